What follows belongs to an exercise in optimizing a design on an open flow for small area and a short achievable clock period; a production flow would make more cautious choices. The RTL was checked by simulation tests, not by an equivalence proof against the original design. Runs are listed by start time; runs that overlapped did not see each other's results, and the first one shown may already differ from the original design. Some runs may be left out. An edit can pass the tests and still lose a function that they never use.

`flow/run.sh`:
```
#!/bin/bash
# synth_recipe.tcl (not shown) runs the flow's synth.tcl, then flattens the netlist and writes it again
# the make line also repeats each setting of config.mk as NAME=value (left out here)
make -C /OpenROAD-flow-scripts/flow DESIGN_CONFIG=/design/flow/config.mk WORK_HOME=/design/flow/orfs CLKGATE_MAP_FILE= SYNTH_SCRIPT=/design/flow/synth_recipe.tcl finish
```
`flow/config.mk`:
```
export PLATFORM = sky130hd
export DESIGN_NAME = KEYBOARD_CONTROLLER
export DESIGN_NICKNAME = KEYBOARD_CONTROLLER
export VERILOG_FILES = /design/flow/design.v
export SDC_FILE = /design/flow/constraint.sdc
export NUM_CORES = 4
export LEC_CHECK = 0
export CAP_MARGIN = 20
export CORE_MARGIN = 2
export CORE_UTILIZATION = 40
export SLEW_MARGIN = 20
```
`flow/constraint.sdc`:
```
create_clock -name core_clock -period 160.0 [get_ports {CLK_50MHZ}]
set_input_delay 32.0000 -clock core_clock [delete_from_list [all_inputs] [get_ports {CLK_50MHZ}]]
set_output_delay 32.0000 -clock core_clock [all_outputs]
set_load 0.01 [all_outputs]
```
`flow/design.v`:
```
`timescale 1ns/1ps
module KEYBOARD_CONTROLLER (
	RST_N     ,
	DATA      ,
	CLK_50MHZ ,
	PS2CLK    ,
	ASCII_OUT ,
	COLOR     ,
	COMMAND
	);
	input        RST_N;
	input        DATA;
	input        CLK_50MHZ;
	input        PS2CLK;
	output [7:0] ASCII_OUT;
	output [7:0] COLOR;
	output [1:0] COMMAND;
	wire clk = CLK_50MHZ;
	localparam [5:0] Y_PT = 6'b010000, Y_LP = 6'b010010, Y_RP = 6'b010011,
		Y_SP = 6'b010100, Y_EQ = 6'b010101, Y_QU = 6'b010110, Y_MI = 6'b011001,
		Y_SL = 6'b011011;
	function [5:0] L;    
		input [4:0] n;
		L = {1'b1, n};
	endfunction
	function [5:0] scan2sym;
		input [7:0] s;
		case (s)
			8'h45, 8'h70: scan2sym = 6'd0;
			8'h16, 8'h69: scan2sym = 6'd1;
			8'h1E, 8'h72: scan2sym = 6'd2;
			8'h26, 8'h7A: scan2sym = 6'd3;
			8'h25, 8'h6B: scan2sym = 6'd4;
			8'h2E, 8'h73: scan2sym = 6'd5;
			8'h36, 8'h74: scan2sym = 6'd6;
			8'h3D, 8'h6C: scan2sym = 6'd7;
			8'h3E, 8'h75: scan2sym = 6'd8;
			8'h46, 8'h7D: scan2sym = 6'd9;
			8'h1C: scan2sym = L(1);   8'h32: scan2sym = L(2);   8'h21: scan2sym = L(3);
			8'h23: scan2sym = L(4);   8'h24: scan2sym = L(5);   8'h2B: scan2sym = L(6);
			8'h34: scan2sym = L(7);   8'h33: scan2sym = L(8);   8'h43: scan2sym = L(9);
			8'h3B: scan2sym = L(10);  8'h42: scan2sym = L(11);  8'h4B: scan2sym = L(12);
			8'h3A: scan2sym = L(13);  8'h31: scan2sym = L(14);  8'h44: scan2sym = L(15);
			8'h4D: scan2sym = L(16);  8'h15: scan2sym = L(17);  8'h2D: scan2sym = L(18);
			8'h1B: scan2sym = L(19);  8'h2C: scan2sym = L(20);  8'h3C: scan2sym = L(21);
			8'h2A: scan2sym = L(22);  8'h1D: scan2sym = L(23);  8'h22: scan2sym = L(24);
			8'h35: scan2sym = L(25);  8'h1A: scan2sym = L(26);
			8'h4E, 8'h7B: scan2sym = Y_MI;
			8'h55:        scan2sym = Y_EQ;
			8'h41:        scan2sym = 6'b010001;
			8'h49, 8'h71: scan2sym = Y_PT;
			8'h4A:        scan2sym = Y_SL;
			8'h7C:        scan2sym = 6'b011010;
			8'h79:        scan2sym = 6'b011000;
			8'h54:        scan2sym = Y_LP;
			8'h5B:        scan2sym = Y_RP;
			8'h52:        scan2sym = Y_QU;
			default:      scan2sym = Y_SP;
		endcase
	endfunction
	function [6:0] sym2asc;
		input [5:0] y;
		if (y[5])
			sym2asc = {2'b11, y[4:0]};
		else if (!y[4])
			sym2asc = {3'b011, y[3:0]};
		else
			case (y[3:0])
				4'b0000: sym2asc = 7'h2E;
				4'b0001: sym2asc = 7'h2C;
				4'b0010: sym2asc = 7'h28;
				4'b0011: sym2asc = 7'h29;
				4'b0100: sym2asc = 7'h20;
				4'b0101: sym2asc = 7'h3D;
				4'b0110: sym2asc = 7'h22;
				4'b1000: sym2asc = 7'h2B;
				4'b1001: sym2asc = 7'h2D;
				4'b1010: sym2asc = 7'h2A;
				default: sym2asc = 7'h2F;
			endcase
	endfunction
	function [2:0] sym2col;
		input [5:0] y;
		if (y[5] || y == Y_QU)
			sym2col = 3'b100;
		else if (!y[4] || y[3:1] == 3'b000)
			sym2col = 3'b010;
		else if (y == Y_SP)
			sym2col = 3'b111;
		else
			sym2col = 3'b001;
	endfunction
	function [31:0] atan32;
		input [4:0] i;
		case (i)
			5'd0  : atan32 = 32'b11001001000011111101101010100010;
			5'd1  : atan32 = 32'b01110110101100011001110000010110;
			5'd2  : atan32 = 32'b00111110101101101110101111110010;
			5'd3  : atan32 = 32'b00011111110101011011101010011011;
			5'd4  : atan32 = 32'b00001111111110101010110111011100;
			5'd5  : atan32 = 32'b00000111111111110101010101101111;
			5'd6  : atan32 = 32'b00000011111111111110101010101011;
			5'd7  : atan32 = 32'b00000001111111111111110101010101;
			5'd8  : atan32 = 32'b00000000111111111111111110101011;
			5'd9  : atan32 = 32'b00000000011111111111111111110101;
			5'd10 : atan32 = 32'b00000000001111111111111111111111;
			default: atan32 = 32'd1 << (6'd32 - {1'b0, i});
		endcase
	endfunction
	reg       c1, c2, d1;
	reg [3:0] bc;
	reg [7:0] sr;
	reg       bdone;
	reg       rel;
	wire      fall = c2 & ~c1;
	always @(posedge clk or negedge RST_N) begin
		if (!RST_N) begin
			c1    <= 1'b1;
			c2    <= 1'b1;
			bc    <= 4'd0;
			bdone <= 1'b0;
			rel   <= 1'b0;
		end
		else begin
			c1    <= PS2CLK;
			c2    <= c1;
			bdone <= fall & (bc == 4'd8);
			if (fall)
				bc <= (bc == 4'd10) ? 4'd0 : bc + 4'd1;
			if (bdone) begin
				if (sr == 8'hF0)
					rel <= 1'b1;
				else if (sr != 8'hE0)
					rel <= 1'b0;
			end
		end
	end
	always @(posedge clk) begin
		d1 <= DATA;
		if (fall && bc != 4'd0 && bc <= 4'd8)
			sr <= {d1, sr[7:1]};
	end
	wire kev   = bdone & ~rel & (sr != 8'hF0) & (sr != 8'hE0);
	wire k_ent = (sr == 8'h5A);
	wire k_bs  = (sr == 8'h66);
	wire [5:0] ksym = scan2sym(sr);
	reg [5:0] ring [0:79];
	reg [6:0] ph;
	reg [6:0] count;
	reg [6:0] r;
	reg       pend;
	reg       lock;
	reg       wen;
	reg [5:0] wdat;
	wire [5:0] rout = ring[79];
	integer gi;
	always @(posedge clk) begin
		for (gi = 79; gi > 0; gi = gi - 1)
			ring[gi] <= ring[gi-1];
		ring[0] <= wen ? wdat : ring[79];
	end
	reg [34:0] A, X, Y, T;
	reg [1:0]  psel;
	reg [2:0]  qsel;
	reg [2:0]  kidx;
	reg        sub, cinx, mask;
	reg [1:0]  aop;
	reg        abin;
	reg [2:0]  xop;
	reg        xbin;
	reg [1:0]  yop;
	reg [1:0]  top;
	reg [5:0] st;
	reg [5:0] cnt;
	reg [4:0] it;
	reg [1:0] dret;
	reg       fr, mulf, fb, qs, negr;
	reg [5:0] sym;
	reg       sym_ent;
	reg       x_int, x_fract, y_int, y_fract, letter, neg_oper, err;
	reg [2:0] oper;
	reg [2:0] cd;
	reg [1:0] cc;
	reg [5:0] mat;      
	reg [3:0] dlast;
	reg [1:0] conv;
	reg [34:0] P, Q, K;
	always @(*) begin
		case (kidx)
			3'd0:    K = {31'd0, sym[3:0]};
			3'd1:    K = {31'd0, dlast};
			3'd2:    K = 35'd100000;
			3'd3:    K = 35'd10;
			3'd4:    K = {3'b000, atan32(it)};
			3'd5:    K = {32'b001_10010010000111111011010101000, 3'b000};
			default: K = {32'b000_10011011011100111111011111001, 3'b000};
		endcase
		case (psel)
			2'd0:    P = A;
			2'd1:    P = X;
			2'd2:    P = Y;
			default: P = 35'd0;
		endcase
		case (qsel)
			3'd1:    Q = X;
			3'd2:    Q = Y;
			3'd3:    Q = T;
			3'd4:    Q = K;
			default: Q = 35'd0;
		endcase
	end
	wire [35:0] S    = {1'b0, P} + {1'b0, Q ^ {35{sub}}} + {35'd0, sub | cinx};
	wire        cout = S[35];
	wire [34:0] Sm   = mask ? {3'b000, S[31:0]} : S[34:0];
	always @(posedge clk) begin
		case (aop)
			2'd1: A <= Sm;
			2'd2: A <= {1'b0, S[34:1]};
			2'd3: A <= {A[33:0], abin};
			default: ;
		endcase
		case (xop)
			3'd1: X <= Sm;
			3'd2: X <= {X[33:0], xbin};
			3'd3: X[15:0] <= {X[14:0], xbin};
			3'd4: X[31:16] <= A[15:0];
			default: ;
		endcase
		case (yop)
			2'd1: Y <= Sm;
			2'd2: Y <= {3'b000, S[0], Y[31:1]};
			default: ;
		endcase
		case (top)
			2'd1: T <= Sm;
			2'd2: T <= {T[34], T[34:1]};
			default: ;
		endcase
	end
	localparam [5:0]
		S_IDLE = 6'd0,  S_FETCH = 6'd1, S_DISP = 6'd2,  S_M1 = 6'd3,   S_M2 = 6'd4,
		S_M3   = 6'd5,  S_M4 = 6'd6,    S_M5 = 6'd7,    S_DG6 = 6'd8,  S_DG7 = 6'd9,
		S_CLRA = 6'd10, S_FR0 = 6'd11,  S_FRA = 6'd12,  S_FRB = 6'd13, S_FRC = 6'd14,
		S_FRE  = 6'd15, S_YI = 6'd16,   S_YS = 6'd17,   S_EV = 6'd18,  S_CLRY = 6'd19,
		S_MST  = 6'd20, S_EVT = 6'd21,  S_QZ1 = 6'd22,  S_QZ2 = 6'd23, S_DV0 = 6'd24,
		S_DV2  = 6'd25, S_DV3 = 6'd26,  S_DS1 = 6'd27,  S_DS2 = 6'd28, S_DV4 = 6'd29,
		S_C1   = 6'd30, S_C2 = 6'd31,   S_C3 = 6'd32,   S_C4 = 6'd33,  S_C5 = 6'd34,
		S_I1   = 6'd35, S_I2 = 6'd36,   S_I3 = 6'd37,   S_I4 = 6'd38,  S_I5 = 6'd39,
		S_I6   = 6'd40, S_I7 = 6'd41,   S_R1 = 6'd42,   S_R2 = 6'd43,  S_R3 = 6'd44,
		S_R4   = 6'd45, S_R5 = 6'd46,   S_P0 = 6'd47,   S_P1 = 6'd48,  S_P2 = 6'd49,
		S_P3   = 6'd50, S_P4 = 6'd51,   S_PF1 = 6'd52,  S_PF2 = 6'd53, S_PF3 = 6'd54,
		S_PF4  = 6'd55, S_PF5 = 6'd56,  S_PF6 = 6'd57,  S_PF7 = 6'd58, S_PF8 = 6'd59,
		S_PSH  = 6'd60, S_PF9 = 6'd61,  S_OUT = 6'd62,  S_ERR = 6'd63;
	wire any_n  = x_int | x_fract | y_int | y_fract;
	wire none   = ~any_n & ~letter;
	wire is_dig = (sym[5:4] == 2'b00);
	wire is_pt  = (sym[5:1] == 5'b01000);
	wire is_op  = (sym[5:2] == 4'b0110);
	wire is_let = sym[5];
	wire cd_nz  = (cd != 3'd0);
	wire sgn_z  = A[34];                  
	wire cp     = ~A[34] & (A[33:3] > 31'b01_10111101011100001010001111011);
	wire cn     =  A[34] & (A[33:3] < 31'b10_01001100100011110101110000101);
	wire fnz    = |Y[31:0];
	wire is_sin = mat[1] & mat[3] & mat[5];
	wire is_cos = mat[0] & mat[2] & mat[4];
	wire c_swap = conv[1];
	wire srcY   = (oper[0] == c_swap);
	wire negv   = c_swap & (oper[0] ^ conv[0]);
	reg [5:0] msym;
	reg       mend;
	always @(*) begin
		mend = 1'b0;
		msym = Y_SP;
		case (cnt[4:0])
			5'd0: msym = Y_SP;   5'd1: msym = L(5);   5'd2: msym = L(18);  5'd3: msym = L(18);
			5'd4: msym = L(15);  5'd5: msym = L(18);  5'd6: msym = Y_SL;   5'd7: msym = Y_SP;
			default:
				if (err)
					case (cnt[4:0])
						5'd8:  msym = L(21); 5'd9:  msym = L(14); 5'd10: msym = L(11); 5'd11: msym = L(14);
						5'd12: msym = L(15); 5'd13: msym = L(23); 5'd14: msym = L(14); 5'd15: msym = Y_SP;
						5'd16: msym = L(3);  5'd17: msym = L(15); 5'd18: msym = L(13); 5'd19: msym = L(13);
						5'd20: msym = L(1);  5'd21: msym = L(14); 5'd22: msym = L(4);
						default: mend = 1'b1;
					endcase
				else if (sym_ent)
					case (cnt[4:0])
						5'd8:  msym = L(5);  5'd9:  msym = L(24); 5'd10: msym = L(16); 5'd11: msym = L(18);
						5'd12: msym = L(5);  5'd13: msym = L(19); 5'd14: msym = L(19); 5'd15: msym = L(9);
						5'd16: msym = L(15); 5'd17: msym = L(14); 5'd18: msym = Y_SP;  5'd19: msym = L(14);
						5'd20: msym = L(15); 5'd21: msym = L(20); 5'd22: msym = Y_SP;  5'd23: msym = L(6);
						5'd24: msym = L(21); 5'd25: msym = L(12); 5'd26: msym = L(12);
						default: mend = 1'b1;
					endcase
				else
					case (cnt[4:0])
						5'd8:  msym = L(21); 5'd9:  msym = L(14); 5'd10: msym = L(5);  5'd11: msym = L(24);
						5'd12: msym = L(16); 5'd13: msym = L(5);  5'd14: msym = L(3);  5'd15: msym = L(20);
						5'd16: msym = L(5);  5'd17: msym = L(4);  5'd18: msym = Y_SP;  5'd19: msym = L(20);
						5'd20: msym = L(15); 5'd21: msym = L(11); 5'd22: msym = L(5);  5'd23: msym = L(14);
						5'd24: msym = Y_SP;  5'd25: msym = Y_QU;  5'd27: msym = Y_QU;
						5'd26: if (sym[5:1] == 5'b01001) mend = 1'b1; else msym = sym;
						default: mend = 1'b1;
					endcase
		endcase
	end
	always @(*) begin
		psel = 2'd3; qsel = 3'd0; kidx = 3'd0; sub = 1'b0; cinx = 1'b0; mask = 1'b0;
		aop = 2'd0; abin = 1'b0; xop = 3'd0; xbin = 1'b0; yop = 2'd0; top = 2'd0;
		case (st)
			S_IDLE: begin aop = 2'd1; xop = 3'd1; yop = 2'd1; end
			S_DISP: begin
				if (!sym_ent && is_pt && cd_nz && x_int) begin
					xop = 3'd4; aop = 2'd1;
				end
				else if (!sym_ent && is_pt && cd_nz && y_int && !letter) begin
					psel = 2'd0; yop = 2'd1;
				end
				else if (!sym_ent && is_op && !letter && x_int) begin
					xop = 3'd4; aop = 2'd1;
				end
				else if (!sym_ent && sym == Y_RP && letter && x_int && cd_nz) begin
					xop = 3'd4; aop = 2'd1;
				end
			end
			S_CLRA: aop = 2'd1;
			S_M1:  begin psel = 2'd0; top = 2'd1; end
			S_M2, S_M3, S_M5, S_FRA: aop = 2'd3;
			S_M4:  begin psel = 2'd0; qsel = 3'd3; aop = 2'd1; end
			S_DG6: begin psel = 2'd0; mask = 1'b1; if (letter) yop = 2'd1; end
			S_DG7: begin psel = 2'd0; qsel = 3'd4; kidx = 3'd0; aop = 2'd1; end
			S_FRB: begin
				psel = 2'd0; qsel = 3'd4; kidx = 3'd2; sub = 1'b1;
				if (cout) aop = 2'd1;
				if (x_fract) begin xop = 3'd3; xbin = cout; end
			end
			S_FRC: begin psel = 2'd2; qsel = 3'd2; cinx = fb; mask = 1'b1; yop = 2'd1; end
			S_FRE: if (x_fract) aop = 2'd1;
			S_YI:  begin psel = 2'd0; mask = 1'b1; yop = 2'd1; end
			S_YS:  begin psel = 2'd2; qsel = 3'd2; mask = 1'b1; yop = 2'd1; end
			S_EV: begin
				case (oper[1:0])
					2'b00: begin psel = 2'd1; qsel = 3'd2; aop = 2'd1; end
					2'b01: begin psel = 2'd1; qsel = 3'd2; sub = 1'b1; mask = 1'b1; aop = 2'd1; end
					2'b10: aop = 2'd1;
					default: ;
				endcase
			end
			S_CLRY: yop = 2'd1;
			S_MST: begin psel = 2'd0; qsel = (mulf & Y[0]) ? 3'd1 : 3'd0; aop = 2'd2; yop = 2'd2; end
			S_EVT: if (oper != 3'b011 && !oper[2]) aop = 2'd1;
			S_QZ1: begin psel = 2'd2; mask = 1'b1; xop = 3'd1; end
			S_QZ2: begin qsel = 3'd4; kidx = 3'd1; yop = 2'd1; end
			S_DV0: begin
				if (Y[31:0] == 32'd0) aop = 2'd1;
				else if (X[31]) begin qsel = 3'd1; sub = 1'b1; mask = 1'b1; xop = 3'd1; end
			end
			S_DV2: if (Y[31]) begin qsel = 3'd2; sub = 1'b1; mask = 1'b1; yop = 2'd1; end
			S_DV3: aop = 2'd1;
			S_DS1: begin aop = 2'd3; abin = X[31]; end
			S_DS2: begin
				psel = 2'd0; qsel = 3'd2; sub = 1'b1;
				if (cout) aop = 2'd1;
				xop = 3'd2; xbin = cout;
			end
			S_DV4: begin qsel = 3'd1; sub = qs; mask = 1'b1; aop = 2'd1; end
			S_C1:  xop = 3'd2;
			S_C2:  begin qsel = 3'd1; sub = neg_oper; aop = 2'd1; end
			S_C3:  if (cp | cn) begin psel = 2'd0; qsel = 3'd4; kidx = 3'd5; sub = cp; aop = 2'd1; end
			S_C4:  begin qsel = 3'd4; kidx = 3'd6; xop = 3'd1; end
			S_C5:  yop = 2'd1;
			S_I1:  begin qsel = 3'd2; top = 2'd1; end
			S_I2, S_I5, S_R2, S_PF3: top = (st == S_PF3 || cnt != 6'd0) ? 2'd2 : 2'd0;
			S_I3:  begin psel = 2'd1; qsel = 3'd3; sub = ~sgn_z; xop = 3'd1; end
			S_I4:  begin psel = 2'd1; qsel = 3'd3; sub = sgn_z; top = 2'd1; end
			S_I6:  begin psel = 2'd2; qsel = 3'd3; sub = sgn_z; yop = 2'd1; end
			S_I7:  begin psel = 2'd0; qsel = 3'd4; kidx = 3'd4; sub = ~sgn_z; aop = 2'd1; end
			S_R1:  begin qsel = srcY ? 3'd2 : 3'd1; top = 2'd1; end
			S_R3:  begin qsel = 3'd3; sub = negv; mask = 1'b1; top = 2'd1; end
			S_R4:  if (T[31]) begin qsel = 3'd3; sub = 1'b1; mask = 1'b1; top = 2'd1; end
			S_R5:  begin qsel = 3'd3; aop = 2'd1; end
			S_P4:  if (!A[31]) begin psel = 2'd0; xop = 3'd1; end
			S_PF1: begin qsel = 3'd4; kidx = 3'd2; top = 2'd1; end
			S_PF2: aop = 2'd1;
			S_PF4: if (Y[31]) begin psel = 2'd0; qsel = 3'd3; aop = 2'd1; end
			S_PF5: begin psel = 2'd2; qsel = 3'd2; yop = 2'd1; end
			S_PF6: begin psel = 2'd1; top = 2'd1; end
			S_PF7: begin psel = 2'd0; xop = 3'd1; end
			S_PF8: begin qsel = 3'd4; kidx = 3'd3; yop = 2'd1; end
			S_PF9: begin qsel = 3'd3; xop = 3'd1; end
			default: ;
		endcase
	end
	reg [1:0] ocmd;
	reg [6:0] oasc;
	reg [2:0] ocol;
	reg       e_sym, e_nl, e_del;
	reg [5:0] esym;
	assign COMMAND   = ocmd;
	assign ASCII_OUT = {1'b0, oasc};
	assign COLOR     = {{3{ocol[2]}}, {3{ocol[1]}}, {2{ocol[0]}}};
	always @(posedge clk or negedge RST_N) begin
		if (!RST_N) begin
			ocmd <= 2'b11;
			oasc <= 7'd0;
			ocol <= 3'b111;
		end
		else if (e_sym) begin
			ocmd <= 2'b00;
			oasc <= sym2asc(esym);
			ocol <= sym2col(esym);
		end
		else begin
			ocmd <= e_nl ? 2'b10 : e_del ? 2'b01 : 2'b11;
			oasc <= 7'd0;
			ocol <= 3'b111;
		end
	end
	wire ph_r  = (ph == r);
	wire ph_c  = (ph == count);
	always @(*) begin
		e_sym = 1'b0; e_nl = 1'b0; e_del = 1'b0; esym = ksym;
		wen = 1'b0; wdat = ksym;
		if (pend && ph_c)
			wen = 1'b1;
		if (kev && !lock) begin
			if (k_bs) begin
				if (count != 7'd0) e_del = 1'b1;
			end
			else if (!k_ent && count != 7'd80)
				e_sym = 1'b1;
		end
		case (st)
			S_PSH: begin
				wdat = (dret == 2'd3) ? Y_PT : {2'b00, A[3:0]};
				wen  = ph_c;
			end
			S_P0, S_P2: begin e_sym = 1'b1; esym = Y_SP; end
			S_P1:       begin e_sym = 1'b1; esym = Y_EQ; end
			S_P3:       begin e_sym = negr; esym = Y_MI; end
			S_P4:       e_nl = A[31];
			S_OUT:      if (cnt[0] && ph_r) begin e_sym = 1'b1; esym = rout; end
			S_ERR:      if (cnt[5]) ; else if (mend) e_nl = 1'b1; else begin e_sym = 1'b1; esym = msym; end
			default: ;
		endcase
		if (st == S_OUT && cnt == 6'd2) begin e_nl = 1'b1; e_sym = 1'b0; end
	end
	always @(posedge clk or negedge RST_N) begin
		if (!RST_N) begin
			st    <= S_IDLE;
			ph    <= 7'd0;
			count <= 7'd0;
			r     <= 7'd0;
			pend  <= 1'b0;
			lock  <= 1'b0;
			cnt <= 6'd0; it <= 5'd0; dret <= 2'd0; fr <= 1'b0; mulf <= 1'b0; fb <= 1'b0;
			qs <= 1'b0; negr <= 1'b0; sym <= 6'd0; sym_ent <= 1'b0;
			x_int <= 1'b0; x_fract <= 1'b0; y_int <= 1'b0; y_fract <= 1'b0;
			letter <= 1'b0; neg_oper <= 1'b0; err <= 1'b0; oper <= 3'd0; cd <= 3'd0;
			cc <= 2'd0; mat <= 6'd0; dlast <= 4'd0; conv <= 2'd0;
		end
		else begin
			ph <= (ph == 7'd79) ? 7'd0 : ph + 7'd1;
			if (pend && ph_c) begin
				pend  <= 1'b0;
				count <= count + 7'd1;
			end
			if (kev && !lock) begin
				if (k_bs) begin
					if (count != 7'd0) count <= count - 7'd1;
				end
				else if (k_ent)
					lock <= 1'b1;
				else if (count != 7'd80)
					pend <= 1'b1;
			end
			case (st)
				S_FETCH: begin
					if (r == count) begin
						sym_ent <= 1'b1;
						st <= S_DISP;
					end
					else if (ph_r) begin
						sym     <= rout;
						sym_ent <= 1'b0;
						r       <= r + 7'd1;
						st      <= S_DISP;
					end
				end
				S_PSH: if (ph_c) begin
					count <= count - 7'd1;
					if (dret == 2'd3) begin
						dret <= 2'd2;
						st <= S_PF9;
					end
					else if (dret == 2'd1) begin
						it <= it - 5'd1;
						if (it == 5'd1) dret <= 2'd3;
						else st <= S_DV3;
					end
					else if (X[31:0] == 32'd0) begin
						r   <= count - 7'd1;
						cnt <= 6'd0;
						st  <= S_OUT;
					end
					else
						st <= S_DV3;
				end
				S_OUT: begin
					if (cnt == 6'd2) begin
						lock  <= 1'b0;
						count <= 7'd0;
						st    <= S_IDLE;
					end
					else if (!cnt[0]) begin
						r   <= r + 7'd1;
						cnt <= 6'd1;
					end
					else if (ph_r) begin
						if (r == 7'd79) cnt <= 6'd2;
						else cnt <= 6'd0;
					end
				end
				S_ERR: begin
					if (cnt[5] || mend) begin
						lock  <= 1'b0;
						count <= 7'd0;
						st    <= S_IDLE;
					end
					else
						cnt <= cnt + 6'd1;
				end
				S_P4: begin
					if (A[31]) begin
						cnt <= 6'd32;
						st  <= S_ERR;
					end
					else begin
						count <= 7'd79;
						dret  <= fnz ? 2'd1 : 2'd2;
						it    <= 5'd5;
						st    <= fnz ? S_PF1 : S_PF8;
					end
				end
				S_IDLE: begin
					if (lock && !pend) begin
						r <= 7'd0;
						st <= S_FETCH;
					end
					x_int <= 1'b0; x_fract <= 1'b0; y_int <= 1'b0; y_fract <= 1'b0;
					letter <= 1'b0; neg_oper <= 1'b0; err <= 1'b0; negr <= 1'b0;
					oper <= 3'b000; cd <= 3'd0; cc <= 2'd0; mat <= 6'd0;
				end
				S_DISP: begin
					if (sym_ent) begin
						if (letter)                 st <= S_EVT;
						else if (y_int && cd_nz)    st <= S_YI;
						else if (y_fract)           st <= S_FR0;
						else                        begin cnt <= 6'd0; st <= S_ERR; end
					end
					else if (is_dig) begin
						if (none) begin x_int <= 1'b1; fr <= 1'b0; st <= S_M1; end
						else if (any_n) begin fr <= 1'b0; st <= S_M1; end
						else begin cnt <= 6'd0; st <= S_ERR; end
					end
					else if (is_pt) begin
						if (cd_nz && x_int) begin
							x_int <= 1'b0; x_fract <= 1'b1; cd <= 3'd0; st <= S_FETCH;
						end
						else if (cd_nz && y_int) begin
							y_int <= 1'b0; y_fract <= 1'b1; cd <= 3'd0; st <= S_CLRA;
						end
						else begin cnt <= 6'd0; st <= S_ERR; end
					end
					else if (is_op) begin
						if (!letter) begin
							if (x_int) begin
								x_int <= 1'b0; y_int <= 1'b1; oper <= {1'b0, sym[1:0]}; cd <= 3'd0;
								st <= S_FETCH;
							end
							else if (x_fract) begin
								oper <= {1'b0, sym[1:0]};
								st <= S_FR0;
							end
							else begin cnt <= 6'd0; st <= S_ERR; end
						end
						else if (x_int && !cd_nz && sym[1:0] == 2'b01 && !neg_oper) begin
							neg_oper <= 1'b1; st <= S_FETCH;
						end
						else begin cnt <= 6'd0; st <= S_ERR; end
					end
					else if (is_let) begin
						if (none || (letter && !any_n)) begin
							letter <= 1'b1;
							cc <= cc + 2'd1;
							case (cc)
								2'd0: mat[1:0] <= {sym == L(19), sym == L(3)};
								2'd1: mat[3:2] <= {sym == L(9),  sym == L(15)};
								2'd2: mat[5:4] <= {sym == L(14), sym == L(19)};
								default: ;
							endcase
							st <= S_FETCH;
						end
						else begin cnt <= 6'd0; st <= S_ERR; end
					end
					else if (sym == Y_LP) begin
						if (letter) begin
							x_int <= 1'b1;
							if (is_sin)      begin oper <= 3'b100; st <= S_FETCH; end
							else if (is_cos) begin oper <= 3'b101; st <= S_FETCH; end
							else begin err <= 1'b1; cnt <= 6'd0; st <= S_ERR; end
						end
						else begin cnt <= 6'd0; st <= S_ERR; end
					end
					else if (sym == Y_RP) begin
						if (letter && x_int && cd_nz) begin
							x_int <= 1'b0; y_int <= 1'b1; oper <= 3'b011; cd <= 3'd0;
							st <= S_FETCH;
						end
						else if (letter && x_fract) st <= S_FR0;
						else begin cnt <= 6'd0; st <= S_ERR; end
					end
					else if (sym == Y_SP) st <= S_FETCH;
					else begin cnt <= 6'd0; st <= S_ERR; end
				end
				S_CLRA: st <= S_FETCH;
				S_M1: st <= S_M2;
				S_M2: st <= S_M3;
				S_M3: st <= S_M4;
				S_M4: st <= S_M5;
				S_M5: begin
					if (cd != 3'd7) cd <= cd + 3'd1;
					st <= fr ? S_FR0 : S_DG6;
				end
				S_DG6: begin
					if (letter) dlast <= sym[3:0];
					st <= S_DG7;
				end
				S_DG7: st <= S_FETCH;
				S_FR0: begin
					if (cd == 3'd0 || cd > 3'd5) begin cnt <= 6'd0; st <= S_ERR; end
					else if (cd != 3'd5) begin fr <= 1'b1; st <= S_M1; end
					else begin cd <= 3'd0; cnt <= 6'd16; st <= S_FRA; end
				end
				S_FRA: st <= S_FRB;
				S_FRB: begin
					fb <= cout;
					if (x_fract) begin
						cnt <= cnt - 6'd1;
						st <= cnt == 6'd1 ? S_FRE : S_FRA;
					end
					else st <= S_FRC;
				end
				S_FRC: begin
					cnt <= cnt - 6'd1;
					st <= cnt == 6'd1 ? S_FRE : S_FRA;
				end
				S_FRE: begin
					if (x_fract) begin
						x_fract <= 1'b0; y_int <= 1'b1; st <= S_FETCH;
					end
					else begin
						y_fract <= 1'b0; st <= S_EV;
					end
				end
				S_YI: begin y_int <= 1'b0; cnt <= 6'd16; st <= S_YS; end
				S_YS: begin
					cnt <= cnt - 6'd1;
					if (cnt == 6'd1) st <= S_EV;
				end
				S_EV: begin
					mulf <= (oper[1:0] == 2'b10);
					case (oper[1:0])
						2'b00, 2'b01: begin cnt <= 6'd16; st <= S_CLRY; end
						2'b10: begin cnt <= 6'd32; st <= S_MST; end
						default: st <= S_DV0;
					endcase
				end
				S_CLRY: begin
					mulf <= 1'b0;
					st <= cnt == 6'd0 ? S_P0 : S_MST;
				end
				S_MST: begin
					cnt <= cnt - 6'd1;
					if (cnt == 6'd1) st <= S_P0;
				end
				S_EVT: begin
					if (oper == 3'b011) st <= S_QZ1;
					else if (oper[2]) begin cnt <= 6'd16; st <= S_C1; end
					else begin cnt <= 6'd0; st <= S_CLRY; end
				end
				S_QZ1: st <= S_QZ2;
				S_QZ2: st <= S_DV0;
				S_DV0: begin
					qs <= X[31] ^ Y[31];
					dret <= 2'd0;
					if (Y[31:0] == 32'd0) begin cnt <= 6'd0; st <= S_CLRY; end
					else st <= S_DV2;
				end
				S_DV2: st <= S_DV3;
				S_DV3: begin cnt <= 6'd32; st <= S_DS1; end
				S_DS1: st <= S_DS2;
				S_DS2: begin
					cnt <= cnt - 6'd1;
					if (cnt != 6'd1) st <= S_DS1;
					else if (dret == 2'd0) st <= S_DV4;
					else st <= S_PSH;
				end
				S_DV4: begin cnt <= 6'd0; st <= S_CLRY; end
				S_C1: begin
					cnt <= cnt - 6'd1;
					if (cnt == 6'd1) st <= S_C2;
				end
				S_C2: st <= S_C3;
				S_C3: begin
					conv <= cp ? 2'b10 : cn ? 2'b11 : 2'b00;
					st <= S_C4;
				end
				S_C4: st <= S_C5;
				S_C5: begin it <= 5'd0; st <= S_I1; end
				S_I1: begin cnt <= {1'b0, it}; st <= S_I2; end
				S_I2: begin
					if (cnt == 6'd0) st <= S_I3;
					else cnt <= cnt - 6'd1;
				end
				S_I3: st <= S_I4;
				S_I4: begin cnt <= {1'b0, it}; st <= S_I5; end
				S_I5: begin
					if (cnt == 6'd0) st <= S_I6;
					else cnt <= cnt - 6'd1;
				end
				S_I6: st <= S_I7;
				S_I7: begin
					it <= it + 5'd1;
					st <= it == 5'd31 ? S_R1 : S_I1;
				end
				S_R1: begin cnt <= 6'd3; st <= S_R2; end
				S_R2: begin
					cnt <= cnt - 6'd1;
					if (cnt == 6'd1) st <= S_R3;
				end
				S_R3: st <= S_R4;
				S_R4: begin
					if (T[31]) negr <= 1'b1;
					st <= S_R5;
				end
				S_R5: begin cnt <= 6'd29; st <= S_CLRY; end
				S_P0: st <= S_P1;
				S_P1: st <= S_P2;
				S_P2: st <= S_P3;
				S_P3: st <= S_P4;
				S_PF1: st <= S_PF2;
				S_PF2: begin cnt <= 6'd16; st <= S_PF3; end
				S_PF3: st <= S_PF4;
				S_PF4: st <= S_PF5;
				S_PF5: begin
					cnt <= cnt - 6'd1;
					st <= cnt == 6'd1 ? S_PF6 : S_PF3;
				end
				S_PF6: st <= S_PF7;
				S_PF7: st <= S_PF8;
				S_PF8: st <= S_DV3;
				S_PF9: st <= S_DV3;
				default: ;
			endcase
		end
	end
endmodule  
```
==> results of run 1 <==
## cell families after synthesis
group | count (synthesis)
adder cells (fa/ha/maj) | 79
other | 1
AND/OR/NAND/NOR | 1032
multiplexers | 111
buffers and inverters | 295
XOR/XNOR | 115
flip-flops | 736
AO/OA/AOI/OAI | 990
## worst reg2reg max path: stages, from the launching register on
cell and delay (ps):
dfrtp_1 750, buf_4 550, nor2b_1 210, a22o_1 230
nand2_1 80, a21o_1 120, nand2_1 50, buf_4 260
a2111oi_0 780, nand3_1 860, buf_4 500, o21ai_0 220
ha_1 280, nand4_1 170, or2_2 360, a211oi_1 450
nor4_1 210, a211oi_1 600, a2111oi_0 230, nor2_1 140
nor2_1 140, o21ai_4 570, buf_4 500
## layout make-up
class / instances / area [µm²] / share of cell area
tap: 1060 / 1330 / 0.0366
timing repair buffer: 83 / 674 / 0.0186
clock buffer: 104 / 2240 / 0.0618
inverter: 61 / 229 / 0.00632
clock inverter: 42 / 460 / 0.0127
sequential: 736 / 16700 / 0.462
multi-input combinational: 2328 / 14500 / 0.402
## worst max path at each step
stage                to  slack, ps
3_3_place_gp      st[3]     126580
6_report       COLOR[2]     126280
3_5_place_dp      st[3]     126560
2_1_floorplan  COLOR[3]     127340
5_1_grt        COLOR[2]     126240
4_1_cts        COLOR[2]     126240
## layer usage
metal  wire length, µm  part of all wire  vias to the layer above  global-route usage
met2             45200              0.43                     1265               0.376
li1                  -                 -                    12100                   -
met4              4240             0.041                        2               0.101
met5                 9          0.000087                        -                   0
met3              8700             0.084                      234              0.0461
met1             45700              0.44                    12700               0.345
## state kept, by name (all words and copies together), names as in the netlist, 3 cells and up, named ones only
name and count:
A 35, it 5, ocol 3, cnt 6
sym 6, X 35, r 7, Y 35
st 6, oper 3, dlast 4, T 35
cd 3, oasc 7, mat 6, sr 8
ph 7, bc 4, ring 480, count 7
## per-stage QoR
stage	setup slack [ps]	utilization	area (µm²)
6_report	126280	0.450	36200
5_1_grt	126240	0.450	36200
4_1_cts	126240	0.450	36200
3_5_place_dp	126560	0.417	33500
3_3_place_gp	126580	0.416	33500
2_1_floorplan	127340	-	32400
## layout by cell type (no fill, tap or decap), drive strengths merged, types with 77 or more instances in the layout
cell / Yosys / final
dfxtp: 487 / 487
nand2: 375 / 375
o21ai: 343 / 343
nor2: 223 / 223
a21oi: 193 / 193
edfxtp: 148 / 148
clkbuf: 156 / 104
nand3: 95 / 95
dfrtp: 94 / 94
mux2i: 87 / 87
ha: 77 / 77
==> flow_summary.toml, run 1 <==
[worst_setup_path]
crit_arrival_ps = 1720
cp-start-kind = "flip-flop"
cp_slowest_stage_delay_ps = 530
startpoint = "ocol[1]"
reg2reg_to = "A[22]"
crit_chain = "clkdlybuf4s50_1"
cp.required_ps = 128000
crit_slowest_cell = "dfstp_2"
cp.depth = 1
cp_max_fo = 3
r2r-start = "st[4]"
endpoint_kind = "output pin"
rrSetupSlack_ps = 151300
reg2regPathDepth = 22
critical_path_class = "flip-flop to output pin"
crit_buf_inv = 1
critPathTopFamily = "flip-flops"

[logic_synthesis]
synthMuxAreaShare = 0.0357
seq_area_frac_synth = 0.516
yosysTopAreaCellShare = 0.301
synthFlopType = "dfxtp_1"
async_reset_ff_frac = 0.137
synth_cell_type_count = 101
synthXorXnorAreaFrac = 0.0311
synth_top_family_by_area = "compound AO/OA/AOI/OAI gates"
yosys.area_share.simple = 0.151
synth.avg_cell_area_um2 = 9.65
syn_inst = 3359
ys_top_cells_by_count = "487 x dfxtp_1, 375 x nand2_1, 336 x o21ai_0"
yosys_warnings = 2
synth_top_area_cell = "dfxtp_1"
synth_seq_cells = 736
synth_compound_area_frac = 0.197
post-synth-top-count-cell = "dfxtp_1"
synth_nets = 3442
synth_area_um2 = 32400
synth_edf_count = 148
yosys-top-cells-area = "dfxtp_1 30%, edfxtp_1 14%, dfrtp_1 7.3%"
synth_fa_ha_area_frac = 0.0310

[min_path]
worst_hold_path.endpoint = "ring[77][3]"
whs_path_depth = 0
hold_path_class = "flip-flop to flip-flop"
hold_start = "ring[76][3]"

[detailed_routing]
viasPerCell = 5.97
drt-total-wl_mm = 104
vias = 26300
drc = 0
avgRoutedWirePerCell_um = 23.5
ant_nets = 0
drt_pass1_iterations = 6
drt_iter0_drc = 2806

[layout]
diodes = 0
fin_cells = 4414
drive_gt1_frac = 0.0868
areaGrowthSynthToFinish_pct = 11.7
fillers = 7713
layout.nets = 3371

[placed_design]
portBuffers = 20
gp_congestion = 1.01
place.detailed.hpwl_mm = 72.0
placed_cells = 4268

[clock_tree]
cts_resized = 0
post_cts_buffers = 0
worstSkewPairLatency_ps = 660
path_clk_slew_ps = 60
clkSinkCount = 736
cts_tree = "built"
clk_root_buffer_cell = "clkbuf_16"
cts_buffers = 78
h-tree-depth = 3
cts_buffer_depth = 3
cts_hold_buf = 0

[global_route]
grt_max_degree = 73
track_usage = 0.247
grt_pass1_wl_mm = 159
gr-total-overflow = 0
antenna_found_initial = 5
grt_pass1_vias = 24900

[sta]
finalCriticalPeriod_ps = 33720
max-slew-margin-rel = 0.291
tightest_slew_ps = 1030
fin_hold_ws_ps = 299
finalHoldViolCount = 0
rsz0062_at_grt = "no"
skew_ps = 40.3
setup_viol = 0
clock.fmax_mhz = 29.7
final_max_slew_viol_count = 0
tns_ps = 0
min_period_over_period = 0.211

[floorplanning]
initial_core_util = 0.403
die_w_um = 289
die_y_um = 289
io_pins = 22
fp.dieArea_um2 = 83300
core.rowCount = 104
coreArea_um2 = 80400

[run]
drv_cap = 0

[outcome]
status = "finished clean"
Power of run 1 is not shown: the default activity estimate is doubtful for this run.
==> run 2: changes to the inputs <==
==> flow/design.v (replaced) <==
`timescale 1ns/1ps
module KEYBOARD_CONTROLLER (
	RST_N     ,
	DATA      ,
	CLK_50MHZ ,
	PS2CLK    ,
	ASCII_OUT ,
	COLOR     ,
	COMMAND
	);
	input        RST_N;
	input        DATA;
	input        CLK_50MHZ;
	input        PS2CLK;
	output [7:0] ASCII_OUT;
	output [7:0] COLOR;
	output [1:0] COMMAND;
	wire clk = CLK_50MHZ;
	localparam [5:0] Y_PT = 6'b010000, Y_LP = 6'b010010, Y_RP = 6'b010011,
		Y_SP = 6'b010100, Y_EQ = 6'b010101, Y_QU = 6'b010110, Y_MI = 6'b011001,
		Y_SL = 6'b011011;
	function [5:0] L;    
		input [4:0] n;
		L = {1'b1, n};
	endfunction
	function [5:0] scan2sym;
		input [7:0] s;
		case (s)
			8'h45, 8'h70: scan2sym = 6'd0;
			8'h16, 8'h69: scan2sym = 6'd1;
			8'h1E, 8'h72: scan2sym = 6'd2;
			8'h26, 8'h7A: scan2sym = 6'd3;
			8'h25, 8'h6B: scan2sym = 6'd4;
			8'h2E, 8'h73: scan2sym = 6'd5;
			8'h36, 8'h74: scan2sym = 6'd6;
			8'h3D, 8'h6C: scan2sym = 6'd7;
			8'h3E, 8'h75: scan2sym = 6'd8;
			8'h46, 8'h7D: scan2sym = 6'd9;
			8'h1C: scan2sym = L(1);   8'h32: scan2sym = L(2);   8'h21: scan2sym = L(3);
			8'h23: scan2sym = L(4);   8'h24: scan2sym = L(5);   8'h2B: scan2sym = L(6);
			8'h34: scan2sym = L(7);   8'h33: scan2sym = L(8);   8'h43: scan2sym = L(9);
			8'h3B: scan2sym = L(10);  8'h42: scan2sym = L(11);  8'h4B: scan2sym = L(12);
			8'h3A: scan2sym = L(13);  8'h31: scan2sym = L(14);  8'h44: scan2sym = L(15);
			8'h4D: scan2sym = L(16);  8'h15: scan2sym = L(17);  8'h2D: scan2sym = L(18);
			8'h1B: scan2sym = L(19);  8'h2C: scan2sym = L(20);  8'h3C: scan2sym = L(21);
			8'h2A: scan2sym = L(22);  8'h1D: scan2sym = L(23);  8'h22: scan2sym = L(24);
			8'h35: scan2sym = L(25);  8'h1A: scan2sym = L(26);
			8'h4E, 8'h7B: scan2sym = Y_MI;
			8'h55:        scan2sym = Y_EQ;
			8'h41:        scan2sym = 6'b010001;
			8'h49, 8'h71: scan2sym = Y_PT;
			8'h4A:        scan2sym = Y_SL;
			8'h7C:        scan2sym = 6'b011010;
			8'h79:        scan2sym = 6'b011000;
			8'h54:        scan2sym = Y_LP;
			8'h5B:        scan2sym = Y_RP;
			8'h52:        scan2sym = Y_QU;
			default:      scan2sym = Y_SP;
		endcase
	endfunction
	function [6:0] sym2asc;
		input [5:0] y;
		if (y[5])
			sym2asc = {2'b11, y[4:0]};
		else if (!y[4])
			sym2asc = {3'b011, y[3:0]};
		else
			case (y[3:0])
				4'b0000: sym2asc = 7'h2E;
				4'b0001: sym2asc = 7'h2C;
				4'b0010: sym2asc = 7'h28;
				4'b0011: sym2asc = 7'h29;
				4'b0100: sym2asc = 7'h20;
				4'b0101: sym2asc = 7'h3D;
				4'b0110: sym2asc = 7'h22;
				4'b1000: sym2asc = 7'h2B;
				4'b1001: sym2asc = 7'h2D;
				4'b1010: sym2asc = 7'h2A;
				default: sym2asc = 7'h2F;
			endcase
	endfunction
	function [2:0] sym2col;
		input [5:0] y;
		if (y[5] || y == Y_QU)
			sym2col = 3'b100;
		else if (!y[4] || y[3:1] == 3'b000)
			sym2col = 3'b010;
		else if (y == Y_SP)
			sym2col = 3'b111;
		else
			sym2col = 3'b001;
	endfunction
	function [31:0] atan32;
		input [4:0] i;
		case (i)
			5'd0  : atan32 = 32'b11001001000011111101101010100010;
			5'd1  : atan32 = 32'b01110110101100011001110000010110;
			5'd2  : atan32 = 32'b00111110101101101110101111110010;
			5'd3  : atan32 = 32'b00011111110101011011101010011011;
			5'd4  : atan32 = 32'b00001111111110101010110111011100;
			5'd5  : atan32 = 32'b00000111111111110101010101101111;
			5'd6  : atan32 = 32'b00000011111111111110101010101011;
			5'd7  : atan32 = 32'b00000001111111111111110101010101;
			5'd8  : atan32 = 32'b00000000111111111111111110101011;
			5'd9  : atan32 = 32'b00000000011111111111111111110101;
			5'd10 : atan32 = 32'b00000000001111111111111111111111;
			default: atan32 = 32'd1 << (6'd32 - {1'b0, i});
		endcase
	endfunction
	reg       c1, c2, d1;
	reg [3:0] bc;
	reg [7:0] sr;
	reg       bdone;
	reg       rel;
	wire      fall = c2 & ~c1;
	always @(posedge clk or negedge RST_N) begin
		if (!RST_N) begin
			c1    <= 1'b1;
			c2    <= 1'b1;
			bc    <= 4'd0;
			bdone <= 1'b0;
			rel   <= 1'b0;
		end
		else begin
			c1    <= PS2CLK;
			c2    <= c1;
			bdone <= fall & (bc == 4'd8);
			if (fall)
				bc <= (bc == 4'd10) ? 4'd0 : bc + 4'd1;
			if (bdone) begin
				if (sr == 8'hF0)
					rel <= 1'b1;
				else if (sr != 8'hE0)
					rel <= 1'b0;
			end
		end
	end
	always @(posedge clk) begin
		d1 <= DATA;
		if (fall && bc != 4'd0 && bc <= 4'd8)
			sr <= {d1, sr[7:1]};
	end
	wire kev   = bdone & ~rel & (sr != 8'hF0) & (sr != 8'hE0);
	wire k_ent = (sr == 8'h5A);
	wire k_bs  = (sr == 8'h66);
	wire [5:0] ksym = scan2sym(sr);
	reg [5:0] ring [0:79];
	reg [6:0] ph;
	reg [6:0] count;
	reg [6:0] r;
	reg       pend;
	reg       lock;
	reg       wen;
	reg [5:0] wdat;
	wire [5:0] rout = ring[79];
	integer gi;
	always @(posedge clk) begin
		for (gi = 79; gi > 0; gi = gi - 1)
			ring[gi] <= ring[gi-1];
		ring[0] <= wen ? wdat : ring[79];
	end
	reg [34:0] A, X, Y, T;
	reg [5:0]  b;                  
	wire       pe = (b == 6'd34);  
	wire       b0 = (b == 6'd0);
	reg [6:0] st;
	reg [5:0] cnt;
	reg [4:0] it;
	reg [1:0] dret;
	reg       fr, mulf, qs, negr, got;
	reg [5:0] sym;
	reg       sym_ent;
	reg       x_int, x_fract, y_int, y_fract, letter, neg_oper, err;
	reg [2:0] oper;
	reg [2:0] cd;
	reg [1:0] cc;
	reg [5:0] mat;
	reg [3:0] dlast;
	reg [1:0] conv;
	reg       cpf, cnf;
	reg       xs, ys, yz, tsg, aneg, fz, ybit, xz;
	reg        c;         
	reg        ad;        
	reg        ex, ey;    
	reg        y0f, s0f, tsf;
	reg        asg;       
	reg [2:0]  psel;      
	reg [2:0]  qsel;      
	reg [3:0]  kidx;
	reg        sub, cinx, mask, abin;
	reg [1:0]  amode;     
	reg [2:0]  xmode;     
	reg        xbin;
	reg [1:0]  ymode;     
	reg        ybin;
	reg [1:0]  tmode;     
	function kbit;
		input [3:0] k;
		input [5:0] bb;
		input [4:0] ii;
		input [5:0] sy;
		input [3:0] dl;
		reg [34:0] v;
		reg [31:0] at;
		begin
			at = atan32(ii);
			case (k)
				4'd0:    v = {31'd0, sy[3:0]};
				4'd1:    v = {31'd0, dl};
				4'd2:    v = 35'd100000;
				4'd3:    v = 35'd10;
				4'd4:    v = {3'b000, at};
				4'd5:    v = {32'b001_10010010000111111011010101000, 3'b000};
				4'd6:    v = {32'b000_10011011011100111111011111001, 3'b000};
				4'd7:    v = {1'b0, 31'b01_10111101011100001010001111011 + 31'd1, 3'b000};
				default: v = {1'b1, 31'b10_01001100100011110101110000101, 3'b000};
			endcase
			kbit = v[bb];
		end
	endfunction
	reg pb, qb;
	always @(*) begin
		case (psel)
			3'd0:    pb = A[0];
			3'd1:    pb = X[0];
			3'd2:    pb = Y[0];
			3'd4:    pb = b0 ? abin : ad;
			default: pb = 1'b0;
		endcase
		case (qsel)
			3'd1:    qb = X[0];
			3'd2:    qb = Y[0];
			3'd3:    qb = T[0];
			3'd4:    qb = kbit(kidx, b, it, sym, dlast);
			default: qb = 1'b0;
		endcase
	end
	wire qx   = qb ^ sub;
	wire ci   = b0 ? (sub | cinx) : c;
	wire sb   = pb ^ qx ^ ci;
	wire co   = (pb & qx) | (pb & ci) | (qx & ci);
	wire sbm  = sb & ~(mask & b[5]);      
	wire y0   = b0 ? Y[0] : y0f;
	reg a34;    
	always @(*) begin
		case (amode)
			2'd1:    a34 = sbm;
			2'd2:    a34 = 1'b0;
			default: a34 = A[0];
		endcase
	end
	always @(posedge clk) begin
		b  <= pe ? 6'd0 : b + 6'd1;
		c  <= co;
		ad <= A[0];
		ex <= X[0];
		ey <= Y[0];
		if (b0) begin
			y0f <= Y[0];
			s0f <= sb;
			tsf <= T[34];
		end
		if (pe) asg <= a34;
		if (amode == 2'd2)
			A <= {1'b0, pe ? 1'b0 : sb, A[33:1]};
		else
			A <= {a34, A[34:1]};
		case (xmode)
			3'd1:    X <= {sbm, X[34:1]};
			3'd2:    X <= {(b >= 6'd16 && b < 6'd32) ? A[19] : X[0], X[34:1]};
			3'd3:    X <= {b0 ? xbin : ex, X[34:1]};
			3'd4:    X <= {b0 ? xbin : (b < 6'd16) ? ex : X[0], X[34:1]};
			default: X <= {X[0], X[34:1]};
		endcase
		case (ymode)
			2'd1:    Y <= {sbm, Y[34:1]};
			2'd2:    Y <= {1'b0, (b < 6'd32) ? Y[0] : (b == 6'd32) ? s0f : 1'b0, Y[33:1]};
			2'd3:    Y <= {b0 ? ybin : ey, Y[34:1]};
			default: Y <= {Y[0], Y[34:1]};
		endcase
		case (tmode)
			2'd1:    T <= {sbm, T[34:1]};
			2'd2:    T <= {tsf, pe ? tsf : T[0], T[33:1]};
			default: T <= {T[0], T[34:1]};
		endcase
	end
	localparam [6:0]
		S_IDLE = 7'd0,  S_FETCH = 7'd1, S_DISP = 7'd2,  S_M1 = 7'd3,   S_M2 = 7'd4,
		S_M3   = 7'd5,  S_M4 = 7'd6,    S_DG6 = 7'd8,  S_DG7 = 7'd9,
		S_CLRA = 7'd10, S_FR0 = 7'd11,  S_FRA = 7'd12,  S_FRF = 7'd13, S_YM = 7'd14,
		S_YI   = 7'd16, S_YS = 7'd17,   S_EV = 7'd18,  S_CLRY = 7'd19,
		S_MST  = 7'd20, S_EVT = 7'd21,  S_QZ1 = 7'd22,  S_QZ2 = 7'd23, S_DV0 = 7'd24,
		S_DV1  = 7'd7,  S_DV2 = 7'd25,  S_DV3 = 7'd26,  S_DS = 7'd27,  S_DSF = 7'd28, S_DV4 = 7'd29,
		S_C1   = 7'd30, S_C2 = 7'd31,   S_C3A = 7'd32,  S_C3B = 7'd15, S_C3C = 7'd64, S_C4 = 7'd33,
		S_C5   = 7'd34,
		S_I1   = 7'd35, S_I2 = 7'd36,   S_I3 = 7'd37,   S_I4 = 7'd38,  S_I5 = 7'd39,
		S_I6   = 7'd40, S_I7 = 7'd41,   S_R1 = 7'd42,   S_R2 = 7'd43,  S_R3 = 7'd44,
		S_R4   = 7'd45, S_R5 = 7'd46,   S_P0 = 7'd47,   S_P1 = 7'd48,  S_P2 = 7'd49,
		S_P3   = 7'd50, S_P4 = 7'd51,   S_PF1 = 7'd52,  S_PF2 = 7'd53, S_PF3 = 7'd54,
		S_PF4  = 7'd55, S_ZR = 7'd56,   S_PF6 = 7'd57,  S_PF7 = 7'd58, S_PF8 = 7'd59,
		S_PSH  = 7'd60, S_PF9 = 7'd61,  S_OUT = 7'd62,  S_ERR = 7'd63, S_PPT = 7'd65;
	wire any_n  = x_int | x_fract | y_int | y_fract;
	wire none   = ~any_n & ~letter;
	wire is_dig = (sym[5:4] == 2'b00);
	wire is_pt  = (sym[5:1] == 5'b01000);
	wire is_op  = (sym[5:2] == 4'b0110);
	wire is_let = sym[5];
	wire cd_nz  = (cd != 3'd0);
	wire is_sin = mat[1] & mat[3] & mat[5];
	wire is_cos = mat[0] & mat[2] & mat[4];
	wire c_swap = conv[1];
	wire srcY   = (oper[0] == c_swap);
	wire negv   = c_swap & (oper[0] ^ conv[0]);
	wire d_pt_x = !sym_ent && is_pt && cd_nz && x_int;
	wire d_pt_y = !sym_ent && is_pt && cd_nz && !x_int && y_int;
	wire d_op_x = !sym_ent && is_op && !letter && x_int;
	wire d_rp_x = !sym_ent && !is_pt && !is_op && sym == Y_RP && letter && x_int && cd_nz;
	reg [5:0] msym;
	reg       mend;
	always @(*) begin
		mend = 1'b0;
		msym = Y_SP;
		case (cnt[4:0])
			5'd0: msym = Y_SP;   5'd1: msym = L(5);   5'd2: msym = L(18);  5'd3: msym = L(18);
			5'd4: msym = L(15);  5'd5: msym = L(18);  5'd6: msym = Y_SL;   5'd7: msym = Y_SP;
			default:
				if (err)
					case (cnt[4:0])
						5'd8:  msym = L(21); 5'd9:  msym = L(14); 5'd10: msym = L(11); 5'd11: msym = L(14);
						5'd12: msym = L(15); 5'd13: msym = L(23); 5'd14: msym = L(14); 5'd15: msym = Y_SP;
						5'd16: msym = L(3);  5'd17: msym = L(15); 5'd18: msym = L(13); 5'd19: msym = L(13);
						5'd20: msym = L(1);  5'd21: msym = L(14); 5'd22: msym = L(4);
						default: mend = 1'b1;
					endcase
				else if (sym_ent)
					case (cnt[4:0])
						5'd8:  msym = L(5);  5'd9:  msym = L(24); 5'd10: msym = L(16); 5'd11: msym = L(18);
						5'd12: msym = L(5);  5'd13: msym = L(19); 5'd14: msym = L(19); 5'd15: msym = L(9);
						5'd16: msym = L(15); 5'd17: msym = L(14); 5'd18: msym = Y_SP;  5'd19: msym = L(14);
						5'd20: msym = L(15); 5'd21: msym = L(20); 5'd22: msym = Y_SP;  5'd23: msym = L(6);
						5'd24: msym = L(21); 5'd25: msym = L(12); 5'd26: msym = L(12);
						default: mend = 1'b1;
					endcase
				else
					case (cnt[4:0])
						5'd8:  msym = L(21); 5'd9:  msym = L(14); 5'd10: msym = L(5);  5'd11: msym = L(24);
						5'd12: msym = L(16); 5'd13: msym = L(5);  5'd14: msym = L(3);  5'd15: msym = L(20);
						5'd16: msym = L(5);  5'd17: msym = L(4);  5'd18: msym = Y_SP;  5'd19: msym = L(20);
						5'd20: msym = L(15); 5'd21: msym = L(11); 5'd22: msym = L(5);  5'd23: msym = L(14);
						5'd24: msym = Y_SP;  5'd25: msym = Y_QU;  5'd27: msym = Y_QU;
						5'd26: if (sym[5:1] == 5'b01001) mend = 1'b1; else msym = sym;
						default: mend = 1'b1;
					endcase
		endcase
	end
	always @(*) begin
		psel = 3'd3; qsel = 3'd0; kidx = 4'd0; sub = 1'b0; cinx = 1'b0; mask = 1'b0; abin = 1'b0;
		amode = 2'd0; xmode = 3'd0; xbin = 1'b0; ymode = 2'd0; ybin = 1'b0; tmode = 2'd0;
		case (st)
			S_IDLE: begin amode = 2'd1; xmode = 3'd1; ymode = 2'd1; end
			S_DISP: begin
				if (d_pt_x || d_op_x || d_rp_x) xmode = 3'd2;
				else if (d_pt_y && !letter) begin psel = 3'd0; ymode = 2'd1; end
			end
			S_CLRA, S_DV3, S_PF2, S_ZR: amode = 2'd1;
			S_M1:  begin psel = 3'd4; tmode = 2'd1; end
			S_M2, S_M3: begin psel = 3'd4; amode = 2'd1; end
			S_M4:  begin psel = 3'd4; qsel = 3'd3; amode = 2'd1; end
			S_DG6: if (letter) begin psel = 3'd0; mask = 1'b1; ymode = 2'd1; end
			S_DG7: begin psel = 3'd0; qsel = 3'd4; kidx = 4'd0; amode = 2'd1; end
			S_FRA: begin
				psel = 3'd4; qsel = 3'd4; kidx = 4'd2; sub = ~asg; amode = 2'd1;
				if (cnt != 6'd16) begin
					if (x_fract) begin xmode = 3'd4; xbin = ~asg; end
					else begin ymode = 2'd3; ybin = ~asg; end
				end
			end
			S_FRF: begin
				if (x_fract) begin xmode = 3'd4; xbin = ~asg; end
				else begin ymode = 2'd3; ybin = ~asg; end
			end
			S_YM:  begin psel = 3'd2; mask = 1'b1; ymode = 2'd1; end
			S_YI:  begin psel = 3'd0; ymode = 2'd1; end
			S_YS:  begin psel = 3'd2; qsel = 3'd2; mask = 1'b1; ymode = 2'd1; end
			S_EV: begin
				case (oper[1:0])
					2'b00: begin psel = 3'd1; qsel = 3'd2; amode = 2'd1; end
					2'b01: begin psel = 3'd1; qsel = 3'd2; sub = 1'b1; mask = 1'b1; amode = 2'd1; end
					2'b10: amode = 2'd1;
					default: ;
				endcase
			end
			S_CLRY, S_C5: ymode = 2'd1;
			S_MST: begin psel = 3'd0; qsel = (mulf & y0) ? 3'd1 : 3'd0; amode = 2'd2; ymode = 2'd2; end
			S_EVT: if (oper != 3'b011 && !oper[2]) amode = 2'd1;
			S_QZ1: begin psel = 3'd2; mask = 1'b1; xmode = 3'd1; end
			S_QZ2: begin qsel = 3'd4; kidx = 4'd1; ymode = 2'd1; end
			S_DV1: if (xs) begin qsel = 3'd1; sub = 1'b1; mask = 1'b1; xmode = 3'd1; end
			S_DV2: if (ys) begin qsel = 3'd2; sub = 1'b1; mask = 1'b1; ymode = 2'd1; end
			S_DS:  begin psel = 3'd4; abin = X[31]; qsel = 3'd2; sub = ~asg; amode = 2'd1; xmode = 3'd3; xbin = ~asg; end
			S_DSF: begin
				xmode = 3'd3; xbin = ~asg;
				if (asg) begin psel = 3'd0; qsel = 3'd2; amode = 2'd1; end
			end
			S_DV4: begin qsel = 3'd1; sub = qs; mask = 1'b1; amode = 2'd1; end
			S_C1:  xmode = 3'd3;
			S_C2:  begin qsel = 3'd1; sub = neg_oper; amode = 2'd1; end
			S_C3A: begin psel = 3'd0; qsel = 3'd4; kidx = 4'd7; sub = 1'b1; end
			S_C3B: begin psel = 3'd0; qsel = 3'd4; kidx = 4'd8; sub = 1'b1; end
			S_C3C: if (cpf | cnf) begin psel = 3'd0; qsel = 3'd4; kidx = 4'd5; sub = cpf; amode = 2'd1; end
			S_C4:  begin qsel = 3'd4; kidx = 4'd6; xmode = 3'd1; end
			S_I1:  begin qsel = 3'd2; tmode = 2'd1; end
			S_I2, S_I5, S_R2: tmode = 2'd2;
			S_PF3: begin tmode = 2'd2; ymode = 2'd3; end
			S_I3:  begin psel = 3'd1; qsel = 3'd3; sub = ~asg; xmode = 3'd1; end
			S_I4:  begin psel = 3'd1; qsel = 3'd3; sub = asg; tmode = 2'd1; end
			S_I6:  begin psel = 3'd2; qsel = 3'd3; sub = asg; ymode = 2'd1; end
			S_I7:  begin psel = 3'd0; qsel = 3'd4; kidx = 4'd4; sub = ~asg; amode = 2'd1; end
			S_R1:  begin qsel = srcY ? 3'd2 : 3'd1; tmode = 2'd1; end
			S_R3:  begin qsel = 3'd3; sub = negv; mask = 1'b1; tmode = 2'd1; end
			S_R4:  if (tsg) begin qsel = 3'd3; sub = 1'b1; mask = 1'b1; tmode = 2'd1; end
			S_R5:  begin qsel = 3'd3; amode = 2'd1; end
			S_P4:  if (!aneg) begin psel = 3'd0; xmode = 3'd1; end
			S_PF1: begin qsel = 3'd4; kidx = 4'd2; tmode = 2'd1; end
			S_PF4: if (ybit) begin psel = 3'd0; qsel = 3'd3; amode = 2'd1; end
			S_PF6: begin psel = 3'd1; tmode = 2'd1; end
			S_PF7: begin psel = 3'd0; xmode = 3'd1; end
			S_PF8: begin qsel = 3'd4; kidx = 4'd3; ymode = 2'd1; end
			S_PF9: begin qsel = 3'd3; xmode = 3'd1; end
			default: ;
		endcase
	end
	reg [1:0] ocmd;
	reg [6:0] oasc;
	reg [2:0] ocol;
	reg       e_sym, e_nl, e_del;
	reg [5:0] esym;
	assign COMMAND   = ocmd;
	assign ASCII_OUT = {1'b0, oasc};
	assign COLOR     = {{3{ocol[2]}}, {3{ocol[1]}}, {2{ocol[0]}}};
	always @(posedge clk or negedge RST_N) begin
		if (!RST_N) begin
			ocmd <= 2'b11;
			oasc <= 7'd0;
			ocol <= 3'b111;
		end
		else if (e_sym) begin
			ocmd <= 2'b00;
			oasc <= sym2asc(esym);
			ocol <= sym2col(esym);
		end
		else begin
			ocmd <= e_nl ? 2'b10 : e_del ? 2'b01 : 2'b11;
			oasc <= 7'd0;
			ocol <= 3'b111;
		end
	end
	wire ph_r  = (ph == r);
	wire ph_c  = (ph == count);
	wire psh_w = (st == S_PSH || st == S_PPT) && ph_c && !got && !b0;
	always @(*) begin
		e_sym = 1'b0; e_nl = 1'b0; e_del = 1'b0; esym = ksym;
		wen = 1'b0; wdat = ksym;
		if (pend && ph_c)
			wen = 1'b1;
		if (kev && !lock) begin
			if (k_bs) begin
				if (count != 7'd0) e_del = 1'b1;
			end
			else if (!k_ent && count != 7'd80)
				e_sym = 1'b1;
		end
		if (psh_w) begin
			wen  = 1'b1;
			wdat = (st == S_PPT) ? Y_PT : sym;
		end
		case (st)
			S_P0, S_P2: begin e_sym = b0; esym = Y_SP; end
			S_P1:       begin e_sym = b0; esym = Y_EQ; end
			S_P3:       begin e_sym = b0 & negr; esym = Y_MI; end
			S_P4:       e_nl = b0 & aneg;
			S_OUT:      if (cnt == 6'd2) e_nl = 1'b1; else if (cnt[0] && ph_r) begin e_sym = 1'b1; esym = rout; end
			S_ERR:      if (mend) e_nl = 1'b1; else begin e_sym = 1'b1; esym = msym; end
			default: ;
		endcase
	end
	always @(posedge clk or negedge RST_N) begin
		if (!RST_N) begin
			st    <= S_IDLE;
			ph    <= 7'd0;
			count <= 7'd0;
			r     <= 7'd0;
			pend  <= 1'b0;
			lock  <= 1'b0;
			cnt <= 6'd0; it <= 5'd0; dret <= 2'd0; fr <= 1'b0; mulf <= 1'b0; got <= 1'b0;
			qs <= 1'b0; negr <= 1'b0; sym <= 6'd0; sym_ent <= 1'b0;
			x_int <= 1'b0; x_fract <= 1'b0; y_int <= 1'b0; y_fract <= 1'b0;
			letter <= 1'b0; neg_oper <= 1'b0; err <= 1'b0; oper <= 3'd0; cd <= 3'd0;
			cc <= 2'd0; mat <= 6'd0; dlast <= 4'd0; conv <= 2'd0;
			cpf <= 1'b0; cnf <= 1'b0; xs <= 1'b0; ys <= 1'b0; yz <= 1'b0; tsg <= 1'b0;
			aneg <= 1'b0; fz <= 1'b0; ybit <= 1'b0; xz <= 1'b0;
		end
		else begin
			ph <= (ph == 7'd79) ? 7'd0 : ph + 7'd1;
			if (pend && ph_c) begin
				pend  <= 1'b0;
				count <= count + 7'd1;
			end
			if (kev && !lock) begin
				if (k_bs) begin
					if (count != 7'd0) count <= count - 7'd1;
				end
				else if (k_ent)
					lock <= 1'b1;
				else if (count != 7'd80)
					pend <= 1'b1;
			end
			if (psh_w) begin
				count <= count - 7'd1;
				got   <= 1'b1;
			end
			if (b == 6'd31) begin
				xs   <= X[0];
				ys   <= Y[0];
				aneg <= A[0];
				ybit <= Y[0];
			end
			if (st == S_R3 && b == 6'd31) tsg <= sbm;
			if (b0) begin
				yz <= ~Y[0];
				fz <= Y[0];
				xz <= X[0];
			end
			else if (!b[5]) begin
				yz <= yz & ~Y[0];
				fz <= fz | Y[0];
				xz <= xz | X[0];
			end
			if (st == S_PSH && b0) sym <= {2'b00, A[3:0]};
			case (st)
				S_IDLE: begin
					x_int <= 1'b0; x_fract <= 1'b0; y_int <= 1'b0; y_fract <= 1'b0;
					letter <= 1'b0; neg_oper <= 1'b0; err <= 1'b0; negr <= 1'b0;
					oper <= 3'b000; cd <= 3'd0; cc <= 2'd0; mat <= 6'd0; got <= 1'b0;
					if (lock && !pend && pe) begin
						r  <= 7'd0;
						st <= S_FETCH;
					end
				end
				S_FETCH: begin
					if (!got) begin
						if (r == count) begin
							sym_ent <= 1'b1;
							got     <= 1'b1;
						end
						else if (ph_r) begin
							sym     <= rout;
							sym_ent <= 1'b0;
							r       <= r + 7'd1;
							got     <= 1'b1;
						end
					end
					if (pe && got) begin
						got <= 1'b0;
						st  <= S_DISP;
					end
				end
				S_PSH: if (pe && got) begin
					got <= 1'b0;
					if (dret == 2'd1) begin
						it <= it - 5'd1;
						st <= (it == 5'd1) ? S_PPT : S_DV3;
					end
					else if (!xz) begin
						r   <= count;
						cnt <= 6'd0;
						st  <= S_OUT;
					end
					else
						st <= S_DV3;
				end
				S_PPT: if (pe && got) begin
					got  <= 1'b0;
					dret <= 2'd2;
					st   <= S_PF9;
				end
				S_OUT: begin
					if (cnt == 6'd2) begin
						lock  <= 1'b0;
						count <= 7'd0;
						st    <= S_IDLE;
					end
					else if (!cnt[0]) begin
						r   <= r + 7'd1;
						cnt <= 6'd1;
					end
					else if (ph_r) begin
						if (r == 7'd79) cnt <= 6'd2;
						else cnt <= 6'd0;
					end
				end
				S_ERR: begin
					if (mend) begin
						lock  <= 1'b0;
						count <= 7'd0;
						st    <= S_IDLE;
					end
					else
						cnt <= cnt + 6'd1;
				end
				default: if (pe) begin
					case (st)
						S_DISP: begin
							if (sym_ent) begin
								if (letter)                 st <= S_EVT;
								else if (y_int && cd_nz)    st <= S_YI;
								else if (y_fract)           st <= S_FR0;
								else begin cnt <= 6'd0; st <= S_ERR; end
							end
							else if (is_dig) begin
								if (none) begin x_int <= 1'b1; fr <= 1'b0; st <= S_M1; end
								else if (any_n) begin fr <= 1'b0; st <= S_M1; end
								else begin cnt <= 6'd0; st <= S_ERR; end
							end
							else if (is_pt) begin
								if (cd_nz && x_int) begin
									x_int <= 1'b0; x_fract <= 1'b1; cd <= 3'd0; st <= S_CLRA;
								end
								else if (cd_nz && y_int) begin
									y_int <= 1'b0; y_fract <= 1'b1; cd <= 3'd0; st <= S_CLRA;
								end
								else begin cnt <= 6'd0; st <= S_ERR; end
							end
							else if (is_op) begin
								if (!letter) begin
									if (x_int) begin
										x_int <= 1'b0; y_int <= 1'b1; oper <= {1'b0, sym[1:0]}; cd <= 3'd0;
										st <= S_CLRA;
									end
									else if (x_fract) begin
										oper <= {1'b0, sym[1:0]};
										st <= S_FR0;
									end
									else begin cnt <= 6'd0; st <= S_ERR; end
								end
								else if (x_int && !cd_nz && sym[1:0] == 2'b01 && !neg_oper) begin
									neg_oper <= 1'b1; st <= S_FETCH;
								end
								else begin cnt <= 6'd0; st <= S_ERR; end
							end
							else if (is_let) begin
								if (none || (letter && !any_n)) begin
									letter <= 1'b1;
									cc <= cc + 2'd1;
									case (cc)
										2'd0: mat[1:0] <= {sym == L(19), sym == L(3)};
										2'd1: mat[3:2] <= {sym == L(9),  sym == L(15)};
										2'd2: mat[5:4] <= {sym == L(14), sym == L(19)};
										default: ;
									endcase
									st <= S_FETCH;
								end
								else begin cnt <= 6'd0; st <= S_ERR; end
							end
							else if (sym == Y_LP) begin
								if (letter) begin
									x_int <= 1'b1;
									if (is_sin)      begin oper <= 3'b100; st <= S_FETCH; end
									else if (is_cos) begin oper <= 3'b101; st <= S_FETCH; end
									else begin err <= 1'b1; cnt <= 6'd0; st <= S_ERR; end
								end
								else begin cnt <= 6'd0; st <= S_ERR; end
							end
							else if (sym == Y_RP) begin
								if (letter && x_int && cd_nz) begin
									x_int <= 1'b0; y_int <= 1'b1; oper <= 3'b011; cd <= 3'd0;
									st <= S_CLRA;
								end
								else if (letter && x_fract) st <= S_FR0;
								else begin cnt <= 6'd0; st <= S_ERR; end
							end
							else if (sym == Y_SP) st <= S_FETCH;
							else begin cnt <= 6'd0; st <= S_ERR; end
						end
						S_CLRA: st <= S_FETCH;
						S_M1: st <= S_M2;
						S_M2: st <= S_M3;
						S_M3: st <= S_M4;
						S_M4: begin
							if (cd != 3'd7) cd <= cd + 3'd1;
							st <= fr ? S_FR0 : S_DG6;
						end
						S_DG6: begin
							if (letter) dlast <= sym[3:0];
							st <= S_DG7;
						end
						S_DG7: st <= S_FETCH;
						S_FR0: begin
							if (cd == 3'd0 || cd > 3'd5) begin cnt <= 6'd0; st <= S_ERR; end
							else if (cd != 3'd5) begin fr <= 1'b1; st <= S_M1; end
							else begin cd <= 3'd0; cnt <= 6'd16; st <= S_FRA; end
						end
						S_FRA: begin
							cnt <= cnt - 6'd1;
							if (cnt == 6'd1) st <= S_FRF;
						end
						S_FRF: begin
							if (x_fract) begin
								x_fract <= 1'b0; y_int <= 1'b1; st <= S_CLRA;
							end
							else begin
								y_fract <= 1'b0; st <= S_YM;
							end
						end
						S_YM: st <= S_EV;
						S_YI: begin y_int <= 1'b0; cnt <= 6'd16; st <= S_YS; end
						S_YS: begin
							cnt <= cnt - 6'd1;
							if (cnt == 6'd1) st <= S_EV;
						end
						S_EV: begin
							mulf <= (oper[1:0] == 2'b10);
							case (oper[1:0])
								2'b00, 2'b01: begin cnt <= 6'd16; st <= S_CLRY; end
								2'b10: begin cnt <= 6'd32; st <= S_MST; end
								default: st <= S_DV0;
							endcase
						end
						S_CLRY: begin
							mulf <= 1'b0;
							st <= (cnt == 6'd0) ? S_P0 : S_MST;
						end
						S_MST: begin
							cnt <= cnt - 6'd1;
							if (cnt == 6'd1) st <= S_P0;
						end
						S_EVT: begin
							if (oper == 3'b011) st <= S_QZ1;
							else if (oper[2]) begin cnt <= 6'd16; st <= S_C1; end
							else begin cnt <= 6'd0; st <= S_CLRY; end
						end
						S_QZ1: st <= S_QZ2;
						S_QZ2: st <= S_DV0;
						S_DV0: begin
							qs   <= xs ^ ys;
							dret <= 2'd0;
							st   <= yz ? S_ZR : S_DV1;
						end
						S_ZR: begin cnt <= 6'd0; st <= S_CLRY; end
						S_DV1: st <= S_DV2;
						S_DV2: st <= S_DV3;
						S_DV3: begin cnt <= 6'd32; st <= S_DS; end
						S_DS: begin
							cnt <= cnt - 6'd1;
							if (cnt == 6'd1) st <= S_DSF;
						end
						S_DSF: st <= (dret == 2'd0) ? S_DV4 : S_PSH;
						S_DV4: begin cnt <= 6'd0; st <= S_CLRY; end
						S_C1: begin
							cnt <= cnt - 6'd1;
							if (cnt == 6'd1) st <= S_C2;
						end
						S_C2:  st <= S_C3A;
						S_C3A: begin cpf <= ~asg & co; st <= S_C3B; end
						S_C3B: begin cnf <= asg & ~co; st <= S_C3C; end
						S_C3C: begin conv <= cpf ? 2'b10 : cnf ? 2'b11 : 2'b00; st <= S_C4; end
						S_C4:  st <= S_C5;
						S_C5:  begin it <= 5'd0; st <= S_I1; end
						S_I1:  begin cnt <= {1'b0, it}; st <= (it == 5'd0) ? S_I3 : S_I2; end
						S_I2:  begin cnt <= cnt - 6'd1; if (cnt == 6'd1) st <= S_I3; end
						S_I3:  st <= S_I4;
						S_I4:  begin cnt <= {1'b0, it}; st <= (it == 5'd0) ? S_I6 : S_I5; end
						S_I5:  begin cnt <= cnt - 6'd1; if (cnt == 6'd1) st <= S_I6; end
						S_I6:  st <= S_I7;
						S_I7:  begin it <= it + 5'd1; st <= (it == 5'd31) ? S_R1 : S_I1; end
						S_R1:  begin cnt <= 6'd3; st <= S_R2; end
						S_R2:  begin cnt <= cnt - 6'd1; if (cnt == 6'd1) st <= S_R3; end
						S_R3:  st <= S_R4;
						S_R4:  begin if (tsg) negr <= 1'b1; st <= S_R5; end
						S_R5:  begin cnt <= 6'd29; st <= S_CLRY; end
						S_P0:  st <= S_P1;
						S_P1:  st <= S_P2;
						S_P2:  st <= S_P3;
						S_P3:  st <= S_P4;
						S_P4: begin
							if (aneg) begin
								lock  <= 1'b0;
								count <= 7'd0;
								st    <= S_IDLE;
							end
							else begin
								count <= 7'd79;
								dret  <= fz ? 2'd1 : 2'd2;
								it    <= 5'd5;
								st    <= fz ? S_PF1 : S_PF8;
							end
						end
						S_PF1: st <= S_PF2;
						S_PF2: begin cnt <= 6'd16; st <= S_PF3; end
						S_PF3: st <= S_PF4;
						S_PF4: begin
							cnt <= cnt - 6'd1;
							st <= (cnt == 6'd1) ? S_PF6 : S_PF3;
						end
						S_PF6: st <= S_PF7;
						S_PF7: st <= S_PF8;
						S_PF8: st <= S_DV3;
						S_PF9: st <= S_DV3;
						default: st <= S_IDLE;
					endcase
				end
			endcase
		end
	end
endmodule  
==> run 2 against run 1 <==
Effect of this change:
- global-route usage fell by 2.4 points
- die area is 16% lower
- via count shrank 22%
- hold slack worse by 15 ps
- cell count fell by 20%
- worst setup slack lost 2.0 ps
- critical path type unchanged
- critical endpoint is now COLOR[6]
==> flow_summary.toml, run 2 <==
[outcome]
status = "finished clean"

[sta]
finalCriticalPeriod_ps = 33720
tns_ps = 0
setup_viol = 0
fin_ws_ps = 126280
min_period_over_period = 0.211
skew_ps = 63.7
finalHoldViolCount = 0
final_max_slew_viol_count = 0
clock.fmax_mhz = 29.7
max-slew-margin-rel = 0.279
rsz0062_at_grt = "no"
tightest_slew_ps = 1070

[clock_tree]
cts_resized = 0
worstSkewPairLatency_ps = 640
cts_hold_buf = 0
cts_buffers = 75
clkSinkCount = 760
post_cts_buffers = 0
cts_tree = "built"
path_clk_slew_ps = 60
cts_buffer_depth = 3
h-tree-depth = 3
clk_root_buffer_cell = "clkbuf_16"

[worst_setup_path]
reg2regPathDepth = 19
endpoint_kind = "output pin"
startpoint = "ocol[2]"
reg2reg_to = "A[34]"
cp_slowest_stage_delay_ps = 540
cp.depth = 1
crit_slowest_cell = "dfstp_2"
crit_chain = "clkdlybuf4s50_1"
endpoint = "COLOR[6]"
r2r-start = "it[1]"
critPathTopFamily = "flip-flops"
crit_arrival_ps = 1720
critical_path_class = "flip-flop to output pin"
cp.required_ps = 128000
rrSetupSlack_ps = 154180
cp-start-kind = "flip-flop"
crit_buf_inv = 1
cp_max_fo = 3

[layout]
largest_register = "ring"
fillers = 6228
layout.nets = 2651
fin_cells = 3533
final_cell_mix = "638 x dfxtp_1, 227 x nor2_1, 205 x nand2_1"
final_util = 0.458
drive_gt1_frac = 0.0974
multi_input_area_um2 = 10200
areaGrowthSynthToFinish_pct = 13.6
regArea_um2 = 15900
final_common_cell = "dfxtp_1"
largest_reg_flops = 480

[placed_design]
place.detailed.hpwl_mm = 54.0
gp_congestion = 0.971
placed_cells = 3394
portBuffers = 20
pre_cts_slack_ps = 126420

[detailed_routing]
viasPerCell = 5.78
drc = 0
drt_pass1_iterations = 6
vias = 20400
ant_nets = 0
drt-total-wl_mm = 78.5
avgRoutedWirePerCell_um = 22.2
drt_iter0_drc = 2155

[logic_synthesis]
seq_area_frac_synth = 0.588
synth_top_area_cell = "dfxtp_1"
async_reset_ff_frac = 0.146
post-synth-top-count-cell = "dfxtp_1"
yosys-top-cells-area = "dfxtp_1 47%, dfrtp_1 9.6%, a21oi_1 3.2%"
yosys_warnings = 2
synth_area_um2 = 27000
synth_cell_type_count = 112
yosysTopAreaCellShare = 0.473
synth_nets = 2673
synth_edf_count = 11
synth_seq_cells = 760
ys_top_cells_by_count = "638 x dfxtp_1, 229 x nor2_1, 205 x nand2_1"
synth.avg_cell_area_um2 = 10.3
syn_inst = 2622
synthFlopType = "dfxtp_1"

[floorplanning]
die_y_um = 264
core.rowCount = 95
initial_core_util = 0.403
io_pins = 22
coreArea_um2 = 67000
die_w_um = 264
fp.dieArea_um2 = 69600

[global_route]
grt_pass1_vias = 19800
grt_max_degree = 71
track_usage = 0.223
grt_pass1_wl_mm = 121
antenna_found_initial = 2
gr-total-overflow = 0

[min_path]
hold_path_class = "flip-flop to flip-flop"

[run]
drv_cap = 0
==> run 2: worst min-delay path by stage <==
stage	depth (start not counted)	start	slack (ps)	to
floorplan	0	A[11]	310	A[10]
global placement	0	Y[31]	310	Y[30]
detailed placement	0	A[15]	310	A[14]
CTS	0	A[26]	280	A[25]
global route	0	A[26]	300	A[25]
finish	0	A[26]	280	A[25]
==> run 2: cell type report <==
class,instances,share of cell area
Clock inverter,41,0.0214
Timing Repair Buffer,59,0.0165
Antenna cell,1,0.0000815
Inverter,62,0.00758
Tap cell,873,0.0356
Clock buffer,95,0.0686
Multi-Input combinational cell,1642,0.333
Sequential cell,760,0.518
==> run 2: cells by family (layout without fill, tap and decap cells) <==
| logic type | Yosys count | after routing | share of synthesized area |
|---|---|---|---|
| simple gates | 835 | 835 | 0.158 |
| compound gates | 674 | 674 | 0.166 |
| fa+ha+maj | 47 | 47 | 0.0220 |
| flops | 760 | 760 | 0.588 |
| mux | 43 | 43 | 0.0169 |
| xor+xnor | 42 | 42 | 0.0136 |
| buf+inv | 220 | 257 | 0.0354 |
| other cells | 1 | 2 | 0.000139 |
==> run 2: layer usage <==
metal | vias up | track usage | share of wire
li1 | 9358 | - | -
met1 | 9909 | 0.301 | 0.43
met2 | 934 | 0.342 | 0.44
met3 | 236 | 0.0391 | 0.072
met4 | 0 | 0.119 | 0.051
met5 | - | 0 | 0
==> run 2: per-stage QoR <==
step / cell area [µm²] / hold slack [ps]
after floorplan: 27000 / 310
after global placement: 27900 / 310
after detailed placement: 27900 / 312
after CTS: 30700 / 279
after global routing: 30700 / 296
final: 30700 / 284
Power of run 2 is not shown: the default activity estimate is doubtful for this run.
==> run 3: changes to the inputs <==
--- a/flow/config.mk
+++ b/flow/config.mk
@@ -5,7 +5,9 @@
 export SDC_FILE = /design/flow/constraint.sdc
 export NUM_CORES = 4
 export LEC_CHECK = 0
+export ABC_AREA = 1
 export CAP_MARGIN = 20
 export CORE_MARGIN = 2
 export CORE_UTILIZATION = 40
+export CTS_BUF_LIST = sky130_fd_sc_hd__clkbuf_4
 export SLEW_MARGIN = 20
==> run 3 against run 2 <==
Effect of this change:
- die area down 0.30%
- design area down 0.93%
- maximum frequency decreased by 0.97%
- first-iteration DRC count decreased by 12%
- utilization down 0.35 points
- largest cell class unchanged
- critical path depth unchanged
- clock skew up 22 ps
- sequential cell count unchanged
- still clean
- sequential share of layout area grew 0.48 points
- critical endpoint unchanged
- via count increased by 2.7%
==> flow_summary.toml, run 3 <==
[layout]
final_cell_mix = "638 x dfxtp_1, 480 x nand2_1, 320 x nor2_1"
areaGrowthSynthToFinish_pct = 12.9
fillers = 6555
layout.nets = 3160
postLayoutCellArea_um2 = 30400
largest_register = "ring"
drive_gt1_frac = 0.134
multi_input_area_um2 = 9350
final_common_cell = "dfxtp_1"
largest_reg_flops = 480
regArea_um2 = 15900

[clock_tree]
cts_hold_buf = 0
cts_buffer_depth = 3
h-tree-depth = 4
worstSkewPairLatency_ps = 1020
cts_resized = 0
post_cts_buffers = 0
path_clk_slew_ps = 70
clk_root_buffer_cell = "clkbuf_4"
cts_buffers = 183
clkSinkCount = 760
cts_tree = "built"

[worst_setup_path]
crit_buf_inv = 1
cp.required_ps = 128000
critPathTopFamily = "flip-flops"
endpoint_kind = "output pin"
crit_chain = "clkdlybuf4s50_1"
crit_slowest_cell = "dfstp_2"
critical_path_class = "flip-flop to output pin"
cp_slowest_stage_delay_ps = 550
cp-start-kind = "flip-flop"
crit_arrival_ps = 2050
cp_max_fo = 3

[logic_synthesis]
post-synth-top-count-cell = "dfxtp_1"
synth_nets = 3014
synth_area_um2 = 26900
yosys.area_share.simple = 0.214
synth_fa_ha_area_frac = 0.0221
synth_seq_cells = 760
yosysTopAreaCellShare = 0.474
async_reset_ff_frac = 0.146
synth_edf_count = 11
seq_area_frac_synth = 0.590
synthMuxAreaShare = 0.00209
synth.avg_cell_area_um2 = 9.09
synth_cell_type_count = 75
synthXorXnorAreaFrac = 0.0123
syn_inst = 2963
synth_compound_area_frac = 0.0971
yosys_warnings = 2
yosys-top-cells-area = "dfxtp_1 47%, dfrtp_1 9.7%, nand2_1 6.7%"
synthFlopType = "dfxtp_1"
synth_top_family_by_area = "simple AND/OR/NAND/NOR gates"
ys_top_cells_by_count = "638 x dfxtp_1, 480 x nand2_1, 320 x nor2_1"
synth_top_area_cell = "dfxtp_1"

[sta]
max-slew-margin-rel = 0.364
skew_ps = 86.1
finalCriticalPeriod_ps = 34050
tns_ps = 0
final_max_slew_viol_count = 0
rsz0062_at_grt = "no"
setup_viol = 0
min_period_over_period = 0.213
finalHoldViolCount = 0
tightest_slew_ps = 951
fin_hold_ws_ps = 285
clock.fmax_mhz = 29.4

[detailed_routing]
drt-total-wl_mm = 71.0
avgRoutedWirePerCell_um = 17.2
drt_iter0_drc = 1904
drt_pass1_iterations = 6
vias = 21000
viasPerCell = 5.08
drc = 0
ant_nets = 0

[placed_design]
portBuffers = 20
place.detailed.hpwl_mm = 50.4
gp_congestion = 1.03
placed_cell_area_um2 = 27900

[global_route]
grt_pass1_wl_mm = 112
antenna_found_initial = 2
grt_pass1_vias = 20100
track_usage = 0.205
gr-total-overflow = 0
grt_max_degree = 59

[floorplanning]
io_pins = 22
coreArea_um2 = 66900
fp.dieArea_um2 = 69400
die_w_um = 263
initial_core_util = 0.402
core.rowCount = 95
die_y_um = 263

[run]
drv_cap = 0

[min_path]
hold_path_class = "flip-flop to flip-flop"

[outcome]
status = "finished clean"
-- run 3: cell count changes in the layout (fill, tap and decap cells not counted), sizes merged, moves of 30 or more --
cell | before | now
a21oi | 177 | 93
buf | 39 | 7
clkbuf | 96 | 276
clkinv | 22 | 52
inv | 68 | 356
nand2 | 207 | 502
nand3 | 71 | 231
nor2 | 232 | 355
o21ai | 166 | 198
-- run 3: worst paths after layout --
path | start | to | slack, ps | cells after the start
min | ring[34][2] | ring[35][2] | 280 | 0
min in group asynchronous | RST_N | tsg | 31100 | 1
max | ocol[2] | COLOR[6] | 125950 | 1
min reg2reg | ring[34][2] | ring[35][2] | 280 | 0
max reg2reg | it[0] | asg | 154920 | 28
max in group asynchronous | RST_N | oasc[2] | 127550 | 2
-- run 3: metal layers --
layer	up-vias	global-route usage	share of wire
met2	858	0.302	0.43
met4	0	0.0911	0.034
met5	-	0	0
met3	156	0.0549	0.080
li1	10200	-	-
met1	9772	0.283	0.46
-- run 3: final cells by class --
class | instances | share of cell area
sequential | 760 | 0.523
multi-input combinational | 1786 | 0.308
clock buffer | 276 | 0.0681
inverter | 352 | 0.0435
tap | 873 | 0.0359
clock inverter | 57 | 0.0142
timing repair buffer | 26 | 0.00798
antenna | 3 | 0.000247
-- run 3: metrics by stage --
stage	util	worst slack, ps	instances
2_1_floorplan	-	127340	2963
3_3_place_gp	0.417	126510	3797
3_5_place_dp	0.417	126500	3797
4_1_cts	0.454	125780	4130
5_1_grt	0.454	125820	4133
6_report	0.454	125950	4133
-- run 3: kinds of logic after synthesis --
logic type	after synthesis
other	1
and+or+nand+nor	1265
AOI/OAI and AO/OA	431
DFF	760
adders and majority gates	47
buffers and inverters	417
xor gates and xnor gates	37
muxes	5
Power of run 3 is not shown: the default activity estimate is doubtful for this run.
==> run 4: changes to the inputs <==
--- a/flow/design.v
+++ b/flow/design.v
@@ -163,7 +163,9 @@
 	reg [5:0]  b;                  
 	wire       pe = (b == 6'd34);  
 	wire       b0 = (b == 6'd0);
-	reg [6:0] st;
+	reg [6:0] st_n;
+	reg       rdy;
+	wire [6:0] st;
 	reg [5:0] cnt;
 	reg [4:0] it;
 	reg [1:0] dret;
@@ -484,24 +486,18 @@
 			default: ;
 		endcase
 	end
+	assign st = rdy ? st_n : S_IDLE;
+	wire rel_line = (st == S_OUT && cnt == 6'd2) || (st == S_ERR && mend) || (st == S_P4 && pe && aneg);
+	wire set79    = (st == S_P4 && pe && !aneg);
 	always @(posedge clk or negedge RST_N) begin
 		if (!RST_N) begin
-			st    <= S_IDLE;
-			ph    <= 7'd0;
+			rdy   <= 1'b0;
 			count <= 7'd0;
-			r     <= 7'd0;
 			pend  <= 1'b0;
 			lock  <= 1'b0;
-			cnt <= 6'd0; it <= 5'd0; dret <= 2'd0; fr <= 1'b0; mulf <= 1'b0; got <= 1'b0;
-			qs <= 1'b0; negr <= 1'b0; sym <= 6'd0; sym_ent <= 1'b0;
-			x_int <= 1'b0; x_fract <= 1'b0; y_int <= 1'b0; y_fract <= 1'b0;
-			letter <= 1'b0; neg_oper <= 1'b0; err <= 1'b0; oper <= 3'd0; cd <= 3'd0;
-			cc <= 2'd0; mat <= 6'd0; dlast <= 4'd0; conv <= 2'd0;
-			cpf <= 1'b0; cnf <= 1'b0; xs <= 1'b0; ys <= 1'b0; yz <= 1'b0; tsg <= 1'b0;
-			aneg <= 1'b0; fz <= 1'b0; ybit <= 1'b0; xz <= 1'b0;
 		end
 		else begin
-			ph <= (ph == 7'd79) ? 7'd0 : ph + 7'd1;
+			rdy <= 1'b1;
 			if (pend && ph_c) begin
 				pend  <= 1'b0;
 				count <= count + 7'd1;
@@ -515,10 +511,18 @@
 				else if (count != 7'd80)
 					pend <= 1'b1;
 			end
-			if (psh_w) begin
-				count <= count - 7'd1;
-				got   <= 1'b1;
+			if (psh_w) count <= count - 7'd1;
+			if (set79) count <= 7'd79;
+			if (rel_line) begin
+				lock  <= 1'b0;
+				count <= 7'd0;
 			end
+		end
+	end
+	always @(posedge clk) begin
+		begin
+			ph <= (ph == 7'd79) ? 7'd0 : ph + 7'd1;
+			if (psh_w) got <= 1'b1;
 			if (b == 6'd31) begin
 				xs   <= X[0];
 				ys   <= Y[0];
@@ -544,8 +548,10 @@
 					oper <= 3'b000; cd <= 3'd0; cc <= 2'd0; mat <= 6'd0; got <= 1'b0;
 					if (lock && !pend && pe) begin
 						r  <= 7'd0;
-						st <= S_FETCH;
+						st_n <= S_FETCH;
 					end
+					else
+						st_n <= S_IDLE;
 				end
 				S_FETCH: begin
 					if (!got) begin
@@ -562,33 +568,31 @@
 					end
 					if (pe && got) begin
 						got <= 1'b0;
-						st  <= S_DISP;
+						st_n  <= S_DISP;
 					end
 				end
 				S_PSH: if (pe && got) begin
 					got <= 1'b0;
 					if (dret == 2'd1) begin
 						it <= it - 5'd1;
-						st <= (it == 5'd1) ? S_PPT : S_DV3;
+						st_n <= (it == 5'd1) ? S_PPT : S_DV3;
 					end
 					else if (!xz) begin
 						r   <= count;
 						cnt <= 6'd0;
-						st  <= S_OUT;
+						st_n  <= S_OUT;
 					end
 					else
-						st <= S_DV3;
+						st_n <= S_DV3;
 				end
 				S_PPT: if (pe && got) begin
 					got  <= 1'b0;
 					dret <= 2'd2;
-					st   <= S_PF9;
+					st_n <= S_PF9;
 				end
 				S_OUT: begin
 					if (cnt == 6'd2) begin
-						lock  <= 1'b0;
-						count <= 7'd0;
-						st    <= S_IDLE;
+						st_n  <= S_IDLE;
 					end
 					else if (!cnt[0]) begin
 						r   <= r + 7'd1;
@@ -601,9 +605,7 @@
 				end
 				S_ERR: begin
 					if (mend) begin
-						lock  <= 1'b0;
-						count <= 7'd0;
-						st    <= S_IDLE;
+						st_n  <= S_IDLE;
 					end
 					else
 						cnt <= cnt + 6'd1;
@@ -612,41 +614,41 @@
 					case (st)
 						S_DISP: begin
 							if (sym_ent) begin
-								if (letter)                 st <= S_EVT;
-								else if (y_int && cd_nz)    st <= S_YI;
-								else if (y_fract)           st <= S_FR0;
-								else begin cnt <= 6'd0; st <= S_ERR; end
+								if (letter)                 st_n <= S_EVT;
+								else if (y_int && cd_nz)    st_n <= S_YI;
+								else if (y_fract)           st_n <= S_FR0;
+								else begin cnt <= 6'd0; st_n <= S_ERR; end
 							end
 							else if (is_dig) begin
-								if (none) begin x_int <= 1'b1; fr <= 1'b0; st <= S_M1; end
-								else if (any_n) begin fr <= 1'b0; st <= S_M1; end
-								else begin cnt <= 6'd0; st <= S_ERR; end
+								if (none) begin x_int <= 1'b1; fr <= 1'b0; st_n <= S_M1; end
+								else if (any_n) begin fr <= 1'b0; st_n <= S_M1; end
+								else begin cnt <= 6'd0; st_n <= S_ERR; end
 							end
 							else if (is_pt) begin
 								if (cd_nz && x_int) begin
-									x_int <= 1'b0; x_fract <= 1'b1; cd <= 3'd0; st <= S_CLRA;
+									x_int <= 1'b0; x_fract <= 1'b1; cd <= 3'd0; st_n <= S_CLRA;
 								end
 								else if (cd_nz && y_int) begin
-									y_int <= 1'b0; y_fract <= 1'b1; cd <= 3'd0; st <= S_CLRA;
+									y_int <= 1'b0; y_fract <= 1'b1; cd <= 3'd0; st_n <= S_CLRA;
 								end
-								else begin cnt <= 6'd0; st <= S_ERR; end
+								else begin cnt <= 6'd0; st_n <= S_ERR; end
 							end
 							else if (is_op) begin
 								if (!letter) begin
 									if (x_int) begin
 										x_int <= 1'b0; y_int <= 1'b1; oper <= {1'b0, sym[1:0]}; cd <= 3'd0;
-										st <= S_CLRA;
+										st_n <= S_CLRA;
 									end
 									else if (x_fract) begin
 										oper <= {1'b0, sym[1:0]};
-										st <= S_FR0;
+										st_n <= S_FR0;
 									end
-									else begin cnt <= 6'd0; st <= S_ERR; end
+									else begin cnt <= 6'd0; st_n <= S_ERR; end
 								end
 								else if (x_int && !cd_nz && sym[1:0] == 2'b01 && !neg_oper) begin
-									neg_oper <= 1'b1; st <= S_FETCH;
+									neg_oper <= 1'b1; st_n <= S_FETCH;
 								end
-								else begin cnt <= 6'd0; st <= S_ERR; end
+								else begin cnt <= 6'd0; st_n <= S_ERR; end
 							end
 							else if (is_let) begin
 								if (none || (letter && !any_n)) begin
@@ -658,155 +660,152 @@
 										2'd2: mat[5:4] <= {sym == L(14), sym == L(19)};
 										default: ;
 									endcase
-									st <= S_FETCH;
+									st_n <= S_FETCH;
 								end
-								else begin cnt <= 6'd0; st <= S_ERR; end
+								else begin cnt <= 6'd0; st_n <= S_ERR; end
 							end
 							else if (sym == Y_LP) begin
 								if (letter) begin
 									x_int <= 1'b1;
-									if (is_sin)      begin oper <= 3'b100; st <= S_FETCH; end
-									else if (is_cos) begin oper <= 3'b101; st <= S_FETCH; end
-									else begin err <= 1'b1; cnt <= 6'd0; st <= S_ERR; end
+									if (is_sin)      begin oper <= 3'b100; st_n <= S_FETCH; end
+									else if (is_cos) begin oper <= 3'b101; st_n <= S_FETCH; end
+									else begin err <= 1'b1; cnt <= 6'd0; st_n <= S_ERR; end
 								end
-								else begin cnt <= 6'd0; st <= S_ERR; end
+								else begin cnt <= 6'd0; st_n <= S_ERR; end
 							end
 							else if (sym == Y_RP) begin
 								if (letter && x_int && cd_nz) begin
 									x_int <= 1'b0; y_int <= 1'b1; oper <= 3'b011; cd <= 3'd0;
-									st <= S_CLRA;
+									st_n <= S_CLRA;
 								end
-								else if (letter && x_fract) st <= S_FR0;
-								else begin cnt <= 6'd0; st <= S_ERR; end
+								else if (letter && x_fract) st_n <= S_FR0;
+								else begin cnt <= 6'd0; st_n <= S_ERR; end
 							end
-							else if (sym == Y_SP) st <= S_FETCH;
-							else begin cnt <= 6'd0; st <= S_ERR; end
+							else if (sym == Y_SP) st_n <= S_FETCH;
+							else begin cnt <= 6'd0; st_n <= S_ERR; end
 						end
-						S_CLRA: st <= S_FETCH;
-						S_M1: st <= S_M2;
-						S_M2: st <= S_M3;
-						S_M3: st <= S_M4;
+						S_CLRA: st_n <= S_FETCH;
+						S_M1: st_n <= S_M2;
+						S_M2: st_n <= S_M3;
+						S_M3: st_n <= S_M4;
 						S_M4: begin
 							if (cd != 3'd7) cd <= cd + 3'd1;
-							st <= fr ? S_FR0 : S_DG6;
+							st_n <= fr ? S_FR0 : S_DG6;
 						end
 						S_DG6: begin
 							if (letter) dlast <= sym[3:0];
-							st <= S_DG7;
+							st_n <= S_DG7;
 						end
-						S_DG7: st <= S_FETCH;
+						S_DG7: st_n <= S_FETCH;
 						S_FR0: begin
-							if (cd == 3'd0 || cd > 3'd5) begin cnt <= 6'd0; st <= S_ERR; end
-							else if (cd != 3'd5) begin fr <= 1'b1; st <= S_M1; end
-							else begin cd <= 3'd0; cnt <= 6'd16; st <= S_FRA; end
+							if (cd == 3'd0 || cd > 3'd5) begin cnt <= 6'd0; st_n <= S_ERR; end
+							else if (cd != 3'd5) begin fr <= 1'b1; st_n <= S_M1; end
+							else begin cd <= 3'd0; cnt <= 6'd16; st_n <= S_FRA; end
 						end
 						S_FRA: begin
 							cnt <= cnt - 6'd1;
-							if (cnt == 6'd1) st <= S_FRF;
+							if (cnt == 6'd1) st_n <= S_FRF;
 						end
 						S_FRF: begin
 							if (x_fract) begin
-								x_fract <= 1'b0; y_int <= 1'b1; st <= S_CLRA;
+								x_fract <= 1'b0; y_int <= 1'b1; st_n <= S_CLRA;
 							end
 							else begin
-								y_fract <= 1'b0; st <= S_YM;
+								y_fract <= 1'b0; st_n <= S_YM;
 							end
 						end
-						S_YM: st <= S_EV;
-						S_YI: begin y_int <= 1'b0; cnt <= 6'd16; st <= S_YS; end
+						S_YM: st_n <= S_EV;
+						S_YI: begin y_int <= 1'b0; cnt <= 6'd16; st_n <= S_YS; end
 						S_YS: begin
 							cnt <= cnt - 6'd1;
-							if (cnt == 6'd1) st <= S_EV;
+							if (cnt == 6'd1) st_n <= S_EV;
 						end
 						S_EV: begin
 							mulf <= (oper[1:0] == 2'b10);
 							case (oper[1:0])
-								2'b00, 2'b01: begin cnt <= 6'd16; st <= S_CLRY; end
-								2'b10: begin cnt <= 6'd32; st <= S_MST; end
-								default: st <= S_DV0;
+								2'b00, 2'b01: begin cnt <= 6'd16; st_n <= S_CLRY; end
+								2'b10: begin cnt <= 6'd32; st_n <= S_MST; end
+								default: st_n <= S_DV0;
 							endcase
 						end
 						S_CLRY: begin
 							mulf <= 1'b0;
-							st <= (cnt == 6'd0) ? S_P0 : S_MST;
+							st_n <= (cnt == 6'd0) ? S_P0 : S_MST;
 						end
 						S_MST: begin
 							cnt <= cnt - 6'd1;
-							if (cnt == 6'd1) st <= S_P0;
+							if (cnt == 6'd1) st_n <= S_P0;
 						end
 						S_EVT: begin
-							if (oper == 3'b011) st <= S_QZ1;
-							else if (oper[2]) begin cnt <= 6'd16; st <= S_C1; end
-							else begin cnt <= 6'd0; st <= S_CLRY; end
+							if (oper == 3'b011) st_n <= S_QZ1;
+							else if (oper[2]) begin cnt <= 6'd16; st_n <= S_C1; end
+							else begin cnt <= 6'd0; st_n <= S_CLRY; end
 						end
-						S_QZ1: st <= S_QZ2;
-						S_QZ2: st <= S_DV0;
+						S_QZ1: st_n <= S_QZ2;
+						S_QZ2: st_n <= S_DV0;
 						S_DV0: begin
 							qs   <= xs ^ ys;
 							dret <= 2'd0;
-							st   <= yz ? S_ZR : S_DV1;
+							st_n <= yz ? S_ZR : S_DV1;
 						end
-						S_ZR: begin cnt <= 6'd0; st <= S_CLRY; end
-						S_DV1: st <= S_DV2;
-						S_DV2: st <= S_DV3;
-						S_DV3: begin cnt <= 6'd32; st <= S_DS; end
+						S_ZR: begin cnt <= 6'd0; st_n <= S_CLRY; end
+						S_DV1: st_n <= S_DV2;
+						S_DV2: st_n <= S_DV3;
+						S_DV3: begin cnt <= 6'd32; st_n <= S_DS; end
 						S_DS: begin
 							cnt <= cnt - 6'd1;
-							if (cnt == 6'd1) st <= S_DSF;
+							if (cnt == 6'd1) st_n <= S_DSF;
 						end
-						S_DSF: st <= (dret == 2'd0) ? S_DV4 : S_PSH;
-						S_DV4: begin cnt <= 6'd0; st <= S_CLRY; end
+						S_DSF: st_n <= (dret == 2'd0) ? S_DV4 : S_PSH;
+						S_DV4: begin cnt <= 6'd0; st_n <= S_CLRY; end
 						S_C1: begin
 							cnt <= cnt - 6'd1;
-							if (cnt == 6'd1) st <= S_C2;
+							if (cnt == 6'd1) st_n <= S_C2;
 						end
-						S_C2:  st <= S_C3A;
-						S_C3A: begin cpf <= ~asg & co; st <= S_C3B; end
-						S_C3B: begin cnf <= asg & ~co; st <= S_C3C; end
-						S_C3C: begin conv <= cpf ? 2'b10 : cnf ? 2'b11 : 2'b00; st <= S_C4; end
-						S_C4:  st <= S_C5;
-						S_C5:  begin it <= 5'd0; st <= S_I1; end
-						S_I1:  begin cnt <= {1'b0, it}; st <= (it == 5'd0) ? S_I3 : S_I2; end
-						S_I2:  begin cnt <= cnt - 6'd1; if (cnt == 6'd1) st <= S_I3; end
-						S_I3:  st <= S_I4;
-						S_I4:  begin cnt <= {1'b0, it}; st <= (it == 5'd0) ? S_I6 : S_I5; end
-						S_I5:  begin cnt <= cnt - 6'd1; if (cnt == 6'd1) st <= S_I6; end
-						S_I6:  st <= S_I7;
-						S_I7:  begin it <= it + 5'd1; st <= (it == 5'd31) ? S_R1 : S_I1; end
-						S_R1:  begin cnt <= 6'd3; st <= S_R2; end
-						S_R2:  begin cnt <= cnt - 6'd1; if (cnt == 6'd1) st <= S_R3; end
-						S_R3:  st <= S_R4;
-						S_R4:  begin if (tsg) negr <= 1'b1; st <= S_R5; end
-						S_R5:  begin cnt <= 6'd29; st <= S_CLRY; end
-						S_P0:  st <= S_P1;
-						S_P1:  st <= S_P2;
-						S_P2:  st <= S_P3;
-						S_P3:  st <= S_P4;
+						S_C2:  st_n <= S_C3A;
+						S_C3A: begin cpf <= ~asg & co; st_n <= S_C3B; end
+						S_C3B: begin cnf <= asg & ~co; st_n <= S_C3C; end
+						S_C3C: begin conv <= cpf ? 2'b10 : cnf ? 2'b11 : 2'b00; st_n <= S_C4; end
+						S_C4:  st_n <= S_C5;
+						S_C5:  begin it <= 5'd0; st_n <= S_I1; end
+						S_I1:  begin cnt <= {1'b0, it}; st_n <= (it == 5'd0) ? S_I3 : S_I2; end
+						S_I2:  begin cnt <= cnt - 6'd1; if (cnt == 6'd1) st_n <= S_I3; end
+						S_I3:  st_n <= S_I4;
+						S_I4:  begin cnt <= {1'b0, it}; st_n <= (it == 5'd0) ? S_I6 : S_I5; end
+						S_I5:  begin cnt <= cnt - 6'd1; if (cnt == 6'd1) st_n <= S_I6; end
+						S_I6:  st_n <= S_I7;
+						S_I7:  begin it <= it + 5'd1; st_n <= (it == 5'd31) ? S_R1 : S_I1; end
+						S_R1:  begin cnt <= 6'd3; st_n <= S_R2; end
+						S_R2:  begin cnt <= cnt - 6'd1; if (cnt == 6'd1) st_n <= S_R3; end
+						S_R3:  st_n <= S_R4;
+						S_R4:  begin if (tsg) negr <= 1'b1; st_n <= S_R5; end
+						S_R5:  begin cnt <= 6'd29; st_n <= S_CLRY; end
+						S_P0:  st_n <= S_P1;
+						S_P1:  st_n <= S_P2;
+						S_P2:  st_n <= S_P3;
+						S_P3:  st_n <= S_P4;
 						S_P4: begin
 							if (aneg) begin
-								lock  <= 1'b0;
-								count <= 7'd0;
-								st    <= S_IDLE;
+								st_n  <= S_IDLE;
 							end
 							else begin
-								count <= 7'd79;
 								dret  <= fz ? 2'd1 : 2'd2;
 								it    <= 5'd5;
-								st    <= fz ? S_PF1 : S_PF8;
+								st_n  <= fz ? S_PF1 : S_PF8;
 							end
 						end
-						S_PF1: st <= S_PF2;
-						S_PF2: begin cnt <= 6'd16; st <= S_PF3; end
-						S_PF3: st <= S_PF4;
+						S_PF1: st_n <= S_PF2;
+						S_PF2: begin cnt <= 6'd16; st_n <= S_PF3; end
+						S_PF3: st_n <= S_PF4;
 						S_PF4: begin
 							cnt <= cnt - 6'd1;
-							st <= (cnt == 6'd1) ? S_PF6 : S_PF3;
+							st_n <= (cnt == 6'd1) ? S_PF6 : S_PF3;
 						end
-						S_PF6: st <= S_PF7;
-						S_PF7: st <= S_PF8;
-						S_PF8: st <= S_DV3;
-						S_PF9: st <= S_DV3;
-						default: st <= S_IDLE;
+						S_PF6: st_n <= S_PF7;
+						S_PF7: st_n <= S_PF8;
+						S_PF8: st_n <= S_DV3;
+						S_PF9: st_n <= S_DV3;
+						default: st_n <= S_IDLE;
 					endcase
 				end
 			endcase
--- a/flow/config.mk
+++ b/flow/config.mk
@@ -5,9 +5,10 @@
 export SDC_FILE = /design/flow/constraint.sdc
 export NUM_CORES = 4
 export LEC_CHECK = 0
-export ABC_AREA = 1
 export CAP_MARGIN = 20
 export CORE_MARGIN = 2
 export CORE_UTILIZATION = 40
-export CTS_BUF_LIST = sky130_fd_sc_hd__clkbuf_4
+export CTS_BUF_LIST = sky130_fd_sc_hd__clkbuf_16
+export CTS_CLUSTER_DIAMETER = 60
+export CTS_CLUSTER_SIZE = 20
 export SLEW_MARGIN = 20
==> run 4 against run 3 <==
Effect of this change:
- non-clock buffer count is 26 higher
- wire length rose by 2.3%
- clock skew fell by 21 ps
- synthesized area decreased by 2.7%
- cell count fell by 20%
- first-iteration DRC count decreased by 8.4%
- sequential share of layout area up 3.9 points
- critical path depth did not move
- die area decreased by 2.6%
- global-route usage increased by 0.79 points
- clock-buffer cell count decreased by 222
- synthesized cell count shrank 17%
==> flow_summary.toml, run 4 <==
[outcome]
status = "finished clean"

[layout]
diodes = 0
drive_gt1_frac = 0.0695
largest_register = "ring"
fillers = 6035
largest_reg_flops = 480
postLayoutCellArea_um2 = 28800
multi_input_area_um2 = 9280
areaGrowthSynthToFinish_pct = 9.98
layout.nets = 2469
final_cell_mix = "652 x dfxtp_1, 210 x nor2_1, 206 x nand2_1"
regArea_um2 = 16200
final_common_cell = "dfxtp_1"

[worst_setup_path]
cp-start-kind = "flip-flop"
critPathTopFamily = "flip-flops"
cp_max_fo = 3
endpoint_kind = "output pin"
cp_slowest_stage_delay_ps = 540
cp.required_ps = 128000
crit_arrival_ps = 1720
critical_path_class = "flip-flop to output pin"
crit_buf_inv = 1
crit_slowest_cell = "dfstp_2"
crit_chain = "clkdlybuf4s50_1"

[run]
drv_cap = 0

[min_path]
hold_path_class = "flip-flop to flip-flop"

[detailed_routing]
ant_nets = 0
drt-total-wl_mm = 72.6
drc = 0
drt_iter0_drc = 1744
avgRoutedWirePerCell_um = 22.0
viasPerCell = 5.65
vias = 18700
drt_pass1_iterations = 6

[clock_tree]
clk_root_buffer_cell = "clkbuf_16"
worstSkewPairLatency_ps = 640
path_clk_slew_ps = 80
cts_hold_buf = 0
cts_resized = 0
clkSinkCount = 761
cts_tree = "built"
cts_buffer_depth = 3
cts_buffers = 54
post_cts_buffers = 0
h-tree-depth = 2

[placed_design]
placed_cell_area_um2 = 27100
portBuffers = 20
place.detailed.hpwl_mm = 50.3
gp_congestion = 0.946

[sta]
finalHoldViolCount = 0
finalCriticalPeriod_ps = 33720
setup_viol = 0
clock.fmax_mhz = 29.7
max-slew-margin-rel = 0.258
tns_ps = 0
final_max_slew_viol_count = 0
fin_hold_ws_ps = 281
min_period_over_period = 0.211
rsz0062_at_grt = "no"
skew_ps = 65.0
tightest_slew_ps = 1080

[logic_synthesis]
synthFlopType = "dfxtp_1"
yosys-top-cells-area = "dfxtp_1 50%, edfxtp_1 9.0%, nor2_1 3.0%"
synth_edf_count = 79
async_reset_ff_frac = 0.0394
syn_inst = 2454
synth_seq_cells = 761
yosysTopAreaCellShare = 0.498
synth_top_area_cell = "dfxtp_1"
synth_cell_type_count = 105
seq_area_frac_synth = 0.617
yosys_warnings = 2
ys_top_cells_by_count = "652 x dfxtp_1, 210 x nor2_1, 206 x nand2_1"
synth.avg_cell_area_um2 = 10.7
synth_nets = 2505
post-synth-top-count-cell = "dfxtp_1"
synth_area_um2 = 26200

[global_route]
grt_pass1_vias = 18100
track_usage = 0.213
grt_pass1_wl_mm = 112
gr-total-overflow = 0
antenna_found_initial = 1
grt_max_degree = 36

[floorplanning]
die_w_um = 260
coreArea_um2 = 64600
initial_core_util = 0.406
die_y_um = 260
io_pins = 22
fp.dieArea_um2 = 67600
core.rowCount = 93
==> run 4: changes by cell type in the layout (fill, tap and decap cells not counted), sizes merged, moves of 28 or more <==
cell | before | now
a21oi | 93 | 136
nor2b | 0 | 36
mux2i | 0 | 28
o21ai | 198 | 136
nand3 | 231 | 71
dfrtp | 104 | 23
nor2 | 355 | 211
nand4 | 55 | 22
nand2 | 502 | 206
clkinv | 52 | 15
inv | 356 | 59
clkbuf | 276 | 54
edfxtp | 11 | 79
==> run 4: final timing paths <==
kind                          from        to  slack, ps  cells past startpoint
hold / removal               Y[27]     Y[26]        280                      0
min in group asynchronous    RST_N   oasc[6]      31750                      2
max in group asynchronous    RST_N   ocmd[0]     127930                      2
setup / recovery           ocol[1]  COLOR[4]     126280                      1
hold reg to reg              Y[27]     Y[26]        280                      0
setup reg to reg             it[3]     X[34]     153570                     16
==> run 4: routing by layer <==
metal	up-vias	wire (µm)	global-route usage	part of all wire
met5	-	0	0	0
met4	0	2500	0.0787	0.034
met3	140	4320	0.0263	0.060
met2	719	32500	0.333	0.45
met1	9128	33200	0.303	0.46
li1	8674	-	-	-
==> run 4: metrics by stage <==
step	instances	worst slack [ps]	utilization
after floorplan	2454	127340	-
after global placement	3217	126960	0.420
after detailed placement	3217	126940	0.420
after CTS	3300	126240	0.446
after global routing	3300	126220	0.446
final	3300	126280	0.446
==> run 4: cell families (layout without fill, tap and decap cells) <==
logic type	after synthesis	after routing	share of synthesized area
buf+inv	192	183	0.0303
mux	36	36	0.0141
xor+xnor	49	49	0.0164
simple gates	789	789	0.151
flops	761	761	0.617
other cells	2	2	0.000286
fa+ha+maj	48	48	0.0231
compound gates	577	577	0.148
==> run 4: final cells by class <==
| cell class | instances | area share |
|---|---|---|
| clock buffer | 54 | 0.0469 |
| clock inverter | 29 | 0.0112 |
| inverter | 48 | 0.00625 |
| multi-input combinational | 1501 | 0.322 |
| sequential | 761 | 0.561 |
| tap | 855 | 0.0371 |
| timing repair buffer | 52 | 0.0153 |
Power of run 4 is not shown: the default activity estimate is doubtful for this run.
==> run 5: changes to the inputs <==
--- a/flow/config.mk
+++ b/flow/config.mk
@@ -8,7 +8,7 @@
 export CAP_MARGIN = 20
 export CORE_MARGIN = 2
 export CORE_UTILIZATION = 40
-export CTS_BUF_LIST = sky130_fd_sc_hd__clkbuf_16
-export CTS_CLUSTER_DIAMETER = 60
-export CTS_CLUSTER_SIZE = 20
+export CTS_BUF_LIST = sky130_fd_sc_hd__clkbuf_8
+export CTS_CLUSTER_DIAMETER = 50
+export CTS_CLUSTER_SIZE = 12
 export SLEW_MARGIN = 20
==> run 5 against run 4 <==
Effect of this change:
- critical path type unchanged
- clock skew about the same
- highest routed layer unchanged
- sequential share of layout area increased by 0.21 points
- clock-buffer cell count increased by 30
==> flow_summary.toml, run 5 <==
[outcome]
status = "finished clean"

[worst_setup_path]
critical_path_class = "flip-flop to output pin"
critPathTopFamily = "flip-flops"
crit_chain = "clkdlybuf4s50_1"
cp-start-kind = "flip-flop"
crit_arrival_ps = 1820
reg2regPathDepth = 16
crit_buf_inv = 1
r2r-start = "it[3]"
cp_slowest_stage_delay_ps = 550
reg2reg_to = "X[34]"
cp_max_fo = 3
startpoint = "ocol[1]"
rrSetupSlack_ps = 153490
endpoint_kind = "output pin"
cp.required_ps = 128000
endpoint = "COLOR[4]"
cp.depth = 1
crit_slowest_cell = "dfstp_2"

[layout]
final_util = 0.445
final_cell_mix = "652 x dfxtp_1, 210 x nor2_1, 206 x nand2_1"
largest_register = "ring"
multi_input_area_um2 = 9280
largest_reg_flops = 480
drive_gt1_frac = 0.0826
layout.nets = 2499
fillers = 6064
final_common_cell = "dfxtp_1"
regArea_um2 = 16200
areaGrowthSynthToFinish_pct = 9.57

[sta]
setup_viol = 0
rsz0062_at_grt = "no"
finalCriticalPeriod_ps = 33820
max-slew-margin-rel = 0.262
final_max_slew_viol_count = 0
fin_ws_ps = 126180
tns_ps = 0
clock.fmax_mhz = 29.6
skew_ps = 65.2
finalHoldViolCount = 0
tightest_slew_ps = 1080
min_period_over_period = 0.211
fin_hold_ws_ps = 305

[detailed_routing]
met3_length_mm = 4.05
ant_nets = 0
vias = 18900
met2WireLength_mm = 32.8
wl_met1_mm = 33.6
viasPerCell = 5.67
drt_iter0_drc = 1635
drt-total-wl_mm = 73.0
avgRoutedWirePerCell_um = 21.9
top_layer_used = "met4"
drt_pass1_iterations = 6
drc = 0

[clock_tree]
worstSkewPairLatency_ps = 730
h-tree-depth = 3
post_cts_buffers = 0
cts_resized = 0
cts_tree = "built"
cts_buffer_depth = 3
cts_buffers = 84
cts_hold_buf = 0
clkSinkCount = 761
clk_root_buffer_cell = "clkbuf_8"
path_clk_slew_ps = 80

[floorplanning]
initial_core_util = 0.406
core.rowCount = 93
die_w_um = 260
fp.dieArea_um2 = 67600
io_pins = 22
die_y_um = 260
coreArea_um2 = 64600

[min_path]
hold_path_class = "flip-flop to flip-flop"
hold_start = "ring[39][2]"
whs_path_depth = 0

[logic_synthesis]
yosys-top-cells-area = "dfxtp_1 50%, edfxtp_1 9.0%, nor2_1 3.0%"
async_reset_ff_frac = 0.0394
synth_edf_count = 79
yosys.area_share.simple = 0.151
yosys_warnings = 2
synth_cell_type_count = 105
seq_area_frac_synth = 0.617
synth_fa_ha_area_frac = 0.0231
synthFlopType = "dfxtp_1"
syn_inst = 2454
synth_compound_area_frac = 0.148
synthMuxAreaShare = 0.0141
ys_top_cells_by_count = "652 x dfxtp_1, 210 x nor2_1, 206 x nand2_1"
synth_top_area_cell = "dfxtp_1"
synth_top_family_by_area = "simple AND/OR/NAND/NOR gates"
synthXorXnorAreaFrac = 0.0164
synth_seq_cells = 761
synth_nets = 2505
yosysTopAreaCellShare = 0.498
synth.avg_cell_area_um2 = 10.7
post-synth-top-count-cell = "dfxtp_1"
synth_area_um2 = 26200

[global_route]
antenna_found_initial = 2
track_usage = 0.217
gr-total-overflow = 0
grt_pass1_wl_mm = 113
grt_max_degree = 36
grt_pass1_vias = 18400

[placed_design]
gp_congestion = 0.946
place.detailed.hpwl_mm = 50.3
portBuffers = 20
pre_cts_slack_ps = 126940

[run]
drv_cap = 0
[run 5: cell counts after synthesis]
No cell type changed its count.
[run 5: logic make-up after synthesis]
kind of cell | Yosys count
buffers and inverters | 192
other | 2
xor gates and xnor gates | 49
and+or+nand+nor | 789
adders and majority gates | 48
AOI/OAI and AO/OA | 577
DFF | 761
muxes | 36
[run 5: worst min-delay path by stage]
stage,end,slack [ps]
2_1_floorplan,A[10],310
4_1_cts,ring[71][3],310
3_3_place_gp,ring[79][0],310
5_1_grt,X[33],310
3_5_place_dp,Y[0],310
6_report,ring[40][2],310
[run 5: worst reg2reg max path: cells and delay by family, from the launching register on]
kind                     cells  cell delay (ps)
adder cells (fa/ha/maj)      2             1070
AND/OR/NAND/NOR              5             1130
XOR/XNOR                     1              190
flip-flops                   1             1040
AO/OA/AOI/OAI                8             2940
[run 5: area by class of cell]
| cell class | count | area share |
|---|---|---|
| repair buffers | 52 | 0.0153 |
| clock buffers | 84 | 0.0402 |
| multi-input cells | 1501 | 0.323 |
| inverters | 48 | 0.00627 |
| well taps | 855 | 0.0372 |
| diodes | 1 | 0.0000871 |
| flip-flops and latches | 761 | 0.563 |
| clock inverters | 37 | 0.0142 |
[run 5: layer usage]
metal / vias up / GRT usage
met5: - / 0
met4: 0 / 0.0859
met3: 170 / 0.0317
met2: 709 / 0.337
met1: 9297 / 0.303
li1: 8755 / -
[run 5: per-stage QoR]
stage | instance area (µm²) | instances
global placement | 27100 | 3217
finish | 28700 | 3339
floorplan | 26200 | 2454
global route | 28700 | 3339
CTS | 28700 | 3338
detailed placement | 27100 | 3217
Power of run 5 is not shown: the default activity estimate is doubtful for this run.
==> run 6: changes to the inputs <==
--- a/flow/config.mk
+++ b/flow/config.mk
@@ -8,7 +8,7 @@
 export CAP_MARGIN = 20
 export CORE_MARGIN = 2
 export CORE_UTILIZATION = 40
-export CTS_BUF_LIST = sky130_fd_sc_hd__clkbuf_8
-export CTS_CLUSTER_DIAMETER = 50
-export CTS_CLUSTER_SIZE = 12
+export CTS_BUF_LIST = sky130_fd_sc_hd__clkbuf_16
+export CTS_CLUSTER_DIAMETER = 80
+export CTS_CLUSTER_SIZE = 28
 export SLEW_MARGIN = 20
==> run 6 against run 5 <==
Effect of this change:
- wire length is 1.1% lower
- synthesized cell count stayed put
- first-iteration DRC count is 9.5% higher
- still clean
- clock-buffer cell count is 44 lower
- cell count is 1.9% lower
- non-clock buffer count stayed put
- utilization is 0.37 points lower
- sequential cell count stayed put
- hold slack better by 9.5 ps
- critical path type unchanged
==> flow_summary.toml, run 6 <==
[worst_setup_path]
crit_arrival_ps = 1710
cp.required_ps = 128000
cp_slowest_stage_delay_ps = 550
crit_chain = "clkdlybuf4s50_1"
cp_max_fo = 3
crit_buf_inv = 1
critical_path_class = "flip-flop to output pin"
critPathTopFamily = "flip-flops"
crit_slowest_cell = "dfstp_2"
endpoint_kind = "output pin"
cp-start-kind = "flip-flop"

[global_route]
grt_pass1_wl_mm = 111
grt_pass1_vias = 17900
globalRouteMet1Util = 0.301
grtUsageMet3 = 0.0272
grt_most_used_layer = "met2"
track_usage = 0.212
antenna_found_initial = 1
grt_use_met2 = 0.329
gr-total-overflow = 0
grt_max_degree = 36

[layout]
largest_register = "ring"
final_common_cell = "dfxtp_1"
diodes = 0
final_cell_mix = "652 x dfxtp_1, 210 x nor2_1, 206 x nand2_1"
areaGrowthSynthToFinish_pct = 8.66
fillers = 6044
drive_gt1_frac = 0.0624
layout.nets = 2454
largest_reg_flops = 480

[logic_synthesis]
synth.avg_cell_area_um2 = 10.7
synth_top_area_cell = "dfxtp_1"
yosys_warnings = 2
synth_edf_count = 79
synth_cell_type_count = 105
synth_nets = 2505
post-synth-top-count-cell = "dfxtp_1"
synth_area_um2 = 26200
synth_seq_cells = 761
syn_inst = 2454
async_reset_ff_frac = 0.0394
synthFlopType = "dfxtp_1"
yosys-top-cells-area = "dfxtp_1 50%, edfxtp_1 9.0%, nor2_1 3.0%"
yosysTopAreaCellShare = 0.498
ys_top_cells_by_count = "652 x dfxtp_1, 210 x nor2_1, 206 x nand2_1"
seq_area_frac_synth = 0.617

[detailed_routing]
drt_iter0_drc = 1791
avgRoutedWirePerCell_um = 22.0
drt_pass1_iterations = 6
drc = 0
ant_nets = 0
viasPerCell = 5.67
drt-total-wl_mm = 72.2
vias = 18600

[sta]
finalHoldViolCount = 0
tightest_slew_ps = 1130
max-slew-margin-rel = 0.245
clock.fmax_mhz = 29.7
rsz0062_at_grt = "no"
finalCriticalPeriod_ps = 33710
skew_ps = 31.6
setup_viol = 0
tns_ps = 0
final_max_slew_viol_count = 0
min_period_over_period = 0.211

[floorplanning]
die_y_um = 260
coreArea_um2 = 64600
io_pins = 22
core.rowCount = 93
die_w_um = 260
initial_core_util = 0.406
fp.dieArea_um2 = 67600

[clock_tree]
cts_resized = 0
worstSkewPairLatency_ps = 620
cts_buffer_depth = 3
cts_tree = "built"
clkSinkCount = 761
h-tree-depth = 2
cts_buffers = 39
clk_root_buffer_cell = "clkbuf_16"
path_clk_slew_ps = 100
cts_hold_buf = 0
post_cts_buffers = 0

[min_path]
hold_path_class = "flip-flop to flip-flop"

[placed_design]
place.detailed.hpwl_mm = 50.3
portBuffers = 20
gp_congestion = 0.946

[run]
drv_cap = 0

[outcome]
status = "finished clean"
## run 6: cell counts after synthesis
Identical to the previous run, type by type.
## run 6: final timing paths
| kind | end | from | depth (start not counted) | slack (ps) |
|---|---|---|---|---|
| hold reg to reg | X[33] | X[34] | 0 | 310 |
| min in group asynchronous | oasc[6] | RST_N | 2 | 31760 |
| max in group asynchronous | c2 | RST_N | 2 | 127910 |
| hold / removal | X[33] | X[34] | 0 | 310 |
| setup / recovery | COLOR[4] | ocol[1] | 1 | 126290 |
| setup reg to reg | X[34] | it[3] | 16 | 153480 |
## run 6: area by class of cell
type | instances | area [µm²] | share of cell area
clock buffer | 40 | 1000 | 0.0351
multi-input combinational | 1501 | 9280 | 0.326
sequential | 761 | 16200 | 0.568
inverter | 48 | 180 | 0.00633
tap | 855 | 1070 | 0.0376
timing repair buffer | 52 | 440 | 0.0155
clock inverter | 18 | 328 | 0.0115
## run 6: cell families (layout without fill, tap and decap cells)
family	count (synthesis)	in the layout	synth area share
multiplexers	36	36	0.0141
AO/OA/AOI/OAI	577	577	0.148
flip-flops	761	761	0.617
XOR/XNOR	49	49	0.0164
AND/OR/NAND/NOR	789	789	0.151
other	2	2	0.000286
buffers and inverters	192	158	0.0303
adder cells (fa/ha/maj)	48	48	0.0231
## run 6: routing by layer
metal	share of wire	vias to the layer above	wire length, µm
met5	0	-	0
met4	0.038	0	2740
met3	0.059	152	4250
met2	0.44	684	31900
met1	0.46	9100	33300
li1	-	8627	-
## run 6: stage by stage
stage | instance area, µm² | setup WS [ps] | std cells | hold slack, ps | utilization
after CTS | 28500 | 126250 | 3275 | 304 | 0.441
after global placement | 27100 | 126960 | 3217 | 311 | 0.420
after global routing | 28500 | 126230 | 3275 | 298 | 0.441
after floorplan | 26200 | 127340 | 2454 | 310 | -
final | 28500 | 126290 | 3275 | 315 | 0.441
after detailed placement | 27100 | 126940 | 3217 | 312 | 0.420
Power of run 6 is not shown: the default activity estimate is doubtful for this run.
==> run 7: changes to the inputs <==
--- a/flow/config.mk
+++ b/flow/config.mk
@@ -8,7 +8,7 @@
 export CAP_MARGIN = 20
 export CORE_MARGIN = 2
 export CORE_UTILIZATION = 40
-export CTS_BUF_LIST = sky130_fd_sc_hd__clkbuf_16
-export CTS_CLUSTER_DIAMETER = 80
-export CTS_CLUSTER_SIZE = 28
+export CTS_BUF_LIST = sky130_fd_sc_hd__clkbuf_8
+export CTS_CLUSTER_DIAMETER = 60
+export CTS_CLUSTER_SIZE = 16
 export SLEW_MARGIN = 20
==> run 7 against run 6 <==
Effect of this change:
- non-clock buffer count did not move
- largest cell class unchanged
- highest routed layer unchanged
- cell count up 0.92%
- sequential share of layout area up 0.41 points
- clock-buffer cell count is 22 higher
- still clean on timing, DRC and antenna
- critical path type unchanged
==> flow_summary.toml, run 7 <==
[outcome]
status = "finished clean"

[sta]
final_max_slew_viol_count = 0
max-slew-margin-rel = 0.235
min_period_over_period = 0.211
tns_ps = 0
clock.fmax_mhz = 29.6
finalCriticalPeriod_ps = 33810
rsz0062_at_grt = "no"
skew_ps = 38.6
fin_hold_ws_ps = 311
setup_viol = 0
finalHoldViolCount = 0
tightest_slew_ps = 1140

[logic_synthesis]
yosys-top-cells-area = "dfxtp_1 50%, edfxtp_1 9.0%, nor2_1 3.0%"
post-synth-top-count-cell = "dfxtp_1"
synth_seq_cells = 761
async_reset_ff_frac = 0.0394
synth_nets = 2505
yosys_warnings = 2
ys_top_cells_by_count = "652 x dfxtp_1, 210 x nor2_1, 206 x nand2_1"
synth_edf_count = 79
synth_top_area_cell = "dfxtp_1"
syn_inst = 2454
synth_area_um2 = 26200
seq_area_frac_synth = 0.617
synth.avg_cell_area_um2 = 10.7
yosysTopAreaCellShare = 0.498
synthFlopType = "dfxtp_1"
synth_cell_type_count = 105

[floorplanning]
coreArea_um2 = 64600
core.rowCount = 93
io_pins = 22
initial_core_util = 0.406
die_y_um = 260
die_w_um = 260
fp.dieArea_um2 = 67600

[detailed_routing]
drt_iter0_drc = 1699
vias = 18700
drt_pass1_iterations = 6
drt-total-wl_mm = 72.4
avgRoutedWirePerCell_um = 21.9
ant_nets = 0
drc = 0
viasPerCell = 5.66

[worst_setup_path]
cp_slowest_stage_delay_ps = 550
crit_buf_inv = 1
crit_arrival_ps = 1810
critPathTopFamily = "flip-flops"
cp_max_fo = 3
crit_slowest_cell = "dfstp_2"
crit_chain = "clkdlybuf4s50_1"
cp.required_ps = 128000
endpoint_kind = "output pin"
cp-start-kind = "flip-flop"
critical_path_class = "flip-flop to output pin"

[layout]
fillers = 6099
areaGrowthSynthToFinish_pct = 7.88
multi_input_area_um2 = 9280
layout.nets = 2476
final_cell_mix = "652 x dfxtp_1, 210 x nor2_1, 206 x nand2_1"
regArea_um2 = 16200
drive_gt1_frac = 0.0723
largest_register = "ring"
largest_reg_flops = 480
final_common_cell = "dfxtp_1"

[global_route]
track_usage = 0.213
grt_pass1_wl_mm = 112
gr-total-overflow = 0
antenna_found_initial = 2
grt_use_met2 = 0.331
grtUsageMet3 = 0.0292
globalRouteMet1Util = 0.301
grt_pass1_vias = 18200
grt_max_degree = 36
grt_most_used_layer = "met2"

[clock_tree]
clkSinkCount = 761
cts_tree = "built"
cts_resized = 0
path_clk_slew_ps = 90
h-tree-depth = 2
worstSkewPairLatency_ps = 720
post_cts_buffers = 0
cts_buffer_depth = 3
cts_buffers = 61
cts_hold_buf = 0
clk_root_buffer_cell = "clkbuf_8"

[placed_design]
place.detailed.hpwl_mm = 50.3
portBuffers = 20
gp_congestion = 0.946

[run]
drv_cap = 0

[min_path]
hold_path_class = "flip-flop to flip-flop"
==> run 7: cell count changes in the layout (fill, tap and decap cells not counted), sizes merged <==
| cell | previous run | this run |
|---|---|---|
| clkbuf | 40 | 62 |
| inv | 54 | 61 |
| clkinv | 10 | 11 |
| clkinvlp | 1 | 0 |
| diode | 0 | 1 |
==> run 7: per-layer routing <==
layer	vias to the layer above	routed length [µm]	share of wire
met1	9228	33000	0.46
met4	0	2810	0.039
met2	668	32200	0.44
met3	156	4410	0.061
li1	8670	-	-
met5	-	0	0
==> run 7: through the flow <==
step	cells	setup slack [ps]	cell area, µm²	utilization
2_1_floorplan	2454	127340	26200	-
3_3_place_gp	3217	126960	27100	0.420
3_5_place_dp	3217	126940	27100	0.420
4_1_cts	3304	126120	28300	0.438
5_1_grt	3305	126120	28300	0.438
6_report	3305	126190	28300	0.438
==> run 7: cell families after synthesis <==
logic type      Yosys count  synth area share
simple gates            789             0.151
flops                   761             0.617
compound gates          577             0.148
buf+inv                 192            0.0303
xor+xnor                 49            0.0164
fa+ha+maj                48            0.0231
mux                      36            0.0141
other cells               2          0.000286
==> run 7: final timing paths <==
check / from / endpoint / slack [ps] / cells past startpoint
min reg2reg: ring[20][5] / ring[21][5] / 310 / 0
min in group asynchronous: RST_N / oasc[6] / 31670 / 2
min: ring[20][5] / ring[21][5] / 310 / 0
max: ocol[2] / COLOR[7] / 126190 / 1
max reg2reg: it[3] / X[34] / 153540 / 16
max in group asynchronous: RST_N / c2 / 128010 / 2
==> run 7: worst reg2reg max path: stages (launching register included) <==
cell and delay [ps]:
edfxtp_1 1050, nor2_1 230, and2_1 270, ha_1 440, a311oi_1 710, nand2_1 430
o32ai_1 450, nor3_1 70, o311ai_0 340, nand3_1 140, o31ai_1 510, a221oi_2 120
xor2_1 190, fa_1 630, o21a_1 270, a22oi_1 120, o311ai_0 370
==> run 7: area by class of cell <==
type                       instances  area share
inverter                          48     0.00637
clock inverter                    25     0.00951
timing repair buffer              52      0.0156
antenna                            1   0.0000885
clock buffer                      62      0.0302
tap                              855      0.0378
multi-input combinational       1501       0.328
sequential                       761       0.572
Power of run 7 is not shown: the default activity estimate is doubtful for this run.
==> run 8: changes to the inputs <==
--- a/flow/config.mk
+++ b/flow/config.mk
@@ -9,6 +9,6 @@
 export CORE_MARGIN = 2
 export CORE_UTILIZATION = 40
 export CTS_BUF_LIST = sky130_fd_sc_hd__clkbuf_8
-export CTS_CLUSTER_DIAMETER = 60
-export CTS_CLUSTER_SIZE = 16
+export CTS_CLUSTER_DIAMETER = 65
+export CTS_CLUSTER_SIZE = 19
 export SLEW_MARGIN = 20
==> run 8 against run 7 <==
Effect of this change:
- still clean
- sequential share of layout area is 0.29 points higher
- worst setup slack better by 1.0 ps
- cell count is 0.27% lower
- utilization is 0.22 points lower
- register-to-register slack worse by 80 ps
- sequential cell count stayed put
- via count is 0.62% lower
- critical path type unchanged
- critical endpoint is now COLOR[4]
==> flow_summary.toml, run 8 <==
[detailed_routing]
drt_pass1_iterations = 6
viasPerCell = 5.64
drt-total-wl_mm = 72.3
vias = 18600
drc = 0
ant_nets = 0
avgRoutedWirePerCell_um = 21.9
drt_iter0_drc = 1699

[sta]
setup_viol = 0
tns_ps = 0
finalCriticalPeriod_ps = 33810
min_period_over_period = 0.211
finalHoldViolCount = 0
skew_ps = 42.3
clock.fmax_mhz = 29.6
max-slew-margin-rel = 0.260
rsz0062_at_grt = "no"
tightest_slew_ps = 1080
final_max_slew_viol_count = 0
fin_ws_ps = 126190

[worst_setup_path]
cp-start-kind = "flip-flop"
reg2regPathDepth = 16
cp.depth = 1
critical_path_class = "flip-flop to output pin"
crit_buf_inv = 1
critPathTopFamily = "flip-flops"
endpoint_kind = "output pin"
cp_max_fo = 3
cp.required_ps = 128000
crit_chain = "clkdlybuf4s50_1"
crit_slowest_cell = "dfstp_2"
crit_arrival_ps = 1810
cp_slowest_stage_delay_ps = 560

[logic_synthesis]
synthXorXnorAreaFrac = 0.0164
synth_compound_area_frac = 0.148
yosysTopAreaCellShare = 0.498
async_reset_ff_frac = 0.0394
seq_area_frac_synth = 0.617
yosys-top-cells-area = "dfxtp_1 50%, edfxtp_1 9.0%, nor2_1 3.0%"
yosys_warnings = 2
yosys.area_share.simple = 0.151
synthFlopType = "dfxtp_1"
synth_top_family_by_area = "simple AND/OR/NAND/NOR gates"
synth.avg_cell_area_um2 = 10.7
synth_cell_type_count = 105
ys_top_cells_by_count = "652 x dfxtp_1, 210 x nor2_1, 206 x nand2_1"
synth_seq_cells = 761
synth_area_um2 = 26200
post-synth-top-count-cell = "dfxtp_1"
synth_fa_ha_area_frac = 0.0231
synthMuxAreaShare = 0.0141
syn_inst = 2454
synth_edf_count = 79
synth_top_area_cell = "dfxtp_1"
synth_nets = 2505

[global_route]
grt_max_degree = 36
track_usage = 0.213
gr-total-overflow = 0
antenna_found_initial = 2
grt_pass1_vias = 18000
grt_pass1_wl_mm = 111

[clock_tree]
cts_buffer_depth = 3
path_clk_slew_ps = 110
h-tree-depth = 2
worstSkewPairLatency_ps = 710
clk_root_buffer_cell = "clkbuf_8"
cts_buffers = 53
cts_tree = "built"
cts_resized = 0
cts_hold_buf = 0
clkSinkCount = 761
post_cts_buffers = 0

[floorplanning]
fp.dieArea_um2 = 67600
die_y_um = 260
die_w_um = 260
io_pins = 22
coreArea_um2 = 64600
initial_core_util = 0.406
core.rowCount = 93

[layout]
drive_gt1_frac = 0.0681
areaGrowthSynthToFinish_pct = 7.34
final_util = 0.436
final_cell_mix = "652 x dfxtp_1, 210 x nor2_1, 206 x nand2_1"
fillers = 6098
largest_reg_flops = 480
largest_register = "ring"
layout.nets = 2468
postLayoutCellArea_um2 = 28100
regArea_um2 = 16200
final_common_cell = "dfxtp_1"
multi_input_area_um2 = 9280

[placed_design]
placed_cell_area_um2 = 27100
gp_congestion = 0.946
place.detailed.hpwl_mm = 50.3
pre_cts_slack_ps = 126940
portBuffers = 20

[min_path]
hold_path_class = "flip-flop to flip-flop"
whs_path_depth = 0

[run]
drv_cap = 0

[outcome]
status = "finished clean"
## run 8: cell counts after synthesis
Identical to the previous run, type by type.
## run 8: area by class of cell
cell class,count,area share
multi-input combinational,1501,0.330
antenna,2,0.000178
inverter,48,0.00640
clock inverter,24,0.00880
sequential,761,0.575
tap,855,0.0380
timing repair buffer,52,0.0157
clock buffer,53,0.0259
## run 8: cell families after synthesis
logic type / count (synthesis)
AO/OA/AOI/OAI: 577
XOR/XNOR: 49
adder cells (fa/ha/maj): 48
AND/OR/NAND/NOR: 789
flip-flops: 761
buffers and inverters: 192
multiplexers: 36
other: 2
## run 8: metrics by stage
step | instances | hold slack (ps)
after floorplan | 2454 | 310
after detailed placement | 3217 | 312
after global placement | 3217 | 311
after global routing | 3296 | 308
after CTS | 3294 | 324
final | 3296 | 308
## run 8: path summary, 6_finish.rpt
path | end | startpoint | slack (ps)
max | COLOR[4] | ocol[1] | 126190
min | ring[22][5] | ring[21][5] | 310
max reg2reg | X[34] | it[3] | 153460
min reg2reg | ring[22][5] | ring[21][5] | 310
max in group asynchronous | ocmd[0] | RST_N | 128000
min in group asynchronous | bc[0] | RST_N | 31660
## run 8: layer usage
metal,vias to the layer above,track usage,part of all wire
met5,-,0,0
met4,0,0.0790,0.036
met3,151,0.0289,0.059
met2,682,0.330,0.44
met1,9111,0.302,0.46
li1,8661,-,-
Power of run 8 is not shown: the default activity estimate is doubtful for this run.
==> run 9: changes to the inputs <==
==> flow/flow/run.sh (new file) <==
#!/bin/bash
set -euo pipefail
export BUFFER_PORTS_ARGS="-buffer_cell sky130_fd_sc_hd__buf_2"
bash standard.sh finish > flow_make.log 2>&1
==> flow/standard.sh (new file) <==
#!/bin/bash
# synth_recipe.tcl (not shown) runs the flow's synth.tcl, then flattens the netlist and writes it again
# the make line also repeats each setting of config.mk as NAME=value (left out here)
make -C /OpenROAD-flow-scripts/flow DESIGN_CONFIG=/design/flow/config.mk WORK_HOME=/design/flow/orfs CLKGATE_MAP_FILE= SYNTH_SCRIPT=/design/flow/synth_recipe.tcl "${@:-finish}"
--- a/flow/config.mk
+++ b/flow/config.mk
@@ -9,6 +9,6 @@
 export CORE_MARGIN = 2
 export CORE_UTILIZATION = 40
 export CTS_BUF_LIST = sky130_fd_sc_hd__clkbuf_8
-export CTS_CLUSTER_DIAMETER = 65
-export CTS_CLUSTER_SIZE = 19
+export CTS_CLUSTER_DIAMETER = 60
+export CTS_CLUSTER_SIZE = 16
 export SLEW_MARGIN = 20
removed: flow/run.sh
==> run 9 against run 8 <==
Effect of this change:
- still clean
- utilization increased by 0.27 points
- die area unchanged
- synthesized area stayed put
- sequential share of layout area shrank 0.35 points
- sequential cell count unchanged
- via count is 1.3% higher
- clock skew increased by 29 ps
- design area is 0.61% higher
- worst setup slack improved by 430 ps
==> flow_summary.toml, run 9 <==
[logic_synthesis]
synth_area_um2 = 26200
yosys.area_share.simple = 0.151
yosys-top-cells-area = "dfxtp_1 50%, edfxtp_1 9.0%, nor2_1 3.0%"
yosys_warnings = 2
synth_top_family_by_area = "simple AND/OR/NAND/NOR gates"
synth_cell_type_count = 105
async_reset_ff_frac = 0.0394
synth_compound_area_frac = 0.148
synthMuxAreaShare = 0.0141
post-synth-top-count-cell = "dfxtp_1"
synth_edf_count = 79
synthFlopType = "dfxtp_1"
synth_seq_cells = 761
synthXorXnorAreaFrac = 0.0164
yosysTopAreaCellShare = 0.498
synth.avg_cell_area_um2 = 10.7
synth_nets = 2505
seq_area_frac_synth = 0.617
synth_top_area_cell = "dfxtp_1"
syn_inst = 2454
ys_top_cells_by_count = "652 x dfxtp_1, 210 x nor2_1, 206 x nand2_1"
synth_fa_ha_area_frac = 0.0231

[placed_design]
portBuffers = 20
placed_cell_area_um2 = 27100
place.detailed.hpwl_mm = 49.4
gp_congestion = 0.942

[sta]
min_period_over_period = 0.209
final_max_slew_viol_count = 0
skew_ps = 71.5
tightest_slew_ps = 1070
clock.fmax_mhz = 30.0
finalHoldViolCount = 0
max-slew-margin-rel = 0.283
tns_ps = 0
finalCriticalPeriod_ps = 33380
rsz0062_at_grt = "no"
setup_viol = 0
fin_hold_ws_ps = 309

[global_route]
grt_pass1_vias = 18500
gr-total-overflow = 0
track_usage = 0.214
grt_max_degree = 36
grt_pass1_wl_mm = 113
antenna_found_initial = 2

[detailed_routing]
ant_nets = 0
drc = 0
drt-total-wl_mm = 72.2
drt_pass1_iterations = 7
viasPerCell = 5.68
drt_iter0_drc = 1932
avgRoutedWirePerCell_um = 21.8
vias = 18900

[layout]
final_util = 0.438
final_common_cell = "dfxtp_1"
final_cell_mix = "652 x dfxtp_1, 210 x nor2_1, 206 x nand2_1"
layout.nets = 2486
postLayoutCellArea_um2 = 28300
fillers = 6179
largest_reg_flops = 480
areaGrowthSynthToFinish_pct = 7.99
drive_gt1_frac = 0.0856
largest_register = "ring"

[worst_setup_path]
cp.required_ps = 128000
crit_chain = "buf_2"
reg2regPathDepth = 18
cp_slowest_stage_delay_ps = 540
cp-start-kind = "flip-flop"
cp_max_fo = 3
rrSetupSlack_ps = 153770
crit_buf_inv = 1
crit_arrival_ps = 1380
endpoint_kind = "output pin"
crit_slowest_cell = "dfstp_2"
critical_path_class = "flip-flop to output pin"
r2r-start = "it[1]"
critPathTopFamily = "flip-flops"
reg2reg_to = "X[34]"

[clock_tree]
path_clk_slew_ps = 100
clkSinkCount = 761
cts_hold_buf = 0
worstSkewPairLatency_ps = 710
clk_root_buffer_cell = "clkbuf_8"
cts_resized = 0
cts_buffer_depth = 3
cts_buffers = 67
cts_tree = "built"
post_cts_buffers = 0
h-tree-depth = 3

[min_path]
worst_hold_path.endpoint = "ring[74][0]"
hold_path_class = "flip-flop to flip-flop"
hold_start = "ring[73][0]"
whs_path_depth = 0

[floorplanning]
io_pins = 22
die_y_um = 260
core.rowCount = 93
initial_core_util = 0.406
die_w_um = 260
coreArea_um2 = 64600
fp.dieArea_um2 = 67600

[outcome]
status = "finished clean"

[run]
drv_cap = 0
-- run 9: cell counts after synthesis --
No cell type changed its count.
-- run 9: stage by stage --
stage | std cells | worst slack (ps)
after global routing | 3321 | 126560
after global placement | 3221 | 127370
after detailed placement | 3221 | 127370
after CTS | 3319 | 126580
final | 3321 | 126620
after floorplan | 2454 | 127340
-- run 9: layer usage --
layer  track usage  share of wire  vias to the layer above
li1              -              -                     8722
met1         0.298           0.45                     9153
met2         0.323           0.43                      769
met3        0.0381          0.067                      210
met4         0.102          0.049                        0
met5             0              0                        -
-- run 9: worst max-delay path by stage --
stage / from / endpoint / slack, ps / cells after the start
4_1_cts: ocol[2] / COLOR[5] / 126580 / 1
3_3_place_gp: ocol[2] / COLOR[5] / 127370 / 1
3_5_place_dp: ocol[1] / COLOR[2] / 127370 / 1
2_1_floorplan: ocol[1] / COLOR[3] / 127340 / 1
5_1_grt: ocol[2] / COLOR[5] / 126560 / 1
6_report: ocol[2] / COLOR[5] / 126620 / 1
-- run 9: cells by family (layout without fill, tap and decap cells) --
logic type / after synthesis / in the layout
AOI/OAI and AO/OA: 577 / 577
xor gates and xnor gates: 49 / 49
adders and majority gates: 48 / 48
buffers and inverters: 192 / 202
DFF: 761 / 761
muxes: 36 / 36
other: 2 / 4
and+or+nand+nor: 789 / 789
-- run 9: cell type report --
cell class	count	area, µm²	share of cell area
Clock inverter	31	302	0.0107
Antenna cell	2	5.00	0.000177
Multi-Input combinational cell	1501	9280	0.328
Inverter	48	180	0.00636
Tap cell	855	1070	0.0378
Timing Repair Buffer	56	370	0.0131
Clock buffer	67	922	0.0326
Sequential cell	761	16200	0.572
Power of run 9 is not shown: the default activity estimate is doubtful for this run.
==> run 10: changes to the inputs <==
--- a/flow/design.v
+++ b/flow/design.v
@@ -115,8 +115,8 @@
 	wire      fall = c2 & ~c1;
 	always @(posedge clk or negedge RST_N) begin
 		if (!RST_N) begin
-			c1    <= 1'b1;
-			c2    <= 1'b1;
+			c1    <= 1'b0;
+			c2    <= 1'b0;
 			bc    <= 4'd0;
 			bdone <= 1'b0;
 			rel   <= 1'b0;
@@ -432,29 +432,29 @@
 			default: ;
 		endcase
 	end
-	reg [1:0] ocmd;
+	reg [1:0] ocmd_n;
 	reg [6:0] oasc;
-	reg [2:0] ocol;
+	reg [2:0] ocol_n;
 	reg       e_sym, e_nl, e_del;
 	reg [5:0] esym;
-	assign COMMAND   = ocmd;
+	assign COMMAND   = ~ocmd_n;
 	assign ASCII_OUT = {1'b0, oasc};
-	assign COLOR     = {{3{ocol[2]}}, {3{ocol[1]}}, {2{ocol[0]}}};
+	assign COLOR     = ~{{3{ocol_n[2]}}, {3{ocol_n[1]}}, {2{ocol_n[0]}}};
 	always @(posedge clk or negedge RST_N) begin
 		if (!RST_N) begin
-			ocmd <= 2'b11;
-			oasc <= 7'd0;
-			ocol <= 3'b111;
+			ocmd_n <= 2'b00;
+			oasc   <= 7'd0;
+			ocol_n <= 3'b000;
 		end
 		else if (e_sym) begin
-			ocmd <= 2'b00;
-			oasc <= sym2asc(esym);
-			ocol <= sym2col(esym);
+			ocmd_n <= 2'b11;
+			oasc   <= sym2asc(esym);
+			ocol_n <= ~sym2col(esym);
 		end
 		else begin
-			ocmd <= e_nl ? 2'b10 : e_del ? 2'b01 : 2'b11;
-			oasc <= 7'd0;
-			ocol <= 3'b111;
+			ocmd_n <= e_nl ? 2'b01 : e_del ? 2'b10 : 2'b00;
+			oasc   <= 7'd0;
+			ocol_n <= 3'b000;
 		end
 	end
 	wire ph_r  = (ph == r);
==> run 10 against run 9 <==
Effect of this change:
- critical endpoint is now COLOR[7]
- first-iteration DRC count shrank 7.2%
- register-to-register slack worse by 330 ps
- global-route usage is 0.45 points higher
- wire length is 2.4% higher
- largest cell class unchanged
- sequential share of layout area down 0.16 points
- utilization hardly changed
- die area hardly changed
- clock skew decreased by 24 ps
- synthesized area about the same
- cell count increased by 0.81%
==> flow_summary.toml, run 10 <==
[floorplanning]
initial_core_util = 0.406
core.rowCount = 93
die_y_um = 260
die_w_um = 260
fp.dieArea_um2 = 67700
io_pins = 22
coreArea_um2 = 64700

[worst_setup_path]
r2r-start = "it[1]"
startpoint = "ocol_n[2]"
rrSetupSlack_ps = 153440
cp_slowest_stage_delay_ps = 360
endpoint_kind = "output pin"
crit_chain = "inv_1, buf_2"
crit_arrival_ps = 1240
reg2reg_to = "A[34]"
cp_max_fo = 3
crit_slowest_cell = "dfrtp_1"
reg2regPathDepth = 18
cp.required_ps = 128000
critical_path_class = "flip-flop to output pin"
cp-start-kind = "flip-flop"

[min_path]
hold_path_class = "flip-flop to flip-flop"
worst_hold_path.endpoint = "X[7]"
whs_path_depth = 0
hold_start = "X[8]"

[clock_tree]
cts_resized = 0
clkSinkCount = 761
clk_root_buffer_cell = "clkbuf_8"
cts_hold_buf = 0
post_cts_buffers = 0
cts_buffers = 67
h-tree-depth = 3
cts_tree = "built"
cts_buffer_depth = 3
worstSkewPairLatency_ps = 690
path_clk_slew_ps = 100

[sta]
min_period_over_period = 0.208
max-slew-margin-rel = 0.272
tightest_slew_ps = 1080
skew_ps = 47.9
finalCriticalPeriod_ps = 33240
tns_ps = 0
finalHoldViolCount = 0
clock.fmax_mhz = 30.1
final_max_slew_viol_count = 0
setup_viol = 0
fin_ws_ps = 126760
rsz0062_at_grt = "no"

[placed_design]
pre_cts_slack_ps = 127430
place.detailed.hpwl_mm = 51.2
portBuffers = 20
gp_congestion = 0.955
placed_cell_area_um2 = 27100

[layout]
final_cell_mix = "652 x dfxtp_1, 201 x nand2_1, 192 x nor2_1"
fillers = 6246
final_util = 0.439
drive_gt1_frac = 0.0803
final_common_cell = "dfxtp_1"
postLayoutCellArea_um2 = 28400
layout.nets = 2514
largest_register = "ring"
largest_reg_flops = 480
areaGrowthSynthToFinish_pct = 8.15

[logic_synthesis]
yosysTopAreaCellShare = 0.497
synth.avg_cell_area_um2 = 10.6
seq_area_frac_synth = 0.617
synthXorXnorAreaFrac = 0.0180
synth_nets = 2533
synth_top_family_by_area = "simple AND/OR/NAND/NOR gates"
synth_cell_type_count = 104
synth_seq_cells = 761
yosys_warnings = 2
post-synth-top-count-cell = "dfxtp_1"
synthMuxAreaShare = 0.0126
synth_edf_count = 79
synthFlopType = "dfxtp_1"
ys_top_cells_by_count = "652 x dfxtp_1, 201 x nand2_1, 192 x nor2_1"
yosys.area_share.simple = 0.150
yosys-top-cells-area = "dfxtp_1 50%, edfxtp_1 9.0%, a21oi_1 3.2%"
synth_area_um2 = 26200
synth_compound_area_frac = 0.147
synth_fa_ha_area_frac = 0.0227
synth_top_area_cell = "dfxtp_1"
syn_inst = 2482
async_reset_ff_frac = 0.0394

[global_route]
antenna_found_initial = 2
grt_max_degree = 37
grt_pass1_vias = 18600
track_usage = 0.219
gr-total-overflow = 0
grt_pass1_wl_mm = 113

[detailed_routing]
drt_iter0_drc = 1792
viasPerCell = 5.66
vias = 18900
drc = 0
drt_pass1_iterations = 6
avgRoutedWirePerCell_um = 22.1
ant_nets = 0
drt-total-wl_mm = 74.0

[outcome]
status = "finished clean"

[run]
drv_cap = 0
==> run 10: cell types whose count changed after synthesis, moves of 9 or more <==
cell,previous run,this run
nand4_1,21,37
nand3_1,71,83
inv_1,43,58
a31oi_1,30,43
a21oi_1,136,167
nor2b_1,36,27
nor2_1,210,192
nand3b_1,5,15
==> run 10: per-layer routing <==
layer | share of wire | GRT usage | wire length (µm)
met5 | 0 | 0 | 0
met4 | 0.040 | 0.101 | 2980
met3 | 0.073 | 0.0401 | 5420
met2 | 0.44 | 0.336 | 32800
met1 | 0.44 | 0.299 | 32700
==> run 10: logic make-up (layout without fill, tap and decap cells) <==
group	Yosys count	in the layout
and+or+nand+nor	787	787
muxes	32	32
xor gates and xnor gates	54	54
adders and majority gates	47	47
AOI/OAI and AO/OA	591	591
other	2	3
DFF	761	761
buffers and inverters	208	218
==> run 10: layout make-up <==
| cell class | count | area [µm²] | area share |
|---|---|---|---|
| Tap cell | 855 | 1070 | 0.0377 |
| Antenna cell | 1 | 2.50 | 0.0000882 |
| Timing Repair Buffer | 60 | 400 | 0.0141 |
| Multi-Input combinational cell | 1513 | 9240 | 0.326 |
| Inverter | 60 | 225 | 0.00794 |
| Clock buffer | 69 | 950 | 0.0335 |
| Clock inverter | 29 | 309 | 0.0109 |
| Sequential cell | 761 | 16200 | 0.570 |
==> run 10: worst max path at each step <==
stage / endpoint / slack [ps] / cells past startpoint
floorplan: COLOR[3] / 127410 / 2
global placement: COLOR[3] / 127470 / 2
detailed placement: COLOR[7] / 127430 / 2
CTS: COLOR[7] / 126690 / 2
global route: COLOR[5] / 126680 / 2
finish: COLOR[7] / 126760 / 2
==> run 10: worst max-delay path, delay by kind of cell, from the launching register on <==
family / cells / cell delay [ps]
buffers and inverters: 2 / 230
flip-flops: 1 / 360
==> run 10: per-stage QoR <==
step	std cells	hold WS, ps
floorplan	2482	310
global placement	3249	311
detailed placement	3249	312
CTS	3347	318
global route	3347	326
finish	3348	307
Power of run 10 is not shown: the default activity estimate is doubtful for this run.
==> run 11: changes to the inputs <==
--- a/flow/design.v
+++ b/flow/design.v
@@ -115,8 +115,8 @@
 	wire      fall = c2 & ~c1;
 	always @(posedge clk or negedge RST_N) begin
 		if (!RST_N) begin
-			c1    <= 1'b0;
-			c2    <= 1'b0;
+			c1    <= 1'b1;
+			c2    <= 1'b1;
 			bc    <= 4'd0;
 			bdone <= 1'b0;
 			rel   <= 1'b0;
@@ -432,29 +432,29 @@
 			default: ;
 		endcase
 	end
-	reg [1:0] ocmd_n;
+	reg [1:0] ocmd;
 	reg [6:0] oasc;
-	reg [2:0] ocol_n;
+	reg [2:0] ocol;
 	reg       e_sym, e_nl, e_del;
 	reg [5:0] esym;
-	assign COMMAND   = ~ocmd_n;
+	assign COMMAND   = ocmd;
 	assign ASCII_OUT = {1'b0, oasc};
-	assign COLOR     = ~{{3{ocol_n[2]}}, {3{ocol_n[1]}}, {2{ocol_n[0]}}};
+	assign COLOR     = {{3{ocol[2]}}, {3{ocol[1]}}, {2{ocol[0]}}};
 	always @(posedge clk or negedge RST_N) begin
 		if (!RST_N) begin
-			ocmd_n <= 2'b00;
-			oasc   <= 7'd0;
-			ocol_n <= 3'b000;
+			ocmd <= 2'b11;
+			oasc <= 7'd0;
+			ocol <= 3'b111;
 		end
 		else if (e_sym) begin
-			ocmd_n <= 2'b11;
-			oasc   <= sym2asc(esym);
-			ocol_n <= ~sym2col(esym);
+			ocmd <= 2'b00;
+			oasc <= sym2asc(esym);
+			ocol <= sym2col(esym);
 		end
 		else begin
-			ocmd_n <= e_nl ? 2'b01 : e_del ? 2'b10 : 2'b00;
-			oasc   <= 7'd0;
-			ocol_n <= 3'b000;
+			ocmd <= e_nl ? 2'b10 : e_del ? 2'b01 : 2'b11;
+			oasc <= 7'd0;
+			ocol <= 3'b111;
 		end
 	end
 	wire ph_r  = (ph == r);
==> flow/run.sh (new file) <==
#!/bin/bash
# synth_recipe.tcl (not shown) runs the flow's synth.tcl, then flattens the netlist and writes it again
# the make line also repeats each setting of config.mk as NAME=value (left out here)
make -C /OpenROAD-flow-scripts/flow DESIGN_CONFIG=/design/flow/config.mk WORK_HOME=/design/flow/orfs CLKGATE_MAP_FILE= SYNTH_SCRIPT=/design/flow/synth_recipe.tcl finish
--- a/flow/config.mk
+++ b/flow/config.mk
@@ -7,7 +7,7 @@
 export LEC_CHECK = 0
 export CAP_MARGIN = 20
 export CORE_MARGIN = 2
-export CORE_UTILIZATION = 40
+export CORE_UTILIZATION = 65
 export CTS_BUF_LIST = sky130_fd_sc_hd__clkbuf_8
 export CTS_CLUSTER_DIAMETER = 60
 export CTS_CLUSTER_SIZE = 16
removed: flow/flow/run.sh
removed: flow/standard.sh
==> run 11 against run 10 <==
Effect of this change:
- hold slack got worse by 2.8 ps
- sequential cell count stayed put
- clock skew is 1.5 ps lower
- still clean
- cell count fell by 11%
- design area fell by 2.3%
- wire length down 0.64%
- die area is 38% lower
- worst setup slack worse by 590 ps
- critical endpoint is now COLOR[5]
==> flow_summary.toml, run 11 <==
[clock_tree]
post_cts_buffers = 0
clkSinkCount = 761
path_clk_slew_ps = 90
h-tree-depth = 2
cts_hold_buf = 0
worstSkewPairLatency_ps = 710
cts_buffers = 56
cts_buffer_depth = 3
cts_resized = 0
cts_tree = "built"
clk_root_buffer_cell = "clkbuf_8"

[logic_synthesis]
yosysTopAreaCellShare = 0.498
synth_area_um2 = 26200
yosys_warnings = 2
synth_seq_cells = 761
synth_top_area_cell = "dfxtp_1"
seq_area_frac_synth = 0.617
yosys-top-cells-area = "dfxtp_1 50%, edfxtp_1 9.0%, nor2_1 3.0%"
synth_edf_count = 79
synthFlopType = "dfxtp_1"
synth_cell_type_count = 105
synth_nets = 2505
synth.avg_cell_area_um2 = 10.7
syn_inst = 2454
async_reset_ff_frac = 0.0394
ys_top_cells_by_count = "652 x dfxtp_1, 210 x nor2_1, 206 x nand2_1"
post-synth-top-count-cell = "dfxtp_1"

[detailed_routing]
viasPerCell = 6.61
drc = 0
drt_iter0_drc = 3245
drt-total-wl_mm = 73.5
avgRoutedWirePerCell_um = 24.7
vias = 19600
drt_pass1_iterations = 6
ant_nets = 0

[min_path]
hold_start = "ring[4][1]"
hold_path_class = "flip-flop to flip-flop"

[placed_design]
portBuffers = 20
gp_congestion = 1.01
place.detailed.hpwl_mm = 51.5

[worst_setup_path]
cp_max_fo = 3
crit_buf_inv = 1
endpoint_kind = "output pin"
critPathTopFamily = "flip-flops"
cp.required_ps = 128000
crit_arrival_ps = 1830
crit_slowest_cell = "dfstp_2"
critical_path_class = "flip-flop to output pin"
cp_slowest_stage_delay_ps = 570
cp-start-kind = "flip-flop"
r2r-start = "it[3]"
crit_chain = "clkdlybuf4s50_1"
startpoint = "ocol[2]"

[floorplanning]
die_y_um = 205
fp.dieArea_um2 = 42000
coreArea_um2 = 39700
die_w_um = 205
io_pins = 22
initial_core_util = 0.660
core.rowCount = 73

[layout]
layout.nets = 2473
final_cell_mix = "652 x dfxtp_1, 210 x nor2_1, 206 x nand2_1"
fillers = 2791
drive_gt1_frac = 0.0663
largest_reg_flops = 480
final_common_cell = "dfxtp_1"
areaGrowthSynthToFinish_pct = 5.74
largest_register = "ring"

[sta]
finalHoldViolCount = 0
setup_viol = 0
tightest_slew_ps = 1030
min_period_over_period = 0.211
skew_ps = 46.4
final_max_slew_viol_count = 0
max-slew-margin-rel = 0.292
tns_ps = 0
clock.fmax_mhz = 29.6
finalCriticalPeriod_ps = 33830
rsz0062_at_grt = "no"

[global_route]
grt_pass1_wl_mm = 113
grt_max_degree = 36
grt_pass1_vias = 19200
track_usage = 0.353
antenna_found_initial = 2
gr-total-overflow = 0

[outcome]
status = "finished clean"

[run]
drv_cap = 0
[run 11: final timing paths]
kind,cells after the start,slack (ps),to
worst max-delay path,1,126170,COLOR[5]
worst min-delay path,0,300,ring[5][1]
worst max register to register,17,153590,A[34]
worst min register to register,0,300,ring[5][1]
max in group asynchronous,2,128010,c1
min in group asynchronous,2,31680,count[1]
[run 11: metal layers]
layer	up-vias	wire length, µm	global-route usage
met5	-	0	0
met4	0	3740	0.162
met3	292	8080	0.0873
met2	1357	32400	0.536
met1	9310	29300	0.477
li1	8684	-	-
[run 11: cell type report]
| type | count | area, µm² | area share |
|---|---|---|---|
| clock inverter | 23 | 194 | 0.00700 |
| clock buffer | 57 | 785 | 0.0283 |
| inverter | 48 | 180 | 0.00650 |
| antenna | 1 | 2.50 | 0.0000903 |
| sequential | 761 | 16200 | 0.584 |
| tap | 525 | 657 | 0.0237 |
| timing repair buffer | 54 | 455 | 0.0164 |
| multi-input combinational | 1501 | 9260 | 0.334 |
[run 11: kinds of logic (layout without fill, tap and decap cells)]
| kind of cell | after synthesis | after routing | share of synthesized area |
|---|---|---|---|
| muxes | 36 | 36 | 0.0141 |
| adders and majority gates | 48 | 48 | 0.0231 |
| and+or+nand+nor | 789 | 789 | 0.151 |
| AOI/OAI and AO/OA | 577 | 577 | 0.148 |
| xor gates and xnor gates | 49 | 49 | 0.0164 |
| other | 2 | 3 | 0.000286 |
| DFF | 761 | 761 | 0.617 |
| buffers and inverters | 192 | 182 | 0.0303 |
[run 11: metrics by stage]
step	cells	hold WS, ps	setup slack (ps)	utilization	cell area (µm²)
after floorplan	2454	310	127340	-	26200
after global placement	2889	310	126950	0.673	26700
after detailed placement	2889	312	126900	0.673	26700
after CTS	2969	321	126140	0.697	27700
after global routing	2970	331	126110	0.698	27700
final	2970	304	126170	0.698	27700
Power of run 11 is not shown: the default activity estimate is doubtful for this run.
==> run 12: changes to the inputs <==
--- a/flow/design.v
+++ b/flow/design.v
@@ -115,8 +115,8 @@
 	wire      fall = c2 & ~c1;
 	always @(posedge clk or negedge RST_N) begin
 		if (!RST_N) begin
-			c1    <= 1'b1;
-			c2    <= 1'b1;
+			c1    <= 1'b0;
+			c2    <= 1'b0;
 			bc    <= 4'd0;
 			bdone <= 1'b0;
 			rel   <= 1'b0;
@@ -432,29 +432,29 @@
 			default: ;
 		endcase
 	end
-	reg [1:0] ocmd;
+	reg [1:0] ocmd_n;
 	reg [6:0] oasc;
-	reg [2:0] ocol;
+	reg [2:0] ocol_n;
 	reg       e_sym, e_nl, e_del;
 	reg [5:0] esym;
-	assign COMMAND   = ocmd;
+	assign COMMAND   = ~ocmd_n;
 	assign ASCII_OUT = {1'b0, oasc};
-	assign COLOR     = {{3{ocol[2]}}, {3{ocol[1]}}, {2{ocol[0]}}};
+	assign COLOR     = ~{{3{ocol_n[2]}}, {3{ocol_n[1]}}, {2{ocol_n[0]}}};
 	always @(posedge clk or negedge RST_N) begin
 		if (!RST_N) begin
-			ocmd <= 2'b11;
-			oasc <= 7'd0;
-			ocol <= 3'b111;
+			ocmd_n <= 2'b00;
+			oasc   <= 7'd0;
+			ocol_n <= 3'b000;
 		end
 		else if (e_sym) begin
-			ocmd <= 2'b00;
-			oasc <= sym2asc(esym);
-			ocol <= sym2col(esym);
+			ocmd_n <= 2'b11;
+			oasc   <= sym2asc(esym);
+			ocol_n <= ~sym2col(esym);
 		end
 		else begin
-			ocmd <= e_nl ? 2'b10 : e_del ? 2'b01 : 2'b11;
-			oasc <= 7'd0;
-			ocol <= 3'b111;
+			ocmd_n <= e_nl ? 2'b01 : e_del ? 2'b10 : 2'b00;
+			oasc   <= 7'd0;
+			ocol_n <= 3'b000;
 		end
 	end
 	wire ph_r  = (ph == r);
==> flow/flow/run.sh (new file) <==
#!/bin/bash
set -euo pipefail
export BUFFER_PORTS_ARGS="-buffer_cell sky130_fd_sc_hd__buf_2"
bash standard.sh finish > flow_make.log 2>&1
==> flow/standard.sh (new file) <==
#!/bin/bash
# synth_recipe.tcl (not shown) runs the flow's synth.tcl, then flattens the netlist and writes it again
# the make line also repeats each setting of config.mk as NAME=value (left out here)
make -C /OpenROAD-flow-scripts/flow DESIGN_CONFIG=/design/flow/config.mk WORK_HOME=/design/flow/orfs CLKGATE_MAP_FILE= SYNTH_SCRIPT=/design/flow/synth_recipe.tcl "${@:-finish}"
--- a/flow/config.mk
+++ b/flow/config.mk
@@ -7,7 +7,7 @@
 export LEC_CHECK = 0
 export CAP_MARGIN = 20
 export CORE_MARGIN = 2
-export CORE_UTILIZATION = 65
+export CORE_UTILIZATION = 60
 export CTS_BUF_LIST = sky130_fd_sc_hd__clkbuf_8
 export CTS_CLUSTER_DIAMETER = 60
 export CTS_CLUSTER_SIZE = 16
removed: flow/run.sh
==> run 12 against run 11 <==
Effect of this change:
- still clean on timing, DRC and antenna
- register-to-register slack better by 140 ps
- sequential share of layout area down 0.092 points
- utilization down 5.3 points
- clock skew down 9.1 ps
- clock-buffer cell count up 5
- design area up 0.10%
- cell count up 2.8%
- synthesized cell count up 1.1%
- sequential cell count unchanged
- hold slack worse by 4.7 ps
- global-route usage down 3.8 points
- highest routed layer unchanged
==> flow_summary.toml, run 12 <==
[outcome]
status = "finished clean"

[floorplanning]
coreArea_um2 = 43100
die_w_um = 213
core.rowCount = 76
die_y_um = 213
fp.dieArea_um2 = 45400
initial_core_util = 0.609
io_pins = 22

[worst_setup_path]
crit_buf_inv = 2
cp_max_fo = 2
crit_slowest_cell = "dfrtp_1"
critPathTopFamily = "flip-flops"
critical_path_class = "flip-flop to output pin"
cp-start-kind = "flip-flop"
endpoint_kind = "output pin"
crit_arrival_ps = 1300
cp.required_ps = 128000
crit_chain = "inv_1, buf_2"
cp_slowest_stage_delay_ps = 390

[layout]
final_common_cell = "dfxtp_1"
drive_gt1_frac = 0.0709
largest_register = "ring"
final_cell_mix = "652 x dfxtp_1, 201 x nand2_1, 191 x nor2_1"
fillers = 3349
largest_reg_flops = 480
layout.nets = 2495
diodes = 0
areaGrowthSynthToFinish_pct = 5.76

[global_route]
gr-total-overflow = 0
grt_pass1_wl_mm = 109
grt_max_degree = 37
antenna_found_initial = 0
grt_pass1_vias = 18400
track_usage = 0.314

[detailed_routing]
viasPerCell = 6.29
drt_pass1_iterations = 5
ant_nets = 0
drt-total-wl_mm = 71.5
drc = 0
drt_iter0_drc = 2551
avgRoutedWirePerCell_um = 23.4
vias = 19200

[sta]
fin_hold_ws_ps = 299
finalHoldViolCount = 0
rsz0062_at_grt = "no"
finalCriticalPeriod_ps = 33300
clock.fmax_mhz = 30.0
min_period_over_period = 0.208
setup_viol = 0
tns_ps = 0
final_max_slew_viol_count = 0
skew_ps = 37.3
tightest_slew_ps = 1180
max-slew-margin-rel = 0.209

[logic_synthesis]
ys_top_cells_by_count = "652 x dfxtp_1, 201 x nand2_1, 192 x nor2_1"
synth.avg_cell_area_um2 = 10.6
synth_cell_type_count = 104
synth_area_um2 = 26200
yosys-top-cells-area = "dfxtp_1 50%, edfxtp_1 9.0%, a21oi_1 3.2%"
synth_edf_count = 79
synth_nets = 2533
yosys_warnings = 2
synth_top_area_cell = "dfxtp_1"
yosysTopAreaCellShare = 0.497
syn_inst = 2482
seq_area_frac_synth = 0.617
post-synth-top-count-cell = "dfxtp_1"
async_reset_ff_frac = 0.0394
synthFlopType = "dfxtp_1"
synth_seq_cells = 761

[clock_tree]
worstSkewPairLatency_ps = 730
cts_buffers = 60
cts_resized = 0
clkSinkCount = 761
cts_hold_buf = 0
post_cts_buffers = 0
cts_tree = "built"
cts_buffer_depth = 3
path_clk_slew_ps = 100
h-tree-depth = 2
clk_root_buffer_cell = "clkbuf_8"

[placed_design]
portBuffers = 20
place.detailed.hpwl_mm = 49.3
gp_congestion = 1.02

[run]
drv_cap = 0

[min_path]
hold_path_class = "flip-flop to flip-flop"
[run 12: final cells by class]
type | instances | area [µm²] | area share
multi-input combinational | 1513 | 9210 | 0.332
clock inverter | 25 | 243 | 0.00875
tap | 585 | 732 | 0.0264
timing repair buffer | 48 | 310 | 0.0112
inverter | 60 | 225 | 0.00812
sequential | 761 | 16200 | 0.583
clock buffer | 62 | 853 | 0.0308
[run 12: metrics by stage]
stage	instances	instance area (µm²)	setup slack, ps	util
CTS	3054	27700	126650	0.644
detailed placement	2967	26700	127380	0.619
finish	3054	27700	126700	0.644
global placement	2967	26600	127450	0.619
global route	3054	27700	126630	0.644
floorplan	2482	26200	127410	-
[run 12: logic make-up after synthesis]
family / Yosys count / share of synthesized area
compound gates: 591 / 0.147
xor+xnor: 54 / 0.0180
fa+ha+maj: 47 / 0.0227
buf+inv: 208 / 0.0330
flops: 761 / 0.617
mux: 32 / 0.0126
other cells: 2 / 0.000286
simple gates: 787 / 0.150
[run 12: worst paths after layout]
check	cells past startpoint	slack [ps]	to	startpoint
worst max-delay path	2	126700	COLOR[1]	ocol_n[0]
worst min-delay path	0	300	ring[27][2]	ring[26][2]
worst max register to register	18	153730	A[34]	it[1]
worst min register to register	0	300	ring[27][2]	ring[26][2]
max in group asynchronous	1	128190	bc[2]	RST_N
min in group asynchronous	1	31320	oasc[2]	RST_N
[run 12: routing by layer]
layer  global-route usage  share of wire
met5                    0              0
met1                0.419           0.41
met4                0.135          0.045
met2                0.499           0.45
met3               0.0644          0.093
Power of run 12 is not shown: the default activity estimate is doubtful for this run.
==> run 13: changes to the inputs <==
--- a/flow/config.mk
+++ b/flow/config.mk
@@ -7,8 +7,8 @@
 export LEC_CHECK = 0
 export CAP_MARGIN = 20
 export CORE_MARGIN = 2
-export CORE_UTILIZATION = 60
-export CTS_BUF_LIST = sky130_fd_sc_hd__clkbuf_8
+export CORE_UTILIZATION = 40
+export CTS_BUF_LIST = sky130_fd_sc_hd__clkbuf_8 sky130_fd_sc_hd__clkbuf_16
 export CTS_CLUSTER_DIAMETER = 60
 export CTS_CLUSTER_SIZE = 16
 export SLEW_MARGIN = 20
==> run 13 against run 12 <==
Effect of this change:
- non-clock buffer count increased by 12
- sequential share of layout area shrank 2.8 points
- design area grew 5.1%
- hold slack better by 15 ps
- clock skew shrank 16 ps
- wire length up 3.8%
- critical path depth stayed put
- via count shrank 1.2%
- global-route usage fell by 9.5 points
- synthesized area did not move
- sequential cell count is the same
- utilization decreased by 19 points
- critical endpoint is now COLOR[7]
==> flow_summary.toml, run 13 <==
[outcome]
status = "finished clean"

[global_route]
grt_max_degree = 37
grt_pass1_vias = 18600
antenna_found_initial = 2
track_usage = 0.219
grt_pass1_wl_mm = 114
gr-total-overflow = 0

[sta]
tns_ps = 0
max-slew-margin-rel = 0.243
min_period_over_period = 0.207
rsz0062_at_grt = "no"
setup_viol = 0
skew_ps = 21.3
clock.fmax_mhz = 30.1
finalHoldViolCount = 0
finalCriticalPeriod_ps = 33170
final_max_slew_viol_count = 0
tightest_slew_ps = 1130

[clock_tree]
worstSkewPairLatency_ps = 610
cts_hold_buf = 0
clkSinkCount = 761
cts_buffer_depth = 3
cts_tree = "built"
cts_resized = 0
cts_buffers = 67
post_cts_buffers = 0
h-tree-depth = 3
clk_root_buffer_cell = "clkbuf_16"
path_clk_slew_ps = 70

[logic_synthesis]
synthFlopType = "dfxtp_1"
synth_edf_count = 79
yosys.area_share.simple = 0.150
synth.avg_cell_area_um2 = 10.6
synthXorXnorAreaFrac = 0.0180
synth_cell_type_count = 104
synth_area_um2 = 26200
yosys-top-cells-area = "dfxtp_1 50%, edfxtp_1 9.0%, a21oi_1 3.2%"
synth_seq_cells = 761
synth_top_area_cell = "dfxtp_1"
synth_compound_area_frac = 0.147
async_reset_ff_frac = 0.0394
seq_area_frac_synth = 0.617
yosys_warnings = 2
synth_nets = 2533
synth_top_family_by_area = "simple AND/OR/NAND/NOR gates"
ys_top_cells_by_count = "652 x dfxtp_1, 201 x nand2_1, 192 x nor2_1"
post-synth-top-count-cell = "dfxtp_1"
synthMuxAreaShare = 0.0126
yosysTopAreaCellShare = 0.497
syn_inst = 2482
synth_fa_ha_area_frac = 0.0227

[min_path]
hold_start = "ring[65][2]"
hold_path_class = "flip-flop to flip-flop"

[worst_setup_path]
cp-start-kind = "flip-flop"
critPathTopFamily = "flip-flops"
startpoint = "ocol_n[2]"
crit_chain = "inv_1, buf_2"
crit_buf_inv = 2
critical_path_class = "flip-flop to output pin"
cp_max_fo = 3
cp_slowest_stage_delay_ps = 360
cp.required_ps = 128000
crit_arrival_ps = 1170
endpoint_kind = "output pin"
crit_slowest_cell = "dfrtp_1"
r2r-start = "it[1]"

[detailed_routing]
viasPerCell = 5.67
drc = 0
avgRoutedWirePerCell_um = 22.2
ant_nets = 0
drt_iter0_drc = 1825
drt-total-wl_mm = 74.2
vias = 19000
drt_pass1_iterations = 6

[placed_design]
place.detailed.hpwl_mm = 51.2
portBuffers = 20
gp_congestion = 0.955

[layout]
largest_register = "ring"
final_common_cell = "dfxtp_1"
final_cell_mix = "652 x dfxtp_1, 201 x nand2_1, 192 x nor2_1"
areaGrowthSynthToFinish_pct = 11.1
layout.nets = 2514
drive_gt1_frac = 0.0803
largest_reg_flops = 480

[floorplanning]
core.rowCount = 93
die_w_um = 260
die_y_um = 260
initial_core_util = 0.406
io_pins = 22
coreArea_um2 = 64700
fp.dieArea_um2 = 67700

[run]
drv_cap = 0
==> run 13: changes by cell type in the layout (fill, tap and decap cells not counted), moves of 3 or more <==
cell       change
bufinv_16      +3
clkbuf_16     +69
clkinv_4       -3
inv_8          +3
buf_4         +12
inv_12         -3
clkbuf_8      -61
==> run 13: area by class of cell <==
type,instances,area [µm²]
tap,855,1070
multi-input combinational,1513,9240
clock inverter,28,305
inverter,60,225
sequential,761,16200
timing repair buffer,60,400
antenna,1,2.50
clock buffer,70,1740
fill,6185,35500
==> run 13: kinds of logic after synthesis <==
logic type	Yosys count
AND/OR/NAND/NOR	787
flip-flops	761
AO/OA/AOI/OAI	591
buffers and inverters	208
XOR/XNOR	54
adder cells (fa/ha/maj)	47
multiplexers	32
other	2
==> run 13: final timing paths <==
check,endpoint,slack (ps),depth (start not counted)
hold reg to reg,ring[66][2],310,0
min in group asynchronous,c2,31420,1
setup reg to reg,A[34],153450,18
max in group asynchronous,oasc[6],128120,1
hold / removal,ring[66][2],310,0
setup / recovery,COLOR[7],126830,2
==> run 13: metrics by stage <==
step	util	instance area (µm²)	hold slack (ps)	instances	worst slack, ps
2_1_floorplan	-	26200	310	2482	127410
3_3_place_gp	0.419	27100	311	3249	127470
3_5_place_dp	0.419	27100	312	3249	127430
4_1_cts	0.450	29100	318	3347	126790
5_1_grt	0.451	29200	327	3347	126770
6_report	0.451	29200	315	3348	126830
==> run 13: layer usage <==
metal,vias to the layer above,wire (µm),global-route usage
li1,8769,-,-
met1,9247,32900,0.298
met2,777,33000,0.338
met3,192,5250,0.0426
met4,0,3030,0.0978
met5,-,0,0
Power of run 13 is not shown: the default activity estimate is doubtful for this run.
==> run 14: changes to the inputs <==
==> flow/config.mk (replaced) <==
export PLATFORM = sky130hd
export DESIGN_NAME = KEYBOARD_CONTROLLER
export DESIGN_NICKNAME = KEYBOARD_CONTROLLER
export VERILOG_FILES = /design/flow/design.v
export SDC_FILE = /design/flow/constraint.sdc
export NUM_CORES = 4
export LEC_CHECK = 0
export CAP_MARGIN = 20
export CORE_MARGIN = 2
export CORE_UTILIZATION = 60
export CTS_BUF_LIST = sky130_fd_sc_hd__clkbuf_8
export CTS_CLUSTER_DIAMETER = 50
export CTS_CLUSTER_SIZE = 18
export SLEW_MARGIN = 20
==> run 14 against run 13 <==
Effect of this change:
- worst setup slack got worse by 110 ps
- synthesized area unchanged
- maximum frequency down 0.34%
- sequential cell count did not move
- design area shrank 4.9%
- largest cell class unchanged
==> flow_summary.toml, run 14 <==
[outcome]
status = "finished clean"

[global_route]
grt_max_degree = 37
gr-total-overflow = 0
grt_pass1_vias = 18400
grt_pass1_wl_mm = 108
antenna_found_initial = 0
track_usage = 0.312

[sta]
max-slew-margin-rel = 0.205
finalCriticalPeriod_ps = 33290
finalHoldViolCount = 0
setup_viol = 0
final_max_slew_viol_count = 0
tightest_slew_ps = 1180
tns_ps = 0
rsz0062_at_grt = "no"
min_period_over_period = 0.208
clock.fmax_mhz = 30.0
skew_ps = 46.6

[worst_setup_path]
cp_max_fo = 3
critical_path_class = "flip-flop to output pin"
crit_arrival_ps = 1290
rrSetupSlack_ps = 153780
cp-start-kind = "flip-flop"
endpoint_kind = "output pin"
cp.required_ps = 128000

[layout]
multi_input_area_um2 = 9210
final_common_cell = "dfxtp_1"
fillers = 3360
diodes = 0
regArea_um2 = 16200
layout.nets = 2493
largest_register = "ring"
areaGrowthSynthToFinish_pct = 5.69
drive_gt1_frac = 0.0717
largest_reg_flops = 480
final_cell_mix = "652 x dfxtp_1, 201 x nand2_1, 191 x nor2_1"

[clock_tree]
cts_hold_buf = 0
h-tree-depth = 2
cts_tree = "built"
clkSinkCount = 761
clk_root_buffer_cell = "clkbuf_8"
post_cts_buffers = 0
cts_resized = 0
path_clk_slew_ps = 110
cts_buffer_depth = 3
worstSkewPairLatency_ps = 720
cts_buffers = 58

[floorplanning]
fp.dieArea_um2 = 45400
core.rowCount = 76
initial_core_util = 0.609
die_w_um = 213
io_pins = 22
die_y_um = 213
coreArea_um2 = 43100

[logic_synthesis]
yosys-top-cells-area = "dfxtp_1 50%, edfxtp_1 9.0%, a21oi_1 3.2%"
yosysTopAreaCellShare = 0.497
synth_top_family_by_area = "simple AND/OR/NAND/NOR gates"
synth_seq_cells = 761
synth_top_area_cell = "dfxtp_1"
async_reset_ff_frac = 0.0394
synth_nets = 2533
synth_cell_type_count = 104
synth_edf_count = 79
post-synth-top-count-cell = "dfxtp_1"
synthFlopType = "dfxtp_1"
syn_inst = 2482
synth_compound_area_frac = 0.147
ys_top_cells_by_count = "652 x dfxtp_1, 201 x nand2_1, 192 x nor2_1"
yosys_warnings = 2
synth_fa_ha_area_frac = 0.0227
synthXorXnorAreaFrac = 0.0180
synth.avg_cell_area_um2 = 10.6
synthMuxAreaShare = 0.0126
yosys.area_share.simple = 0.150
seq_area_frac_synth = 0.617
synth_area_um2 = 26200

[detailed_routing]
viasPerCell = 6.31
avgRoutedWirePerCell_um = 23.3
drt_iter0_drc = 2536
drt_pass1_iterations = 6
ant_nets = 0
drc = 0
vias = 19300
drt-total-wl_mm = 71.1

[placed_design]
portBuffers = 20
place.detailed.hpwl_mm = 49.3
gp_congestion = 1.02

[run]
drv_cap = 0

[min_path]
hold_path_class = "flip-flop to flip-flop"
## run 14: changes by cell type in the layout (fill, tap and decap cells not counted), moves of 3 or more
cell,change
bufinv_16,-3
clkbuf_16,-69
buf_4,-12
inv_12,+3
clkbuf_8,+59
inv_1,-5
## run 14: through the flow
stage          setup slack [ps]  cell area [µm²]   util  hold WS [ps]  std cells
2_1_floorplan            127410            26200      -           310       2482
3_3_place_gp             127450            26600  0.619           310       2967
3_5_place_dp             127380            26700  0.619           312       2967
4_1_cts                  126670            27700  0.644           329       3053
5_1_grt                  126650            27700  0.644           325       3053
6_report                 126710            27700  0.644           319       3053
## run 14: final timing paths
| kind | to | from | cells past startpoint |
|---|---|---|---|
| worst max-delay path | COLOR[2] | ocol_n[1] | 2 |
| worst min-delay path | ring[78][4] | ring[77][4] | 0 |
| worst max register to register | A[34] | it[1] | 18 |
| worst min register to register | ring[78][4] | ring[77][4] | 0 |
| max in group asynchronous | bdone | RST_N | 1 |
| min in group asynchronous | c1 | RST_N | 1 |
## run 14: cell type report
type / count / share of cell area
clock buffers: 60 / 0.0298
well taps: 585 / 0.0264
flip-flops and latches: 761 / 0.583
repair buffers: 48 / 0.0112
inverters: 60 / 0.00812
clock inverters: 26 / 0.00907
multi-input cells: 1513 / 0.332
## run 14: worst max-delay path, cell delays in order (launching register included)
cell	delay (ps)
dfrtp_1	380
inv_1	70
buf_2	130
## run 14: cells by family after synthesis
kind of cell               after synthesis
and+or+nand+nor                        787
DFF                                    761
AOI/OAI and AO/OA                      591
buffers and inverters                  208
xor gates and xnor gates                54
adders and majority gates               47
muxes                                   32
other                                    2
## run 14: metal layers
| layer | routed length [µm] | track usage | share of wire | up-vias |
|---|---|---|---|---|
| li1 | - | - | - | 8719 |
| met1 | 29300 | 0.418 | 0.41 | 9266 |
| met2 | 32100 | 0.493 | 0.45 | 1059 |
| met3 | 6630 | 0.0655 | 0.093 | 235 |
| met4 | 3050 | 0.129 | 0.043 | 0 |
| met5 | 0 | 0 | 0 | - |
Power of run 14 is not shown: the default activity estimate is doubtful for this run.
==> run 15: changes to the inputs <==
--- a/flow/config.mk
+++ b/flow/config.mk
@@ -7,8 +7,8 @@
 export LEC_CHECK = 0
 export CAP_MARGIN = 20
 export CORE_MARGIN = 2
-export CORE_UTILIZATION = 60
+export CORE_UTILIZATION = 70
 export CTS_BUF_LIST = sky130_fd_sc_hd__clkbuf_8
-export CTS_CLUSTER_DIAMETER = 50
-export CTS_CLUSTER_SIZE = 18
+export CTS_CLUSTER_DIAMETER = 60
+export CTS_CLUSTER_SIZE = 16
 export SLEW_MARGIN = 20
==> run 15 against run 14 <==
Effect of this change:
- still clean on timing, DRC and antenna
- maximum frequency shrank 0.15%
- sequential share of layout area increased by 0.57 points
- via count rose by 10%
- clock skew up 24 ps
- clock-buffer cell count fell by 3
- register-to-register slack got worse by 480 ps
- worst setup slack lost 51 ps
- critical path depth unchanged
- cell count shrank 3.9%
- non-clock buffer count grew 1
- hold slack got worse by 25 ps
- wire length grew 20%
==> flow_summary.toml, run 15 <==
[outcome]
status = "finished clean"

[placed_design]
place.detailed.hpwl_mm = 56.3
portBuffers = 20
gp_congestion = 1.03

[detailed_routing]
ant_nets = 0
drc = 0
drt-total-wl_mm = 85.2
drt_pass1_iterations = 14
avgRoutedWirePerCell_um = 29.0
drt_iter0_drc = 3920
viasPerCell = 7.26
vias = 21300

[logic_synthesis]
ys_top_cells_by_count = "652 x dfxtp_1, 201 x nand2_1, 192 x nor2_1"
synthFlopType = "dfxtp_1"
synth_cell_type_count = 104
async_reset_ff_frac = 0.0394
seq_area_frac_synth = 0.617
yosys_warnings = 2
synth_edf_count = 79
syn_inst = 2482
yosys-top-cells-area = "dfxtp_1 50%, edfxtp_1 9.0%, a21oi_1 3.2%"
post-synth-top-count-cell = "dfxtp_1"
synth_seq_cells = 761
synth_area_um2 = 26200
synth.avg_cell_area_um2 = 10.6
yosysTopAreaCellShare = 0.497
synth_top_area_cell = "dfxtp_1"
synth_nets = 2533

[floorplanning]
core.rowCount = 70
fp.dieArea_um2 = 39000
die_w_um = 198
coreArea_um2 = 36800
io_pins = 22
die_y_um = 198
initial_core_util = 0.713

[clock_tree]
cts_hold_buf = 0
cts_tree = "built"
worstSkewPairLatency_ps = 740
post_cts_buffers = 0
cts_resized = 0
clkSinkCount = 761
path_clk_slew_ps = 120
cts_buffer_depth = 3
clk_root_buffer_cell = "clkbuf_8"
cts_buffers = 56
h-tree-depth = 2

[worst_setup_path]
crit_arrival_ps = 1340
critPathTopFamily = "flip-flops"
cp.required_ps = 128000
cp-start-kind = "flip-flop"
crit_chain = "inv_1, buf_2"
cp_slowest_stage_delay_ps = 400
crit_buf_inv = 2
crit_slowest_cell = "dfrtp_1"
cp_max_fo = 3
critical_path_class = "flip-flop to output pin"
endpoint_kind = "output pin"

[layout]
largest_reg_flops = 480
final_common_cell = "dfxtp_1"
diodes = 0
layout.nets = 2492
drive_gt1_frac = 0.0681
final_cell_mix = "652 x dfxtp_1, 201 x nand2_1, 192 x nor2_1"
areaGrowthSynthToFinish_pct = 4.67
largest_register = "ring"

[run]
drv_cap = 0

[global_route]
grt_pass1_vias = 20800
track_usage = 0.438
grt_max_degree = 37
gr-total-overflow = 0
grt_pass1_wl_mm = 127
antenna_found_initial = 5

[sta]
skew_ps = 70.1
rsz0062_at_grt = "no"
clock.fmax_mhz = 30.0
tightest_slew_ps = 1080
final_max_slew_viol_count = 0
finalCriticalPeriod_ps = 33340
min_period_over_period = 0.208
finalHoldViolCount = 0
max-slew-margin-rel = 0.273
tns_ps = 0
setup_viol = 0

[min_path]
hold_path_class = "flip-flop to flip-flop"
[run 15: path summary, 6_finish.rpt]
kind,slack (ps),startpoint,depth (start not counted),to
setup / recovery,126660,ocol_n[2],2,COLOR[5]
hold / removal,290,ring[34][4],0,ring[35][4]
setup reg to reg,153300,it[0],18,A[34]
hold reg to reg,290,ring[34][4],0,ring[35][4]
max in group asynchronous,128170,RST_N,1,bc[0]
min in group asynchronous,31330,RST_N,1,count[0]
[run 15: layout make-up]
type	count	area [µm²]
repair buffers	49	318
inverters	60	225
clock buffers	57	785
clock inverters	26	155
well taps	468	586
fillers	2245	9320
multi-input cells	1513	9220
flip-flops and latches	761	16200
[run 15: layer usage]
layer | routed length [µm] | track usage | vias to the layer above
met1 | 28200 | 0.511 | 9739
met2 | 37600 | 0.679 | 2067
met3 | 11300 | 0.148 | 765
li1 | - | - | 8712
met5 | 28 | 0 | -
met4 | 8090 | 0.315 | 4
[run 15: cells by family (layout without fill, tap and decap cells)]
group / count (synthesis) / in the layout / share of synthesized area
AOI/OAI and AO/OA: 591 / 591 / 0.147
buffers and inverters: 208 / 192 / 0.0330
muxes: 32 / 32 / 0.0126
DFF: 761 / 761 / 0.617
adders and majority gates: 47 / 47 / 0.0227
xor gates and xnor gates: 54 / 54 / 0.0180
other: 2 / 2 / 0.000286
and+or+nand+nor: 787 / 787 / 0.150
[run 15: worst register-to-register path, stage by stage (launching register included)]
cell       delay, ps
edfxtp_1         560
inv_1            200
ha_1             590
nor3b_1          380
ha_1             680
nor2_1           180
o211a_1          470
nand4_1          240
nand3_1          180
a2111oi_4        390
o2bb2ai_1        170
o2111ai_1        260
o21ai_1          170
xor2_1           220
fa_1             710
a21boi_1         570
nand2_1          140
o21ai_0          310
nor2b_1          230
[run 15: per-stage QoR]
stage               std cells  hold slack (ps)   util  worst slack (ps)  instance area [µm²]
floorplan                2482              310      -            127410                26200
global placement         2851              310  0.721            127450                26500
detailed placement       2851              312  0.721            127400                26500
CTS                      2934              323  0.746            126670                27400
global route             2934              328  0.747            126640                27500
finish                   2934              294  0.747            126660                27500
Power of run 15 is not shown: the default activity estimate is doubtful for this run.
==> run 16: changes to the inputs <==
--- a/flow/design.v
+++ b/flow/design.v
@@ -251,8 +251,17 @@
 			default: a34 = A[0];
 		endcase
 	end
+	always @(posedge clk or negedge RST_N) begin
+		if (!RST_N) begin
+			b  <= 6'd0;
+			ph <= 7'd0;
+		end
+		else begin
+			b  <= pe ? 6'd0 : b + 6'd1;
+			ph <= (ph == 7'd79) ? 7'd0 : ph + 7'd1;
+		end
+	end
 	always @(posedge clk) begin
-		b  <= pe ? 6'd0 : b + 6'd1;
 		c  <= co;
 		ad <= A[0];
 		ex <= X[0];
@@ -521,7 +530,6 @@
 	end
 	always @(posedge clk) begin
 		begin
-			ph <= (ph == 7'd79) ? 7'd0 : ph + 7'd1;
 			if (psh_w) got <= 1'b1;
 			if (b == 6'd31) begin
 				xs   <= X[0];
--- a/flow/config.mk
+++ b/flow/config.mk
@@ -7,7 +7,7 @@
 export LEC_CHECK = 0
 export CAP_MARGIN = 20
 export CORE_MARGIN = 2
-export CORE_UTILIZATION = 70
+export CORE_UTILIZATION = 60
 export CTS_BUF_LIST = sky130_fd_sc_hd__clkbuf_8
 export CTS_CLUSTER_DIAMETER = 60
 export CTS_CLUSTER_SIZE = 16
==> run 16 against run 15 <==
Effect of this change:
- design area grew 3.2%
- register-to-register slack gained 390 ps
- hold slack gained 19 ps
- critical endpoint is now COLOR[3]
- clock-buffer cell count grew 3
- worst setup slack gained 50 ps
- wire length shrank 12%
==> flow_summary.toml, run 16 <==
[logic_synthesis]
async_reset_ff_frac = 0.0565
yosys.area_share.simple = 0.158
synth.avg_cell_area_um2 = 10.6
synth_nets = 2561
synth_compound_area_frac = 0.149
synthFlopType = "dfxtp_1"
yosysTopAreaCellShare = 0.479
synth_edf_count = 79
yosys-top-cells-area = "dfxtp_1 48%, edfxtp_1 8.9%, dfrtp_1 4.0%"
seq_area_frac_synth = 0.608
synth_cell_type_count = 108
post-synth-top-count-cell = "dfxtp_1"
ys_top_cells_by_count = "639 x dfxtp_1, 207 x nand2_1, 188 x nor2_1"
synth_fa_ha_area_frac = 0.0223
synthXorXnorAreaFrac = 0.0163
syn_inst = 2510
yosys_warnings = 2
synthMuxAreaShare = 0.0130
synth_area_um2 = 26700
synth_top_area_cell = "dfxtp_1"
synth_top_family_by_area = "simple AND/OR/NAND/NOR gates"
synth_seq_cells = 761

[global_route]
grt_use_met2 = 0.503
grtUsageMet3 = 0.0664
gr-total-overflow = 0
grt_most_used_layer = "met2"
grt_pass1_wl_mm = 116
grt_pass1_vias = 19400
grt_max_degree = 45
globalRouteMet1Util = 0.429
antenna_found_initial = 2
track_usage = 0.322

[placed_design]
portBuffers = 20
gp_congestion = 1.03
place.detailed.hpwl_mm = 53.6

[clock_tree]
clk_root_buffer_cell = "clkbuf_8"
path_clk_slew_ps = 100
cts_hold_buf = 0
post_cts_buffers = 0
cts_tree = "built"
cts_buffers = 59
cts_buffer_depth = 3
worstSkewPairLatency_ps = 720
h-tree-depth = 2
cts_resized = 0
clkSinkCount = 761

[worst_setup_path]
crit_arrival_ps = 1290
critical_path_class = "flip-flop to output pin"
crit_chain = "inv_1, buf_2"
cp_max_fo = 3
cp-start-kind = "flip-flop"
crit_slowest_cell = "dfrtp_1"
critPathTopFamily = "flip-flops"
cp_slowest_stage_delay_ps = 380
crit_buf_inv = 2
cp.required_ps = 128000
endpoint_kind = "output pin"

[detailed_routing]
ant_nets = 0
viasPerCell = 6.46
vias = 20000
drt_iter0_drc = 2826
drc = 0
avgRoutedWirePerCell_um = 24.4
drt_pass1_iterations = 9
drt-total-wl_mm = 75.4

[layout]
diodes = 0
fillers = 3513
final_util = 0.642
final_cell_mix = "639 x dfxtp_1, 207 x nand2_1, 188 x nor2_1"
largest_register = "ring"
layout.nets = 2525
largest_reg_flops = 480
final_common_cell = "dfxtp_1"
areaGrowthSynthToFinish_pct = 6.02
drive_gt1_frac = 0.0801

[sta]
finalCriticalPeriod_ps = 33290
finalHoldViolCount = 0
rsz0062_at_grt = "no"
min_period_over_period = 0.208
tns_ps = 0
tightest_slew_ps = 1070
final_max_slew_viol_count = 0
setup_viol = 0
clock.fmax_mhz = 30.0
max-slew-margin-rel = 0.281
skew_ps = 40.1
fin_hold_ws_ps = 313

[floorplanning]
core.rowCount = 77
coreArea_um2 = 44100
io_pins = 22
initial_core_util = 0.606
die_w_um = 215
fp.dieArea_um2 = 46300
die_y_um = 215

[min_path]
hold_path_class = "flip-flop to flip-flop"

[outcome]
status = "finished clean"

[run]
drv_cap = 0
run 16: cell count changes in the layout (fill, tap and decap cells not counted), sizes merged, moves of 11 or more:
| cell | before | now |
|---|---|---|
| a21oi | 168 | 127 |
| nand3 | 83 | 95 |
| nand2b | 32 | 21 |
| a31oi | 43 | 26 |
| o21ai | 137 | 123 |
| dfrtp | 30 | 43 |
| dfxtp | 652 | 639 |
run 16: worst paths after layout:
path	start	end	slack (ps)	cells past startpoint
worst max-delay path	ocol_n[1]	COLOR[3]	126710	2
worst min-delay path	ring[13][3]	ring[14][3]	310	0
worst max register to register	it[0]	A[34]	153690	19
worst min register to register	ring[13][3]	ring[14][3]	310	0
max in group asynchronous	RST_N	ph[4]	128340	1
min in group asynchronous	RST_N	c2	31260	1
run 16: cell families after synthesis:
group / count (synthesis)
buf+inv: 217
simple gates: 820
other cells: 2
mux: 33
fa+ha+maj: 47
compound gates: 582
xor+xnor: 48
flops: 761
run 16: cell type report:
| class | instances | area [µm²] | area share |
|---|---|---|---|
| Tap cell | 592 | 741 | 0.0261 |
| Timing Repair Buffer | 58 | 388 | 0.0137 |
| Clock inverter | 24 | 280 | 0.00989 |
| Clock buffer | 60 | 826 | 0.0291 |
| Inverter | 62 | 233 | 0.00821 |
| Sequential cell | 761 | 16200 | 0.573 |
| Multi-Input combinational cell | 1532 | 9630 | 0.340 |
run 16: metrics by stage:
| step | cell area, µm² | instances | worst slack (ps) |
|---|---|---|---|
| after floorplan | 26700 | 2510 | 127410 |
| final | 28300 | 3089 | 126710 |
| after global routing | 28300 | 3089 | 126670 |
| after global placement | 27200 | 3005 | 127230 |
| after CTS | 28300 | 3089 | 126690 |
| after detailed placement | 27200 | 3005 | 127150 |
run 16: routing by layer:
layer	wire length [µm]	share of wire	up-vias
li1	-	-	8918
met2	33700	0.45	1238
met5	11	0.00015	-
met1	29900	0.40	9530
met4	4010	0.053	2
met3	7850	0.10	262
Power of run 16 is not shown: the default activity estimate is doubtful for this run.
==> run 17: changes to the inputs <==
--- a/flow/design.v
+++ b/flow/design.v
@@ -328,41 +328,49 @@
 	wire d_rp_x = !sym_ent && !is_pt && !is_op && sym == Y_RP && letter && x_int && cd_nz;
 	reg [5:0] msym;
 	reg       mend;
+	reg [4:0] mc;    
 	always @(*) begin
-		mend = 1'b0;
-		msym = Y_SP;
+		mc = 5'd0;
 		case (cnt[4:0])
-			5'd0: msym = Y_SP;   5'd1: msym = L(5);   5'd2: msym = L(18);  5'd3: msym = L(18);
-			5'd4: msym = L(15);  5'd5: msym = L(18);  5'd6: msym = Y_SL;   5'd7: msym = Y_SP;
+			5'd0: mc = 5'd0;   5'd1: mc = 5'd5;   5'd2: mc = 5'd18;  5'd3: mc = 5'd18;
+			5'd4: mc = 5'd15;  5'd5: mc = 5'd18;  5'd6: mc = 5'd27;   5'd7: mc = 5'd0;
 			default:
 				if (err)
 					case (cnt[4:0])
-						5'd8:  msym = L(21); 5'd9:  msym = L(14); 5'd10: msym = L(11); 5'd11: msym = L(14);
-						5'd12: msym = L(15); 5'd13: msym = L(23); 5'd14: msym = L(14); 5'd15: msym = Y_SP;
-						5'd16: msym = L(3);  5'd17: msym = L(15); 5'd18: msym = L(13); 5'd19: msym = L(13);
-						5'd20: msym = L(1);  5'd21: msym = L(14); 5'd22: msym = L(4);
-						default: mend = 1'b1;
+						5'd8:  mc = 5'd21; 5'd9:  mc = 5'd14; 5'd10: mc = 5'd11; 5'd11: mc = 5'd14;
+						5'd12: mc = 5'd15; 5'd13: mc = 5'd23; 5'd14: mc = 5'd14; 5'd15: mc = 5'd0;
+						5'd16: mc = 5'd3;  5'd17: mc = 5'd15; 5'd18: mc = 5'd13; 5'd19: mc = 5'd13;
+						5'd20: mc = 5'd1;  5'd21: mc = 5'd14; 5'd22: mc = 5'd4;
+						default: mc = 5'd31;
 					endcase
 				else if (sym_ent)
 					case (cnt[4:0])
-						5'd8:  msym = L(5);  5'd9:  msym = L(24); 5'd10: msym = L(16); 5'd11: msym = L(18);
-						5'd12: msym = L(5);  5'd13: msym = L(19); 5'd14: msym = L(19); 5'd15: msym = L(9);
-						5'd16: msym = L(15); 5'd17: msym = L(14); 5'd18: msym = Y_SP;  5'd19: msym = L(14);
-						5'd20: msym = L(15); 5'd21: msym = L(20); 5'd22: msym = Y_SP;  5'd23: msym = L(6);
-						5'd24: msym = L(21); 5'd25: msym = L(12); 5'd26: msym = L(12);
-						default: mend = 1'b1;
+						5'd8:  mc = 5'd5;  5'd9:  mc = 5'd24; 5'd10: mc = 5'd16; 5'd11: mc = 5'd18;
+						5'd12: mc = 5'd5;  5'd13: mc = 5'd19; 5'd14: mc = 5'd19; 5'd15: mc = 5'd9;
+						5'd16: mc = 5'd15; 5'd17: mc = 5'd14; 5'd18: mc = 5'd0;  5'd19: mc = 5'd14;
+						5'd20: mc = 5'd15; 5'd21: mc = 5'd20; 5'd22: mc = 5'd0;  5'd23: mc = 5'd6;
+						5'd24: mc = 5'd21; 5'd25: mc = 5'd12; 5'd26: mc = 5'd12;
+						default: mc = 5'd31;
 					endcase
 				else
 					case (cnt[4:0])
-						5'd8:  msym = L(21); 5'd9:  msym = L(14); 5'd10: msym = L(5);  5'd11: msym = L(24);
-						5'd12: msym = L(16); 5'd13: msym = L(5);  5'd14: msym = L(3);  5'd15: msym = L(20);
-						5'd16: msym = L(5);  5'd17: msym = L(4);  5'd18: msym = Y_SP;  5'd19: msym = L(20);
-						5'd20: msym = L(15); 5'd21: msym = L(11); 5'd22: msym = L(5);  5'd23: msym = L(14);
-						5'd24: msym = Y_SP;  5'd25: msym = Y_QU;  5'd27: msym = Y_QU;
-						5'd26: if (sym[5:1] == 5'b01001) mend = 1'b1; else msym = sym;
-						default: mend = 1'b1;
+						5'd8:  mc = 5'd21; 5'd9:  mc = 5'd14; 5'd10: mc = 5'd5;  5'd11: mc = 5'd24;
+						5'd12: mc = 5'd16; 5'd13: mc = 5'd5;  5'd14: mc = 5'd3;  5'd15: mc = 5'd20;
+						5'd16: mc = 5'd5;  5'd17: mc = 5'd4;  5'd18: mc = 5'd0;  5'd19: mc = 5'd20;
+						5'd20: mc = 5'd15; 5'd21: mc = 5'd11; 5'd22: mc = 5'd5;  5'd23: mc = 5'd14;
+						5'd24: mc = 5'd0;  5'd25: mc = 5'd28;  5'd27: mc = 5'd28;
+						5'd26: mc = 5'd29;
+						default: mc = 5'd31;
 					endcase
 		endcase
+		case (mc)
+			5'd0:    msym = Y_SP;
+			5'd27:   msym = Y_SL;
+			5'd28:   msym = Y_QU;
+			5'd29:   msym = sym;
+			default: msym = {1'b1, mc};
+		endcase
+		mend = (mc == 5'd31) || (mc == 5'd29 && sym[5:1] == 5'b01001);
 	end
 	always @(*) begin
 		psel = 3'd3; qsel = 3'd0; kidx = 4'd0; sub = 1'b0; cinx = 1'b0; mask = 1'b0; abin = 1'b0;
==> run 17 against run 16 <==
Effect of this change:
- synthesized cell count decreased by 2.3%
- highest routed layer is now met4
- design area decreased by 2.1%
- hold slack got worse by 9.9 ps
- worst setup slack got worse by 61 ps
==> flow_summary.toml, run 17 <==
[outcome]
status = "finished clean"

[sta]
clock.fmax_mhz = 30.0
rsz0062_at_grt = "no"
setup_viol = 0
finalCriticalPeriod_ps = 33350
finalHoldViolCount = 0
min_period_over_period = 0.208
max-slew-margin-rel = 0.339
skew_ps = 64.3
tns_ps = 0
tightest_slew_ps = 984
final_max_slew_viol_count = 0

[floorplanning]
io_pins = 22
die_y_um = 213
die_w_um = 213
fp.dieArea_um2 = 45300
coreArea_um2 = 43100
core.rowCount = 76
initial_core_util = 0.607

[min_path]
hold_path_class = "flip-flop to flip-flop"
worst_hold_path.endpoint = "A[16]"
whs_path_depth = 0
hold_start = "A[17]"

[logic_synthesis]
synth_top_family_by_area = "simple AND/OR/NAND/NOR gates"
yosysTopAreaCellShare = 0.489
seq_area_frac_synth = 0.621
post-synth-top-count-cell = "dfxtp_1"
syn_inst = 2452
synth_cell_type_count = 95
synth_top_area_cell = "dfxtp_1"
synthFlopType = "dfxtp_1"
synth_area_um2 = 26200
yosys.area_share.simple = 0.156
synth.avg_cell_area_um2 = 10.7
async_reset_ff_frac = 0.0565
synth_edf_count = 79
synth_fa_ha_area_frac = 0.0223
yosys_warnings = 2
yosys-top-cells-area = "dfxtp_1 49%, edfxtp_1 9.1%, dfrtp_1 4.1%"
synth_compound_area_frac = 0.138
synthXorXnorAreaFrac = 0.0167
synth_seq_cells = 761
synth_nets = 2502
ys_top_cells_by_count = "639 x dfxtp_1, 207 x nand2_1, 190 x nor2_1"
synthMuxAreaShare = 0.0155

[clock_tree]
cts_hold_buf = 0
cts_tree = "built"
cts_resized = 0
post_cts_buffers = 0
worstSkewPairLatency_ps = 720
path_clk_slew_ps = 100
h-tree-depth = 2
cts_buffer_depth = 3
cts_buffers = 59
clk_root_buffer_cell = "clkbuf_8"
clkSinkCount = 761

[worst_setup_path]
crit_arrival_ps = 1350
cp_max_fo = 3
reg2reg_to = "A[34]"
reg2regPathDepth = 18
critical_path_class = "flip-flop to output pin"
cp-start-kind = "flip-flop"
endpoint_kind = "output pin"
rrSetupSlack_ps = 154190
r2r-start = "it[0]"
cp.required_ps = 128000

[detailed_routing]
drt_pass1_iterations = 7
vias = 19000
ant_nets = 0
viasPerCell = 6.26
avgRoutedWirePerCell_um = 23.8
drt-total-wl_mm = 72.4
drc = 0
drt_iter0_drc = 2653

[layout]
areaGrowthSynthToFinish_pct = 6.05
final_cell_mix = "639 x dfxtp_1, 207 x nand2_1, 190 x nor2_1"
drive_gt1_frac = 0.0737
layout.nets = 2479
largest_register = "ring"
largest_reg_flops = 480
final_util = 0.644
postLayoutCellArea_um2 = 27700
fin_cells = 3041
final_common_cell = "dfxtp_1"
fillers = 3260

[global_route]
antenna_found_initial = 1
track_usage = 0.320
grt_pass1_wl_mm = 110
grt_pass1_vias = 18400
gr-total-overflow = 0
grt_max_degree = 44

[placed_design]
place.detailed.hpwl_mm = 52.1
gp_congestion = 1.05
placed_cells = 2953
placed_cell_area_um2 = 26700
portBuffers = 20

[run]
drv_cap = 0
-- run 17: cell count changes after synthesis, moves of 10 or more --
cell / change
clkbuf_1: +13
buf_1: -10
buf_2: -16
a21o_1: +12
nand3_1: -14
o21ai_0: -15
a21oi_1: +34
nand2b_1: +10
a211oi_1: -13
-- run 17: worst max path at each step --
stage                    from       end  slack [ps]  cells past startpoint
finish              ocol_n[2]  COLOR[7]      126650                      2
global route        ocol_n[2]  COLOR[6]      126610                      2
CTS                 ocol_n[2]  COLOR[6]      126620                      2
detailed placement      RST_N     bc[0]      127020                      1
global placement        RST_N     bc[2]      127100                      1
floorplan           ocol_n[1]  COLOR[3]      127410                      2
-- run 17: cell families after synthesis --
kind of cell,count (synthesis)
fa+ha+maj,46
flops,761
buf+inv,195
mux,38
other cells,2
compound gates,549
simple gates,811
xor+xnor,50
-- run 17: layout make-up --
type                            count  area, µm²  area share
Sequential cell                   761      16200       0.586
Multi-Input combinational cell   1496       9150       0.330
Clock buffer                       61        840      0.0303
Tap cell                          585        732      0.0264
Timing Repair Buffer               53        350      0.0126
Inverter                           58        218     0.00785
Clock inverter                     26        204     0.00735
Antenna cell                        1       2.50   0.0000902
-- run 17: per-stage QoR --
stage	setup WS [ps]	hold slack, ps
6_report	126650	303
2_1_floorplan	127410	310
3_5_place_dp	127020	312
3_3_place_gp	127100	310
5_1_grt	126610	297
4_1_cts	126620	293
-- run 17: worst max-delay path: stages (launching register included) --
cell and delay, ps:
dfrtp_1 390, inv_1 100, buf_2 150
-- run 17: metal layers --
metal / GRT usage / vias up / wire length (µm)
met4: 0.141 / 0 / 3420
li1: - / 8648 / -
met5: 0 / - / 0
met3: 0.0756 / 271 / 6790
met1: 0.428 / 8996 / 30400
met2: 0.499 / 1109 / 31800
Power of run 17 is not shown: the default activity estimate is doubtful for this run.
==> run 18: changes to the inputs <==
--- a/flow/config.mk
+++ b/flow/config.mk
@@ -5,10 +5,10 @@
 export SDC_FILE = /design/flow/constraint.sdc
 export NUM_CORES = 4
 export LEC_CHECK = 0
-export CAP_MARGIN = 20
+export CAP_MARGIN = 5
 export CORE_MARGIN = 2
 export CORE_UTILIZATION = 60
 export CTS_BUF_LIST = sky130_fd_sc_hd__clkbuf_8
 export CTS_CLUSTER_DIAMETER = 60
 export CTS_CLUSTER_SIZE = 16
-export SLEW_MARGIN = 20
+export SLEW_MARGIN = 5
==> run 18 against run 17 <==
Effect of this change:
- die area unchanged
- maximum frequency barely moved
- via count is 0.36% higher
- synthesized cell count unchanged
- sequential share of layout area about the same
- critical path depth unchanged
- register-to-register slack about the same
- non-clock buffer count stayed put
==> flow_summary.toml, run 18 <==
[sta]
tns_ps = 0
finalCriticalPeriod_ps = 33350
clock.fmax_mhz = 30.0
final_max_slew_viol_count = 0
max-slew-margin-rel = 0.209
min_period_over_period = 0.208
setup_viol = 0
fin_ws_ps = 126650
tightest_slew_ps = 1160
finalHoldViolCount = 0
skew_ps = 63.2
rsz0062_at_grt = "no"

[clock_tree]
cts_buffer_depth = 3
worstSkewPairLatency_ps = 710
cts_tree = "built"
path_clk_slew_ps = 100
cts_hold_buf = 0
cts_buffers = 59
h-tree-depth = 2
clk_root_buffer_cell = "clkbuf_8"
clkSinkCount = 761
post_cts_buffers = 0
cts_resized = 0

[outcome]
status = "finished clean"

[logic_synthesis]
synth_cell_type_count = 95
post-synth-top-count-cell = "dfxtp_1"
seq_area_frac_synth = 0.621
synthFlopType = "dfxtp_1"
synth_seq_cells = 761
ys_top_cells_by_count = "639 x dfxtp_1, 207 x nand2_1, 190 x nor2_1"
synth_nets = 2502
synth_top_area_cell = "dfxtp_1"
syn_inst = 2452
synth.avg_cell_area_um2 = 10.7
synth_edf_count = 79
synth_area_um2 = 26200
yosysTopAreaCellShare = 0.489
async_reset_ff_frac = 0.0565
yosys_warnings = 2
yosys-top-cells-area = "dfxtp_1 49%, edfxtp_1 9.1%, dfrtp_1 4.1%"

[floorplanning]
coreArea_um2 = 43100
core.rowCount = 76
die_w_um = 213
die_y_um = 213
fp.dieArea_um2 = 45300
initial_core_util = 0.607
io_pins = 22

[layout]
postLayoutCellArea_um2 = 27700
areaGrowthSynthToFinish_pct = 6.00
layout.nets = 2479
final_common_cell = "dfxtp_1"
largest_register = "ring"
largest_reg_flops = 480
final_cell_mix = "639 x dfxtp_1, 207 x nand2_1, 190 x nor2_1"
diodes = 0
drive_gt1_frac = 0.0733
final_util = 0.643

[global_route]
antenna_found_initial = 1
gr-total-overflow = 0
track_usage = 0.320
grt_pass1_wl_mm = 110
grt_pass1_vias = 18400
grt_max_degree = 44

[placed_design]
placed_cell_area_um2 = 26700
pre_cts_slack_ps = 127020
place.detailed.hpwl_mm = 52.1
gp_congestion = 1.05
portBuffers = 20

[detailed_routing]
drc = 0
vias = 19100
drt_iter0_drc = 2690
ant_nets = 0
drt-total-wl_mm = 72.5
avgRoutedWirePerCell_um = 23.8
viasPerCell = 6.28
drt_pass1_iterations = 8

[worst_setup_path]
cp_max_fo = 3
crit_arrival_ps = 1350
cp-start-kind = "flip-flop"
cp.required_ps = 128000
endpoint_kind = "output pin"
critical_path_class = "flip-flop to output pin"

[min_path]
hold_path_class = "flip-flop to flip-flop"

[run]
drv_cap = 0
run 18: cell counts after synthesis:
No cell type changed its count.
run 18: cells by family (layout without fill, tap and decap cells):
| logic type | after synthesis | after routing | synth area share |
|---|---|---|---|
| DFF | 761 | 761 | 0.621 |
| and+or+nand+nor | 811 | 811 | 0.156 |
| adders and majority gates | 46 | 46 | 0.0223 |
| muxes | 38 | 38 | 0.0155 |
| other | 2 | 2 | 0.000287 |
| AOI/OAI and AO/OA | 549 | 549 | 0.138 |
| xor gates and xnor gates | 50 | 50 | 0.0167 |
| buffers and inverters | 195 | 198 | 0.0301 |
run 18: through the flow:
stage | hold WS, ps | cells
after CTS | 293 | 3040
after detailed placement | 312 | 2953
final | 305 | 3040
after global routing | 297 | 3040
after global placement | 310 | 2953
after floorplan | 310 | 2452
run 18: per-layer routing:
metal  up-vias  part of all wire  GRT usage
met5         -           0.00015          0
met4         2             0.045      0.141
met3       241             0.093     0.0756
met2      1065              0.44      0.499
met1      9140              0.42      0.428
li1       8644                 -          -
run 18: worst max-delay path, stage by stage, from the launching register on:
cell and delay (ps):
dfrtp_1 390, inv_1 100, buf_2 150
run 18: final timing paths:
path / to / start / slack (ps) / cells after the start
worst max-delay path: COLOR[7] / ocol_n[2] / 126650 / 2
worst min-delay path: A[16] / A[17] / 310 / 0
worst max register to register: A[34] / it[0] / 154200 / 19
worst min register to register: A[16] / A[17] / 310 / 0
max in group asynchronous: b[1] / RST_N / 127820 / 1
min in group asynchronous: pend / RST_N / 31500 / 1
run 18: final cells by class:
type | count | area, µm²
sequential | 761 | 16200
fill | 3260 | 15400
multi-input combinational | 1496 | 9140
clock buffer | 61 | 840
tap | 585 | 732
timing repair buffer | 53 | 348
inverter | 58 | 218
clock inverter | 26 | 204
Power of run 18 is not shown: the default activity estimate is doubtful for this run.

[what the ideal ports hide]
In the flow no input, the clock included, has a driving cell. The finished layouts below were timed again as built, in two steps. Step 1: set_driving_cell puts a clkbuf_16 on CLK_50MHZ and a buf_2 on each other input, an assumption about the parent block. Step 2 moves the port delays by t, midway between the first and last clock arrival at a register: inputs arrive t later, outputs are due t later. That takes back most of the time a late clock gives input paths. a / b / c = ideal / step 1 / step 2; a / b = the first two.
run | shift t [ns] | setup WS [ns] | worst setup path after step 2 | slew at the worst register clock pin (ns)
run 1 | 0.710 | 126.281 / 126.213 / 126.923 | register to output | 0.07 / 0.07
run 2 | 0.672 | 126.279 / 126.219 / 126.755 | input, reset recovery | 0.07 / 0.07
run 3 | 1.034 | 125.950 / 125.892 / 126.525 | input, reset recovery | 0.08 / 0.08
run 4 | 0.672 | 126.277 / 126.214 / 126.886 | register to output | 0.08 / 0.08
run 5 | 0.762 | 126.178 / 126.115 / 126.878 | register to output | 0.08 / 0.08
run 6 | 0.666 | 126.286 / 126.222 / 126.888 | register to output | 0.10 / 0.10
run 7 | 0.763 | 126.192 / 126.129 / 126.892 | register to output | 0.10 / 0.10
run 8 | 0.748 | 126.193 / 126.129 / 126.877 | register to output | 0.11 / 0.11
run 9 | 0.738 | 126.622 / 126.558 / 127.296 | register to output | 0.10 / 0.10
run 10 | 0.724 | 126.761 / 126.706 / 127.429 | register to output | 0.10 / 0.10
run 11 | 0.740 | 126.167 / 126.111 / 126.851 | register to output | 0.11 / 0.11
run 12 | 0.761 | 126.700 / 126.649 / 127.410 | register to output | 0.10 / 0.10
run 13 | 0.659 | 126.826 / 126.766 / 127.425 | register to output | 0.07 / 0.07
run 14 | 0.744 | 126.714 / 126.662 / 127.406 | register to output | 0.11 / 0.11
run 15 | 0.764 | 126.663 / 126.608 / 127.372 | register to output | 0.12 / 0.12
run 16 | 0.754 | 126.713 / 126.660 / 127.413 | register to output | 0.10 / 0.10
run 17 | 0.740 | 126.652 / 126.598 / 127.337 | register to output | 0.11 / 0.11
run 18 | 0.736 | 126.653 / 126.598 / 127.091 | input, reset recovery | 0.11 / 0.11
After both steps every run listed still meets setup and hold. Setup slack includes reset recovery checks.
